Background: an optimization exercise with open tools, aiming at small area and a short achievable clock period. Do not read the settings as production practice.
At most, simulation tests tie the RTL to the original design; equivalence was not proved.
Runs are listed by start time; runs that overlapped did not see each other's results, and the first one shown may already differ from the original design.
The series may have gaps, and a smaller design here may also do less where the tests do not look.
Function not checked in runs 2 to 4 and 7 to 11: the RTL went through the layout flow alone.
Power and IR drop assume default switching activity.

==> design.v <==
`timescale 1ns / 1ps
module line_buffer1
#(parameter  h_fpga = 150, w_fpga = 450,
msb_x = 8, msb_y = 7, msb_address_camera = 16,  
msb_gradien = 9, msb_phi = 6, msb_cordic_phi = 15,
thresh_gradien_add = 10,
thresh_gradien_sqrt = 16,  
dx_min = 5, dx_max = 50,
msb_rho = 8,                     
phi_min = 5, phi_max = 75, phi_min_ram = 0, phi_max_ram = phi_max,
rho_min = 12, rho_max = 60, rho_min_ram = 0, rho_max_ram = rho_max,
msb_number_vote = 8,
msb_address_bkram = ((msb_rho-3+1) + (msb_phi+1) - 1),
msb_depth_ram = 8192,  
msb_sin = 9, msb_cos = 9,
DEPTH = 16, W = 450,
T = 2.2
)
(clk, new_pixel, gray3x3_out);
input[7:0] new_pixel;
input clk;
output[71:0] gray3x3_out;
integer i;
reg[7:0] fifo_0[0:W-1], fifo_1[0:W-1];
reg[7:0] g1, g2, g3;
wire[7:0] g4, g5, g6, g7, g8, g9;
always @(posedge clk) begin
    fifo_0[0] <= new_pixel;
    fifo_1[0] <= fifo_0[W-1];
    for(i = 1; i < W; i = i +1) begin
        fifo_0[i] <= fifo_0[i-1];
        fifo_1[i] <= fifo_1[i-1];
    end      
end
always @(posedge clk) begin    
    g3 <= fifo_1[W-1];
    g2 <= g3;
    g1 <= g2;
end
assign g9 = fifo_0[0], g8 = fifo_0[1], g7 = fifo_0[2];
assign g6 = fifo_1[0], g5 = fifo_1[1], g4 = fifo_1[2];
assign gray3x3_out= {g1,g2,g3,g4,g5,g6,g7,g8,g9};
endmodule  
`timescale 1ns / 1ps
module gaussian(clk, gray3x3_in, gray_after_filter);
input clk;
input[71:0] gray3x3_in;
output[7:0] gray_after_filter;
wire[7:0] g1,g2,g3,g4,g5,g6,g7,g8,g9;
reg[7:0] pl_a5, pl_a6, pl_g5;
assign {g1,g2,g3,g4,g5,g6,g7,g8,g9} = gray3x3_in;
assign gray_after_filter = pl_a5 + pl_g5 + pl_a6;
always @(posedge clk) begin
    pl_a5 <= ((g1>>4) + (g3>>4)) + ((g7>>4) + (g9>>4));
    pl_a6 <= ((g2>>3) + (g4>>3)) + ((g6>>3) + (g8>>3));
    pl_g5 <= (g5>>2);
end
endmodule  
`timescale 1ns / 1ps
module line_buffer2
#(parameter  h_fpga = 150, w_fpga = 450,
msb_x = 8, msb_y = 7, msb_address_camera = 16,  
msb_gradien = 9, msb_phi = 6, msb_cordic_phi = 15,
thresh_gradien_add = 10,
thresh_gradien_sqrt = 16,  
dx_min = 5, dx_max = 50,
msb_rho = 8,                     
phi_min = 5, phi_max = 75, phi_min_ram = 0, phi_max_ram = phi_max,
rho_min = 12, rho_max = 60, rho_min_ram = 0, rho_max_ram = rho_max,
msb_number_vote = 8,
msb_address_bkram = ((msb_rho-3+1) + (msb_phi+1) - 1),
msb_depth_ram = 8192,  
msb_sin = 9, msb_cos = 9,
DEPTH = 16, W = 450,
T = 2.2
)
(clk, gray_after_filter, gray3x3_out);
input[7:0] gray_after_filter;
input clk;
output[71:0] gray3x3_out;
integer i;
reg[7:0] fifo_0[0:W-1], fifo_1[0:W-1];
reg[7:0] g1, g2, g3;
wire[7:0] g4, g5, g6, g7, g8, g9;
always @(posedge clk) begin
    fifo_0[0] <= gray_after_filter;
    fifo_1[0] <= fifo_0[W-1];
    for(i = 1; i < W; i = i +1) begin
        fifo_0[i] <= fifo_0[i-1];
        fifo_1[i] <= fifo_1[i-1];
    end      
end
always @(posedge clk) begin    
    g3 <= fifo_1[W-1];
    g2 <= g3;
    g1 <= g2;
end
assign g9 = fifo_0[0], g8 = fifo_0[1], g7 = fifo_0[2];
assign g6 = fifo_1[0], g5 = fifo_1[1], g4 = fifo_1[2];
assign gray3x3_out= {g1,g2,g3,g4,g5,g6,g7,g8,g9};
endmodule  
`timescale 1ns / 1ps
module lifo_xyphi
#(parameter  h_fpga = 150, w_fpga = 450,
msb_x = 8, msb_y = 7, msb_address_camera = 16,  
msb_gradien = 9, msb_phi = 6, msb_cordic_phi = 15,
thresh_gradien_add = 10,
thresh_gradien_sqrt = 16,  
dx_min = 5, dx_max = 50,
msb_rho = 8,                     
phi_min = 5, phi_max = 75, phi_min_ram = 0, phi_max_ram = phi_max,
rho_min = 12, rho_max = 60, rho_min_ram = 0, rho_max_ram = rho_max,
msb_number_vote = 8,
msb_address_bkram = ((msb_rho-3+1) + (msb_phi+1) - 1),
msb_depth_ram = 8192,  
msb_sin = 9, msb_cos = 9,
DEPTH = 16, W = 450,
T = 2.2
)
(clk, reset, x_in, phi_in, y_in, we, re, empty, full, x_out, phi_out, y_out);
input clk, we, re, reset;
input[msb_x:0] x_in;
input[msb_phi:0] phi_in;
input[msb_y:0] y_in;
output empty, full;
output[msb_x:0] x_out;
output[msb_phi:0] phi_out;
output[msb_y:0] y_out;
reg[msb_x:0] fifo_x[0:DEPTH-1];
reg[msb_phi:0] fifo_phi[0:DEPTH-1];
reg[msb_y:0] fifo_y[0:DEPTH-1];
reg[4:0] cnt;
reg empty, full;
wire we_real;
wire re_real;
wire re_and_we_same_time;
wire empty_interal, full_interal;
assign we_real = we & ~re & ~full_interal;
assign re_real = ~we & re & ~empty_interal;
assign re_and_we_same_time = we & re;
always @(posedge clk) begin
    if(reset) cnt <= 0;
    else begin
        if(we_real) cnt <= cnt + 1;
        else if(re_real) cnt <= cnt - 1;
        else cnt <= cnt;
    end
end
always @(posedge clk) begin
    if(we_real) begin
        fifo_x[cnt[3:0]] <= x_in;
        fifo_phi[cnt[3:0]] <= phi_in;
        fifo_y[cnt[3:0]] <= y_in;
    end
end
always @(posedge clk) begin
    empty <= empty_interal;
    full <= full_interal;
end
assign full_interal = (cnt == DEPTH);
assign empty_interal = (cnt == 0);
reg[msb_x:0] x_out;
reg[msb_phi:0] phi_out;
reg[msb_y:0] y_out;
wire[3:0] cnt_m1 = cnt[3:0] - 4'd1;  
always @(posedge clk) begin
    x_out <= (re_and_we_same_time) ? x_in : fifo_x[cnt_m1];
    y_out <= (re_and_we_same_time) ? y_in : fifo_y[cnt_m1];
    phi_out <= (re_and_we_same_time) ? phi_in : fifo_phi[cnt_m1];
end
endmodule 
`timescale 1ns / 1ps
module ht_rho_phi_vote
#(parameter  h_fpga = 150, w_fpga = 450,
msb_x = 8, msb_y = 7, msb_address_camera = 16,  
msb_gradien = 9, msb_phi = 6, msb_cordic_phi = 15,
thresh_gradien_add = 10,
thresh_gradien_sqrt = 16,  
dx_min = 5, dx_max = 50,
msb_rho = 8,                     
phi_min = 5, phi_max = 75, phi_min_ram = 0, phi_max_ram = phi_max,
rho_min = 12, rho_max = 60, rho_min_ram = 0, rho_max_ram = rho_max,
msb_number_vote = 8,
msb_address_bkram = ((msb_rho-3+1) + (msb_phi+1) - 1),
msb_depth_ram = 8192,  
msb_sin = 9, msb_cos = 9,
DEPTH = 16, W = 450,
T = 2.2
)
(clk, reset, x_in, y_in, phi_in, lifo_empty, load_new_point, ht_rho_vote, ht_phi_vote, ht_valid_rho_phi_vote);
input clk, reset;
input[msb_x:0] x_in;
input[msb_y:0] y_in;
input[msb_phi:0] phi_in;
input lifo_empty;
output load_new_point;
output[msb_rho-3:0] ht_rho_vote;
output[msb_phi:0] ht_phi_vote;
output ht_valid_rho_phi_vote;
reg[2:0] ht_denta_x;  
reg[3:0] ht_denta_phi;  
reg ht_free;
wire reset_denta_x, reset_denta_phi;
wire done_loop_xphi, phi_eq_10;
wire set_ht_free, rst_ht_free;
wire load_new_point;
assign phi_eq_10 = (ht_denta_phi == 10);
assign done_loop_xphi = (ht_denta_x == 4) & phi_eq_10;
assign load_new_point = (ht_free | done_loop_xphi) & (~lifo_empty);
assign reset_denta_x = load_new_point;
assign reset_denta_phi = load_new_point | phi_eq_10;
assign set_ht_free = (done_loop_xphi & lifo_empty) | reset;
assign rst_ht_free = load_new_point;
always @(posedge clk) begin
    if(set_ht_free) begin
        ht_free <= 1;
    end else begin
        if(rst_ht_free) ht_free <= 0;
    end
end
always @(posedge clk) begin
    if(load_new_point | reset) ht_denta_x <= 0;
    else ht_denta_x <= ht_denta_x + phi_eq_10;
end
always @(posedge clk) begin
    if(load_new_point | phi_eq_10 | reset) ht_denta_phi <= 0;
    else ht_denta_phi <= ht_denta_phi + 1;
end
reg[msb_x:0] ht_x_tmp;
reg[msb_phi:0] ht_phi_tmp;
reg[msb_y:0] ht_y1, ht_y2, ht_y3;
always @(posedge clk) begin
    if(load_new_point) begin
        ht_x_tmp <= x_in - 2;
        ht_phi_tmp <= phi_in - 5;
        ht_y1 <= y_in;
    end
end
wire[msb_sin:0] ht_sin_fxp;
wire[msb_cos:0] ht_cos_fxp;
reg[msb_phi:0] ht_phi_loop;
reg[msb_x:0] ht_x_loop, ht_x_loop_1;
reg[msb_x:0] ht_m1_x;
reg[msb_phi:0] ht_phi1, ht_phi2, ht_phi3, ht_phi4;
reg[msb_y:0] ht_m2_y;
reg[msb_sin:0] ht_m2_sin;
reg[msb_cos:0] ht_m1_cos;
always @(posedge clk) begin
    ht_phi_loop <= ht_phi_tmp + ht_denta_phi;
end
lut_sin md_lut_sin(.clk(clk), .phi_in(ht_phi_loop), .sin(ht_sin_fxp));
lut_cos md_lut_cos(.clk(clk), .phi_in(ht_phi_loop), .cos(ht_cos_fxp));
always @(posedge clk) begin
    ht_x_loop <= ht_x_tmp + ht_denta_x;
    ht_x_loop_1 <= ht_x_loop;
    ht_y2 <= ht_y1;
    ht_y3 <= ht_y2;
end
always @(posedge clk) begin
    ht_m1_x <= ht_x_loop_1;
    ht_m2_y <= ht_y3;
    ht_m1_cos <= ht_cos_fxp;
    ht_m2_sin <= ht_sin_fxp;
end
reg[(msb_rho*2+1):0] ht_m1, ht_m2;
reg[msb_rho-3:0] ht_rho;
always @(posedge clk) begin
    ht_m1 <= ht_m1_cos * {1'b0, ht_m1_x};
    ht_m2 <= ht_m2_sin * {2'b0, ht_m2_y};
    ht_rho <= ((ht_m1[(msb_rho*2+1):10] + ht_m2[(msb_rho*2+1):10]) >> 3);
end
always @(posedge clk) begin
    ht_phi1 <= ht_phi_loop;
    ht_phi2 <= ht_phi1;
    ht_phi3 <= ht_phi2;
    ht_phi4 <= ht_phi3;
end
reg ht_valid_gen_xyphi1, ht_valid_gen_xyphi2, ht_valid_gen_xyphi3, ht_valid_gen_xyphi4, ht_valid_gen_xyphi5;
always @(posedge clk) begin
    ht_valid_gen_xyphi1 <= ~ht_free;
    ht_valid_gen_xyphi2 <= ht_valid_gen_xyphi1;
    ht_valid_gen_xyphi3 <= ht_valid_gen_xyphi2;
    ht_valid_gen_xyphi4 <= ht_valid_gen_xyphi3;
    ht_valid_gen_xyphi5 <= ht_valid_gen_xyphi4;
end
assign ht_rho_vote = ht_rho;
assign ht_phi_vote = ht_phi4;
assign ht_valid_rho_phi_vote = ht_valid_gen_xyphi5;  
endmodule  
`timescale 1ns / 1ps
module lut_sin
#(parameter  h_fpga = 150, w_fpga = 450,
msb_x = 8, msb_y = 7, msb_address_camera = 16,  
msb_gradien = 9, msb_phi = 6, msb_cordic_phi = 15,
thresh_gradien_add = 10,
thresh_gradien_sqrt = 16,  
dx_min = 5, dx_max = 50,
msb_rho = 8,                     
phi_min = 5, phi_max = 75, phi_min_ram = 0, phi_max_ram = phi_max,
rho_min = 12, rho_max = 60, rho_min_ram = 0, rho_max_ram = rho_max,
msb_number_vote = 8,
msb_address_bkram = ((msb_rho-3+1) + (msb_phi+1) - 1),
msb_depth_ram = 8192,  
msb_sin = 9, msb_cos = 9,
DEPTH = 16, W = 450,
T = 2.2
)
(clk, phi_in, sin);
input clk;
input[msb_phi:0] phi_in;
output[msb_sin:0] sin;
reg[msb_sin:0] sin_q;
always @(posedge clk) begin
    case (phi_in)
    7'd0: sin_q <= 10'b0000000000;  
    7'd1: sin_q <= 10'b0000010001;  
    7'd2: sin_q <= 10'b0000100011;  
    7'd3: sin_q <= 10'b0000110101;  
    7'd4: sin_q <= 10'b0001000111;  
    7'd5: sin_q <= 10'b0001011001;  
    7'd6: sin_q <= 10'b0001101011;  
    7'd7: sin_q <= 10'b0001111100;  
    7'd8: sin_q <= 10'b0010001110;  
    7'd9: sin_q <= 10'b0010100000;  
    7'd10: sin_q <= 10'b0010110001;  
    7'd11: sin_q <= 10'b0011000011;  
    7'd12: sin_q <= 10'b0011010100;  
    7'd13: sin_q <= 10'b0011100110;  
    7'd14: sin_q <= 10'b0011110111;  
    7'd15: sin_q <= 10'b0100001001;  
    7'd16: sin_q <= 10'b0100011010;  
    7'd17: sin_q <= 10'b0100101011;  
    7'd18: sin_q <= 10'b0100111100;  
    7'd19: sin_q <= 10'b0101001101;  
    7'd20: sin_q <= 10'b0101011110;  
    7'd21: sin_q <= 10'b0101101110;  
    7'd22: sin_q <= 10'b0101111111;  
    7'd23: sin_q <= 10'b0110010000;  
    7'd24: sin_q <= 10'b0110100000;  
    7'd25: sin_q <= 10'b0110110000;  
    7'd26: sin_q <= 10'b0111000000;  
    7'd27: sin_q <= 10'b0111010000;  
    7'd28: sin_q <= 10'b0111100000;  
    7'd29: sin_q <= 10'b0111110000;  
    7'd30: sin_q <= 10'b0111111111;  
    7'd31: sin_q <= 10'b1000001111;  
    7'd32: sin_q <= 10'b1000011110;  
    7'd33: sin_q <= 10'b1000101101;  
    7'd34: sin_q <= 10'b1000111100;  
    7'd35: sin_q <= 10'b1001001011;  
    7'd36: sin_q <= 10'b1001011001;  
    7'd37: sin_q <= 10'b1001101000;  
    7'd38: sin_q <= 10'b1001110110;  
    7'd39: sin_q <= 10'b1010000100;  
    7'd40: sin_q <= 10'b1010010010;  
    7'd41: sin_q <= 10'b1010011111;  
    7'd42: sin_q <= 10'b1010101101;  
    7'd43: sin_q <= 10'b1010111010;  
    7'd44: sin_q <= 10'b1011000111;  
    7'd45: sin_q <= 10'b1011010100;  
    7'd46: sin_q <= 10'b1011100000;  
    7'd47: sin_q <= 10'b1011101100;  
    7'd48: sin_q <= 10'b1011111000;  
    7'd49: sin_q <= 10'b1100000100;  
    7'd50: sin_q <= 10'b1100010000;  
    7'd51: sin_q <= 10'b1100011011;  
    7'd52: sin_q <= 10'b1100100110;  
    7'd53: sin_q <= 10'b1100110001;  
    7'd54: sin_q <= 10'b1100111100;  
    7'd55: sin_q <= 10'b1101000110;  
    7'd56: sin_q <= 10'b1101010000;  
    7'd57: sin_q <= 10'b1101011010;  
    7'd58: sin_q <= 10'b1101100100;  
    7'd59: sin_q <= 10'b1101101101;  
    7'd60: sin_q <= 10'b1101110110;  
    7'd61: sin_q <= 10'b1101111111;  
    7'd62: sin_q <= 10'b1110001000;  
    7'd63: sin_q <= 10'b1110010000;  
    7'd64: sin_q <= 10'b1110011000;  
    7'd65: sin_q <= 10'b1110100000;  
    7'd66: sin_q <= 10'b1110100111;  
    7'd67: sin_q <= 10'b1110101110;  
    7'd68: sin_q <= 10'b1110110101;  
    7'd69: sin_q <= 10'b1110111011;  
    7'd70: sin_q <= 10'b1111000010;  
    7'd71: sin_q <= 10'b1111001000;  
    7'd72: sin_q <= 10'b1111001101;  
    7'd73: sin_q <= 10'b1111010011;  
    7'd74: sin_q <= 10'b1111011000;  
    7'd75: sin_q <= 10'b1111011101;  
    default: sin_q <= 10'b0000000000;
    endcase
end
assign sin = sin_q;
endmodule  
`timescale 1ns / 1ps
module lut_cos
#(parameter  h_fpga = 150, w_fpga = 450,
msb_x = 8, msb_y = 7, msb_address_camera = 16,  
msb_gradien = 9, msb_phi = 6, msb_cordic_phi = 15,
thresh_gradien_add = 10,
thresh_gradien_sqrt = 16,  
dx_min = 5, dx_max = 50,
msb_rho = 8,                     
phi_min = 5, phi_max = 75, phi_min_ram = 0, phi_max_ram = phi_max,
rho_min = 12, rho_max = 60, rho_min_ram = 0, rho_max_ram = rho_max,
msb_number_vote = 8,
msb_address_bkram = ((msb_rho-3+1) + (msb_phi+1) - 1),
msb_depth_ram = 8192,  
msb_sin = 9, msb_cos = 9,
DEPTH = 16, W = 450,
T = 2.2
)
(clk, phi_in, cos);
input clk;
input[msb_phi:0] phi_in;
output[msb_cos:0] cos;
reg[msb_cos:0] cos_q;
always @(posedge clk) begin
    case (phi_in)
    7'd0: cos_q <= 10'b1111111111;  
    7'd1: cos_q <= 10'b1111111111;  
    7'd2: cos_q <= 10'b1111111111;  
    7'd3: cos_q <= 10'b1111111110;  
    7'd4: cos_q <= 10'b1111111101;  
    7'd5: cos_q <= 10'b1111111100;  
    7'd6: cos_q <= 10'b1111111010;  
    7'd7: cos_q <= 10'b1111111000;  
    7'd8: cos_q <= 10'b1111110110;  
    7'd9: cos_q <= 10'b1111110011;  
    7'd10: cos_q <= 10'b1111110000;  
    7'd11: cos_q <= 10'b1111101101;  
    7'd12: cos_q <= 10'b1111101001;  
    7'd13: cos_q <= 10'b1111100101;  
    7'd14: cos_q <= 10'b1111100001;  
    7'd15: cos_q <= 10'b1111011101;  
    7'd16: cos_q <= 10'b1111011000;  
    7'd17: cos_q <= 10'b1111010011;  
    7'd18: cos_q <= 10'b1111001101;  
    7'd19: cos_q <= 10'b1111001000;  
    7'd20: cos_q <= 10'b1111000010;  
    7'd21: cos_q <= 10'b1110111011;  
    7'd22: cos_q <= 10'b1110110101;  
    7'd23: cos_q <= 10'b1110101110;  
    7'd24: cos_q <= 10'b1110100111;  
    7'd25: cos_q <= 10'b1110100000;  
    7'd26: cos_q <= 10'b1110011000;  
    7'd27: cos_q <= 10'b1110010000;  
    7'd28: cos_q <= 10'b1110001000;  
    7'd29: cos_q <= 10'b1101111111;  
    7'd30: cos_q <= 10'b1101110110;  
    7'd31: cos_q <= 10'b1101101101;  
    7'd32: cos_q <= 10'b1101100100;  
    7'd33: cos_q <= 10'b1101011010;  
    7'd34: cos_q <= 10'b1101010000;  
    7'd35: cos_q <= 10'b1101000110;  
    7'd36: cos_q <= 10'b1100111100;  
    7'd37: cos_q <= 10'b1100110001;  
    7'd38: cos_q <= 10'b1100100110;  
    7'd39: cos_q <= 10'b1100011011;  
    7'd40: cos_q <= 10'b1100010000;  
    7'd41: cos_q <= 10'b1100000100;  
    7'd42: cos_q <= 10'b1011111000;  
    7'd43: cos_q <= 10'b1011101100;  
    7'd44: cos_q <= 10'b1011100000;  
    7'd45: cos_q <= 10'b1011010100;  
    7'd46: cos_q <= 10'b1011000111;  
    7'd47: cos_q <= 10'b1010111010;  
    7'd48: cos_q <= 10'b1010101101;  
    7'd49: cos_q <= 10'b1010011111;  
    7'd50: cos_q <= 10'b1010010010;  
    7'd51: cos_q <= 10'b1010000100;  
    7'd52: cos_q <= 10'b1001110110;  
    7'd53: cos_q <= 10'b1001101000;  
    7'd54: cos_q <= 10'b1001011001;  
    7'd55: cos_q <= 10'b1001001011;  
    7'd56: cos_q <= 10'b1000111100;  
    7'd57: cos_q <= 10'b1000101101;  
    7'd58: cos_q <= 10'b1000011110;  
    7'd59: cos_q <= 10'b1000001111;  
    7'd60: cos_q <= 10'b1000000000;  
    7'd61: cos_q <= 10'b0111110000;  
    7'd62: cos_q <= 10'b0111100000;  
    7'd63: cos_q <= 10'b0111010000;  
    7'd64: cos_q <= 10'b0111000000;  
    7'd65: cos_q <= 10'b0110110000;  
    7'd66: cos_q <= 10'b0110100000;  
    7'd67: cos_q <= 10'b0110010000;  
    7'd68: cos_q <= 10'b0101111111;  
    7'd69: cos_q <= 10'b0101101110;  
    7'd70: cos_q <= 10'b0101011110;  
    7'd71: cos_q <= 10'b0101001101;  
    7'd72: cos_q <= 10'b0100111100;  
    7'd73: cos_q <= 10'b0100101011;  
    7'd74: cos_q <= 10'b0100011010;  
    7'd75: cos_q <= 10'b0100001001;  
    default: cos_q <= 10'b0000000000;
    endcase
end
assign cos = cos_q;
endmodule  
`timescale 1ns / 1ps
module lane_hough
#(parameter  h_fpga = 150, w_fpga = 64,  
msb_x = 8, msb_y = 7, msb_address_camera = 16,  
msb_gradien = 9, msb_phi = 6, msb_cordic_phi = 15,
thresh_gradien_add = 10,
thresh_gradien_sqrt = 16,  
dx_min = 5, dx_max = 50,
msb_rho = 8,                     
phi_min = 5, phi_max = 75, phi_min_ram = 0, phi_max_ram = phi_max,
rho_min = 12, rho_max = 60, rho_min_ram = 0, rho_max_ram = rho_max,
msb_number_vote = 8,
msb_address_bkram = ((msb_rho-3+1) + (msb_phi+1) - 1),
msb_depth_ram = 8192,  
msb_sin = 9, msb_cos = 9,
DEPTH = 16, W = 450,
T = 2.2
)
(clk, reset, in_xy_valid, in_new_pixel, in_x_nms, in_y_nms, in_end_one_row, out_rho_vote, out_phi_vote, out_vote_valid);
input clk, reset;
input[7:0] in_new_pixel;
input[msb_x:0] in_x_nms;
input[msb_y:0] in_y_nms;
input in_xy_valid;
input in_end_one_row;
output[(msb_rho-3):0] out_rho_vote;
output[msb_phi:0] out_phi_vote;
output out_vote_valid;
reg[7:0] new_pixel;
reg end_one_row;
reg[msb_x:0] x_nms1, x_nms2, x_nms3, x_nms4, x_nms5, x_nms6, x_nms7, x_nms8, x_nms9, x_nms10, x_nms11;
reg[msb_y:0] y_nms1, y_nms2, y_nms3, y_nms4, y_nms5, y_nms6, y_nms7, y_nms8, y_nms9, y_nms10, y_nms11, y_nms12, y_nms13;
reg end_one_row1, end_one_row2, end_one_row3, end_one_row4, end_one_row5, end_one_row6, end_one_row7, end_one_row8, end_one_row9, end_one_row10, end_one_row11; 
reg xy_valid1, xy_valid2, xy_valid3, xy_valid4, xy_valid5, xy_valid6, xy_valid7, xy_valid8, xy_valid9, xy_valid10, xy_valid11, xy_valid12;
wire[8*9-1:0] w3x3_first, w3x3_second;
wire[7:0] gray_after_filter;
reg[7:0] g1,g2,g3,g4,g5,g6,g7,g8,g9;
reg[msb_gradien:0] sbx_a1, sbx_a2, sbx_a3, sbx_a4, sbx_a5, sbx_a6;
reg sbx_sign_gx;
reg[msb_gradien:0] sbx_mux1;
reg[msb_gradien:0] sby_a1, sby_a2, sby_a3, sby_a4, sby_a5, sby_a6;
reg sby_sign_gy;
reg[msb_gradien:0] sby_mux1;
reg[msb_gradien:0] cd_y1, cd_y2, cd_y3, cd_y4, cd_y5, cd_y6;
reg[msb_gradien:0] cd_x1, cd_x2, cd_x3, cd_x4, cd_x5, cd_x6, cd_x7;
reg[msb_cordic_phi:0] cd_phi2, cd_phi3, cd_phi4, cd_phi5, cd_phi6;
reg[msb_phi:0] cd_phi7, cd_phi8;
reg cd_signy1, cd_signy2, cd_signy3, cd_signy4, cd_signy5, cd_signy6;
wire flag_left; 
reg ck_angle_left;
reg ck_angle_right;
reg ck_angle_in_roi_1;
reg ck_angle_in_roi_2;
reg ck_angle_in_roi_3;
reg ck_angle_in_roi_4;
reg ck_angle_in_roi_5;
reg ck_angle_in_roi_6;
reg ck_angle_in_roi_7;
reg ck_gadd_1;
reg ck_gadd_2;
reg ck_gadd_3;
reg ck_gadd_4;
reg ck_gadd_5;
reg ck_gadd_6;
reg ck_g_phi;
reg nms_ckgphi_g4;
reg nms_ckgphi_g5;
reg nms_ckgphi_g456;
reg[msb_gradien:0] nms_gadd_g4;
reg nms_gadd_sign_g54;
reg nms_gadd_g456_1;
reg nms_gadd_g456_2;
reg nms_gadd_g456_3;
reg nms_gadd_g456_4;
reg nms_gadd_g456_5;
reg nms_gadd_g456_6;
reg[msb_gradien:0] nms_gadd_g5_sub_g4;
reg nms_all;
reg[msb_phi:0] phiavg_1, phiavg_2, phiavg_3;
reg[7:0] rf_g4_sub_g5;
reg[7:0] rf_g5_sub_g6;
reg rf_g45_eq0, rf_g45_sign;
reg rf_g56_eq0, rf_g56_sign;
reg rf_flag_rise_1, rf_flag_rise_2, rf_flag_rise_3, rf_flag_rise_4, rf_flag_rise_5, rf_flag_rise_6, rf_flag_rise_7, rf_flag_rise_8, rf_flag_rise_9;  
reg rf_flag_fall_1, rf_flag_fall_2, rf_flag_fall_3, rf_flag_fall_4, rf_flag_fall_5, rf_flag_fall_6, rf_flag_fall_7, rf_flag_fall_8, rf_flag_fall_9;
reg rf_flag_rise_all;
reg rf_flag_fall_all;
reg lp_edge_rise, lp_edge_fall, lp_flag_rised, lp_valid1, lp_valid2;
reg[msb_x:0] lp_x, lp_x_mid, lp_denta_x;
reg[msb_phi:0] lp_phi, lp_phi_mid;
reg lp_check_width;
wire lifo_read, lifo_empty, lifo_full;
wire[msb_x:0] lifo_x;
wire[msb_phi:0] lifo_phi;
wire[msb_y:0] lifo_y;
wire[msb_rho-3:0] ht_rho_vote;
wire[msb_phi:0] ht_phi_vote;
wire ht_valid_rho_phi_vote;
always @(posedge clk) begin
    new_pixel <= in_new_pixel;
end
always @(posedge clk) begin
    x_nms1 <= in_x_nms;
    x_nms2 <= x_nms1;
    x_nms3 <= x_nms2;
    x_nms4 <= x_nms3;
    x_nms5 <= x_nms4;
    x_nms6 <= x_nms5;
    x_nms7 <= x_nms6;
    x_nms8 <= x_nms7;
    x_nms9 <= x_nms8;
    x_nms10 <= x_nms9;
    x_nms11 <= x_nms10;
end
always @(posedge clk) begin
    y_nms1 <= in_y_nms;
    y_nms2 <= y_nms1;
    y_nms3 <= y_nms2;
    y_nms4 <= y_nms3;
    y_nms5 <= y_nms4;
    y_nms6 <= y_nms5;
    y_nms7 <= y_nms6;
    y_nms8 <= y_nms7;
    y_nms9 <= y_nms8;
    y_nms10 <= y_nms9;
    y_nms11 <= y_nms10;
    y_nms12 <= y_nms11;
    y_nms13 <= y_nms12;
end
always @(posedge clk) begin
    xy_valid1 <= in_xy_valid;
    xy_valid2 <= xy_valid1;
    xy_valid3 <= xy_valid2;
    xy_valid4 <= xy_valid3;
    xy_valid5 <= xy_valid4;
    xy_valid6 <= xy_valid5;
    xy_valid7 <= xy_valid6;
    xy_valid8 <= xy_valid7;
    xy_valid9 <= xy_valid8;
    xy_valid10 <= xy_valid9;
    xy_valid11 <= xy_valid10;
    xy_valid12 <= xy_valid11;
end
always @(posedge clk) begin
    end_one_row1 <= in_end_one_row;
    end_one_row2 <= end_one_row1;
    end_one_row3 <= end_one_row2;
    end_one_row4 <= end_one_row3;
    end_one_row5 <= end_one_row4;
    end_one_row6 <= end_one_row5;
    end_one_row7 <= end_one_row6;
    end_one_row8 <= end_one_row7;
    end_one_row9 <= end_one_row8;
    end_one_row10 <= end_one_row9;
    end_one_row11 <= end_one_row10;
end
line_buffer1 #(.W(w_fpga)) line_buffer1_md(.clk(clk), .new_pixel(new_pixel), .gray3x3_out(w3x3_first));
gaussian gaussian_md(.clk(clk), .gray3x3_in(w3x3_first), .gray_after_filter(gray_after_filter));
line_buffer2 #(.W(w_fpga)) line_buffer2_md(.clk(clk), .gray_after_filter(gray_after_filter), .gray3x3_out(w3x3_second));
always @(posedge clk) begin
    {g1, g2, g3, g4, g5, g6, g7, g8, g9} <= w3x3_second;
end
always @(posedge clk) begin
    sbx_a2 <= g3 + g9 + (g6 << 1);
    sbx_a4 <= g1 + g7 + (g4 << 1);
end
always @(*) begin
    sbx_a5 <= sbx_a2 - sbx_a4;
    sbx_a6 <= sbx_a4 - sbx_a2;
    sbx_sign_gx <= sbx_a5[msb_gradien];
    sbx_mux1 <= (sbx_sign_gx) ? sbx_a6 : sbx_a5;
end
always @(posedge clk) begin
    sby_a2 <= g7 + g9 + (g8 << 1);
    sby_a4 <= g1 + g3 + (g2 << 1);
end
always @(*) begin
    sby_a5 <= sby_a2 - sby_a4;
    sby_a6 <= sby_a4 - sby_a2;
    sby_sign_gy <= sby_a5[msb_gradien];
    sby_mux1 <= (sby_sign_gy) ? sby_a6 : sby_a5;
end
always @(*) begin
    cd_signy1 <= cd_y1[msb_gradien];
    cd_signy2 <= cd_y2[msb_gradien];
    cd_signy3 <= cd_y3[msb_gradien];
    cd_signy4 <= cd_y4[msb_gradien];
    cd_signy5 <= cd_y5[msb_gradien];
    cd_signy6 <= cd_y6[msb_gradien];
end
wire[msb_cordic_phi:0] cd_romphi[0:6];  
assign cd_romphi[0] = 16'b0101101000000000;  
assign cd_romphi[1] = 16'b0011010100100001;  
assign cd_romphi[2] = 16'b0001110000010010;  
assign cd_romphi[3] = 16'b0000111001000000;  
assign cd_romphi[4] = 16'b0000011100100111;  
assign cd_romphi[5] = 16'b0000001110010100;  
assign cd_romphi[6] = 16'b0000000111001010;  
always @(posedge clk) begin
    cd_y1 <= sby_mux1 - sbx_mux1;
    cd_x1 <= sbx_mux1 + sby_mux1;
    cd_y2 <= (cd_signy1) ? cd_y1 + (cd_x1 >> 1) : cd_y1 - (cd_x1 >> 1);
    cd_x2 <= (cd_signy1) ? cd_x1 - (cd_y1 >> 1) : cd_x1 + (cd_y1 >> 1);
    cd_phi2 <= (cd_signy1) ? cd_romphi[0] + cd_romphi[1] : cd_romphi[0] - cd_romphi[1];
    cd_y3 <= (cd_signy2) ? cd_y2 + (cd_x2 >> 2) : cd_y2 - (cd_x2 >> 2);
    cd_x3 <= (cd_signy2) ? cd_x2 - (cd_y2 >> 2) : cd_x2 + (cd_y2 >> 2);
    cd_phi3 <= (cd_signy2) ? cd_phi2 + cd_romphi[2] : cd_phi2 - cd_romphi[2];
    cd_y4 <= (cd_signy3) ? cd_y3 + (cd_x3 >> 3) : cd_y3 - (cd_x3 >> 3);
    cd_x4 <= (cd_signy3) ? cd_x3 - (cd_y3 >> 3) : cd_x3 + (cd_y3 >> 3);
    cd_phi4 <= (cd_signy3) ? cd_phi3 + cd_romphi[3] : cd_phi3 - cd_romphi[3];
    cd_y5 <= (cd_signy4) ? cd_y4 + (cd_x4 >> 4) : cd_y4 - (cd_x4 >> 4);
    cd_x5 <= (cd_signy4) ? cd_x4 - (cd_y4 >> 4) : cd_x4 + (cd_y4 >> 4);
    cd_phi5 <= (cd_signy4) ? cd_phi4 + cd_romphi[4] : cd_phi4 - cd_romphi[4];
    cd_y6 <= (cd_signy5) ? cd_y5 + (cd_x5 >> 5) : cd_y5 - (cd_x5 >> 5);
    cd_x6 <= (cd_signy5) ? cd_x5 - (cd_y5 >> 5) : cd_x5 + (cd_y5 >> 5);
    cd_phi6 <= (cd_signy5) ? cd_phi5 + cd_romphi[5] : cd_phi5 - cd_romphi[5];
    cd_x7 <= (cd_signy6) ? (cd_x6 - (cd_y6 >> 6)) : (cd_x6 + (cd_y6 >> 6));
    cd_phi7 <= (cd_signy6) ? (cd_phi6[15:9] + cd_romphi[6][15:9]) : (cd_phi6[15:9] - cd_romphi[6][15:9]);
end
always @(*) begin
    cd_phi8 <= 90 - cd_phi7;
end
assign flag_left = 1'b1;
always @(*) begin
    ck_angle_left = ~(sbx_sign_gx ^ sby_sign_gy);
    ck_angle_right = ~ck_angle_left;
end
always @(posedge clk) begin
    ck_angle_in_roi_1 <= (flag_left) ? ck_angle_left : ck_angle_right;
    ck_angle_in_roi_2 <= ck_angle_in_roi_1;
    ck_angle_in_roi_3 <= ck_angle_in_roi_2;
    ck_angle_in_roi_4 <= ck_angle_in_roi_3;
    ck_angle_in_roi_5 <= ck_angle_in_roi_4;
    ck_angle_in_roi_6 <= ck_angle_in_roi_5;
    ck_angle_in_roi_7 <= ck_angle_in_roi_6;
end
always @(posedge clk) begin
    ck_gadd_1 <= (cd_x1 > thresh_gradien_add);
    ck_gadd_2 <= ck_gadd_1;
    ck_gadd_3 <= ck_gadd_2;
    ck_gadd_4 <= ck_gadd_3;
    ck_gadd_5 <= ck_gadd_4;
    ck_gadd_6 <= ck_gadd_5;
end
always @(*) begin
    ck_g_phi <= ck_angle_in_roi_7 & ck_gadd_6 & (cd_phi8 > phi_min) & (cd_phi8 < phi_max);
    nms_ckgphi_g456 <= ck_g_phi & nms_ckgphi_g5 & nms_ckgphi_g4;
end
always @(posedge clk) begin
    nms_ckgphi_g5 <= ck_g_phi;
    nms_ckgphi_g4 <= nms_ckgphi_g5;
end
always @(*) begin
    nms_gadd_g5_sub_g4 <= cd_x1 - nms_gadd_g4;
end
always @(posedge clk) begin
    nms_gadd_g4 <= cd_x1; 
    nms_gadd_sign_g54 <= (nms_gadd_g5_sub_g4 == 0) | nms_gadd_g5_sub_g4[msb_gradien];
    nms_gadd_g456_1 <= nms_gadd_g5_sub_g4[msb_gradien] & (~nms_gadd_sign_g54);
    nms_gadd_g456_2 <= nms_gadd_g456_1;
    nms_gadd_g456_3 <= nms_gadd_g456_2;
    nms_gadd_g456_4 <= nms_gadd_g456_3;
    nms_gadd_g456_5 <= nms_gadd_g456_4;
    nms_gadd_g456_6 <= nms_gadd_g456_5;
end
always @(*) begin
    nms_all <= nms_gadd_g456_6 & nms_ckgphi_g456;
end
always @(*) begin
    phiavg_3 <= (cd_phi8 >> 2) + (phiavg_1 >> 1) + (phiavg_2 >> 2);
end
always @(posedge clk) begin
    phiavg_1 <= cd_phi8;
    phiavg_2 <= phiavg_1;
end
always @(*) begin
    rf_g4_sub_g5 <= g4 - g5;
    rf_g5_sub_g6 <= g5 - g6;
end
always @(posedge clk) begin
    rf_g45_eq0 <= (rf_g4_sub_g5 == 0);
    rf_g45_sign <= rf_g4_sub_g5[7];
    rf_g56_eq0 <= (rf_g5_sub_g6 == 0);
    rf_g56_sign <= rf_g5_sub_g6[7];
end
always @(posedge clk) begin
    rf_flag_rise_1 <= (rf_g45_eq0 | rf_g45_sign) & (rf_g56_eq0 | rf_g56_sign);
    rf_flag_rise_2 <= rf_flag_rise_1;
    rf_flag_rise_3 <= rf_flag_rise_2;
    rf_flag_rise_4 <= rf_flag_rise_3;
    rf_flag_rise_5 <= rf_flag_rise_4;
    rf_flag_rise_6 <= rf_flag_rise_5;
    rf_flag_rise_7 <= rf_flag_rise_6;
    rf_flag_rise_8 <= rf_flag_rise_7;
    rf_flag_rise_9 <= rf_flag_rise_8;
end
always @(posedge clk) begin
    rf_flag_fall_1 <= ~(rf_g45_sign | rf_g56_sign);
    rf_flag_fall_2 <= rf_flag_fall_1;
    rf_flag_fall_3 <= rf_flag_fall_2;
    rf_flag_fall_4 <= rf_flag_fall_3;
    rf_flag_fall_5 <= rf_flag_fall_4;
    rf_flag_fall_6 <= rf_flag_fall_5;
    rf_flag_fall_7 <= rf_flag_fall_6;
    rf_flag_fall_8 <= rf_flag_fall_7;
    rf_flag_fall_9 <= rf_flag_fall_8;
end
always @(*) begin
    rf_flag_rise_all <= rf_flag_rise_7 & rf_flag_rise_8 & rf_flag_rise_9;
    rf_flag_fall_all <= rf_flag_fall_7 & rf_flag_fall_8 & rf_flag_fall_9;
end
always @(*) begin
    lp_edge_rise <= nms_all & rf_flag_rise_all;
    lp_edge_fall <= nms_all & rf_flag_fall_all;
    lp_valid1 <= lp_flag_rised & lp_edge_fall;
    lp_denta_x <= x_nms11 - lp_x;
    lp_check_width <= (lp_denta_x > dx_min) & (lp_denta_x < dx_max);
end
always @(posedge clk) begin
    if(lp_edge_rise) begin
        lp_x <= x_nms11;
        lp_phi <= phiavg_3;
    end 
    lp_flag_rised <= (lp_edge_rise) ? 1'b1 : (lp_edge_fall | end_one_row11) ? 1'b0 : lp_flag_rised;
end
always @(posedge clk) begin
    lp_valid2 <= lp_valid1 & xy_valid12 & lp_check_width;  
    lp_x_mid <= (lp_x >> 1) + (x_nms11 >> 1);
    lp_phi_mid <= (lp_phi >> 1) + (phiavg_3 >> 1);
end
lifo_xyphi md_lifo_xyphi(.clk(clk), .reset(reset), .x_in(lp_x_mid), .phi_in(lp_phi_mid), 
.y_in(y_nms13), .we(lp_valid2), .re(lifo_read), .empty(lifo_empty), 
.full(lifo_full), .x_out(lifo_x), .phi_out(lifo_phi), .y_out(lifo_y));
ht_rho_phi_vote md_ht_rho_phi_vote(.clk(clk), .reset(reset), .x_in(lifo_x), 
.y_in(lifo_y), .phi_in(lifo_phi), .lifo_empty(lifo_empty), .load_new_point(lifo_read), 
.ht_rho_vote(ht_rho_vote), .ht_phi_vote(ht_phi_vote), .ht_valid_rho_phi_vote(ht_valid_rho_phi_vote));
assign out_rho_vote = ht_rho_vote;
assign out_phi_vote = ht_phi_vote;
assign out_vote_valid = ht_valid_rho_phi_vote;
endmodule  
==> run.sh <==
#!/bin/bash
# synth_recipe.tcl (not shown) runs the flow's synth.tcl, then flattens the netlist and writes it again
# the make line also repeats each setting of config.mk as NAME=value (left out here)
make -C /OpenROAD-flow-scripts/flow DESIGN_CONFIG=/design/flow/config.mk WORK_HOME=/design/flow/orfs CLKGATE_MAP_FILE= SYNTH_SCRIPT=/design/flow/synth_recipe.tcl finish
==> config.mk <==
export PLATFORM = sky130hd
export DESIGN_NAME = lane_hough
export DESIGN_NICKNAME = lane_hough
export VERILOG_FILES = /design/flow/design.v
export SDC_FILE = /design/flow/constraint.sdc
export NUM_CORES = 4
export LEC_CHECK = 0
export CAP_MARGIN = 20
export CORE_MARGIN = 2
export CORE_UTILIZATION = 40
export SLEW_MARGIN = 20
==> constraint.sdc <==
create_clock -name core_clock -period 7.0 [get_ports {clk}]
set_input_delay 1.4000 -clock core_clock [delete_from_list [all_inputs] [get_ports {clk}]]
set_output_delay 1.4000 -clock core_clock [all_outputs]
set_load 0.01 [all_outputs]
==> results of run 1 <==
[cell usage in the layout, fill, tap and decap left out, drive strengths merged, types with 44 or more instances in the layout]
cell type,instances
a21o,63
a21oi,238
and2,112
clkbuf,416
clkinv,56
dfxtp,2471
edfxtp,423
fa,183
ha,399
inv,443
mux2i,44
mux4,99
nand2,194
nor2,220
nor3,54
o21ai,135
o21bai,58
xnor2,192
xor2,85
[cell families (layout without fill, tap and decap cells)]
logic type | count (synthesis) | after routing
other | 1 | 2
AO/OA/AOI/OAI | 671 | 671
multiplexers | 173 | 173
XOR/XNOR | 277 | 277
flip-flops | 2894 | 2894
AND/OR/NAND/NOR | 727 | 727
buffers and inverters | 529 | 1006
adder cells (fa/ha/maj) | 582 | 582
[routing by layer]
metal,global-route usage,vias to the layer above,share of wire
li1,-,20090,-
met1,0.1658,19480,0.47
met2,0.1965,721,0.45
met3,0.02534,309,0.044
met4,0.04614,0,0.029
met5,0,-,0
[worst paths after layout]
kind,start,slack (ns),endpoint,cells after the start
worst max-delay path,md_ht_rho_phi_vote.ht_m2_y[7],2.03,md_ht_rho_phi_vote.ht_m2[17],17
worst min-delay path,line_buffer2_md.fifo_0[39][4],0.27,line_buffer2_md.fifo_0[40][4],0
worst min register to register,line_buffer2_md.fifo_0[39][4],0.27,line_buffer2_md.fifo_0[40][4],0
worst max register to register,md_ht_rho_phi_vote.ht_m2_y[7],2.03,md_ht_rho_phi_vote.ht_m2[17],17
[where the power goes]
part           internal [µW]  switching, µW  total [µW]  leakage (µW)
clock network           9120           5990       15100       0.00471
logic                   4610           5260        9860        0.0122
registers              19000            995       20000        0.0242
[worst max-delay path, stage by stage (launching register included)]
cell and delay, ns:
dfxtp_1 0.50, nand2_1 0.14, fa_1 0.54, fa_1 0.55, inv_1 0.05, fa_1 0.53
inv_1 0.05, fa_1 0.52, inv_1 0.04, ha_1 0.30, a211o_1 0.25, a21oi_1 0.19
o31ai_2 0.15, o221a_2 0.26, o31ai_1 0.33, a21boi_0 0.19, nor2_1 0.15, xnor2_1 0.13
[flip-flops by register name, summed over array words and instances (netlist names), 14 cells and up]
signal	flops
cd_phi3	15
cd_phi4	15
cd_phi5	14
line_buffer1_md.fifo_0	384
line_buffer1_md.fifo_1	322
line_buffer2_md.fifo_0	512
line_buffer2_md.fifo_1	512
md_lifo_xyphi.fifo_phi	112
md_lifo_xyphi.fifo_x	144
md_lifo_xyphi.fifo_y	128
[area by class of cell]
class                           instances  area share
Timing Repair Buffer                   69    0.007985
Multi-Input combinational cell       2431      0.2202
Tap cell                             2838     0.03563
Antenna cell                            1  0.00002511
Inverter                              434     0.01635
Sequential cell                      2894      0.6239
Clock inverter                         87    0.009216
Clock buffer                          416     0.08662
[metrics by stage]
stage | worst slack [ns] | cells | total power [µW] | hold slack, ns | util
global route | 1.618 | 9170 | 47790 | 0.2662 | 0.4652
global placement | 2.066 | 8657 | 30160 | 0.3095 | 0.4195
detailed placement | 1.978 | 8664 | 30280 | 0.3121 | 0.4204
finish | 2.035 | 9170 | 44950 | 0.2703 | 0.4652
floorplan | 2.483 | 5854 | 28020 | 0.3096 | -
CTS | 1.973 | 9167 | 45650 | 0.2602 | 0.4649
==> reports/metrics.cfg, run 1 <==
[timing]
min_period_ns=4.965
max_freq_mhz=201.4
fin_skew_ns=0.07004
tightestPinTransition_ns=1.134
fin_tns_setup_ns=0
slew_headroom=0.2422
timing.final.max_slew_violations=0
finalSetupViolCount=0
final_hold_viol_count=0
grt_setup_unrepaired=false
period_share=0.7093

[clock_tree]
root_buffer=clkbuf_16
cts.htree.levels=5
clk_path_buf_depth=4
post_cts_buffers=0
cts_sinks=2894
cts_tree=yes
clk_latency_ns=0.92
cts_resized=0
path_clk_slew_ns=0.07
cts_buffers=292
hold_buffers=0

[synthesis]
synth-edff-count=423
ys_seq_area_frac=0.7231
synth_flop_cell=dfxtp_1
netlist_area_um2=85980
synthTopCellsByCount=2471 x dfxtp_1, 433 x inv_1, 423 x edfxtp_1
synth.most_common_cell=dfxtp_1
synth_xor_area_frac=0.02822
avgSynthCellArea_um2=14.69
synth_largest_area_cell=dfxtp_1
yosysUniqueCellTypes=84
synthAdderAreaFrac=0.1007
ys.warnings.count=12
synth.top_cell.area_share=0.5753
async_flop_share=0
ys_ff_latch=2894
synth_compound_area_frac=0.04895
synth_top_family_by_area=adder cells
synthSimpleGateAreaFrac=0.04046
synth_nets=6465
synth_area_leaders=dfxtp_1 58%, edfxtp_1 15%, ha_1 5.8%
synthMuxAreaShare=0.03503
syn_inst=5854

[run]
drv_cap=0

[cells_and_area]
fin_area_um2=99650
regArea_um2=62180
multi_input_area_um2=21950
drive_above_1_share=0.1025
area_delta_synth_final_pct=15.90
nets=6733
fillCellCount=18420

[critical_path]
cp_max_fo=10
cp.arrival_ns=5.73
worst_ep_required_time_ns=7.76
endpoint_kind=flop
criticalPathCategory=reg -> reg
setup.worst_path.start_class=flop

[die]
die-area_um2=218700
ios=43
coreArea_um2=214200
start_util=0.4014
num_rows=170
fp.dieH_um=467.6
die_w_um=467.6

[placed_design]
gp_congestion=0.7796
hpwl_um=81410
dpl_cell_area_um2=90040
io_buffers=39

[power]
powerDensity_nw_per_um2=451.1
p_leak_uw=0.04107
max-vdd-ir-drop_v=0.0003559

[route]
drt-initial-drc-count=2166
wl_um=132900
dr_total_vias=40600
drc=0
routed_via_density=4.427
drtPass1Iterations=5
drt-wirelength-per-cell_um=14.49
drtAntennaViolNets=0

[outcome]
outcome=complete, no violations

[global_routing]
grt_use_total=0.1234
grt_pass1_vias=41800
grt_max_degree=72
gr-total-overflow=0
antenna_found_initial=4
grt_pass1_wl_um=218700

[worst_hold_path]
holdCritPathClass=reg -> reg

==> inputs of run 2 (changes only) <==
==> design.v (replaced) <==
`timescale 1ns / 1ps
module lane_hough(clk, reset, in_xy_valid, in_new_pixel, in_x_nms, in_y_nms, in_end_one_row,
                  out_rho_vote, out_phi_vote, out_vote_valid);
input clk, reset;
input [7:0] in_new_pixel;
input [8:0] in_x_nms;
input [7:0] in_y_nms;
input in_xy_valid;
input in_end_one_row;
output [5:0] out_rho_vote;
output [6:0] out_phi_vote;
output out_vote_valid;
integer i;
reg [8:0] xd [1:11];
reg [7:0] yd [1:13];
reg [12:1] vd;
reg [11:1] ed;
always @(posedge clk) begin
    xd[1] <= in_x_nms;
    for (i = 2; i <= 11; i = i + 1) xd[i] <= xd[i-1];
    yd[1] <= in_y_nms;
    for (i = 2; i <= 13; i = i + 1) yd[i] <= yd[i-1];
    vd <= {vd[11:1], in_xy_valid};
    ed <= {ed[10:1], in_end_one_row};
end
reg [7:0] c1 [0:131];
always @(posedge clk) begin
    c1[0] <= in_new_pixel;
    for (i = 1; i <= 131; i = i + 1) c1[i] <= c1[i-1];
end
reg [7:0] pl_a5, pl_a6, pl_g5;
always @(posedge clk) begin
    pl_a5 <= ((c1[131] >> 4) + (c1[129] >> 4)) + ((c1[3] >> 4) + (c1[1] >> 4));
    pl_a6 <= ((c1[130] >> 3) + (c1[67] >> 3)) + ((c1[65] >> 3) + (c1[2] >> 3));
    pl_g5 <= (c1[66] >> 2);
end
wire [7:0] gf = pl_a5 + pl_g5 + pl_a6;
reg [7:0] c2 [1:132];
always @(posedge clk) begin
    c2[1] <= gf;
    for (i = 2; i <= 132; i = i + 1) c2[i] <= c2[i-1];
end
wire [7:0] g1 = c2[132], g2 = c2[131], g3 = c2[130];
wire [7:0] g4 = c2[68],  g5 = c2[67],  g6 = c2[66];
wire [7:0] g7 = c2[4],   g8 = c2[3],   g9 = c2[2];
wire [9:0] gxp = {2'b0, g3} + {2'b0, g9} + {1'b0, g6, 1'b0};
wire [9:0] gxn = {2'b0, g1} + {2'b0, g7} + {1'b0, g4, 1'b0};
wire [9:0] gyp = {2'b0, g7} + {2'b0, g9} + {1'b0, g8, 1'b0};
wire [9:0] gyn = {2'b0, g1} + {2'b0, g3} + {1'b0, g2, 1'b0};
reg [9:0] gx, gy;
always @(posedge clk) begin
    gx <= gxp - gxn;
    gy <= gyp - gyn;
end
wire sx = gx[9], sy = gy[9];
wire [7:0] d56 = g5 - g6;
reg [11:1] le_d, ge_d;
always @(posedge clk) begin
    le_d <= {le_d[10:1], (d56 == 8'd0) | d56[7]};
    ge_d <= {ge_d[10:1], ~d56[7]};
end
wire rf_flag_rise_all = le_d[8] & le_d[9] & le_d[10] & le_d[11];
wire rf_flag_fall_all = ge_d[8] & ge_d[9] & ge_d[10] & ge_d[11];
reg [9:0] cd_y1, cd_x1, cd_y2, cd_x2, cd_y3, cd_x3, cd_y4, cd_x4;
reg roi_1;
always @(posedge clk) begin
    cd_x1 <= (gx ^ {10{sx}}) + (gy ^ {10{sy}}) + {9'd0, sx} + {9'd0, sy};
    cd_y1 <= (gy ^ {10{sy}}) + (gx ^ {10{~sx}}) + {9'd0, sy} + {9'd0, ~sx};
    roi_1 <= ~(sx ^ sy);
    cd_y2 <= cd_y1[9] ? cd_y1 + (cd_x1 >> 1) : cd_y1 - (cd_x1 >> 1);
    cd_x2 <= cd_y1[9] ? cd_x1 - (cd_y1 >> 1) : cd_x1 + (cd_y1 >> 1);
    cd_y3 <= cd_y2[9] ? cd_y2 + (cd_x2 >> 2) : cd_y2 - (cd_x2 >> 2);
    cd_x3 <= cd_y2[9] ? cd_x2 - (cd_y2 >> 2) : cd_x2 + (cd_y2 >> 2);
    cd_y4 <= cd_y3[9] ? cd_y3 + (cd_x3 >> 3) : cd_y3 - (cd_x3 >> 3);
    cd_x4 <= cd_y3[9] ? cd_x3 - (cd_y3 >> 3) : cd_x3 + (cd_y3 >> 3);
end
wire [9:0] cd_y5_nx = cd_y4[9] ? cd_y4 + (cd_x4 >> 4) : cd_y4 - (cd_x4 >> 4);
reg cd_sign5;
always @(posedge clk) cd_sign5 <= cd_y5_nx[9];
reg [4:0] s1d; reg [3:0] s2d; reg [2:0] s3d; reg [1:0] s4d; reg s5d;
always @(posedge clk) begin
    s1d <= {s1d[3:0], cd_y1[9]};
    s2d <= {s2d[2:0], cd_y2[9]};
    s3d <= {s3d[1:0], cd_y3[9]};
    s4d <= {s4d[0], cd_y4[9]};
    s5d <= cd_sign5;
end
wire [4:0] sgn7 = {s5d, s4d[1], s3d[2], s2d[3], s1d[4]};
reg [6:0] phi8_nx; reg rng_nx;
always @(*) begin
    case (sgn7)
    5'd0: begin phi8_nx = 7'd99; rng_nx = 1'b0; end
    5'd1: begin phi8_nx = 7'd45; rng_nx = 1'b1; end
    5'd2: begin phi8_nx = 7'd71; rng_nx = 1'b1; end
    5'd3: begin phi8_nx = 7'd17; rng_nx = 1'b1; end
    5'd4: begin phi8_nx = 7'd84; rng_nx = 1'b0; end
    5'd5: begin phi8_nx = 7'd31; rng_nx = 1'b1; end
    5'd6: begin phi8_nx = 7'd56; rng_nx = 1'b1; end
    5'd7: begin phi8_nx = 7'd3; rng_nx = 1'b0; end
    5'd8: begin phi8_nx = 7'd91; rng_nx = 1'b0; end
    5'd9: begin phi8_nx = 7'd38; rng_nx = 1'b1; end
    5'd10: begin phi8_nx = 7'd63; rng_nx = 1'b1; end
    5'd11: begin phi8_nx = 7'd10; rng_nx = 1'b1; end
    5'd12: begin phi8_nx = 7'd77; rng_nx = 1'b0; end
    5'd13: begin phi8_nx = 7'd24; rng_nx = 1'b1; end
    5'd14: begin phi8_nx = 7'd49; rng_nx = 1'b1; end
    5'd15: begin phi8_nx = 7'd124; rng_nx = 1'b0; end
    5'd16: begin phi8_nx = 7'd95; rng_nx = 1'b0; end
    5'd17: begin phi8_nx = 7'd42; rng_nx = 1'b1; end
    5'd18: begin phi8_nx = 7'd67; rng_nx = 1'b1; end
    5'd19: begin phi8_nx = 7'd14; rng_nx = 1'b1; end
    5'd20: begin phi8_nx = 7'd81; rng_nx = 1'b0; end
    5'd21: begin phi8_nx = 7'd28; rng_nx = 1'b1; end
    5'd22: begin phi8_nx = 7'd53; rng_nx = 1'b1; end
    5'd23: begin phi8_nx = 7'd0; rng_nx = 1'b0; end
    5'd24: begin phi8_nx = 7'd88; rng_nx = 1'b0; end
    5'd25: begin phi8_nx = 7'd35; rng_nx = 1'b1; end
    5'd26: begin phi8_nx = 7'd60; rng_nx = 1'b1; end
    5'd27: begin phi8_nx = 7'd7; rng_nx = 1'b1; end
    5'd28: begin phi8_nx = 7'd74; rng_nx = 1'b1; end
    5'd29: begin phi8_nx = 7'd20; rng_nx = 1'b1; end
    5'd30: begin phi8_nx = 7'd46; rng_nx = 1'b1; end
    5'd31: begin phi8_nx = 7'd120; rng_nx = 1'b0; end
    endcase
end
reg [6:0] cd_phi8;    
reg phi_rng;          
always @(posedge clk) begin
    cd_phi8 <= phi8_nx;
    phi_rng <= rng_nx;
end
reg [5:0] rg_d;       
always @(posedge clk) begin
    rg_d <= {rg_d[4:0], roi_1 & (cd_x1 > 10'd10)};
end
wire ck_g_phi = rg_d[5] & phi_rng;
reg nms_ckgphi_g5, nms_ckgphi_g4;
always @(posedge clk) begin
    nms_ckgphi_g5 <= ck_g_phi;
    nms_ckgphi_g4 <= nms_ckgphi_g5;
end
wire nms_ckgphi_g456 = ck_g_phi & nms_ckgphi_g5 & nms_ckgphi_g4;
reg [9:0] nms_gadd_g4;
reg nms_gadd_sign_g54;
reg [6:1] g456;
wire [9:0] g5_sub_g4 = cd_x1 - nms_gadd_g4;
always @(posedge clk) begin
    nms_gadd_g4 <= cd_x1;
    nms_gadd_sign_g54 <= (g5_sub_g4 == 10'd0) | g5_sub_g4[9];
    g456 <= {g456[5:1], g5_sub_g4[9] & ~nms_gadd_sign_g54};
end
wire nms_all = g456[6] & nms_ckgphi_g456;
reg [6:0] phiavg_1, phiavg_2;
always @(posedge clk) begin
    phiavg_1 <= cd_phi8;
    phiavg_2 <= phiavg_1;
end
wire [6:0] phiavg_3 = (cd_phi8 >> 2) + (phiavg_1 >> 1) + (phiavg_2 >> 2);
wire [8:0] x_nms11 = xd[11];
wire lp_edge_rise = nms_all & rf_flag_rise_all;
wire lp_edge_fall = nms_all & rf_flag_fall_all;
reg lp_flag_rised, lp_valid2;
reg [8:0] lp_x, lp_x_mid;
reg [6:0] lp_phi, lp_phi_mid;
wire lp_valid1 = lp_flag_rised & lp_edge_fall;
wire [8:0] lp_denta_x = x_nms11 - lp_x;
wire lp_check_width = (lp_denta_x > 9'd5) & (lp_denta_x < 9'd50);
always @(posedge clk) begin
    if (lp_edge_rise) begin
        lp_x <= x_nms11;
        lp_phi <= phiavg_3;
    end
    lp_flag_rised <= lp_edge_rise ? 1'b1 : (lp_edge_fall | ed[11]) ? 1'b0 : lp_flag_rised;
    lp_valid2 <= lp_valid1 & vd[12] & lp_check_width;
    lp_x_mid <= (lp_x >> 1) + (x_nms11 >> 1);
    lp_phi_mid <= (lp_phi >> 1) + (phiavg_3 >> 1);
end
reg [8:0] fifo_x [0:15];
reg [6:0] fifo_phi [0:15];
reg [7:0] fifo_y [0:15];
reg [4:0] cnt;
reg lifo_empty;
reg [8:0] lifo_x;
reg [6:0] lifo_phi;
reg [7:0] lifo_y;
wire lifo_re;
wire lifo_we = lp_valid2;
wire full_int = (cnt == 5'd16);
wire empty_int = (cnt == 5'd0);
wire we_real = lifo_we & ~lifo_re & ~full_int;
wire re_real = ~lifo_we & lifo_re & ~empty_int;
wire rw_same = lifo_we & lifo_re;
wire [3:0] cnt_m1 = cnt[3:0] - 4'd1;
always @(posedge clk) begin
    if (reset) cnt <= 5'd0;
    else if (we_real) cnt <= cnt + 5'd1;
    else if (re_real) cnt <= cnt - 5'd1;
end
always @(posedge clk) begin
    if (we_real) begin
        fifo_x[cnt[3:0]] <= lp_x_mid;
        fifo_phi[cnt[3:0]] <= lp_phi_mid;
        fifo_y[cnt[3:0]] <= yd[13];
    end
end
always @(posedge clk) begin
    lifo_empty <= empty_int;
    lifo_x <= rw_same ? lp_x_mid : fifo_x[cnt_m1];
    lifo_y <= rw_same ? yd[13] : fifo_y[cnt_m1];
    lifo_phi <= rw_same ? lp_phi_mid : fifo_phi[cnt_m1];
end
reg [2:0] ht_denta_x;
reg [3:0] ht_denta_phi;
reg ht_free;
wire phi_eq_10 = (ht_denta_phi == 4'd10);
wire done_loop_xphi = (ht_denta_x == 3'd4) & phi_eq_10;
wire load_new_point = (ht_free | done_loop_xphi) & ~lifo_empty;
assign lifo_re = load_new_point;
always @(posedge clk) begin
    if ((done_loop_xphi & lifo_empty) | reset) ht_free <= 1'b1;
    else if (load_new_point) ht_free <= 1'b0;
    if (load_new_point | reset) ht_denta_x <= 3'd0;
    else ht_denta_x <= ht_denta_x + {2'b0, phi_eq_10};
    if (load_new_point | phi_eq_10 | reset) ht_denta_phi <= 4'd0;
    else ht_denta_phi <= ht_denta_phi + 4'd1;
end
reg [8:0] ht_x_tmp;
reg [6:0] ht_phi_tmp;
reg [7:0] ht_y1, ht_y2, ht_y3;
always @(posedge clk) begin
    if (load_new_point) begin
        ht_x_tmp <= lifo_x - 9'd2;
        ht_phi_tmp <= lifo_phi - 7'd5;
        ht_y1 <= lifo_y;
    end
end
reg [6:0] ht_phi_loop, ht_phi1, ht_phi2, ht_phi3, ht_phi4;
reg [8:0] ht_x_loop, ht_x_loop_1;
always @(posedge clk) begin
    ht_phi_loop <= ht_phi_tmp + {3'b0, ht_denta_phi};
    ht_x_loop <= ht_x_tmp + {6'b0, ht_denta_x};
    ht_y2 <= ht_y1;
    ht_x_loop_1 <= ht_x_loop;
    ht_y3 <= ht_y2;
    ht_phi1 <= ht_phi_loop;
    ht_phi2 <= ht_phi1;
    ht_phi3 <= ht_phi2;
    ht_phi4 <= ht_phi3;
end
reg [9:0] sin_nx, cos_nx;
always @(*) begin
    case (ht_phi_loop)
    7'd0: sin_nx = 10'd0;
    7'd1: sin_nx = 10'd17;
    7'd2: sin_nx = 10'd35;
    7'd3: sin_nx = 10'd53;
    7'd4: sin_nx = 10'd71;
    7'd5: sin_nx = 10'd89;
    7'd6: sin_nx = 10'd107;
    7'd7: sin_nx = 10'd124;
    7'd8: sin_nx = 10'd142;
    7'd9: sin_nx = 10'd160;
    7'd10: sin_nx = 10'd177;
    7'd11: sin_nx = 10'd195;
    7'd12: sin_nx = 10'd212;
    7'd13: sin_nx = 10'd230;
    7'd14: sin_nx = 10'd247;
    7'd15: sin_nx = 10'd265;
    7'd16: sin_nx = 10'd282;
    7'd17: sin_nx = 10'd299;
    7'd18: sin_nx = 10'd316;
    7'd19: sin_nx = 10'd333;
    7'd20: sin_nx = 10'd350;
    7'd21: sin_nx = 10'd366;
    7'd22: sin_nx = 10'd383;
    7'd23: sin_nx = 10'd400;
    7'd24: sin_nx = 10'd416;
    7'd25: sin_nx = 10'd432;
    7'd26: sin_nx = 10'd448;
    7'd27: sin_nx = 10'd464;
    7'd28: sin_nx = 10'd480;
    7'd29: sin_nx = 10'd496;
    7'd30: sin_nx = 10'd511;
    7'd31: sin_nx = 10'd527;
    7'd32: sin_nx = 10'd542;
    7'd33: sin_nx = 10'd557;
    7'd34: sin_nx = 10'd572;
    7'd35: sin_nx = 10'd587;
    7'd36: sin_nx = 10'd601;
    7'd37: sin_nx = 10'd616;
    7'd38: sin_nx = 10'd630;
    7'd39: sin_nx = 10'd644;
    7'd40: sin_nx = 10'd658;
    7'd41: sin_nx = 10'd671;
    7'd42: sin_nx = 10'd685;
    7'd43: sin_nx = 10'd698;
    7'd44: sin_nx = 10'd711;
    7'd45: sin_nx = 10'd724;
    7'd46: sin_nx = 10'd736;
    7'd47: sin_nx = 10'd748;
    7'd48: sin_nx = 10'd760;
    7'd49: sin_nx = 10'd772;
    7'd50: sin_nx = 10'd784;
    7'd51: sin_nx = 10'd795;
    7'd52: sin_nx = 10'd806;
    7'd53: sin_nx = 10'd817;
    7'd54: sin_nx = 10'd828;
    7'd55: sin_nx = 10'd838;
    7'd56: sin_nx = 10'd848;
    7'd57: sin_nx = 10'd858;
    7'd58: sin_nx = 10'd868;
    7'd59: sin_nx = 10'd877;
    7'd60: sin_nx = 10'd886;
    7'd61: sin_nx = 10'd895;
    7'd62: sin_nx = 10'd904;
    7'd63: sin_nx = 10'd912;
    7'd64: sin_nx = 10'd920;
    7'd65: sin_nx = 10'd928;
    7'd66: sin_nx = 10'd935;
    7'd67: sin_nx = 10'd942;
    7'd68: sin_nx = 10'd949;
    7'd69: sin_nx = 10'd955;
    7'd70: sin_nx = 10'd962;
    7'd71: sin_nx = 10'd968;
    7'd72: sin_nx = 10'd973;
    7'd73: sin_nx = 10'd979;
    7'd74: sin_nx = 10'd984;
    7'd75: sin_nx = 10'd989;
    default: sin_nx = 10'd0;
    endcase
end
always @(*) begin
    case (ht_phi_loop)
    7'd0: cos_nx = 10'd1023;
    7'd1: cos_nx = 10'd1023;
    7'd2: cos_nx = 10'd1023;
    7'd3: cos_nx = 10'd1022;
    7'd4: cos_nx = 10'd1021;
    7'd5: cos_nx = 10'd1020;
    7'd6: cos_nx = 10'd1018;
    7'd7: cos_nx = 10'd1016;
    7'd8: cos_nx = 10'd1014;
    7'd9: cos_nx = 10'd1011;
    7'd10: cos_nx = 10'd1008;
    7'd11: cos_nx = 10'd1005;
    7'd12: cos_nx = 10'd1001;
    7'd13: cos_nx = 10'd997;
    7'd14: cos_nx = 10'd993;
    7'd15: cos_nx = 10'd989;
    7'd16: cos_nx = 10'd984;
    7'd17: cos_nx = 10'd979;
    7'd18: cos_nx = 10'd973;
    7'd19: cos_nx = 10'd968;
    7'd20: cos_nx = 10'd962;
    7'd21: cos_nx = 10'd955;
    7'd22: cos_nx = 10'd949;
    7'd23: cos_nx = 10'd942;
    7'd24: cos_nx = 10'd935;
    7'd25: cos_nx = 10'd928;
    7'd26: cos_nx = 10'd920;
    7'd27: cos_nx = 10'd912;
    7'd28: cos_nx = 10'd904;
    7'd29: cos_nx = 10'd895;
    7'd30: cos_nx = 10'd886;
    7'd31: cos_nx = 10'd877;
    7'd32: cos_nx = 10'd868;
    7'd33: cos_nx = 10'd858;
    7'd34: cos_nx = 10'd848;
    7'd35: cos_nx = 10'd838;
    7'd36: cos_nx = 10'd828;
    7'd37: cos_nx = 10'd817;
    7'd38: cos_nx = 10'd806;
    7'd39: cos_nx = 10'd795;
    7'd40: cos_nx = 10'd784;
    7'd41: cos_nx = 10'd772;
    7'd42: cos_nx = 10'd760;
    7'd43: cos_nx = 10'd748;
    7'd44: cos_nx = 10'd736;
    7'd45: cos_nx = 10'd724;
    7'd46: cos_nx = 10'd711;
    7'd47: cos_nx = 10'd698;
    7'd48: cos_nx = 10'd685;
    7'd49: cos_nx = 10'd671;
    7'd50: cos_nx = 10'd658;
    7'd51: cos_nx = 10'd644;
    7'd52: cos_nx = 10'd630;
    7'd53: cos_nx = 10'd616;
    7'd54: cos_nx = 10'd601;
    7'd55: cos_nx = 10'd587;
    7'd56: cos_nx = 10'd572;
    7'd57: cos_nx = 10'd557;
    7'd58: cos_nx = 10'd542;
    7'd59: cos_nx = 10'd527;
    7'd60: cos_nx = 10'd512;
    7'd61: cos_nx = 10'd496;
    7'd62: cos_nx = 10'd480;
    7'd63: cos_nx = 10'd464;
    7'd64: cos_nx = 10'd448;
    7'd65: cos_nx = 10'd432;
    7'd66: cos_nx = 10'd416;
    7'd67: cos_nx = 10'd400;
    7'd68: cos_nx = 10'd383;
    7'd69: cos_nx = 10'd366;
    7'd70: cos_nx = 10'd350;
    7'd71: cos_nx = 10'd333;
    7'd72: cos_nx = 10'd316;
    7'd73: cos_nx = 10'd299;
    7'd74: cos_nx = 10'd282;
    7'd75: cos_nx = 10'd265;
    default: cos_nx = 10'd0;
    endcase
end
reg [9:0] ht_sin, ht_cos;
always @(posedge clk) begin
    ht_sin <= sin_nx;
    ht_cos <= cos_nx;
end
reg [9:0] m1_lo, m2_lo;
reg [13:0] m1_hi, m2_hi;
reg [7:0] m1_h, m2_h;
reg [5:0] ht_rho;
wire [14:0] m1_lo_full = ht_cos * ht_x_loop_1[4:0];
wire [13:0] m2_lo_full = ht_sin * ht_y3[3:0];
wire [13:0] m1_sum = {4'd0, m1_lo} + m1_hi;
wire [13:0] m2_sum = {4'd0, m2_lo} + m2_hi;
wire [7:0] rho_sum = m1_h + m2_h;
always @(posedge clk) begin
    m1_lo <= m1_lo_full[14:5];
    m1_hi <= ht_cos * ht_x_loop_1[8:5];
    m2_lo <= m2_lo_full[13:4];
    m2_hi <= ht_sin * ht_y3[7:4];
    m1_h <= m1_sum[12:5];
    m2_h <= m2_sum[13:6];
    ht_rho <= {1'b0, rho_sum[7:3]};
end
reg [5:1] ht_valid;
always @(posedge clk) ht_valid <= {ht_valid[4:1], ~ht_free};
assign out_rho_vote = ht_rho;
assign out_phi_vote = ht_phi4;
assign out_vote_valid = ht_valid[5];
endmodule
--- a/config.mk
+++ b/config.mk
@@ -6,6 +6,8 @@
 export NUM_CORES = 4
 export LEC_CHECK = 0
+export ABC_CLOCK_PERIOD_IN_PS = 2700
 export CAP_MARGIN = 20
 export CORE_MARGIN = 2
 export CORE_UTILIZATION = 40
+export SETUP_SLACK_MARGIN = 4.3
 export SLEW_MARGIN = 20
==> reports/metrics.cfg, run 2 <==
[placed_design]
dpl_cell_area_um2=86560
io_buffers=39
gp_congestion=0.7867
dp_slack_ns=3.028
hpwl_um=74150

[clock_tree]
clk_path_buf_depth=4
hold_buffers=0
cts_buffers=291
cts.htree.levels=5
clk_latency_ns=0.92
cts_sinks=2841
root_buffer=clkbuf_16
cts_tree=yes
path_clk_slew_ns=0.06

[power]
max-vdd-ir-drop_v=0.0003945
powerDensity_nw_per_um2=447.0
p_leak_uw=0.03986

[run]
drv_cap=0

[outcome]
outcome=complete, no violations

[global_routing]
gr-total-overflow=0
grt_pass1_vias=40100
grt_max_degree=91
grt_use_total=0.1250
antenna_found_initial=2
grt_pass1_wl_um=212400

[critical_path]
slowest_delay_ns=0.55
endpoint_kind=flop
cp_max_fo=3
setup.worst_path.start_class=flop
path_cells=fa_1, inv_2, fa_1, inv_2, fa_1, inv_2, fa_2, inv_2, a21oi_2, o21bai_1, a21o_1, a21oi_2, o21ai_2, xnor2_1
cp_num_buf_inv=4
criticalPathCategory=reg -> reg
crit_top_cell=inv_2
path_delay_family=adder cells
cp.arrival_ns=4.19
critPathSlowestCell=fa_1
worst_ep_required_time_ns=7.77

[timing]
finalSetupViolCount=0
slew_headroom=0.5431
hold_slack_ns=0.2595
timing.final.max_slew_violations=0
fin_skew_ns=0.08595
worst_slack_ns=3.587
max_freq_mhz=293.0
final_hold_viol_count=0
min_period_ns=3.413
grt_setup_unrepaired=true
period_share=0.4876
fin_tns_setup_ns=0
tightestPinTransition_ns=0.6845

[die]
die_w_um=458.3
ios=43
coreArea_um2=205000
num_rows=166
die-area_um2=210100
start_util=0.4028
fp.dieH_um=458.3

[synthesis]
synth.top_cell.area_share=0.5863
synth_xor_area_frac=0.02737
yosysUniqueCellTypes=75
syn_inst=5502
ys_ff_latch=2841
synth_compound_area_frac=0.04001
synth.most_common_cell=dfxtp_1
avgSynthCellArea_um2=15.01
synthTopCellsByCount=2418 x dfxtp_1, 423 x edfxtp_1, 371 x inv_1
synth_top_family_by_area=adder cells
synthMuxAreaShare=0.03504
ys.warnings.count=5
synthAdderAreaFrac=0.09386
synthSimpleGateAreaFrac=0.04161
synth_nets=6043
synth-edff-count=423
netlist_area_um2=82570
synth_largest_area_cell=dfxtp_1
ys_seq_area_frac=0.7401
synth_flop_cell=dfxtp_1
synth_area_leaders=dfxtp_1 59%, edfxtp_1 15%, ha_1 5.0%
async_flop_share=0

[cells_and_area]
drive_above_1_share=0.1716
final_common_cell=dfxtp_1
area_delta_synth_final_pct=19.15
nets=6454
largest-register=c2
layout_common_cells=2353 x dfxtp_1, 423 x edfxtp_1, 340 x inv_1, 302 x ha_1, 302 x clkbuf_16
fin_area_um2=98380
fillCellCount=17370
largest_reg_flops=1056

[route]
drtAntennaViolNets=0
drtPass1Iterations=5
drc=0
drt-initial-drc-count=2185
wl_um=131100
dr_total_vias=39090
drt-wirelength-per-cell_um=14.90
routed_via_density=4.441

[worst_hold_path]
holdCritPathClass=reg -> reg

-- run 2: changes by cell type after synthesis, sizes merged, moves of 12 or more --
cell	before	now
ha	399	333
inv	434	371
dfxtp	2471	2418
a21oi	238	197
o21bai	58	22
xnor2	192	163
a21o	63	38
o21a	25	13
o21ai	135	123
-- run 2: metrics by stage --
step / cells / power (µW) / util
floorplan: 5502 / 26010 / -
global placement: 8148 / 27820 / 0.4222
detailed placement: 8148 / 27930 / 0.4222
CTS: 8755 / 43650 / 0.4753
global route: 8801 / 46620 / 0.4799
finish: 8801 / 43980 / 0.4799
-- run 2: kinds of logic after synthesis --
| kind of cell | after synthesis |
|---|---|
| muxes | 163 |
| buffers and inverters | 471 |
| and+or+nand+nor | 721 |
| AOI/OAI and AO/OA | 535 |
| DFF | 2841 |
| xor gates and xnor gates | 258 |
| adders and majority gates | 512 |
| other | 1 |
-- run 2: power breakdown --
| part | switching, µW | leakage [µW] | internal [µW] |
|---|---|---|---|
| logic | 4800 | 0.0115 | 4990 |
| registers | 917 | 0.0237 | 18500 |
| clock network | 5830 | 0.00458 | 8950 |
-- run 2: per-layer routing --
layer / vias to the layer above / GRT usage / part of all wire
met1: 18900 / 0.1683 / 0.47
met3: 301 / 0.02811 / 0.051
met5: - / 0 / 0
li1: 19200 / - / -
met2: 688 / 0.1969 / 0.45
met4: 0 / 0.04737 / 0.031
-- run 2: path summary, 6_finish.rpt --
kind / start / slack [ns] / endpoint / depth (start not counted)
worst min-delay path: c1[5][6] / 0.26 / c1[6][6] / 0
worst min register to register: c1[5][6] / 0.26 / c1[6][6] / 0
worst max register to register: c2[130][2] / 3.59 / gx[9] / 14
worst max-delay path: c2[130][2] / 3.59 / gx[9] / 14
-- run 2: final cells by class --
cell class              count  area, µm²  share of cell area
diodes                      1      2.502          0.00002544
clock buffers             418       8521             0.08661
clock inverters            74      822.0            0.008356
inverters                 372       1411             0.01435
multi-input cells        2202      21000              0.2135
flip-flops and latches   2841      61280              0.6229
well taps                2688       3363             0.03419
repair buffers            204       1973             0.02006
repair inverters            1      7.507          0.00007631
-- run 2: worst register-to-register path, stage by stage (launching register included) --
cell and delay, ns:
dfxtp_4 0.36, fa_1 0.55, inv_2 0.04, fa_1 0.54, inv_2 0.04, fa_1 0.54
inv_2 0.05, fa_2 0.36, inv_2 0.07, a21oi_2 0.04, o21bai_1 0.19, a21o_1 0.18
a21oi_2 0.08, o21ai_2 0.12, xnor2_1 0.12
-- run 2: what timing repair did --
item,CTS,global route
buffers inserted,106,40
cloned,9,5
gates resized for setup,224,130
pin swaps,97,84
setup endpoints to repair,476,299
==> inputs of run 3 (changes only) <==
--- a/config.mk
+++ b/config.mk
@@ -6,8 +6,6 @@
 export NUM_CORES = 4
 export LEC_CHECK = 0
-export ABC_CLOCK_PERIOD_IN_PS = 2700
 export CAP_MARGIN = 20
 export CORE_MARGIN = 2
 export CORE_UTILIZATION = 40
-export SETUP_SLACK_MARGIN = 4.3
 export SLEW_MARGIN = 20
==> reports/metrics.cfg, run 3 <==
[outcome]
outcome=complete, no violations

[synthesis]
ys_seq_area_frac=0.7401
synth.top_cell.area_share=0.5863
netlist_area_um2=82570
ys.warnings.count=5
avgSynthCellArea_um2=15.01
yosysUniqueCellTypes=75
synth_largest_area_cell=dfxtp_1
synth-edff-count=423
async_flop_share=0
synth_area_leaders=dfxtp_1 59%, edfxtp_1 15%, ha_1 5.0%
syn_inst=5502
synth_nets=6043
ys_ff_latch=2841
synthTopCellsByCount=2418 x dfxtp_1, 423 x edfxtp_1, 371 x inv_1
synth.most_common_cell=dfxtp_1
synth_flop_cell=dfxtp_1

[critical_path]
worst_ep_required_time_ns=7.71
cp_max_fo=10
criticalPathCategory=reg -> reg
cp.arrival_ns=4.93
critPathSlowestCell=fa_1
crit_top_cell=fa_1
slowest_delay_ns=0.57
path_cells=nand2_1, fa_1, fa_1, fa_1, inv_1, ha_1, nand4_1, o21ai_0, a21oi_1, nor3_1, nor3_1, o21ba_2, xnor2_1
endpoint_kind=flop
setup.worst_path.start_class=flop

[cells_and_area]
area_delta_synth_final_pct=15.76
largest-register=c2
largest_reg_flops=1056
final_common_cell=dfxtp_1
fillCellCount=17690
layout_common_cells=2416 x dfxtp_1, 423 x edfxtp_1, 371 x inv_1, 332 x ha_1, 294 x clkbuf_16
final_util=0.4662
nets=6297
drive_above_1_share=0.1041

[placed_design]
gp_congestion=0.8034
hpwl_um=73940
dp_slack_ns=2.784
io_buffers=39

[route]
dr_total_vias=38260
drtAntennaViolNets=0
routed_via_density=4.425
drc=0
wl_um=125400
drtPass1Iterations=5
drt-wirelength-per-cell_um=14.51
drt-initial-drc-count=1994

[timing]
fin_skew_ns=0.06752
fin_tns_setup_ns=0
grt_setup_unrepaired=false
max_freq_mhz=237.4
slew_headroom=0.2792
tightestPinTransition_ns=1.079
hold_slack_ns=0.2751
period_share=0.6018
finalSetupViolCount=0
timing.final.max_slew_violations=0
worst_slack_ns=2.788
min_period_ns=4.212
final_hold_viol_count=0

[global_routing]
grt_max_degree=91
grt_use_total=0.1216
grt_pass1_wl_um=207600
antenna_found_initial=2
grt_pass1_vias=39630
gr-total-overflow=0

[clock_tree]
post_cts_buffers=0
cts_resized=0
path_clk_slew_ns=0.06
cts_sinks=2841
cts.htree.levels=5
cts_buffers=289
cts_tree=yes
hold_buffers=0
clk_path_buf_depth=4
root_buffer=clkbuf_16
clk_latency_ns=0.91

[power]
p_leak_uw=0.03883
max-vdd-ir-drop_v=0.0002897
powerDensity_nw_per_um2=439.8
power.total_uw=42040

[die]
fp.dieH_um=458.3
coreArea_um2=205000
num_rows=166
die_w_um=458.3
start_util=0.4028
ios=43
die-area_um2=210100

[run]
drv_cap=0

[worst_hold_path]
holdCritPathClass=reg -> reg

-- run 3: cell counts after synthesis --
No cell type changed its count.
-- run 3: kinds of logic after synthesis --
family,after synthesis,synth area share
AOI/OAI and AO/OA,535,0.04001
xor gates and xnor gates,258,0.02737
adders and majority gates,512,0.09386
buffers and inverters,471,0.02194
DFF,2841,0.7401
muxes,163,0.03504
other,1,0.00004542
and+or+nand+nor,721,0.04161
-- run 3: critical path: cells and delay by family (launching register included) --
kind	cells	cell delay (ns)
flops	1	0.50
fa+ha+maj	4	1.89
buf+inv	1	0.05
xor+xnor	1	0.11
simple gates	4	0.64
compound gates	3	0.88
-- run 3: area by class of cell --
| class | instances | area, µm² | share of cell area |
|---|---|---|---|
| clock inverter | 82 | 942.2 | 0.009857 |
| inverter | 372 | 1396 | 0.01461 |
| timing repair buffer | 62 | 663.1 | 0.006938 |
| clock buffer | 408 | 8318 | 0.08703 |
| antenna | 3 | 7.507 | 0.00007854 |
| sequential | 2841 | 61110 | 0.6394 |
| tap | 2688 | 3363 | 0.03519 |
| multi-input combinational | 2190 | 19780 | 0.2069 |
-- run 3: final timing paths --
check / startpoint / endpoint / slack (ns) / depth (start not counted)
max: ht_x_loop_1[4] / m1_lo[9] / 2.79 / 13
min: c2[127][0] / c2[128][0] / 0.28 / 0
max reg2reg: ht_x_loop_1[4] / m1_lo[9] / 2.79 / 13
min reg2reg: c2[127][0] / c2[128][0] / 0.28 / 0
-- run 3: through the flow --
step / instances / cell area (µm²)
floorplan: 5502 / 82570
global placement: 8148 / 86180
detailed placement: 8148 / 86180
CTS: 8638 / 95440
global route: 8645 / 95580
finish: 8646 / 95580
-- run 3: power breakdown --
part | total [µW] | switching (µW) | internal [µW]
Sequential | 19400 | 951 | 18500
Clock | 14700 | 5850 | 8890
Combinational | 7890 | 4160 | 3730
-- run 3: routing by layer --
metal | track usage | up-vias | wire, µm
li1 | - | 18890 | -
met4 | 0.04788 | 2 | 3794
met3 | 0.02604 | 308 | 5108
met5 | 0 | - | 13
met1 | 0.1609 | 18500 | 59080
met2 | 0.1948 | 570 | 57420
==> inputs of run 4 (changes only) <==
--- a/design.v
+++ b/design.v
@@ -36,20 +36,22 @@
 end
 wire [7:0] gf = pl_a5 + pl_g5 + pl_a6;
-reg [7:0] c2 [1:132];
+reg [7:0] c2 [1:131];
 always @(posedge clk) begin
     c2[1] <= gf;
-    for (i = 2; i <= 132; i = i + 1) c2[i] <= c2[i-1];
+    for (i = 2; i <= 131; i = i + 1) c2[i] <= c2[i-1];
+end
+wire [7:0] g5 = c2[67], g6 = c2[66];
+reg [9:0] vr0, vr1, vr2, sbot, stop;
+always @(posedge clk) begin
+    vr0 <= {2'b0, c2[129]} + {2'b0, c2[1]} + {1'b0, c2[65], 1'b0};
+    vr1 <= vr0;
+    vr2 <= vr1;
+    sbot <= {2'b0, c2[3]} + {2'b0, c2[1]} + {1'b0, c2[2], 1'b0};
+    stop <= {2'b0, c2[131]} + {2'b0, c2[129]} + {1'b0, c2[130], 1'b0};
 end
-wire [7:0] g1 = c2[132], g2 = c2[131], g3 = c2[130];
-wire [7:0] g4 = c2[68],  g5 = c2[67],  g6 = c2[66];
-wire [7:0] g7 = c2[4],   g8 = c2[3],   g9 = c2[2];
-wire [9:0] gxp = {2'b0, g3} + {2'b0, g9} + {1'b0, g6, 1'b0};
-wire [9:0] gxn = {2'b0, g1} + {2'b0, g7} + {1'b0, g4, 1'b0};
-wire [9:0] gyp = {2'b0, g7} + {2'b0, g9} + {1'b0, g8, 1'b0};
-wire [9:0] gyn = {2'b0, g1} + {2'b0, g3} + {1'b0, g2, 1'b0};
 reg [9:0] gx, gy;
 always @(posedge clk) begin
-    gx <= gxp - gxn;
-    gy <= gyp - gyn;
+    gx <= vr0 - vr2;
+    gy <= sbot - stop;
 end
 wire sx = gx[9], sy = gy[9];
@@ -151,10 +153,10 @@
 end
 wire nms_all = g456[6] & nms_ckgphi_g456;
-reg [6:0] phiavg_1, phiavg_2;
+reg [6:0] phiavg_1, phiavg_q;
 always @(posedge clk) begin
     phiavg_1 <= cd_phi8;
-    phiavg_2 <= phiavg_1;
+    phiavg_q <= (cd_phi8 >> 1) + (phiavg_1 >> 2);
 end
-wire [6:0] phiavg_3 = (cd_phi8 >> 2) + (phiavg_1 >> 1) + (phiavg_2 >> 2);
+wire [6:0] phiavg_3 = (cd_phi8 >> 2) + phiavg_q;
 wire [8:0] x_nms11 = xd[11];
 wire lp_edge_rise = nms_all & rf_flag_rise_all;
@@ -213,15 +215,18 @@
 reg [3:0] ht_denta_phi;
 reg ht_free;
-wire phi_eq_10 = (ht_denta_phi == 4'd10);
-wire done_loop_xphi = (ht_denta_x == 3'd4) & phi_eq_10;
+reg phi_eq_10;         
+reg done_loop_xphi;    
 wire load_new_point = (ht_free | done_loop_xphi) & ~lifo_empty;
+wire ht_clr = load_new_point | reset;
 assign lifo_re = load_new_point;
 always @(posedge clk) begin
     if ((done_loop_xphi & lifo_empty) | reset) ht_free <= 1'b1;
     else if (load_new_point) ht_free <= 1'b0;
-    if (load_new_point | reset) ht_denta_x <= 3'd0;
+    if (ht_clr) ht_denta_x <= 3'd0;
     else ht_denta_x <= ht_denta_x + {2'b0, phi_eq_10};
-    if (load_new_point | phi_eq_10 | reset) ht_denta_phi <= 4'd0;
+    if (ht_clr | phi_eq_10) ht_denta_phi <= 4'd0;
     else ht_denta_phi <= ht_denta_phi + 4'd1;
+    phi_eq_10 <= ~ht_clr & (ht_denta_phi == 4'd9);
+    done_loop_xphi <= ~ht_clr & (ht_denta_phi == 4'd9) & (ht_denta_x == 3'd4);
 end
 reg [8:0] ht_x_tmp;
@@ -416,20 +421,23 @@
     ht_cos <= cos_nx;
 end
+wire [12:0] m1_a = ht_cos * ht_x_loop_1[2:0];
+wire [12:0] m2_a = ht_sin * ht_y3[2:0];
 reg [9:0] m1_lo, m2_lo;
-reg [13:0] m1_hi, m2_hi;
+reg [12:0] m1_md, m1_hi, m2_md;
+reg [11:0] m2_hi;
 reg [7:0] m1_h, m2_h;
 reg [5:0] ht_rho;
-wire [14:0] m1_lo_full = ht_cos * ht_x_loop_1[4:0];
-wire [13:0] m2_lo_full = ht_sin * ht_y3[3:0];
-wire [13:0] m1_sum = {4'd0, m1_lo} + m1_hi;
-wire [13:0] m2_sum = {4'd0, m2_lo} + m2_hi;
+wire [16:0] m1_sum = {7'd0, m1_lo} + {4'd0, m1_md} + {1'b0, m1_hi, 3'd0};
+wire [15:0] m2_sum = {6'd0, m2_lo} + {3'd0, m2_md} + {1'b0, m2_hi, 3'd0};
 wire [7:0] rho_sum = m1_h + m2_h;
 always @(posedge clk) begin
-    m1_lo <= m1_lo_full[14:5];
-    m1_hi <= ht_cos * ht_x_loop_1[8:5];
-    m2_lo <= m2_lo_full[13:4];
-    m2_hi <= ht_sin * ht_y3[7:4];
-    m1_h <= m1_sum[12:5];
-    m2_h <= m2_sum[13:6];
+    m1_lo <= m1_a[12:3];
+    m1_md <= ht_cos * ht_x_loop_1[5:3];
+    m1_hi <= ht_cos * ht_x_loop_1[8:6];
+    m2_lo <= m2_a[12:3];
+    m2_md <= ht_sin * ht_y3[5:3];
+    m2_hi <= ht_sin * ht_y3[7:6];
+    m1_h <= m1_sum[14:7];
+    m2_h <= m2_sum[14:7];
     ht_rho <= {1'b0, rho_sum[7:3]};
 end
--- a/config.mk
+++ b/config.mk
@@ -9,3 +9,4 @@
 export CORE_MARGIN = 2
 export CORE_UTILIZATION = 40
+export SETUP_SLACK_MARGIN = 4.3
 export SLEW_MARGIN = 20
==> reports/metrics.cfg, run 4 <==
[clock_tree]
cts_tree=yes
clk_latency_ns=0.90
path_clk_slew_ns=0.06
cts_buffers=293
cts.htree.levels=5
cts_sinks=2909
clk_path_buf_depth=4
root_buffer=clkbuf_16

[timing]
period_share=0.3888
max_freq_mhz=367.5
final_hold_viol_count=0
hold_slack_ns=0.2726
worst_slack_ns=4.279
slew_headroom=0.2502
min_period_ns=2.721
tightestPinTransition_ns=1.122
finalSetupViolCount=0
grt_setup_unrepaired=true
fin_skew_ns=0.08361
timing.final.max_slew_violations=0
fin_tns_setup_ns=0

[critical_path]
cp_num_buf_inv=8
crit_top_cell=buf_6
critPathSlowestCell=fa_1
reg2reg_from=ht_cos[2]
r2r-end=m1_md[6]
cp.arrival_ns=3.44
endpoint_kind=flop
path_delay_family=adder cells
reg2reg_depth=15
worst_ep_required_time_ns=7.72
cp_max_fo=6
regToRegSetupSlack_ns=4.28
slowest_delay_ns=0.45
criticalPathCategory=reg -> reg
path_cells=buf_6, buf_4, nand2_1, fa_1, buf_4, fa_2, nor2b_2, o21ai_2, a21boi_2, buf_4, buf_6, buf_6, buf_6, buf_6, nor2_2
setup.worst_path.start_class=flop

[power]
comb_power_share=0.185
p_int_uw=31850
p_sw_uw=11080
seqPwrFrac=0.462
max-vdd-ir-drop_v=0.0003709
p_sw_frac=0.2582
p_leak_uw=0.04020
powerDensity_nw_per_um2=434.0
p_clk_frac=0.353

[placed_design]
io_buffers=39
hpwl_um=74800
gp_congestion=0.7647
dp_cells=8448
dp_slack_ns=3.466

[die]
ios=43
fp.dieH_um=463.5
die_w_um=463.5
start_util=0.4026
coreArea_um2=209800
num_rows=168
die-area_um2=214900

[synthesis]
yosysUniqueCellTypes=76
syn_inst=5703
avgSynthCellArea_um2=14.81
ys.warnings.count=5
synthMuxAreaShare=0.03607
synth_largest_area_cell=dfxtp_1
ys_ff_latch=2909
synth.most_common_cell=dfxtp_1
synth_area_leaders=dfxtp_1 59%, edfxtp_1 15%, ha_1 5.5%
netlist_area_um2=84460
synthAdderAreaFrac=0.08533
ys_seq_area_frac=0.7396
synth-edff-count=423
synthTopCellsByCount=2486 x dfxtp_1, 423 x edfxtp_1, 368 x ha_1
synth_nets=6230
synthSimpleGateAreaFrac=0.04564
synth_top_family_by_area=adder cells
async_flop_share=0
synth_compound_area_frac=0.04357
synth_xor_area_frac=0.03007
synth.top_cell.area_share=0.5892
synth_flop_cell=dfxtp_1

[route]
drc=0
drt-wirelength-per-cell_um=14.41
wl_um=130200
dr_total_vias=40110
routed_via_density=4.438
drtPass1Iterations=7
drtAntennaViolNets=0
drt-initial-drc-count=1979

[cells_and_area]
drive_above_1_share=0.1407
layout_common_cells=2430 x dfxtp_1, 423 x edfxtp_1, 363 x ha_1, 296 x inv_1, 296 x clkbuf_16
largest-register=c2
fillCellCount=18250
final_common_cell=dfxtp_1
area_delta_synth_final_pct=17.10
fin_cells=9037
nets=6551
largest_reg_flops=1048

[worst_hold_path]
hp-start=c2[108][0]
hold_end=c2[109][0]
holdCritPathClass=reg -> reg
whs_path_depth=0

[global_routing]
grt_pass1_wl_um=211800
grt_max_degree=77
grt_use_total=0.1203
grt_pass1_vias=40490
antenna_found_initial=3
gr-total-overflow=0

[outcome]
outcome=complete, no violations

[run]
drv_cap=0

-- run 4: cell types whose count changed after synthesis, moves of 14 or more --
cell | previous run | this run
a21o_1 | 38 | 56
and2_1 | 103 | 58
buf_2 | 20 | 34
dfxtp_1 | 2418 | 2486
fa_1 | 179 | 130
ha_1 | 333 | 368
inv_1 | 371 | 299
nand2_1 | 198 | 272
nor2_1 | 210 | 227
nor2b_1 | 35 | 57
nor3_1 | 58 | 86
o21ai_1 | 0 | 26
xnor2_1 | 163 | 185
-- run 4: power by group through the flow --
stage	Clock (µW)	Combinational [µW]	Sequential, µW
finish	15100	7940	19900
CTS	15600	7740	19900
global placement	0	7480	20200
global route	16300	9100	20100
floorplan	0	6230	19800
detailed placement	0	7600	20200
-- run 4: kinds of logic after synthesis --
| logic type | count (synthesis) |
|---|---|
| AO/OA/AOI/OAI | 591 |
| other | 1 |
| multiplexers | 172 |
| buffers and inverters | 413 |
| flip-flops | 2909 |
| adder cells (fa/ha/maj) | 498 |
| AND/OR/NAND/NOR | 829 |
| XOR/XNOR | 290 |
-- run 4: repair_timing --
action                                  in CTS  in global routing
pin swaps                                   11                 50
endpoints found under the setup margin     305                336
setup buffers                               15                 66
hold buffers                                 0                  0
cloned                                       0                  3
gates resized for setup                    156                122
hold endpoints to repair                     0                  0
-- run 4: worst max-delay path by stage --
stage	end	cells past startpoint	slack, ns	from
detailed placement	lifo_x[7]	6	3.47	cnt[0]
CTS	fifo_x[1][2]	7	3.97	cnt[1]
floorplan	fifo_phi[1][0]	10	4.30	cnt[0]
global placement	lifo_x[7]	6	3.49	cnt[0]
finish	m1_md[6]	15	4.28	ht_cos[2]
global route	m1_md[6]	15	4.16	ht_cos[2]
-- run 4: per-layer routing --
| layer | vias to the layer above | track usage | part of all wire |
|---|---|---|---|
| met3 | 319 | 0.02643 | 0.045 |
| met1 | 19240 | 0.1646 | 0.48 |
| li1 | 19860 | - | - |
| met5 | - | 0 | 0 |
| met4 | 0 | 0.04664 | 0.030 |
| met2 | 689 | 0.1861 | 0.45 |
-- run 4: final cells by class --
cell class,instances,area [µm²],area share
Inverter,300,1136,0.01149
Multi-Input combinational cell,2384,20850,0.2108
Antenna cell,1,2.502,0.00002530
Timing Repair Buffer,136,1306,0.01321
Tap cell,2805,3510,0.03548
Clock buffer,397,8258,0.08349
Sequential cell,2909,62620,0.6331
Clock inverter,105,1231,0.01245
-- run 4: worst register-to-register path, delay by kind of cell, from the launching register on --
kind	cells	cell delay (ns)
adders and majority gates	2	0.85
buffers and inverters	8	0.85
DFF	1	0.40
AOI/OAI and AO/OA	2	0.28
and+or+nand+nor	3	0.21
-- run 4: metrics by stage --
| step | util | total power, µW | area [µm²] |
|---|---|---|---|
| 2_1_floorplan | - | 26010 | 84500 |
| 3_3_place_gp | 0.4197 | 27670 | 88050 |
| 3_5_place_dp | 0.4197 | 27810 | 88050 |
| 4_1_cts | 0.4665 | 43240 | 97860 |
| 5_1_grt | 0.4715 | 45420 | 98910 |
| 6_report | 0.4715 | 42930 | 98910 |
==> inputs of run 5 (changes only) <==
--- a/design.v
+++ b/design.v
@@ -183,7 +183,5 @@
 reg [4:0] cnt;
 reg lifo_empty;
-reg [8:0] lifo_x;
-reg [6:0] lifo_phi;
-reg [7:0] lifo_y;
+reg [3:0] lifo_rp;     
 wire lifo_re;
 wire lifo_we = lp_valid2;
@@ -192,6 +190,4 @@
 wire we_real = lifo_we & ~lifo_re & ~full_int;
 wire re_real = ~lifo_we & lifo_re & ~empty_int;
-wire rw_same = lifo_we & lifo_re;
-wire [3:0] cnt_m1 = cnt[3:0] - 4'd1;
 always @(posedge clk) begin
     if (reset) cnt <= 5'd0;
@@ -208,8 +204,9 @@
 always @(posedge clk) begin
     lifo_empty <= empty_int;
-    lifo_x <= rw_same ? lp_x_mid : fifo_x[cnt_m1];
-    lifo_y <= rw_same ? yd[13] : fifo_y[cnt_m1];
-    lifo_phi <= rw_same ? lp_phi_mid : fifo_phi[cnt_m1];
+    lifo_rp <= cnt[3:0] - 4'd1;
 end
+wire [8:0] lifo_x = fifo_x[lifo_rp];
+wire [6:0] lifo_phi = fifo_phi[lifo_rp];
+wire [7:0] lifo_y = fifo_y[lifo_rp];
 reg [2:0] ht_denta_x;
 reg [3:0] ht_denta_phi;
==> reports/metrics.cfg, run 5 <==
[run]
drv_cap=0

[synthesis]
synth_largest_area_cell=dfxtp_1
ys_seq_area_frac=0.7439
synth.top_cell.area_share=0.5917
synth.most_common_cell=dfxtp_1
synthTopCellsByCount=2466 x dfxtp_1, 423 x edfxtp_1, 368 x ha_1
yosysUniqueCellTypes=72
async_flop_share=0
synth_flop_cell=dfxtp_1
ys_ff_latch=2889
avgSynthCellArea_um2=15.08
synth-edff-count=423
ys.warnings.count=5
netlist_area_um2=83430
synth_nets=6060
syn_inst=5533
synth_area_leaders=dfxtp_1 59%, edfxtp_1 15%, ha_1 5.5%

[global_routing]
gr-total-overflow=0
grt_use_total=0.1196
antenna_found_initial=3
grt_pass1_vias=39320
grt_pass1_wl_um=205700
grt_max_degree=81

[clock_tree]
hold_buffers=0
clk_latency_ns=0.90
clk_path_buf_depth=4
root_buffer=clkbuf_16
cts_sinks=2889
cts_tree=yes
cts.htree.levels=5
cts_buffers=292
path_clk_slew_ns=0.06

[power]
p_leak_uw=0.04030
max-vdd-ir-drop_v=0.0003328
powerDensity_nw_per_um2=431.2

[die]
ios=43
die-area_um2=212200
fp.dieH_um=460.7
coreArea_um2=207300
num_rows=167
die_w_um=460.7
start_util=0.4025

[critical_path]
worst_ep_required_time_ns=5.60
cp_num_buf_inv=1
setup.worst_path.start_class=flop
endpoint_kind=output pin
path_delay_family=flip-flops
criticalPathCategory=reg -> out
cp.arrival_ns=1.33
critPathSlowestCell=dfxtp_2
cp_max_fo=1
path_cells=buf_6
slowest_delay_ns=0.31

[route]
wl_um=125400
drtPass1Iterations=8
routed_via_density=4.377
dr_total_vias=38890
drc=0
drtAntennaViolNets=0
drt-wirelength-per-cell_um=14.12
drt-initial-drc-count=2118

[cells_and_area]
area_delta_synth_final_pct=17.86
layout_common_cells=2407 x dfxtp_1, 423 x edfxtp_1, 359 x ha_1, 318 x inv_1, 300 x clkbuf_16
final_common_cell=dfxtp_1
largest-register=c2
final_util=0.4744
drive_above_1_share=0.1496
nets=6413
largest_reg_flops=1048

[placed_design]
gp_congestion=0.7886
hpwl_um=71960
io_buffers=39

[timing]
timing.final.max_slew_violations=0
period_share=0.3899
tightestPinTransition_ns=1.088
min_period_ns=2.730
slew_headroom=0.2731
finalSetupViolCount=0
max_freq_mhz=366.4
final_hold_viol_count=0
grt_setup_unrepaired=true
fin_skew_ns=0.06751
fin_tns_setup_ns=0

[worst_hold_path]
holdCritPathClass=reg -> reg

[outcome]
outcome=complete, no violations

==> run 5: final cells by class <==
class	count	area, µm²
antenna	1	2.502
clock buffer	400	8353
clock inverter	104	1096
fill	17800	108900
inverter	328	1242
multi-input combinational	2215	20430
sequential	2889	62230
tap	2788	3488
timing repair buffer	159	1483
timing repair inverter	1	5.005
==> run 5: cell families after synthesis <==
family	Yosys count	synth area share
DFF	2889	0.7439
and+or+nand+nor	714	0.04085
adders and majority gates	498	0.08638
other	1	0.00004495
muxes	146	0.03697
xor gates and xnor gates	275	0.02887
buffers and inverters	429	0.01996
AOI/OAI and AO/OA	581	0.04298
==> run 5: per-layer routing <==
layer | up-vias | global-route usage | share of wire
met5 | - | 0 | 0.00010
met2 | 683 | 0.1881 | 0.45
met1 | 18520 | 0.1613 | 0.47
met4 | 2 | 0.04358 | 0.027
li1 | 19400 | - | -
met3 | 279 | 0.02761 | 0.049
==> run 5: final timing paths <==
path / slack (ns) / start / end / depth (start not counted)
setup / recovery: 4.27 / ht_valid[5] / out_vote_valid / 1
hold / removal: 0.28 / yd[9][4] / yd[10][4] / 0
setup reg to reg: 4.29 / lifo_rp[0] / ht_x_tmp[7] / 10
hold reg to reg: 0.28 / yd[9][4] / yd[10][4] / 0
==> run 5: through the flow <==
step	power [µW]	hold WS (ns)	cell area [µm²]	cells	setup WS, ns
floorplan	25590	0.3096	83530	5533	4.022
global placement	27230	0.3098	87210	8280	3.061
detailed placement	27370	0.3121	87210	8280	3.066
CTS	42740	0.2677	97450	8829	4.156
global route	44920	0.2732	98330	8885	4.160
finish	42400	0.2756	98330	8885	4.270
==> run 5: timing repair <==
item,in CTS,in global routing
cloned,3,2
gates resized for setup,200,142
pin swaps,21,65
setup buffers,42,53
setup endpoints to repair,273,84
==> run 5: power breakdown <==
part	leakage, µW	internal, µW	switching [µW]
clock network	0.00465	9020	5990
registers	0.0241	18800	953
logic	0.0115	3660	4010
total	0.0403	31400	11000
==> inputs of run 6 (changes only) <==
--- a/config.mk
+++ b/config.mk
@@ -8,5 +8,8 @@
 export CAP_MARGIN = 20
 export CORE_MARGIN = 2
-export CORE_UTILIZATION = 40
-export SETUP_SLACK_MARGIN = 4.3
+export CORE_UTILIZATION = 65
+export CTS_CLUSTER_DIAMETER = 80
+export CTS_CLUSTER_SIZE = 30
+export PLACE_DENSITY = 0.75
+export SETUP_SLACK_MARGIN = 4.4
 export SLEW_MARGIN = 20
==> reports/metrics.cfg, run 6 <==
[outcome]
outcome=complete, no violations

[synthesis]
synth.top_cell.area_share=0.5917
synth.most_common_cell=dfxtp_1
synth_nets=6060
ys_seq_area_frac=0.7439
ys.warnings.count=5
ys_ff_latch=2889
avgSynthCellArea_um2=15.08
synth_flop_cell=dfxtp_1
synth_area_leaders=dfxtp_1 59%, edfxtp_1 15%, ha_1 5.5%
synth-edff-count=423
synth_largest_area_cell=dfxtp_1
yosysUniqueCellTypes=72
synthTopCellsByCount=2466 x dfxtp_1, 423 x edfxtp_1, 368 x ha_1
syn_inst=5533
netlist_area_um2=83430
async_flop_share=0

[cells_and_area]
antenna_cells=0
fin_area_um2=91810
drive_above_1_share=0.1314
layout_common_cells=2390 x dfxtp_1, 423 x edfxtp_1, 348 x ha_1, 308 x inv_1, 222 x nand2_1
largest-register=c2
area_delta_synth_final_pct=10.04
final_common_cell=dfxtp_1
nets=6283
largest_reg_flops=1048

[worst_hold_path]
holdCritPathClass=reg -> reg
hp-start=c2[98][0]

[timing]
final_hold_viol_count=0
period_share=0.3926
timing.final.max_slew_violations=0
max_freq_mhz=363.9
finalSetupViolCount=0
grt_setup_unrepaired=true
min_period_ns=2.748
fin_tns_setup_ns=0
slew_headroom=0.2385
tightestPinTransition_ns=1.140
fin_skew_ns=0.08222

[clock_tree]
clk_path_buf_depth=3
cts_tree=yes
cts.htree.levels=3
cts_buffers=113
clk_latency_ns=0.79
cts_sinks=2889
root_buffer=clkbuf_16
path_clk_slew_ns=0.10

[power]
p_leak_uw=0.03759
max-vdd-ir-drop_v=0.0003051
powerDensity_nw_per_um2=391.2

[global_routing]
grt_use_total=0.2033
gr-total-overflow=0
grt_pass1_vias=39440
grt_max_degree=81
antenna_found_initial=9
grt_pass1_wl_um=210500

[placed_design]
hpwl_um=77500
io_buffers=39
gp_congestion=0.8100
dpl_cell_area_um2=85880

[route]
drtAntennaViolNets=0
drt-wirelength-per-cell_um=17.83
wl_um=133100
drc=0
drt-initial-drc-count=2512
dr_total_vias=38730
routed_via_density=5.189
drtPass1Iterations=5

[die]
num_rows=131
fp.dieH_um=362.3
die_w_um=362.3
start_util=0.6543
coreArea_um2=127500
ios=43
die-area_um2=131200

[critical_path]
endpoint_kind=flop
reg2reg_from=ht_cos[2]
criticalPathCategory=reg -> reg
cp_max_fo=5
cp.arrival_ns=3.36
setup.worst_path.start_class=flop
worst_ep_required_time_ns=7.62
cp-startpoint=ht_cos[2]

[run]
drv_cap=0

[run 6: worst paths after layout]
path                to  slack [ns]  depth (start not counted)
max reg2reg   m1_lo[7]        4.25                         12
min reg2reg  c2[99][0]        0.30                          0
max           m1_lo[7]        4.25                         12
min          c2[99][0]        0.30                          0
[run 6: layout make-up]
cell class	instances	area, µm²
clock buffers	130	2892
clock inverters	30	549.3
fillers	7862	35710
inverters	328	1255
multi-input cells	2215	20880
flip-flops and latches	2889	62270
well taps	1662	2079
repair buffers	207	1877
repair inverters	2	12.51
[run 6: critical path, stage by stage (launching register included)]
cell and delay (ns):
dfxtp_4 0.39, buf_4 0.13, nand2_4 0.04, fa_1 0.45, or3_4 0.35, fa_2 0.39, nor2b_4 0.15, o21ai_2 0.08
a21boi_2 0.18, o21ai_1 0.08, nand2b_1 0.16, a31oi_4 0.12, xnor2_1 0.13
[run 6: metal layers]
metal | up-vias | track usage | share of wire
li1 | 18940 | - | -
met4 | 4 | 0.05524 | 0.022
met1 | 18850 | 0.2855 | 0.46
met5 | - | 0 | 0.00020
met2 | 748 | 0.3350 | 0.48
met3 | 192 | 0.02889 | 0.045
[run 6: kinds of logic after synthesis]
kind of cell | share of synthesized area
AO/OA/AOI/OAI | 0.04298
flip-flops | 0.7439
other | 0.00004495
XOR/XNOR | 0.02887
AND/OR/NAND/NOR | 0.04085
multiplexers | 0.03697
adder cells (fa/ha/maj) | 0.08638
buffers and inverters | 0.01996
[run 6: what timing repair did]
| item | CTS | global route |
|---|---|---|
| pin swaps | 55 | 112 |
| resized for setup | 257 | 216 |
| endpoints found under the setup margin | 317 | 217 |
| buffers inserted | 78 | 59 |
| cloned | 1 | 4 |
| hold buffers | 0 | 0 |
[run 6: stage by stage]
stage	hold WS, ns	total power, µW	setup slack, ns	util	cells
2_1_floorplan	0.3096	25610	4.022	-	5533
3_3_place_gp	0.3095	27150	3.537	0.6735	7160
3_5_place_dp	0.3121	27430	3.490	0.6735	7160
4_1_cts	0.2975	35690	4.257	0.7091	7399
5_1_grt	0.3004	37960	4.146	0.7200	7463
6_report	0.2996	35910	4.252	0.7200	7463
[run 6: where the power goes]
part	total [µW]	internal [µW]	leakage, µW	switching, µW
logic	8180	3870	0.0118	4310
registers	19700	18700	0.0241	964
clock network	8030	3190	0.00166	4840
total	35900	25800	0.0376	10100
==> inputs of run 7 (changes only) <==
--- a/design.v
+++ b/design.v
@@ -163,6 +163,8 @@
 wire lp_edge_fall = nms_all & rf_flag_fall_all;
 reg lp_flag_rised, lp_valid2;
-reg [8:0] lp_x, lp_x_mid;
-reg [6:0] lp_phi, lp_phi_mid;
+reg [8:0] lp_x;
+reg [6:0] lp_phi_h;       
+reg [8:0] lp_x_mid_m2;    
+reg [6:0] lp_phi_mid_m5;  
 wire lp_valid1 = lp_flag_rised & lp_edge_fall;
 wire [8:0] lp_denta_x = x_nms11 - lp_x;
@@ -171,10 +173,10 @@
     if (lp_edge_rise) begin
         lp_x <= x_nms11;
-        lp_phi <= phiavg_3;
+        lp_phi_h <= (phiavg_3 >> 1) - 7'd5;
     end
     lp_flag_rised <= lp_edge_rise ? 1'b1 : (lp_edge_fall | ed[11]) ? 1'b0 : lp_flag_rised;
     lp_valid2 <= lp_valid1 & vd[12] & lp_check_width;
-    lp_x_mid <= (lp_x >> 1) + (x_nms11 >> 1);
-    lp_phi_mid <= (lp_phi >> 1) + (phiavg_3 >> 1);
+    lp_x_mid_m2 <= (lp_x >> 1) + (x_nms11 >> 1) - 9'd2;
+    lp_phi_mid_m5 <= lp_phi_h + (phiavg_3 >> 1);
 end
 reg [8:0] fifo_x [0:15];
@@ -189,4 +191,5 @@
 wire empty_int = (cnt == 5'd0);
 wire we_real = lifo_we & ~lifo_re & ~full_int;
+wire we_mem = lifo_we & ~full_int;
 wire re_real = ~lifo_we & lifo_re & ~empty_int;
 always @(posedge clk) begin
@@ -196,7 +199,7 @@
 end
 always @(posedge clk) begin
-    if (we_real) begin
-        fifo_x[cnt[3:0]] <= lp_x_mid;
-        fifo_phi[cnt[3:0]] <= lp_phi_mid;
+    if (we_mem) begin
+        fifo_x[cnt[3:0]] <= lp_x_mid_m2;
+        fifo_phi[cnt[3:0]] <= lp_phi_mid_m5;
         fifo_y[cnt[3:0]] <= yd[13];
     end
@@ -232,6 +235,6 @@
 always @(posedge clk) begin
     if (load_new_point) begin
-        ht_x_tmp <= lifo_x - 9'd2;
-        ht_phi_tmp <= lifo_phi - 7'd5;
+        ht_x_tmp <= lifo_x;
+        ht_phi_tmp <= lifo_phi;
         ht_y1 <= lifo_y;
     end
@@ -418,23 +421,54 @@
     ht_cos <= cos_nx;
 end
-wire [12:0] m1_a = ht_cos * ht_x_loop_1[2:0];
-wire [12:0] m2_a = ht_sin * ht_y3[2:0];
-reg [9:0] m1_lo, m2_lo;
-reg [12:0] m1_md, m1_hi, m2_md;
-reg [11:0] m2_hi;
+reg [10:0] ht_x3;
+reg [9:0] ht_y3x;
+always @(posedge clk) begin
+    ht_x3 <= {2'b0, ht_x_loop} + {1'b0, ht_x_loop, 1'b0};
+    ht_y3x <= {2'b0, ht_y2} + {1'b0, ht_y2, 1'b0};
+end
+function [10:0] sel_x;
+    input [1:0] d; input [8:0] v; input [10:0] v3;
+    case (d)
+    2'd0: sel_x = 11'd0;
+    2'd1: sel_x = {2'b0, v};
+    2'd2: sel_x = {1'b0, v, 1'b0};
+    default: sel_x = v3;
+    endcase
+endfunction
+function [9:0] sel_y;
+    input [1:0] d; input [7:0] v; input [9:0] v3;
+    case (d)
+    2'd0: sel_y = 10'd0;
+    2'd1: sel_y = {2'b0, v};
+    2'd2: sel_y = {1'b0, v, 1'b0};
+    default: sel_y = v3;
+    endcase
+endfunction
+wire [12:0] m1_a = {2'b0, sel_x(ht_cos[1:0], ht_x_loop_1, ht_x3)} + {sel_x(ht_cos[3:2], ht_x_loop_1, ht_x3), 2'b0};
+wire [12:0] m1_b = {2'b0, sel_x(ht_cos[5:4], ht_x_loop_1, ht_x3)} + {sel_x(ht_cos[7:6], ht_x_loop_1, ht_x3), 2'b0};
+wire [10:0] m1_c = sel_x(ht_cos[9:8], ht_x_loop_1, ht_x3);
+wire [11:0] m2_a = {2'b0, sel_y(ht_sin[1:0], ht_y3, ht_y3x)} + {sel_y(ht_sin[3:2], ht_y3, ht_y3x), 2'b0};
+wire [11:0] m2_b = {2'b0, sel_y(ht_sin[5:4], ht_y3, ht_y3x)} + {sel_y(ht_sin[7:6], ht_y3, ht_y3x), 2'b0};
+wire [9:0] m2_c = sel_y(ht_sin[9:8], ht_y3, ht_y3x);
+reg [8:0] m1_lo;
+reg [12:0] m1_md;
+reg [10:0] m1_hi;
+reg [7:0] m2_lo;
+reg [11:0] m2_md;
+reg [9:0] m2_hi;
 reg [7:0] m1_h, m2_h;
 reg [5:0] ht_rho;
-wire [16:0] m1_sum = {7'd0, m1_lo} + {4'd0, m1_md} + {1'b0, m1_hi, 3'd0};
-wire [15:0] m2_sum = {6'd0, m2_lo} + {3'd0, m2_md} + {1'b0, m2_hi, 3'd0};
+wire [14:0] m1_sum = {6'd0, m1_lo} + {2'd0, m1_md} + {m1_hi, 4'd0};
+wire [13:0] m2_sum = {6'd0, m2_lo} + {2'd0, m2_md} + {m2_hi, 4'd0};
 wire [7:0] rho_sum = m1_h + m2_h;
 always @(posedge clk) begin
-    m1_lo <= m1_a[12:3];
-    m1_md <= ht_cos * ht_x_loop_1[5:3];
-    m1_hi <= ht_cos * ht_x_loop_1[8:6];
-    m2_lo <= m2_a[12:3];
-    m2_md <= ht_sin * ht_y3[5:3];
-    m2_hi <= ht_sin * ht_y3[7:6];
-    m1_h <= m1_sum[14:7];
-    m2_h <= m2_sum[14:7];
+    m1_lo <= m1_a[12:4];
+    m1_md <= m1_b;
+    m1_hi <= m1_c;
+    m2_lo <= m2_a[11:4];
+    m2_md <= m2_b;
+    m2_hi <= m2_c;
+    m1_h <= m1_sum[13:6];
+    m2_h <= m2_sum[13:6];
     ht_rho <= {1'b0, rho_sum[7:3]};
 end
==> reports/metrics.cfg, run 7 <==
[route]
drt-initial-drc-count=2705
drt-wirelength-per-cell_um=18.44
wl_um=133800
dr_total_vias=37930
drtAntennaViolNets=0
drtPass1Iterations=5
routed_via_density=5.227
drc=0

[power]
seqPwrFrac=0.551
p_leak_uw=0.03646
comb_power_share=0.227
p_sw_uw=10140
max-vdd-ir-drop_v=0.0003098
powerDensity_nw_per_um2=399.4
p_int_uw=25910
p_sw_frac=0.2813
p_clk_frac=0.222

[synthesis]
synth_largest_area_cell=dfxtp_1
synth-edff-count=424
synth.top_cell.area_share=0.5963
ys.warnings.count=5
synth_flop_cell=dfxtp_1
synth_area_leaders=dfxtp_1 60%, edfxtp_1 15%, ha_1 5.4%
yosysUniqueCellTypes=77
ys_ff_latch=2901
synthTopCellsByCount=2477 x dfxtp_1, 424 x edfxtp_1, 361 x ha_1
synth_nets=5894
avgSynthCellArea_um2=15.34
async_flop_share=0
ys_seq_area_frac=0.7494
synth.most_common_cell=dfxtp_1
netlist_area_um2=83150
syn_inst=5421

[cells_and_area]
nets=6020
area_delta_synth_final_pct=8.541
fin_cells=7256
largest_reg_flops=1048
layout_common_cells=2410 x dfxtp_1, 424 x edfxtp_1, 346 x ha_1, 251 x inv_1, 154 x a21oi_1
final_common_cell=dfxtp_1
largest-register=c2
drive_above_1_share=0.1214

[die]
num_rows=131
fp.dieH_um=361.7
start_util=0.6538
die-area_um2=130800
die_w_um=361.7
coreArea_um2=127200
ios=43

[timing]
fin_tns_setup_ns=0
tightestPinTransition_ns=1.206
final_hold_viol_count=0
fin_skew_ns=0.04392
timing.final.max_slew_violations=0
period_share=0.3737
finalSetupViolCount=0
grt_setup_unrepaired=true
slew_headroom=0.1941
max_freq_mhz=382.3
min_period_ns=2.616

[outcome]
outcome=complete, no violations

[placed_design]
io_buffers=39
gp_congestion=0.8429
hpwl_um=76190
dp_cells=7013

[clock_tree]
cts_buffers=113
cts_tree=yes
clk_path_buf_depth=3
hold_buffers=0
clk_latency_ns=0.76
path_clk_slew_ns=0.11
cts.htree.levels=3
cts_sinks=2901
root_buffer=clkbuf_16

[critical_path]
endpoint_kind=flop
cp_max_fo=4
worst_ep_required_time_ns=7.65
setup.worst_path.start_class=flop
criticalPathCategory=reg -> reg
cp.arrival_ns=3.27

[run]
drv_cap=0

[global_routing]
grt_max_degree=78
antenna_found_initial=7
grt_pass1_wl_um=210400
gr-total-overflow=0
grt_use_total=0.2047
grt_pass1_vias=38620

[worst_hold_path]
holdCritPathClass=reg -> reg

-- run 7: cell count changes after synthesis, moves of 17 or more --
cell      change
inv_1        -72
nand2_1     -121
mux2_2       +72
o21ai_0      -21
fa_1         -47
and2_1       -38
a22o_1       +70
clkbuf_1     +17
-- run 7: cell type report --
class | count | area, µm²
Multi-Input combinational cell | 2142 | 20190
Timing Repair inverter | 1 | 5.005
Inverter | 257 | 984.7
Fill cell | 7917 | 36940
Clock inverter | 27 | 436.7
Timing Repair Buffer | 131 | 1141
Tap cell | 1662 | 2079
Antenna cell | 2 | 5.005
Sequential cell | 2901 | 62460
Clock buffer | 133 | 2955
-- run 7: cells by family (layout without fill, tap and decap cells) --
group,after synthesis,after routing,synth area share
xor gates and xnor gates,267,267,0.02812
other,1,3,0.00004510
muxes,220,220,0.04645
DFF,2901,2901,0.7494
and+or+nand+nor,557,557,0.03265
adders and majority gates,444,444,0.07430
AOI/OAI and AO/OA,653,653,0.05154
buffers and inverters,378,549,0.01745
-- run 7: power groups by stage --
stage / Combinational [µW] / Clock, µW / Sequential (µW)
floorplan: 5980 / 0 / 19700
global placement: 7140 / 0 / 20100
detailed placement: 7290 / 0 / 20200
CTS: 7730 / 8220 / 19900
global route: 9290 / 8770 / 20000
finish: 8180 / 8010 / 19900
-- run 7: routing by layer --
layer  global-route usage  routed length [µm]  vias up
met5                    0                  20        -
met4              0.04886                2402        2
met3              0.02340                5587      160
met2               0.3532               66320      675
met1               0.2797               59490    18410
li1                     -                   -    18670
-- run 7: worst paths after layout --
| kind | from | to | slack (ns) | depth (start not counted) |
|---|---|---|---|---|
| min | c2[18][2] | c2[19][2] | 0.32 | 0 |
| max | m1_lo[5] | m1_h[6] | 4.38 | 9 |
| max reg2reg | m1_lo[5] | m1_h[6] | 4.38 | 9 |
| min reg2reg | c2[18][2] | c2[19][2] | 0.32 | 0 |
-- run 7: timing repair --
item | in CTS | in global routing
pin swaps | 29 | 63
endpoints found under the setup margin | 105 | 99
gates cloned | 1 | 1
setup buffers | 27 | 50
resized for setup | 190 | 133
-- run 7: critical path, stage by stage (launching register included) --
cell and delay, ns:
dfxtp_2 0.34, fa_1 0.47, ha_1 0.32, o21a_1 0.19, o21a_1 0.17, o21ai_2 0.14
a21oi_2 0.08, o31a_1 0.31, or4_4 0.43, o311ai_2 0.09
-- run 7: through the flow --
step / total power (µW) / instance area, µm² / setup slack, ns / hold slack (ns) / utilization
floorplan: 25720 / 83210 / 4.387 / 0.3096 / -
detailed placement: 27470 / 85370 / 3.746 / 0.3121 / 0.6712
finish: 36050 / 90260 / 4.384 / 0.3153 / 0.7096
global placement: 27250 / 85370 / 3.685 / 0.3096 / 0.6712
global route: 38100 / 90250 / 4.275 / 0.3249 / 0.7096
CTS: 35830 / 89330 / 4.276 / 0.3164 / 0.7023
==> inputs of run 8 (changes only) <==
--- a/config.mk
+++ b/config.mk
@@ -9,7 +9,7 @@
 export CORE_MARGIN = 2
 export CORE_UTILIZATION = 65
-export CTS_CLUSTER_DIAMETER = 80
-export CTS_CLUSTER_SIZE = 30
+export CTS_CLUSTER_DIAMETER = 60
+export CTS_CLUSTER_SIZE = 36
 export PLACE_DENSITY = 0.75
-export SETUP_SLACK_MARGIN = 4.4
+export SETUP_SLACK_MARGIN = 4.45
 export SLEW_MARGIN = 20
==> reports/metrics.cfg, run 8 <==
[placed_design]
gp_congestion=0.8201
hpwl_um=75090
dp_cells=7013
dpl_cell_area_um2=85390
io_buffers=39

[cells_and_area]
regArea_um2=62460
drive_above_1_share=0.1454
area_delta_synth_final_pct=10.78
final_common_cell=dfxtp_1
fillCellCount=7785
nets=6081
fin_cells=7365
largest_reg_flops=1048
largest-register=c2
layout_common_cells=2418 x dfxtp_1, 424 x edfxtp_1, 343 x ha_1, 245 x inv_1, 150 x xnor2_1
antenna_cells=0
multi_input_area_um2=20400
fin_area_um2=92120

[clock_tree]
clk_path_buf_depth=3
cts.htree.levels=4
cts_tree=yes
clk_latency_ns=0.81
cts_sinks=2901
root_buffer=clkbuf_16
path_clk_slew_ns=0.11
cts_buffers=138
hold_buffers=0

[critical_path]
critPathSlowestCell=or4_4
reg2reg_from=ht_sin[0]
cp_max_fo=5
path_cells=mux2_4, a22o_1, ha_1, nand3_2, or4_4, a21boi_4, a311o_2, o31ai_4, o211ai_1, a21boi_1
cp_num_buf_inv=0
criticalPathCategory=reg -> reg
worst_ep_required_time_ns=7.62
endpoint_kind=flop
r2r-end=m2_lo[7]
regToRegSetupSlack_ns=4.24
path_delay_family=compound AO/OA/AOI/OAI gates
reg2reg_depth=10
slowest_delay_ns=0.52
setup.worst_path.start_class=flop
cp.arrival_ns=3.38

[timing]
period_share=0.3942
timing.final.max_slew_violations=0
final_hold_viol_count=0
max_freq_mhz=362.4
fin_skew_ns=0.05054
finalSetupViolCount=0
tightestPinTransition_ns=1.097
fin_tns_setup_ns=0
grt_setup_unrepaired=true
min_period_ns=2.759
slew_headroom=0.2673

[synthesis]
synth.most_common_cell=dfxtp_1
syn_inst=5421
synth_flop_cell=dfxtp_1
synth_largest_area_cell=dfxtp_1
ys.warnings.count=5
synth_area_leaders=dfxtp_1 60%, edfxtp_1 15%, ha_1 5.4%
avgSynthCellArea_um2=15.34
synth-edff-count=424
synth.top_cell.area_share=0.5963
ys_ff_latch=2901
synthTopCellsByCount=2477 x dfxtp_1, 424 x edfxtp_1, 361 x ha_1
ys_seq_area_frac=0.7494
yosysUniqueCellTypes=77
netlist_area_um2=83150
synth_nets=5894
async_flop_share=0

[route]
drt-wirelength-per-cell_um=17.59
dr_total_vias=38180
drc=0
wl_um=129500
drtPass1Iterations=5
drtAntennaViolNets=0
routed_via_density=5.184
drt-initial-drc-count=2667

[worst_hold_path]
holdCritPathClass=reg -> reg
hold_end=c2[126][2]
hp-start=c2[125][2]
whs_path_depth=0

[die]
die-area_um2=130800
fp.dieH_um=361.7
die_w_um=361.7
coreArea_um2=127200
ios=43
start_util=0.6538
num_rows=131

[run]
drv_cap=0

[power]
p_leak_uw=0.03737
max-vdd-ir-drop_v=0.0003289
powerDensity_nw_per_um2=413.1

[global_routing]
antenna_found_initial=3
grt_max_degree=78
grt_pass1_wl_um=205600
grt_pass1_vias=38480
gr-total-overflow=0
grt_use_total=0.1982

[outcome]
outcome=complete, no violations

-- run 8: changes by cell type in the layout (fill, tap and decap cells not counted), sizes merged --
cell and delta:
diode -2, clkbuf +21, clkinv +12, inv +40, clkinvlp +1, buf +36
bufinv +1
-- run 8: area by class of cell --
cell class                 count  area share
clock buffer                 154     0.03959
clock inverter                81     0.01228
inverter                     257     0.01064
multi-input combinational   2142      0.2215
sequential                  2901      0.6780
tap                         1662     0.02257
timing repair buffer         167     0.01528
timing repair inverter         1  0.00008150
-- run 8: cells by family after synthesis --
| kind of cell | count (synthesis) | share of synthesized area |
|---|---|---|
| muxes | 220 | 0.04645 |
| and+or+nand+nor | 557 | 0.03265 |
| AOI/OAI and AO/OA | 653 | 0.05154 |
| adders and majority gates | 444 | 0.07430 |
| DFF | 2901 | 0.7494 |
| buffers and inverters | 378 | 0.01745 |
| other | 1 | 0.00004510 |
| xor gates and xnor gates | 267 | 0.02812 |
-- run 8: report_power, final --
group          leakage [µW]  internal (µW)  switching [µW]
logic                0.0108           4190            4410
clock network       0.00232           4160            5470
registers            0.0242          18800             995
total                0.0374          27200           10900
-- run 8: routing by layer --
layer	GRT usage	part of all wire
met5	0	0
met4	0.05204	0.020
met3	0.02937	0.040
met2	0.3311	0.48
met1	0.2742	0.46
-- run 8: worst max-delay path by stage --
stage	endpoint	start	depth (start not counted)	slack, ns
2_1_floorplan	m2_lo[7]	ht_sin[2]	11	4.39
3_3_place_gp	ht_sin[4]	ht_phi_loop[0]	8	3.51
3_5_place_dp	ht_sin[4]	ht_phi_loop[0]	8	3.49
4_1_cts	m2_lo[7]	ht_sin[0]	10	4.26
5_1_grt	m2_lo[7]	ht_sin[0]	10	4.15
6_report	m2_lo[7]	ht_sin[0]	10	4.24
-- run 8: stage by stage --
stage | utilization | hold slack [ns] | worst slack, ns | total power, µW
4_1_cts | 0.7160 | 0.2923 | 4.262 | 37680
3_3_place_gp | 0.6714 | 0.3095 | 3.511 | 27230
3_5_place_dp | 0.6714 | 0.3121 | 3.485 | 27470
6_report | 0.7242 | 0.2967 | 4.241 | 38060
2_1_floorplan | - | 0.3096 | 4.387 | 25730
5_1_grt | 0.7242 | 0.2924 | 4.154 | 40120
-- run 8: what timing repair did --
item	CTS	global route
hold endpoints to repair	0	0
setup buffers	56	58
setup endpoints to repair	119	79
gates resized for setup	225	137
pin swaps	50	97
cloned	1	0
==> inputs of run 9 (changes only) <==
--- a/design.v
+++ b/design.v
@@ -70,12 +70,12 @@
     cd_y1 <= (gy ^ {10{sy}}) + (gx ^ {10{~sx}}) + {9'd0, sy} + {9'd0, ~sx};
     roi_1 <= ~(sx ^ sy);
-    cd_y2 <= cd_y1[9] ? cd_y1 + (cd_x1 >> 1) : cd_y1 - (cd_x1 >> 1);
-    cd_x2 <= cd_y1[9] ? cd_x1 - (cd_y1 >> 1) : cd_x1 + (cd_y1 >> 1);
-    cd_y3 <= cd_y2[9] ? cd_y2 + (cd_x2 >> 2) : cd_y2 - (cd_x2 >> 2);
-    cd_x3 <= cd_y2[9] ? cd_x2 - (cd_y2 >> 2) : cd_x2 + (cd_y2 >> 2);
-    cd_y4 <= cd_y3[9] ? cd_y3 + (cd_x3 >> 3) : cd_y3 - (cd_x3 >> 3);
-    cd_x4 <= cd_y3[9] ? cd_x3 - (cd_y3 >> 3) : cd_x3 + (cd_y3 >> 3);
+    cd_y2 <= cd_y1 + ((cd_x1 >> 1) ^ {10{~cd_y1[9]}}) + {9'd0, ~cd_y1[9]};
+    cd_x2 <= cd_x1 + ((cd_y1 >> 1) ^ {10{cd_y1[9]}}) + {9'd0, cd_y1[9]};
+    cd_y3 <= cd_y2 + ((cd_x2 >> 2) ^ {10{~cd_y2[9]}}) + {9'd0, ~cd_y2[9]};
+    cd_x3 <= cd_x2 + ((cd_y2 >> 2) ^ {10{cd_y2[9]}}) + {9'd0, cd_y2[9]};
+    cd_y4 <= cd_y3 + ((cd_x3 >> 3) ^ {10{~cd_y3[9]}}) + {9'd0, ~cd_y3[9]};
+    cd_x4 <= cd_x3 + ((cd_y3 >> 3) ^ {10{cd_y3[9]}}) + {9'd0, cd_y3[9]};
 end
-wire [9:0] cd_y5_nx = cd_y4[9] ? cd_y4 + (cd_x4 >> 4) : cd_y4 - (cd_x4 >> 4);
+wire [9:0] cd_y5_nx = cd_y4 + ((cd_x4 >> 4) ^ {10{~cd_y4[9]}}) + {9'd0, ~cd_y4[9]};
 reg cd_sign5;
 always @(posedge clk) cd_sign5 <= cd_y5_nx[9];
@@ -185,5 +185,4 @@
 reg [4:0] cnt;
 reg lifo_empty;
-reg [3:0] lifo_rp;     
 wire lifo_re;
 wire lifo_we = lp_valid2;
@@ -205,11 +204,20 @@
     end
 end
+reg [15:0] lifo_rp_oh;
 always @(posedge clk) begin
     lifo_empty <= empty_int;
-    lifo_rp <= cnt[3:0] - 4'd1;
+    for (i = 0; i < 16; i = i + 1) lifo_rp_oh[i] <= (cnt[3:0] == ((i + 1) & 15));
+end
+reg [8:0] lifo_x;
+reg [6:0] lifo_phi;
+reg [7:0] lifo_y;
+always @(*) begin
+    lifo_x = 9'd0; lifo_phi = 7'd0; lifo_y = 8'd0;
+    for (i = 0; i < 16; i = i + 1) begin
+        lifo_x = lifo_x | (fifo_x[i] & {9{lifo_rp_oh[i]}});
+        lifo_phi = lifo_phi | (fifo_phi[i] & {7{lifo_rp_oh[i]}});
+        lifo_y = lifo_y | (fifo_y[i] & {8{lifo_rp_oh[i]}});
+    end
 end
-wire [8:0] lifo_x = fifo_x[lifo_rp];
-wire [6:0] lifo_phi = fifo_phi[lifo_rp];
-wire [7:0] lifo_y = fifo_y[lifo_rp];
 reg [2:0] ht_denta_x;
 reg [3:0] ht_denta_phi;
@@ -253,171 +261,171 @@
     ht_phi4 <= ht_phi3;
 end
-reg [9:0] sin_nx, cos_nx;
+reg [14:0] sin_oh, cos_oh;
 always @(*) begin
     case (ht_phi_loop)
-    7'd0: sin_nx = 10'd0;
-    7'd1: sin_nx = 10'd17;
-    7'd2: sin_nx = 10'd35;
-    7'd3: sin_nx = 10'd53;
-    7'd4: sin_nx = 10'd71;
-    7'd5: sin_nx = 10'd89;
-    7'd6: sin_nx = 10'd107;
-    7'd7: sin_nx = 10'd124;
-    7'd8: sin_nx = 10'd142;
-    7'd9: sin_nx = 10'd160;
-    7'd10: sin_nx = 10'd177;
-    7'd11: sin_nx = 10'd195;
-    7'd12: sin_nx = 10'd212;
-    7'd13: sin_nx = 10'd230;
-    7'd14: sin_nx = 10'd247;
-    7'd15: sin_nx = 10'd265;
-    7'd16: sin_nx = 10'd282;
-    7'd17: sin_nx = 10'd299;
-    7'd18: sin_nx = 10'd316;
-    7'd19: sin_nx = 10'd333;
-    7'd20: sin_nx = 10'd350;
-    7'd21: sin_nx = 10'd366;
-    7'd22: sin_nx = 10'd383;
-    7'd23: sin_nx = 10'd400;
-    7'd24: sin_nx = 10'd416;
-    7'd25: sin_nx = 10'd432;
-    7'd26: sin_nx = 10'd448;
-    7'd27: sin_nx = 10'd464;
-    7'd28: sin_nx = 10'd480;
-    7'd29: sin_nx = 10'd496;
-    7'd30: sin_nx = 10'd511;
-    7'd31: sin_nx = 10'd527;
-    7'd32: sin_nx = 10'd542;
-    7'd33: sin_nx = 10'd557;
-    7'd34: sin_nx = 10'd572;
-    7'd35: sin_nx = 10'd587;
-    7'd36: sin_nx = 10'd601;
-    7'd37: sin_nx = 10'd616;
-    7'd38: sin_nx = 10'd630;
-    7'd39: sin_nx = 10'd644;
-    7'd40: sin_nx = 10'd658;
-    7'd41: sin_nx = 10'd671;
-    7'd42: sin_nx = 10'd685;
-    7'd43: sin_nx = 10'd698;
-    7'd44: sin_nx = 10'd711;
-    7'd45: sin_nx = 10'd724;
-    7'd46: sin_nx = 10'd736;
-    7'd47: sin_nx = 10'd748;
-    7'd48: sin_nx = 10'd760;
-    7'd49: sin_nx = 10'd772;
-    7'd50: sin_nx = 10'd784;
-    7'd51: sin_nx = 10'd795;
-    7'd52: sin_nx = 10'd806;
-    7'd53: sin_nx = 10'd817;
-    7'd54: sin_nx = 10'd828;
-    7'd55: sin_nx = 10'd838;
-    7'd56: sin_nx = 10'd848;
-    7'd57: sin_nx = 10'd858;
-    7'd58: sin_nx = 10'd868;
-    7'd59: sin_nx = 10'd877;
-    7'd60: sin_nx = 10'd886;
-    7'd61: sin_nx = 10'd895;
-    7'd62: sin_nx = 10'd904;
-    7'd63: sin_nx = 10'd912;
-    7'd64: sin_nx = 10'd920;
-    7'd65: sin_nx = 10'd928;
-    7'd66: sin_nx = 10'd935;
-    7'd67: sin_nx = 10'd942;
-    7'd68: sin_nx = 10'd949;
-    7'd69: sin_nx = 10'd955;
-    7'd70: sin_nx = 10'd962;
-    7'd71: sin_nx = 10'd968;
-    7'd72: sin_nx = 10'd973;
-    7'd73: sin_nx = 10'd979;
-    7'd74: sin_nx = 10'd984;
-    7'd75: sin_nx = 10'd989;
-    default: sin_nx = 10'd0;
+    7'd0: sin_oh = 15'b000000000000000;
+    7'd1: sin_oh = 15'b000000000000101;
+    7'd2: sin_oh = 15'b000010010000000;
+    7'd3: sin_oh = 15'b001000000000011;
+    7'd4: sin_oh = 15'b000010000001010;
+    7'd5: sin_oh = 15'b000000001001101;
+    7'd6: sin_oh = 15'b000010011001000;
+    7'd7: sin_oh = 15'b001100000001000;
+    7'd8: sin_oh = 15'b000100100100000;
+    7'd9: sin_oh = 15'b000000110000000;
+    7'd10: sin_oh = 15'b001000100000001;
+    7'd11: sin_oh = 15'b010010000000000;
+    7'd12: sin_oh = 15'b010000000000110;
+    7'd13: sin_oh = 15'b010000010100010;
+    7'd14: sin_oh = 15'b011010000000010;
+    7'd15: sin_oh = 15'b000000001010001;
+    7'd16: sin_oh = 15'b000000001110100;
+    7'd17: sin_oh = 15'b000010011010000;
+    7'd18: sin_oh = 15'b001100000010000;
+    7'd19: sin_oh = 15'b000100000011001;
+    7'd20: sin_oh = 15'b000100000111100;
+    7'd21: sin_oh = 15'b000100010111000;
+    7'd22: sin_oh = 15'b001110000011000;
+    7'd23: sin_oh = 15'b000000100010100;
+    7'd24: sin_oh = 15'b000000110010000;
+    7'd25: sin_oh = 15'b001000100010000;
+    7'd26: sin_oh = 15'b010000000010000;
+    7'd27: sin_oh = 15'b010000000010100;
+    7'd28: sin_oh = 15'b010000010010000;
+    7'd29: sin_oh = 15'b011000000010000;
+    7'd30: sin_oh = 15'b011110000010000;
+    7'd31: sin_oh = 15'b000111000000000;
+    7'd32: sin_oh = 15'b000101000100100;
+    7'd33: sin_oh = 15'b000101010000001;
+    7'd34: sin_oh = 15'b001101000000000;
+    7'd35: sin_oh = 15'b000011001001000;
+    7'd36: sin_oh = 15'b000001001001101;
+    7'd37: sin_oh = 15'b000001011001000;
+    7'd38: sin_oh = 15'b001001000101010;
+    7'd39: sin_oh = 15'b000001100000010;
+    7'd40: sin_oh = 15'b000001100100100;
+    7'd41: sin_oh = 15'b000111100000100;
+    7'd42: sin_oh = 15'b000101110000001;
+    7'd43: sin_oh = 15'b001001101100000;
+    7'd44: sin_oh = 15'b010011000000010;
+    7'd45: sin_oh = 15'b010001000000110;
+    7'd46: sin_oh = 15'b010001010000000;
+    7'd47: sin_oh = 15'b010101010000000;
+    7'd48: sin_oh = 15'b011001001000000;
+    7'd49: sin_oh = 15'b100000000000010;
+    7'd50: sin_oh = 15'b100000000000100;
+    7'd51: sin_oh = 15'b100010001000100;
+    7'd52: sin_oh = 15'b100000010100010;
+    7'd53: sin_oh = 15'b101000000000001;
+    7'd54: sin_oh = 15'b101100000000000;
+    7'd55: sin_oh = 15'b100000000101010;
+    7'd56: sin_oh = 15'b100000000001100;
+    7'd57: sin_oh = 15'b100000001101100;
+    7'd58: sin_oh = 15'b100000010001010;
+    7'd59: sin_oh = 15'b100100010001001;
+    7'd60: sin_oh = 15'b101000000101010;
+    7'd61: sin_oh = 15'b101110000001000;
+    7'd62: sin_oh = 15'b100000101000000;
+    7'd63: sin_oh = 15'b100000100000100;
+    7'd64: sin_oh = 15'b100000101000100;
+    7'd65: sin_oh = 15'b100000110000000;
+    7'd66: sin_oh = 15'b100010110000010;
+    7'd67: sin_oh = 15'b100100110100000;
+    7'd68: sin_oh = 15'b101000100000011;
+    7'd69: sin_oh = 15'b101010101000000;
+    7'd70: sin_oh = 15'b110000000100000;
+    7'd71: sin_oh = 15'b110000001000000;
+    7'd72: sin_oh = 15'b110100000000001;
+    7'd73: sin_oh = 15'b110010000000100;
+    7'd74: sin_oh = 15'b110000001000100;
+    7'd75: sin_oh = 15'b110100000000101;
+    default: sin_oh = 15'd0;
     endcase
 end
 always @(*) begin
     case (ht_phi_loop)
-    7'd0: cos_nx = 10'd1023;
-    7'd1: cos_nx = 10'd1023;
-    7'd2: cos_nx = 10'd1023;
-    7'd3: cos_nx = 10'd1022;
-    7'd4: cos_nx = 10'd1021;
-    7'd5: cos_nx = 10'd1020;
-    7'd6: cos_nx = 10'd1018;
-    7'd7: cos_nx = 10'd1016;
-    7'd8: cos_nx = 10'd1014;
-    7'd9: cos_nx = 10'd1011;
-    7'd10: cos_nx = 10'd1008;
-    7'd11: cos_nx = 10'd1005;
-    7'd12: cos_nx = 10'd1001;
-    7'd13: cos_nx = 10'd997;
-    7'd14: cos_nx = 10'd993;
-    7'd15: cos_nx = 10'd989;
-    7'd16: cos_nx = 10'd984;
-    7'd17: cos_nx = 10'd979;
-    7'd18: cos_nx = 10'd973;
-    7'd19: cos_nx = 10'd968;
-    7'd20: cos_nx = 10'd962;
-    7'd21: cos_nx = 10'd955;
-    7'd22: cos_nx = 10'd949;
-    7'd23: cos_nx = 10'd942;
-    7'd24: cos_nx = 10'd935;
-    7'd25: cos_nx = 10'd928;
-    7'd26: cos_nx = 10'd920;
-    7'd27: cos_nx = 10'd912;
-    7'd28: cos_nx = 10'd904;
-    7'd29: cos_nx = 10'd895;
-    7'd30: cos_nx = 10'd886;
-    7'd31: cos_nx = 10'd877;
-    7'd32: cos_nx = 10'd868;
-    7'd33: cos_nx = 10'd858;
-    7'd34: cos_nx = 10'd848;
-    7'd35: cos_nx = 10'd838;
-    7'd36: cos_nx = 10'd828;
-    7'd37: cos_nx = 10'd817;
-    7'd38: cos_nx = 10'd806;
-    7'd39: cos_nx = 10'd795;
-    7'd40: cos_nx = 10'd784;
-    7'd41: cos_nx = 10'd772;
-    7'd42: cos_nx = 10'd760;
-    7'd43: cos_nx = 10'd748;
-    7'd44: cos_nx = 10'd736;
-    7'd45: cos_nx = 10'd724;
-    7'd46: cos_nx = 10'd711;
-    7'd47: cos_nx = 10'd698;
-    7'd48: cos_nx = 10'd685;
-    7'd49: cos_nx = 10'd671;
-    7'd50: cos_nx = 10'd658;
-    7'd51: cos_nx = 10'd644;
-    7'd52: cos_nx = 10'd630;
-    7'd53: cos_nx = 10'd616;
-    7'd54: cos_nx = 10'd601;
-    7'd55: cos_nx = 10'd587;
-    7'd56: cos_nx = 10'd572;
-    7'd57: cos_nx = 10'd557;
-    7'd58: cos_nx = 10'd542;
-    7'd59: cos_nx = 10'd527;
-    7'd60: cos_nx = 10'd512;
-    7'd61: cos_nx = 10'd496;
-    7'd62: cos_nx = 10'd480;
-    7'd63: cos_nx = 10'd464;
-    7'd64: cos_nx = 10'd448;
-    7'd65: cos_nx = 10'd432;
-    7'd66: cos_nx = 10'd416;
-    7'd67: cos_nx = 10'd400;
-    7'd68: cos_nx = 10'd383;
-    7'd69: cos_nx = 10'd366;
-    7'd70: cos_nx = 10'd350;
-    7'd71: cos_nx = 10'd333;
-    7'd72: cos_nx = 10'd316;
-    7'd73: cos_nx = 10'd299;
-    7'd74: cos_nx = 10'd282;
-    7'd75: cos_nx = 10'd265;
-    default: cos_nx = 10'd0;
+    7'd0: cos_oh = 15'b111110000000000;
+    7'd1: cos_oh = 15'b111110000000000;
+    7'd2: cos_oh = 15'b111110000000000;
+    7'd3: cos_oh = 15'b111100000100000;
+    7'd4: cos_oh = 15'b111100000000001;
+    7'd5: cos_oh = 15'b111100000000000;
+    7'd6: cos_oh = 15'b111000001100000;
+    7'd7: cos_oh = 15'b111000001000000;
+    7'd8: cos_oh = 15'b111000000100010;
+    7'd9: cos_oh = 15'b111010000000000;
+    7'd10: cos_oh = 15'b111000000000000;
+    7'd11: cos_oh = 15'b110100010000001;
+    7'd12: cos_oh = 15'b110000011000001;
+    7'd13: cos_oh = 15'b110000010000011;
+    7'd14: cos_oh = 15'b110000010000001;
+    7'd15: cos_oh = 15'b110100000000101;
+    7'd16: cos_oh = 15'b110000001000100;
+    7'd17: cos_oh = 15'b110010000000100;
+    7'd18: cos_oh = 15'b110100000000001;
+    7'd19: cos_oh = 15'b110000001000000;
+    7'd20: cos_oh = 15'b110000000100000;
+    7'd21: cos_oh = 15'b101010101000000;
+    7'd22: cos_oh = 15'b101000100000011;
+    7'd23: cos_oh = 15'b100100110100000;
+    7'd24: cos_oh = 15'b100010110000010;
+    7'd25: cos_oh = 15'b100000110000000;
+    7'd26: cos_oh = 15'b100000101000100;
+    7'd27: cos_oh = 15'b100000100000100;
+    7'd28: cos_oh = 15'b100000101000000;
+    7'd29: cos_oh = 15'b101110000001000;
+    7'd30: cos_oh = 15'b101000000101010;
+    7'd31: cos_oh = 15'b100100010001001;
+    7'd32: cos_oh = 15'b100000010001010;
+    7'd33: cos_oh = 15'b100000001101100;
+    7'd34: cos_oh = 15'b100000000001100;
+    7'd35: cos_oh = 15'b100000000101010;
+    7'd36: cos_oh = 15'b101100000000000;
+    7'd37: cos_oh = 15'b101000000000001;
+    7'd38: cos_oh = 15'b100000010100010;
+    7'd39: cos_oh = 15'b100010001000100;
+    7'd40: cos_oh = 15'b100000000000100;
+    7'd41: cos_oh = 15'b100000000000010;
+    7'd42: cos_oh = 15'b011001001000000;
+    7'd43: cos_oh = 15'b010101010000000;
+    7'd44: cos_oh = 15'b010001010000000;
+    7'd45: cos_oh = 15'b010001000000110;
+    7'd46: cos_oh = 15'b010011000000010;
+    7'd47: cos_oh = 15'b001001101100000;
+    7'd48: cos_oh = 15'b000101110000001;
+    7'd49: cos_oh = 15'b000111100000100;
+    7'd50: cos_oh = 15'b000001100100100;
+    7'd51: cos_oh = 15'b000001100000010;
+    7'd52: cos_oh = 15'b001001000101010;
+    7'd53: cos_oh = 15'b000001011001000;
+    7'd54: cos_oh = 15'b000001001001101;
+    7'd55: cos_oh = 15'b000011001001000;
+    7'd56: cos_oh = 15'b001101000000000;
+    7'd57: cos_oh = 15'b000101010000001;
+    7'd58: cos_oh = 15'b000101000100100;
+    7'd59: cos_oh = 15'b000111000000000;
+    7'd60: cos_oh = 15'b000001000000000;
+    7'd61: cos_oh = 15'b011000000010000;
+    7'd62: cos_oh = 15'b010000010010000;
+    7'd63: cos_oh = 15'b010000000010100;
+    7'd64: cos_oh = 15'b010000000010000;
+    7'd65: cos_oh = 15'b001000100010000;
+    7'd66: cos_oh = 15'b000000110010000;
+    7'd67: cos_oh = 15'b000000100010100;
+    7'd68: cos_oh = 15'b001110000011000;
+    7'd69: cos_oh = 15'b000100010111000;
+    7'd70: cos_oh = 15'b000100000111100;
+    7'd71: cos_oh = 15'b000100000011001;
+    7'd72: cos_oh = 15'b001100000010000;
+    7'd73: cos_oh = 15'b000010011010000;
+    7'd74: cos_oh = 15'b000000001110100;
+    7'd75: cos_oh = 15'b000000001010001;
+    default: cos_oh = 15'd0;
     endcase
 end
-reg [9:0] ht_sin, ht_cos;
+reg [4:0] cos_d1, cos_d2, cos_d3, sin_d1, sin_d2, sin_d3;
 always @(posedge clk) begin
-    ht_sin <= sin_nx;
-    ht_cos <= cos_nx;
+    {cos_d3, cos_d2, cos_d1} <= cos_oh;
+    {sin_d3, sin_d2, sin_d1} <= sin_oh;
 end
 reg [10:0] ht_x3;
@@ -428,47 +436,31 @@
 end
 function [10:0] sel_x;
-    input [1:0] d; input [8:0] v; input [10:0] v3;
-    case (d)
-    2'd0: sel_x = 11'd0;
-    2'd1: sel_x = {2'b0, v};
-    2'd2: sel_x = {1'b0, v, 1'b0};
-    default: sel_x = v3;
-    endcase
+    input d1, d2, d3; input [8:0] v; input [10:0] v3;
+    sel_x = ({11{d1}} & {2'b0, v}) | ({11{d2}} & {1'b0, v, 1'b0}) | ({11{d3}} & v3);
 endfunction
 function [9:0] sel_y;
-    input [1:0] d; input [7:0] v; input [9:0] v3;
-    case (d)
-    2'd0: sel_y = 10'd0;
-    2'd1: sel_y = {2'b0, v};
-    2'd2: sel_y = {1'b0, v, 1'b0};
-    default: sel_y = v3;
-    endcase
+    input d1, d2, d3; input [7:0] v; input [9:0] v3;
+    sel_y = ({10{d1}} & {2'b0, v}) | ({10{d2}} & {1'b0, v, 1'b0}) | ({10{d3}} & v3);
 endfunction
-wire [12:0] m1_a = {2'b0, sel_x(ht_cos[1:0], ht_x_loop_1, ht_x3)} + {sel_x(ht_cos[3:2], ht_x_loop_1, ht_x3), 2'b0};
-wire [12:0] m1_b = {2'b0, sel_x(ht_cos[5:4], ht_x_loop_1, ht_x3)} + {sel_x(ht_cos[7:6], ht_x_loop_1, ht_x3), 2'b0};
-wire [10:0] m1_c = sel_x(ht_cos[9:8], ht_x_loop_1, ht_x3);
-wire [11:0] m2_a = {2'b0, sel_y(ht_sin[1:0], ht_y3, ht_y3x)} + {sel_y(ht_sin[3:2], ht_y3, ht_y3x), 2'b0};
-wire [11:0] m2_b = {2'b0, sel_y(ht_sin[5:4], ht_y3, ht_y3x)} + {sel_y(ht_sin[7:6], ht_y3, ht_y3x), 2'b0};
-wire [9:0] m2_c = sel_y(ht_sin[9:8], ht_y3, ht_y3x);
+wire [14:0] m1_a = {4'b0, sel_x(cos_d1[0], cos_d2[0], cos_d3[0], ht_x_loop_1, ht_x3)} + {2'b0, sel_x(cos_d1[1], cos_d2[1], cos_d3[1], ht_x_loop_1, ht_x3), 2'b0} + {sel_x(cos_d1[2], cos_d2[2], cos_d3[2], ht_x_loop_1, ht_x3), 4'b0};
+wire [12:0] m1_b = {2'b0, sel_x(cos_d1[3], cos_d2[3], cos_d3[3], ht_x_loop_1, ht_x3)} + {sel_x(cos_d1[4], cos_d2[4], cos_d3[4], ht_x_loop_1, ht_x3), 2'b0};
+wire [13:0] m2_a = {4'b0, sel_y(sin_d1[0], sin_d2[0], sin_d3[0], ht_y3, ht_y3x)} + {2'b0, sel_y(sin_d1[1], sin_d2[1], sin_d3[1], ht_y3, ht_y3x), 2'b0} + {sel_y(sin_d1[2], sin_d2[2], sin_d3[2], ht_y3, ht_y3x), 4'b0};
+wire [11:0] m2_b = {2'b0, sel_y(sin_d1[3], sin_d2[3], sin_d3[3], ht_y3, ht_y3x)} + {sel_y(sin_d1[4], sin_d2[4], sin_d3[4], ht_y3, ht_y3x), 2'b0};
 reg [8:0] m1_lo;
-reg [12:0] m1_md;
-reg [10:0] m1_hi;
+reg [12:0] m1_hi;
 reg [7:0] m2_lo;
-reg [11:0] m2_md;
-reg [9:0] m2_hi;
+reg [11:0] m2_hi;
 reg [7:0] m1_h, m2_h;
 reg [5:0] ht_rho;
-wire [14:0] m1_sum = {6'd0, m1_lo} + {2'd0, m1_md} + {m1_hi, 4'd0};
-wire [13:0] m2_sum = {6'd0, m2_lo} + {2'd0, m2_md} + {m2_hi, 4'd0};
+wire [12:0] m1_sum = {4'd0, m1_lo} + m1_hi;
+wire [11:0] m2_sum = {4'd0, m2_lo} + m2_hi;
 wire [7:0] rho_sum = m1_h + m2_h;
 always @(posedge clk) begin
-    m1_lo <= m1_a[12:4];
-    m1_md <= m1_b;
-    m1_hi <= m1_c;
-    m2_lo <= m2_a[11:4];
-    m2_md <= m2_b;
-    m2_hi <= m2_c;
-    m1_h <= m1_sum[13:6];
-    m2_h <= m2_sum[13:6];
+    m1_lo <= m1_a[14:6];
+    m1_hi <= m1_b;
+    m2_lo <= m2_a[13:6];
+    m2_hi <= m2_b;
+    m1_h <= m1_sum[11:4];
+    m2_h <= m2_sum[11:4];
     ht_rho <= {1'b0, rho_sum[7:3]};
 end
--- a/config.mk
+++ b/config.mk
@@ -8,8 +8,8 @@
 export CAP_MARGIN = 20
 export CORE_MARGIN = 2
-export CORE_UTILIZATION = 65
-export CTS_CLUSTER_DIAMETER = 60
-export CTS_CLUSTER_SIZE = 36
-export PLACE_DENSITY = 0.75
-export SETUP_SLACK_MARGIN = 4.45
+export CORE_UTILIZATION = 60
+export CTS_CLUSTER_DIAMETER = 80
+export CTS_CLUSTER_SIZE = 26
+export PLACE_DENSITY = 0.7
+export SETUP_SLACK_MARGIN = 4.4
 export SLEW_MARGIN = 20
==> reports/metrics.cfg, run 9 <==
[route]
routed_via_density=5.205
drtAntennaViolNets=0
dr_total_vias=38170
drc=0
wl_um=129100
drtPass1Iterations=7
drt-initial-drc-count=3151
drt-wirelength-per-cell_um=17.61

[synthesis]
synth_largest_area_cell=dfxtp_1
ys_ff_latch=2902
netlist_area_um2=80750
synth_area_leaders=dfxtp_1 61%, edfxtp_1 16%, ha_1 4.9%
yosysUniqueCellTypes=77
syn_inst=5381
synth_flop_cell=dfxtp_1
ys_seq_area_frac=0.7720
synth-edff-count=424
ys.warnings.count=5
synthTopCellsByCount=2478 x dfxtp_1, 424 x edfxtp_1, 317 x ha_1
synth.top_cell.area_share=0.6143
avgSynthCellArea_um2=15.01
async_flop_share=0
synth_nets=5812
synth.most_common_cell=dfxtp_1

[timing]
period_share=0.4394
hold_slack_ns=0.3151
finalSetupViolCount=0
timing.final.max_slew_violations=0
final_hold_viol_count=0
worst_slack_ns=3.924
tightestPinTransition_ns=1.174
fin_tns_setup_ns=0
slew_headroom=0.2152
fin_skew_ns=0.03659
max_freq_mhz=325.1
min_period_ns=3.076
grt_setup_unrepaired=true

[clock_tree]
hold_buffers=0
cts_buffers=132
cts.htree.levels=4
root_buffer=clkbuf_16
cts_sinks=2902
clk_path_buf_depth=3
clk_latency_ns=0.81
path_clk_slew_ns=0.09
cts_tree=yes

[critical_path]
setup.worst_path.start_class=flop
worst_ep_required_time_ns=7.70
criticalPathCategory=reg -> reg
endpoint_kind=flop
cp.arrival_ns=3.78
path_cells=a222oi_1, fa_1, inv_2, ha_4, a21oi_4, and2b_1, o31ai_4, a21oi_2, or3_1, a31oi_1, xor2_1
reg2reg_from=cos_d1[1]
slowest_delay_ns=0.49
critPathSlowestCell=fa_1
cp_max_fo=9
cp-startpoint=cos_d1[1]

[placed_design]
io_buffers=39
dp_slack_ns=3.689
gp_congestion=0.8434
hpwl_um=76230

[global_routing]
grt_use_total=0.1897
grt_pass1_vias=37620
antenna_found_initial=1
grt_pass1_wl_um=204900
gr-total-overflow=0
grt_max_degree=80

[worst_hold_path]
hp-start=c2[57][0]
holdCritPathClass=reg -> reg

[power]
p_leak_uw=0.03576
max-vdd-ir-drop_v=0.0003034
power.total_uw=36620
powerDensity_nw_per_um2=413.4

[cells_and_area]
fillCellCount=9287
largest-register=c2
final_util=0.6638
area_delta_synth_final_pct=9.705
layout_common_cells=2406 x dfxtp_1, 424 x edfxtp_1, 294 x inv_1, 292 x ha_1, 164 x xnor2_1
largest_reg_flops=1048
drive_above_1_share=0.08913
nets=5950
final_common_cell=dfxtp_1

[die]
die-area_um2=137500
ios=43
coreArea_um2=133500
num_rows=134
fp.dieH_um=370.9
die_w_um=370.9
start_util=0.6051

[run]
drv_cap=0

[outcome]
outcome=complete, no violations

## run 9: per-layer routing
metal,vias to the layer above,share of wire,global-route usage
met5,-,0,0
met4,0,0.022,0.05162
met3,205,0.057,0.03302
met2,943,0.46,0.2979
met1,18390,0.47,0.2739
li1,18640,-,-
## run 9: cells by family after synthesis
group,after synthesis,share of synthesized area
XOR/XNOR,278,0.03015
flip-flops,2902,0.7720
AO/OA/AOI/OAI,824,0.07374
AND/OR/NAND/NOR,518,0.03049
buffers and inverters,439,0.02067
multiplexers,17,0.002758
other,1,0.00004644
adder cells (fa/ha/maj),402,0.07019
## run 9: worst paths after layout
kind         cells after the start  slack (ns)         to
max                             11        3.92   m1_lo[8]
min                              0        0.32  c2[58][0]
max reg2reg                     11        3.92   m1_lo[8]
min reg2reg                      0        0.32  c2[58][0]
## run 9: power by group
group	internal (µW)	switching [µW]	total, µW
clock network	3620	4880	8510
registers	18900	943	19800
logic	4070	4250	8320
total	26500	10100	36600
## run 9: stage by stage
step	area (µm²)	std cells
detailed placement	83140	7070
global route	88590	7333
global placement	83140	7070
floorplan	80870	5381
CTS	87560	7288
finish	88590	7334
## run 9: area by class of cell
cell class	count	area, µm²	share of cell area
sequential	2902	62490	0.7054
timing repair buffer	136	1190	0.01343
clock inverter	25	445.4	0.005028
inverter	306	1155	0.01304
antenna	1	2.502	0.00002825
multi-input combinational	2040	17680	0.1995
tap	1768	2212	0.02497
timing repair inverter	1	5.005	0.00005649
clock buffer	155	3411	0.03850
## run 9: repair_timing
item                       CTS  global route
setup endpoints to repair   88           101
pin swaps                   54            83
gates resized for setup    162           143
cloned                       1             0
setup buffers               37            43
## run 9: worst max-delay path, delay by kind of cell (launching register included)
family                   cells  cell delay [ns]
AND/OR/NAND/NOR              2             0.54
buffers and inverters        1             0.08
XOR/XNOR                     1             0.19
flip-flops                   1             0.39
adder cells (fa/ha/maj)      2             0.69
AO/OA/AOI/OAI                5             1.10
==> inputs of run 10 (changes only) <==
--- a/design.v
+++ b/design.v
@@ -443,24 +443,30 @@
     sel_y = ({10{d1}} & {2'b0, v}) | ({10{d2}} & {1'b0, v, 1'b0}) | ({10{d3}} & v3);
 endfunction
-wire [14:0] m1_a = {4'b0, sel_x(cos_d1[0], cos_d2[0], cos_d3[0], ht_x_loop_1, ht_x3)} + {2'b0, sel_x(cos_d1[1], cos_d2[1], cos_d3[1], ht_x_loop_1, ht_x3), 2'b0} + {sel_x(cos_d1[2], cos_d2[2], cos_d3[2], ht_x_loop_1, ht_x3), 4'b0};
-wire [12:0] m1_b = {2'b0, sel_x(cos_d1[3], cos_d2[3], cos_d3[3], ht_x_loop_1, ht_x3)} + {sel_x(cos_d1[4], cos_d2[4], cos_d3[4], ht_x_loop_1, ht_x3), 2'b0};
-wire [13:0] m2_a = {4'b0, sel_y(sin_d1[0], sin_d2[0], sin_d3[0], ht_y3, ht_y3x)} + {2'b0, sel_y(sin_d1[1], sin_d2[1], sin_d3[1], ht_y3, ht_y3x), 2'b0} + {sel_y(sin_d1[2], sin_d2[2], sin_d3[2], ht_y3, ht_y3x), 4'b0};
-wire [11:0] m2_b = {2'b0, sel_y(sin_d1[3], sin_d2[3], sin_d3[3], ht_y3, ht_y3x)} + {sel_y(sin_d1[4], sin_d2[4], sin_d3[4], ht_y3, ht_y3x), 2'b0};
+wire [12:0] m1_a = {2'b0, sel_x(cos_d1[0], cos_d2[0], cos_d3[0], ht_x_loop_1, ht_x3)} + {sel_x(cos_d1[1], cos_d2[1], cos_d3[1], ht_x_loop_1, ht_x3), 2'b0};
+wire [12:0] m1_b = {2'b0, sel_x(cos_d1[2], cos_d2[2], cos_d3[2], ht_x_loop_1, ht_x3)} + {sel_x(cos_d1[3], cos_d2[3], cos_d3[3], ht_x_loop_1, ht_x3), 2'b0};
+wire [10:0] m1_c = sel_x(cos_d1[4], cos_d2[4], cos_d3[4], ht_x_loop_1, ht_x3);
+wire [11:0] m2_a = {2'b0, sel_y(sin_d1[0], sin_d2[0], sin_d3[0], ht_y3, ht_y3x)} + {sel_y(sin_d1[1], sin_d2[1], sin_d3[1], ht_y3, ht_y3x), 2'b0};
+wire [11:0] m2_b = {2'b0, sel_y(sin_d1[2], sin_d2[2], sin_d3[2], ht_y3, ht_y3x)} + {sel_y(sin_d1[3], sin_d2[3], sin_d3[3], ht_y3, ht_y3x), 2'b0};
+wire [9:0] m2_c = sel_y(sin_d1[4], sin_d2[4], sin_d3[4], ht_y3, ht_y3x);
 reg [8:0] m1_lo;
-reg [12:0] m1_hi;
+reg [12:0] m1_md;
+reg [10:0] m1_hi;
 reg [7:0] m2_lo;
-reg [11:0] m2_hi;
+reg [11:0] m2_md;
+reg [9:0] m2_hi;
 reg [7:0] m1_h, m2_h;
 reg [5:0] ht_rho;
-wire [12:0] m1_sum = {4'd0, m1_lo} + m1_hi;
-wire [11:0] m2_sum = {4'd0, m2_lo} + m2_hi;
+wire [14:0] m1_sum = {6'd0, m1_lo} + {2'd0, m1_md} + {m1_hi, 4'd0};
+wire [13:0] m2_sum = {6'd0, m2_lo} + {2'd0, m2_md} + {m2_hi, 4'd0};
 wire [7:0] rho_sum = m1_h + m2_h;
 always @(posedge clk) begin
-    m1_lo <= m1_a[14:6];
-    m1_hi <= m1_b;
-    m2_lo <= m2_a[13:6];
-    m2_hi <= m2_b;
-    m1_h <= m1_sum[11:4];
-    m2_h <= m2_sum[11:4];
+    m1_lo <= m1_a[12:4];
+    m1_md <= m1_b;
+    m1_hi <= m1_c;
+    m2_lo <= m2_a[11:4];
+    m2_md <= m2_b;
+    m2_hi <= m2_c;
+    m1_h <= m1_sum[13:6];
+    m2_h <= m2_sum[13:6];
     ht_rho <= {1'b0, rho_sum[7:3]};
 end
--- a/config.mk
+++ b/config.mk
@@ -10,5 +10,5 @@
 export CORE_UTILIZATION = 60
 export CTS_CLUSTER_DIAMETER = 80
-export CTS_CLUSTER_SIZE = 26
+export CTS_CLUSTER_SIZE = 28
 export PLACE_DENSITY = 0.7
 export SETUP_SLACK_MARGIN = 4.4
==> reports/metrics.cfg, run 10 <==
[synthesis]
ys_seq_area_frac=0.7696
yosysUniqueCellTypes=81
ys_ff_latch=2923
synth.most_common_cell=dfxtp_1
synth_nets=5879
synth.top_cell.area_share=0.6135
netlist_area_um2=81550
ys.warnings.count=5
avgSynthCellArea_um2=14.98
synthTopCellsByCount=2499 x dfxtp_1, 424 x edfxtp_1, 328 x ha_1
synth_area_leaders=dfxtp_1 61%, edfxtp_1 16%, ha_1 5.0%
syn_inst=5442
synth-edff-count=424
synth_largest_area_cell=dfxtp_1
synth_flop_cell=dfxtp_1
async_flop_share=0

[die]
num_rows=135
start_util=0.6035
fp.dieH_um=372.7
die_w_um=372.7
coreArea_um2=135100
ios=43
die-area_um2=138900

[timing]
timing.final.max_slew_violations=0
tightestPinTransition_ns=1.121
min_period_ns=2.625
fin_skew_ns=0.03968
finalSetupViolCount=0
final_hold_viol_count=0
fin_tns_setup_ns=0
slew_headroom=0.2510
max_freq_mhz=381.0
grt_setup_unrepaired=true
period_share=0.3749

[clock_tree]
hold_buffers=0
clk_latency_ns=0.78
cts_buffers=121
clk_path_buf_depth=3
root_buffer=clkbuf_16
cts_tree=yes
cts_sinks=2923
cts.htree.levels=3
path_clk_slew_ns=0.10

[outcome]
outcome=complete, no violations

[critical_path]
criticalPathCategory=reg -> reg
reg2reg_depth=11
reg2reg_from=gy[9]
cp.arrival_ns=3.31
cp_max_fo=4
endpoint_kind=flop
setup.worst_path.start_class=flop
worst_ep_required_time_ns=7.69
r2r-end=cd_x1[9]
regToRegSetupSlack_ns=4.38
cp-startpoint=gy[9]

[power]
comb_power_share=0.216
p_sw_frac=0.2714
p_clk_frac=0.229
power.total_uw=35890
p_int_uw=26150
max-vdd-ir-drop_v=0.0003377
p_sw_uw=9739
powerDensity_nw_per_um2=405.2
p_leak_uw=0.03595
seqPwrFrac=0.555

[run]
drv_cap=0

[cells_and_area]
fin_cells=7381
regArea_um2=62910
largest-register=c2
nets=5983
fillCellCount=9551
drive_above_1_share=0.07787
largest_reg_flops=1048
final_common_cell=dfxtp_1
area_delta_synth_final_pct=8.608
final_util=0.6554
layout_common_cells=2422 x dfxtp_1, 424 x edfxtp_1, 315 x ha_1, 312 x inv_1, 166 x xnor2_1
multi_input_area_um2=17630

[global_routing]
grt_max_degree=80
antenna_found_initial=5
grt_use_total=0.1834
gr-total-overflow=0
grt_pass1_wl_um=203300
grt_pass1_vias=37900

[worst_hold_path]
whs_path_depth=0
holdCritPathClass=reg -> reg
hp-start=c2[105][0]
hold_end=c2[106][0]

[placed_design]
gp_congestion=0.8674
hpwl_um=75330
io_buffers=39
dp_cells=7143

[route]
wl_um=128200
routed_via_density=5.184
drtAntennaViolNets=0
drt-initial-drc-count=2870
drt-wirelength-per-cell_um=17.37
drtPass1Iterations=13
dr_total_vias=38260
drc=0

run 10: changes by cell type after synthesis, moves of 5 or more:
cell / change
a211oi_1: +8
a21o_1: +8
a21oi_1: -6
dfxtp_1: +21
fa_1: -5
ha_1: +11
inv_1: +12
nand2_1: +17
nand3_1: +5
nor2_1: -17
o311ai_0: +5
o31ai_1: -5
run 10: cell families after synthesis:
kind of cell / Yosys count / share of synthesized area
adders and majority gates: 408 / 0.06997
and+or+nand+nor: 532 / 0.03115
muxes: 19 / 0.003130
DFF: 2923 / 0.7696
buffers and inverters: 450 / 0.02163
xor gates and xnor gates: 278 / 0.02986
AOI/OAI and AO/OA: 831 / 0.07460
other: 1 / 0.00004599
run 10: power groups by stage:
| stage | clock network (µW) | registers [µW] | logic (µW) |
|---|---|---|---|
| 2_1_floorplan | 0 | 19900 | 5890 |
| 3_3_place_gp | 0 | 20300 | 6950 |
| 3_5_place_dp | 0 | 20300 | 7100 |
| 4_1_cts | 8440 | 20000 | 7430 |
| 5_1_grt | 9010 | 20100 | 8850 |
| 6_report | 8200 | 19900 | 7760 |
run 10: worst max path at each step:
stage,cells after the start,slack [ns],end
after CTS,10,4.12,cd_y1[9]
after global routing,11,4.28,cd_x1[9]
final,11,4.38,cd_x1[9]
after detailed placement,10,3.78,cd_y1[9]
after global placement,10,3.81,cd_y1[9]
after floorplan,12,4.26,cd_x1[9]
run 10: final cells by class:
class                      count  share of cell area
antenna                        1          0.00002825
clock buffer                 147             0.03576
clock inverter                29            0.004704
inverter                     315             0.01344
multi-input combinational   2069              0.1990
sequential                  2923              0.7103
tap                         1781             0.02516
timing repair buffer         115             0.01156
timing repair inverter         1          0.00005651
run 10: critical path, stage by stage (launching register included):
cell and delay (ns):
dfxtp_4 0.39, xor2_4 0.16, buf_4 0.15, ha_4 0.27
ha_4 0.19, a21o_1 0.19, a21oi_2 0.14, nor2b_1 0.06
o21a_1 0.21, o41ai_4 0.23, or4b_1 0.47, o211ai_1 0.10
run 10: layer usage:
metal  wire, µm  track usage
met5         13            0
met4       2627      0.05139
met3       8514      0.02982
met2      58140       0.2919
met1      58930       0.2620
run 10: per-stage QoR:
step | worst slack, ns | instance area, µm² | hold slack, ns
2_1_floorplan | 4.263 | 81590 | 0.3096
5_1_grt | 4.283 | 88560 | 0.3262
3_3_place_gp | 3.807 | 83860 | 0.3097
6_report | 4.375 | 88570 | 0.3098
3_5_place_dp | 3.782 | 83890 | 0.3121
4_1_cts | 4.120 | 87820 | 0.3152
run 10: repair_timing:
action,in CTS,in global routing
pin swaps,18,40
setup buffers,15,43
endpoints found under the setup margin,68,72
cloned,0,1
resized for setup,123,119
==> inputs of run 11 (changes only) <==
--- a/config.mk
+++ b/config.mk
@@ -9,6 +9,6 @@
 export CORE_MARGIN = 2
 export CORE_UTILIZATION = 60
-export CTS_CLUSTER_DIAMETER = 80
-export CTS_CLUSTER_SIZE = 28
+export CTS_CLUSTER_DIAMETER = 70
+export CTS_CLUSTER_SIZE = 30
 export PLACE_DENSITY = 0.7
 export SETUP_SLACK_MARGIN = 4.4
==> reports/metrics.cfg, run 11 <==
[synthesis]
async_flop_share=0
ys_ff_latch=2923
avgSynthCellArea_um2=14.98
netlist_area_um2=81550
ys.warnings.count=5
synth_largest_area_cell=dfxtp_1
ys_seq_area_frac=0.7696
synth_flop_cell=dfxtp_1
yosysUniqueCellTypes=81
synth.most_common_cell=dfxtp_1
synth-edff-count=424
synth_nets=5879
syn_inst=5442
synth_area_leaders=dfxtp_1 61%, edfxtp_1 16%, ha_1 5.0%
synth.top_cell.area_share=0.6135
synthTopCellsByCount=2499 x dfxtp_1, 424 x edfxtp_1, 328 x ha_1

[outcome]
outcome=complete, no violations

[cells_and_area]
final_common_cell=dfxtp_1
nets=5999
largest_reg_flops=1048
layout_common_cells=2424 x dfxtp_1, 424 x edfxtp_1, 312 x inv_1, 312 x ha_1, 165 x xnor2_1
fillCellCount=9385
area_delta_synth_final_pct=9.522
largest-register=c2
final_util=0.6609
fin_cells=7412
drive_above_1_share=0.08493

[critical_path]
worst_ep_required_time_ns=5.60
endpoint_kind=output pin
cp.arrival_ns=1.24
cp_max_fo=1
cp_num_buf_inv=1
criticalPathCategory=reg -> out
path_cells=buf_6
slowest_delay_ns=0.33
reg2reg_depth=11
regToRegSetupSlack_ns=4.36
critPathSlowestCell=dfxtp_2
path_delay_family=flip-flops
r2r-end=cd_x1[9]
reg2reg_from=gx[9]
setup.worst_path.start_class=flop

[die]
coreArea_um2=135100
ios=43
die-area_um2=138900
num_rows=135
fp.dieH_um=372.7
die_w_um=372.7
start_util=0.6035

[timing]
slew_headroom=0.2418
min_period_ns=2.643
max_freq_mhz=378.3
final_hold_viol_count=0
period_share=0.3776
tightestPinTransition_ns=1.135
finalSetupViolCount=0
grt_setup_unrepaired=true
fin_tns_setup_ns=0
timing.final.max_slew_violations=0
fin_skew_ns=0.04310

[global_routing]
grt_pass1_vias=38040
antenna_found_initial=5
gr-total-overflow=0
grt_use_total=0.1846
grt_max_degree=80
grt_pass1_wl_um=204000

[clock_tree]
cts_buffers=132
cts_tree=yes
path_clk_slew_ns=0.10
cts_sinks=2923
clk_latency_ns=0.81
root_buffer=clkbuf_16
cts.htree.levels=4
clk_path_buf_depth=3

[route]
drtAntennaViolNets=0
wl_um=128100
dr_total_vias=38360
drt-initial-drc-count=2997
drc=0
drtPass1Iterations=8
routed_via_density=5.175
drt-wirelength-per-cell_um=17.28

[placed_design]
hpwl_um=75330
dp_cells=7143
gp_congestion=0.8674
io_buffers=39

[worst_hold_path]
hp-start=c2[92][0]
whs_path_depth=0
holdCritPathClass=reg -> reg
hold_end=c2[93][0]

[power]
p_leak_uw=0.03629
max-vdd-ir-drop_v=0.0003477
powerDensity_nw_per_um2=412.2

[run]
drv_cap=0

## run 11: cell counts after synthesis
Identical to the previous run, type by type.
## run 11: cells by family (layout without fill, tap and decap cells)
logic type	Yosys count	in the layout	share of synthesized area
compound gates	831	831	0.07460
xor+xnor	278	278	0.02986
fa+ha+maj	408	408	0.06997
buf+inv	450	636	0.02163
flops	2923	2923	0.7696
mux	19	19	0.003130
other cells	1	4	0.00004599
simple gates	532	532	0.03115
## run 11: cell type report
| type | count | area, µm² | area share |
|---|---|---|---|
| diodes | 3 | 7.507 | 0.00008406 |
| clock buffers | 149 | 3440 | 0.03851 |
| clock inverters | 51 | 790.8 | 0.008854 |
| inverters | 315 | 1190 | 0.01332 |
| multi-input cells | 2069 | 17690 | 0.1980 |
| flip-flops and latches | 2923 | 62900 | 0.7043 |
| well taps | 1781 | 2228 | 0.02495 |
| repair buffers | 120 | 1061 | 0.01188 |
| repair inverters | 1 | 5.005 | 0.00005604 |
## run 11: per-layer routing
layer / global-route usage / routed length [µm]
met4: 0.04893 / 2478
met1: 0.2639 / 59520
met5: 0 / 0
met2: 0.2921 / 57870
met3: 0.03364 / 8193
## run 11: power by group
group / leakage, µW / total [µW] / switching [µW] / internal [µW]
sequential: 0.0244 / 19900 / 947 / 19000
clock: 0.00205 / 8970 / 5120 / 3850
combinational: 0.00982 / 7920 / 3990 / 3920
## run 11: worst max-delay path by stage
| stage | slack [ns] | from | to | cells past startpoint |
|---|---|---|---|---|
| 6_report | 4.36 | ht_valid[5] | out_vote_valid | 1 |
| 5_1_grt | 4.25 | gy[9] | cd_y1[9] | 10 |
| 4_1_cts | 4.11 | gy[9] | cd_y1[9] | 10 |
| 3_5_place_dp | 3.78 | gy[9] | cd_y1[9] | 10 |
| 3_3_place_gp | 3.81 | gy[9] | cd_y1[9] | 10 |
| 2_1_floorplan | 4.26 | gx[9] | cd_x1[9] | 12 |
## run 11: per-stage QoR
stage | area (µm²) | worst slack, ns | hold slack (ns) | power (µW)
floorplan | 81590 | 4.263 | 0.3096 | 25740
global placement | 83860 | 3.807 | 0.3097 | 27210
detailed placement | 83890 | 3.782 | 0.3121 | 27400
CTS | 88480 | 4.107 | 0.3103 | 36640
global route | 89300 | 4.254 | 0.3146 | 38950
finish | 89310 | 4.357 | 0.3195 | 36810
## run 11: what timing repair did
item	in CTS	in global routing
gates cloned	0	1
setup buffers	15	48
resized for setup	127	118
pin swaps	18	46
hold buffers	0	0
endpoints found under the setup margin	71	79
==> inputs of run 12 (changes only) <==
--- a/design.v
+++ b/design.v
@@ -190,5 +190,4 @@
 wire empty_int = (cnt == 5'd0);
 wire we_real = lifo_we & ~lifo_re & ~full_int;
-wire we_mem = lifo_we & ~full_int;
 wire re_real = ~lifo_we & lifo_re & ~empty_int;
 always @(posedge clk) begin
@@ -197,9 +196,12 @@
     else if (re_real) cnt <= cnt - 5'd1;
 end
+wire rw_rst = lifo_we & lifo_re & reset;
+wire we_mem = lifo_we & (~full_int | (lifo_re & reset));
+wire [3:0] wa = rw_rst ? cnt[3:0] - 4'd1 : cnt[3:0];
 always @(posedge clk) begin
     if (we_mem) begin
-        fifo_x[cnt[3:0]] <= lp_x_mid_m2;
-        fifo_phi[cnt[3:0]] <= lp_phi_mid_m5;
-        fifo_y[cnt[3:0]] <= yd[13];
+        fifo_x[wa] <= lp_x_mid_m2;
+        fifo_phi[wa] <= lp_phi_mid_m5;
+        fifo_y[wa] <= yd[13];
     end
 end
--- a/config.mk
+++ b/config.mk
@@ -9,6 +9,6 @@
 export CORE_MARGIN = 2
 export CORE_UTILIZATION = 60
-export CTS_CLUSTER_DIAMETER = 70
-export CTS_CLUSTER_SIZE = 30
+export CTS_CLUSTER_DIAMETER = 80
+export CTS_CLUSTER_SIZE = 28
 export PLACE_DENSITY = 0.7
 export SETUP_SLACK_MARGIN = 4.4
==> reports/metrics.cfg, run 12 <==
[outcome]
outcome=complete, no violations

[synthesis]
netlist_area_um2=81530
avgSynthCellArea_um2=14.99
ys.warnings.count=5
synthTopCellsByCount=2499 x dfxtp_1, 424 x edfxtp_1, 332 x ha_1
synth-edff-count=424
synth_nets=5881
async_flop_share=0
synth.top_cell.area_share=0.6136
synth_flop_cell=dfxtp_1
syn_inst=5440
synth_largest_area_cell=dfxtp_1
synth_area_leaders=dfxtp_1 61%, edfxtp_1 16%, ha_1 5.1%
synth.most_common_cell=dfxtp_1
ys_seq_area_frac=0.7698
yosysUniqueCellTypes=78
ys_ff_latch=2923

[cells_and_area]
largest_reg_flops=1048
final_util=0.6644
area_delta_synth_final_pct=10.12
largest-register=c2
antenna_cells=0
drive_above_1_share=0.08972
nets=6058
layout_common_cells=2444 x dfxtp_1, 424 x edfxtp_1, 319 x ha_1, 311 x inv_1, 167 x xnor2_1
final_common_cell=dfxtp_1

[die]
start_util=0.6034
ios=43
num_rows=135
coreArea_um2=135100
fp.dieH_um=372.6
die_w_um=372.6
die-area_um2=138800

[placed_design]
hpwl_um=76370
gp_congestion=0.8488
io_buffers=39
dp_slack_ns=2.783

[timing]
timing.final.max_slew_violations=0
tightestPinTransition_ns=0.9126
min_period_ns=2.741
grt_setup_unrepaired=true
hold_slack_ns=0.3183
slew_headroom=0.3910
fin_skew_ns=0.02868
period_share=0.3915
worst_slack_ns=4.259
finalSetupViolCount=0
fin_tns_setup_ns=0
max_freq_mhz=364.9
final_hold_viol_count=0

[global_routing]
grt_max_degree=88
grt_use_total=0.1924
gr-total-overflow=0
antenna_found_initial=5
grt_pass1_vias=38460
grt_pass1_wl_um=210000

[critical_path]
setup.worst_path.start_class=primary input
path_depth=8
reg2reg_from=cnt[1]
path_cells=clkdlybuf4s15_2, and3_4, buf_4, nor4_1, a31oi_4, buf_12, nor2_4, buf_12
critPathSlowestCell=nor4_1
regToRegSetupSlack_ns=4.36
cp_num_buf_inv=4
cp-startpoint=reset
endpoint_kind=flop
cp.arrival_ns=3.21
path_delay_family=simple AND/OR/NAND/NOR gates
cp_max_fo=12
slowest_delay_ns=0.45
crit_top_cell=buf_12
r2r-end=fifo_phi[4][1]
crit_end=fifo_phi[4][1]
criticalPathCategory=in -> reg
worst_ep_required_time_ns=7.47
reg2reg_depth=9

[route]
routed_via_density=5.199
drtAntennaViolNets=0
dr_total_vias=38760
drt-initial-drc-count=3123
drtPass1Iterations=11
wl_um=134000
drc=0
drt-wirelength-per-cell_um=17.98

[clock_tree]
hold_buffers=0
path_clk_slew_ns=0.10
cts_tree=yes
clk_path_buf_depth=3
cts_buffers=130
cts.htree.levels=4
cts_sinks=2923
clk_latency_ns=0.79
root_buffer=clkbuf_16

[power]
max-vdd-ir-drop_v=0.0003394
p_leak_uw=0.03654
powerDensity_nw_per_um2=400.2
power.total_uw=35930

[worst_hold_path]
hp-start=c1[89][5]
holdCritPathClass=reg -> reg

[run]
drv_cap=0

run 12: changes by cell type in the layout (fill, tap and decap cells not counted), sizes merged, moves of 7 or more:
cell	before	now
nor4	8	15
buf	94	134
o21bai	24	34
and2	15	24
and3	9	18
a21oi	165	179
nand2	135	113
nor3	48	28
nor2	154	161
inv	345	328
run 12: area by class of cell:
| class | instances | area, µm² |
|---|---|---|
| clock buffers | 152 | 3410 |
| clock inverters | 36 | 521.8 |
| fillers | 9303 | 45350 |
| inverters | 315 | 1194 |
| multi-input cells | 2087 | 17930 |
| flip-flops and latches | 2923 | 62860 |
| well taps | 1781 | 2228 |
| repair buffers | 160 | 1642 |
run 12: cell families after synthesis:
logic type	count (synthesis)	share of synthesized area
flops	2923	0.7698
compound gates	862	0.07650
mux	11	0.001842
buf+inv	446	0.02083
fa+ha+maj	412	0.07059
simple gates	503	0.03012
other cells	1	0.00004599
xor+xnor	282	0.03029
run 12: report_power, final:
part | total, µW | switching [µW] | leakage, µW | internal [µW]
clock | 8700 | 4950 | 0.00191 | 3750
combinational | 7310 | 3800 | 0.0102 | 3520
sequential | 19900 | 955 | 0.0244 | 19000
run 12: metrics by stage:
| stage | cells | area [µm²] |
|---|---|---|
| floorplan | 5440 | 81810 |
| global placement | 7146 | 84020 |
| detailed placement | 7146 | 84020 |
| CTS | 7422 | 89150 |
| global route | 7454 | 89780 |
| finish | 7454 | 89780 |
run 12: routing by layer:
layer,track usage,vias to the layer above,share of wire
met5,0,-,0
met4,0.06466,0,0.030
met3,0.03553,252,0.062
met2,0.3078,1082,0.46
met1,0.2664,18460,0.45
li1,-,18970,-
run 12: timing repair:
action | 4_1_cts | 5_1_grt
resized for setup | 127 | 112
gates cloned | 16 | 0
pin swaps | 45 | 43
endpoints found under the setup margin | 455 | 377
buffers inserted | 72 | 32
run 12: how the worst min path moves through the flow:
stage	end	slack, ns	cells past startpoint
after floorplan	c1[100][3]	0.31	0
after CTS	yd[6][6]	0.31	0
after global routing	yd[6][6]	0.32	0
final	c1[90][5]	0.32	0
after global placement	yd[4][2]	0.31	0
after detailed placement	c1[52][4]	0.31	0
==> inputs of run 13 (changes only) <==
--- a/config.mk
+++ b/config.mk
@@ -12,4 +12,4 @@
 export CTS_CLUSTER_SIZE = 28
 export PLACE_DENSITY = 0.7
-export SETUP_SLACK_MARGIN = 4.4
+export SETUP_SLACK_MARGIN = 4.3
 export SLEW_MARGIN = 20
==> reports/metrics.cfg, run 13 <==
[timing]
period_share=0.3753
fin_tns_setup_ns=0
tightestPinTransition_ns=0.9712
max_freq_mhz=380.6
final_hold_viol_count=0
min_period_ns=2.627
grt_setup_unrepaired=true
finalSetupViolCount=0
timing.final.max_slew_violations=0
worst_slack_ns=4.373
slew_headroom=0.3519
fin_skew_ns=0.03139

[synthesis]
synth_area_leaders=dfxtp_1 61%, edfxtp_1 16%, ha_1 5.1%
synth_largest_area_cell=dfxtp_1
synth.top_cell.area_share=0.6136
yosysUniqueCellTypes=78
synth_nets=5881
ys.warnings.count=5
synth_flop_cell=dfxtp_1
async_flop_share=0
synth-edff-count=424
ys_ff_latch=2923
synth.most_common_cell=dfxtp_1
avgSynthCellArea_um2=14.99
ys_seq_area_frac=0.7698
synthTopCellsByCount=2499 x dfxtp_1, 424 x edfxtp_1, 332 x ha_1
netlist_area_um2=81530
syn_inst=5440

[placed_design]
io_buffers=39
gp_congestion=0.8438
dp_slack_ns=2.775
hpwl_um=76380

[global_routing]
grt_pass1_vias=38250
grt_pass1_wl_um=208800
gr-total-overflow=0
antenna_found_initial=7
grt_max_degree=88
grt_use_total=0.1908

[cells_and_area]
final_util=0.6622
drive_above_1_share=0.07699
layout_common_cells=2460 x dfxtp_1, 424 x edfxtp_1, 326 x ha_1, 313 x inv_1, 171 x xnor2_1
area_delta_synth_final_pct=9.753
largest-register=c2
largest_reg_flops=1048
nets=6035
final_common_cell=dfxtp_1

[route]
drt-initial-drc-count=3094
dr.max_layer_used=met4
wl_met3_um=8451
wl_met1_um=59940
routed_via_density=5.233
drc=0
drtPass1Iterations=11
dr_total_vias=38900
wl_met2_um=60400
wl_um=132300
drtAntennaViolNets=0
drt-wirelength-per-cell_um=17.80

[run]
drv_cap=0

[critical_path]
path_cells=nor2_1, or2_2, inv_1, and3_4, nor4_2, a31oi_4, nor2_4
criticalPathCategory=reg -> reg
critPathSlowestCell=a31oi_4
slowest_delay_ns=0.62
cp.arrival_ns=3.09
endpoint_kind=flop
worst_ep_required_time_ns=7.47
setup.worst_path.start_class=flop
cp_max_fo=12

[clock_tree]
clk_latency_ns=0.79
cts_sinks=2923
clk_path_buf_depth=3
path_clk_slew_ns=0.10
root_buffer=clkbuf_16
cts_tree=yes
cts_buffers=131
cts.htree.levels=4

[power]
power.total_uw=35770
max-vdd-ir-drop_v=0.0003011
powerDensity_nw_per_um2=399.8
p_leak_uw=0.03646

[die]
fp.dieH_um=372.6
die_w_um=372.6
start_util=0.6034
ios=43
num_rows=135
coreArea_um2=135100
die-area_um2=138800

[worst_hold_path]
holdCritPathClass=reg -> reg

[outcome]
outcome=complete, no violations

[run 13: cell counts after synthesis]
No cell type changed its count.
[run 13: routing by layer]
metal / vias to the layer above / GRT usage
met5: - / 0
met4: 0 / 0.06236
met3: 247 / 0.02645
met2: 1102 / 0.3065
met1: 18640 / 0.2696
li1: 18910 / -
[run 13: repair_timing]
| action | CTS | global route |
|---|---|---|
| buffers inserted | 60 | 20 |
| resized for setup | 103 | 68 |
| hold buffers | 0 | 0 |
| endpoints found under the setup margin | 435 | 383 |
| gates cloned | 16 | 0 |
| pin swaps | 38 | 13 |
[run 13: area by class of cell]
| class | instances | area, µm² |
|---|---|---|
| clock buffer | 155 | 3536 |
| antenna | 2 | 5.005 |
| multi-input combinational | 2087 | 17740 |
| tap | 1781 | 2228 |
| clock inverter | 34 | 509.2 |
| sequential | 2923 | 62830 |
| inverter | 315 | 1190 |
| timing repair buffer | 136 | 1446 |
| fill | 9410 | 45650 |
[run 13: cells by family (layout without fill, tap and decap cells)]
logic type | after synthesis | count (layout) | share of synthesized area
buf+inv | 446 | 640 | 0.02083
fa+ha+maj | 412 | 412 | 0.07059
compound gates | 862 | 862 | 0.07650
xor+xnor | 282 | 282 | 0.03029
other cells | 1 | 3 | 0.00004599
mux | 11 | 11 | 0.001842
simple gates | 503 | 519 | 0.03012
flops | 2923 | 2923 | 0.7698
[run 13: critical path, delay by kind of cell (launching register included)]
kind | cells | cell delay (ns)
AO/OA/AOI/OAI | 1 | 0.62
flip-flops | 1 | 0.38
buffers and inverters | 1 | 0.20
AND/OR/NAND/NOR | 5 | 1.09
[run 13: where the power goes]
group / switching [µW] / leakage, µW / internal, µW
combinational: 3710 / 0.0101 / 3390
sequential: 947 / 0.0244 / 19000
clock: 4950 / 0.00197 / 3820
total: 9600 / 0.0365 / 26200
[run 13: metrics by stage]
step	cell area [µm²]	std cells	hold WS [ns]
6_report	89480	7433	0.3019
5_1_grt	89480	7431	0.3028
4_1_cts	89090	7410	0.2968
3_5_place_dp	83990	7145	0.3121
3_3_place_gp	83990	7145	0.3095
2_1_floorplan	81790	5440	0.3096
[run 13: worst paths after layout]
path / startpoint / to / slack (ns) / cells after the start
min: c2[109][5] / c2[110][5] / 0.30 / 0
min reg2reg: c2[109][5] / c2[110][5] / 0.30 / 0
max: done_loop_xphi / fifo_x[9][3] / 4.37 / 7
max reg2reg: done_loop_xphi / fifo_x[9][3] / 4.37 / 7
==> inputs of run 14 (changes only) <==
--- a/design.v
+++ b/design.v
@@ -197,11 +197,10 @@
 end
 wire rw_rst = lifo_we & lifo_re & reset;
-wire we_mem = lifo_we & (~full_int | (lifo_re & reset));
-wire [3:0] wa = rw_rst ? cnt[3:0] - 4'd1 : cnt[3:0];
+wire we_mem = lifo_we & (~full_int | rw_rst);
 always @(posedge clk) begin
     if (we_mem) begin
-        fifo_x[wa] <= lp_x_mid_m2;
-        fifo_phi[wa] <= lp_phi_mid_m5;
-        fifo_y[wa] <= yd[13];
+        fifo_x[cnt[3:0]] <= lp_x_mid_m2;
+        fifo_phi[cnt[3:0]] <= lp_phi_mid_m5;
+        fifo_y[cnt[3:0]] <= yd[13];
     end
 end
@@ -209,5 +208,6 @@
 always @(posedge clk) begin
     lifo_empty <= empty_int;
-    for (i = 0; i < 16; i = i + 1) lifo_rp_oh[i] <= (cnt[3:0] == ((i + 1) & 15));
+    for (i = 0; i < 16; i = i + 1)
+        lifo_rp_oh[i] <= rw_rst ? (cnt[3:0] == i) : (cnt[3:0] == ((i + 1) & 15));
 end
 reg [8:0] lifo_x;
--- a/config.mk
+++ b/config.mk
@@ -12,4 +12,4 @@
 export CTS_CLUSTER_SIZE = 28
 export PLACE_DENSITY = 0.7
-export SETUP_SLACK_MARGIN = 4.3
+export SETUP_SLACK_MARGIN = 4.4
 export SLEW_MARGIN = 20
==> reports/metrics.cfg, run 14 <==
[outcome]
outcome=complete, no violations

[clock_tree]
clk_path_buf_depth=3
cts.htree.levels=3
cts_sinks=2923
cts_buffers=120
hold_buffers=0
root_buffer=clkbuf_16
cts_tree=yes
path_clk_slew_ns=0.10
clk_latency_ns=0.77

[cells_and_area]
drive_above_1_share=0.07201
fillCellCount=9458
layout_common_cells=2436 x dfxtp_1, 424 x edfxtp_1, 318 x ha_1, 312 x inv_1, 165 x xnor2_1
largest-register=c2
antenna_cells=0
largest_reg_flops=1048
nets=6012
final_common_cell=dfxtp_1
area_delta_synth_final_pct=8.284
fin_cells=7405

[die]
start_util=0.6037
fp.dieH_um=373.0
num_rows=135
coreArea_um2=135300
die_w_um=373.0
ios=43
die-area_um2=139100

[synthesis]
synth_nets=5922
synth_largest_area_cell=dfxtp_1
ys.warnings.count=5
synth_area_leaders=dfxtp_1 61%, edfxtp_1 16%, ha_1 5.0%
async_flop_share=0
synth.top_cell.area_share=0.6125
synth.most_common_cell=dfxtp_1
synth_xor_area_frac=0.02970
synthSimpleGateAreaFrac=0.03159
ys_seq_area_frac=0.7683
synthMuxAreaShare=0.002589
synth_flop_cell=dfxtp_1
synth_compound_area_frac=0.07628
synth-edff-count=424
synth_top_family_by_area=compound AO/OA/AOI/OAI gates
netlist_area_um2=81680
synthAdderAreaFrac=0.06985
yosysUniqueCellTypes=83
avgSynthCellArea_um2=14.89
ys_ff_latch=2923
synthTopCellsByCount=2499 x dfxtp_1, 424 x edfxtp_1, 328 x ha_1
syn_inst=5485

[route]
wl_um=131200
drt-wirelength-per-cell_um=17.72
drtPass1Iterations=11
drc=0
drtAntennaViolNets=0
dr_total_vias=38510
routed_via_density=5.201
drt-initial-drc-count=3013

[timing]
finalSetupViolCount=0
tightestPinTransition_ns=1.164
min_period_ns=2.674
slew_headroom=0.2224
grt_setup_unrepaired=true
hold_slack_ns=0.3039
period_share=0.3819
final_hold_viol_count=0
max_freq_mhz=374.0
timing.final.max_slew_violations=0
worst_slack_ns=4.326
fin_tns_setup_ns=0
fin_skew_ns=0.04243

[placed_design]
gp_congestion=0.8898
dp_cells=7188
dp_slack_ns=3.287
io_buffers=39
hpwl_um=78050

[power]
powerDensity_nw_per_um2=405.2
p_sw_frac=0.2726
max-vdd-ir-drop_v=0.0003071
seqPwrFrac=0.557
p_sw_uw=9771
p_clk_frac=0.225
comb_power_share=0.219
p_leak_uw=0.03595
p_int_uw=26070
power.total_uw=35840

[global_routing]
grt_use_met1=0.2670
grt_use_total=0.1886
grt_pass1_wl_um=209100
grt_pass1_vias=38050
grtUsageMet3=0.02415
busiest_layer=met2
use_met2=0.3101
gr-total-overflow=0
antenna_found_initial=2
grt_max_degree=78

[run]
drv_cap=0

[critical_path]
cp.arrival_ns=3.35
path_cells=xnor2_2, inv_1, ha_4, ha_1, a21o_1, a21oi_2, nor2b_1, o21a_1, o41ai_4, or4b_1, o211ai_1
worst_ep_required_time_ns=7.68
setup.worst_path.start_class=flop
criticalPathCategory=reg -> reg
slowest_delay_ns=0.47
cp_num_buf_inv=1
critPathSlowestCell=or4b_1
endpoint_kind=flop
cp_max_fo=7
path_delay_family=compound AO/OA/AOI/OAI gates

[worst_hold_path]
holdCritPathClass=reg -> reg

run 14: cell types whose count changed in the layout (fill, tap and decap cells not counted), moves of 17 or more:
cell and delta:
nor2_1 +37, nor2_4 -18, buf_12 -27, dfxtp_1 -24
clkbuf_16 -17
run 14: logic make-up (layout without fill, tap and decap cells):
group / Yosys count / count (layout)
buffers and inverters: 451 / 589
and+or+nand+nor: 541 / 541
AOI/OAI and AO/OA: 867 / 868
DFF: 2923 / 2923
other: 1 / 1
muxes: 17 / 17
adders and majority gates: 408 / 408
xor gates and xnor gates: 277 / 277
run 14: cell type report:
class / instances / area (µm²) / share of cell area
flip-flops and latches: 2923 / 62890 / 0.7110
inverters: 316 / 1186 / 0.01341
multi-input cells: 2112 / 17760 / 0.2008
repair buffers: 102 / 907.1 / 0.01026
clock inverters: 32 / 404.1 / 0.004569
clock buffers: 139 / 3074 / 0.03476
well taps: 1781 / 2228 / 0.02519
run 14: worst paths after layout:
check                               start   endpoint  slack (ns)  cells past startpoint
worst max-delay path                gx[9]   cd_x1[9]        4.33                     11
worst min-delay path            yd[12][1]  yd[13][1]        0.30                      0
worst max register to register      gx[9]   cd_x1[9]        4.33                     11
worst min register to register  yd[12][1]  yd[13][1]        0.30                      0
run 14: per-stage QoR:
stage / util / area, µm²
after CTS: 0.6488 / 87790
final: 0.6537 / 88450
after global placement: 0.6210 / 84020
after floorplan: - / 81750
after detailed placement: 0.6212 / 84040
after global routing: 0.6537 / 88450
run 14: what timing repair did:
item / in CTS / in global routing
setup buffers: 18 / 25
gates resized for setup: 112 / 118
gates cloned: 1 / 0
setup endpoints to repair: 87 / 102
pin swaps: 18 / 50
run 14: per-layer routing:
layer	vias up	routed length, µm
li1	18890	-
met1	18530	60180
met2	923	61010
met3	164	7455
met4	0	2544
met5	-	0
run 14: worst register-to-register path, delay by kind of cell, from the launching register on:
family          cells  cell delay, ns
flops               1            0.46
fa+ha+maj           2            0.49
xor+xnor            1            0.15
simple gates        2            0.53
compound gates      5            0.88
buf+inv             1            0.10
run 14: power by group through the flow:
stage / clock (µW) / combinational [µW] / sequential, µW
detailed placement: 0 / 7230 / 20300
finish: 8050 / 7830 / 20000
global placement: 0 / 7090 / 20300
global route: 8880 / 8920 / 20200
floorplan: 0 / 5930 / 19900
CTS: 8310 / 7480 / 20000
==> inputs of run 15 (changes only) <==
--- a/config.mk
+++ b/config.mk
@@ -8,8 +8,8 @@
 export CAP_MARGIN = 20
 export CORE_MARGIN = 2
-export CORE_UTILIZATION = 60
+export CORE_UTILIZATION = 58
 export CTS_CLUSTER_DIAMETER = 80
-export CTS_CLUSTER_SIZE = 28
-export PLACE_DENSITY = 0.7
-export SETUP_SLACK_MARGIN = 4.4
+export CTS_CLUSTER_SIZE = 30
+export PLACE_DENSITY = 0.68
+export SETUP_SLACK_MARGIN = 4.45
 export SLEW_MARGIN = 20
==> reports/metrics.cfg, run 15 <==
[outcome]
outcome=complete, no violations

[power]
p_int_uw=26070
max-vdd-ir-drop_v=0.0003064
p_leak_uw=0.03600
power.total_uw=35910
p_sw_frac=0.2739
comb_power_share=0.223
seqPwrFrac=0.554
powerDensity_nw_per_um2=404.3
p_clk_frac=0.223
p_sw_uw=9835

[synthesis]
synthTopCellsByCount=2499 x dfxtp_1, 424 x edfxtp_1, 328 x ha_1
synth_largest_area_cell=dfxtp_1
ys.warnings.count=5
yosysUniqueCellTypes=83
avgSynthCellArea_um2=14.89
synth.most_common_cell=dfxtp_1
synth-edff-count=424
synth.top_cell.area_share=0.6125
synth_flop_cell=dfxtp_1
synth_area_leaders=dfxtp_1 61%, edfxtp_1 16%, ha_1 5.0%
syn_inst=5485
netlist_area_um2=81680
async_flop_share=0
ys_seq_area_frac=0.7683
ys_ff_latch=2923
synth_nets=5922

[cells_and_area]
nets=6026
largest-register=c2
regArea_um2=62910
layout_common_cells=2427 x dfxtp_1, 424 x edfxtp_1, 309 x inv_1, 305 x ha_1, 167 x xnor2_1
drive_above_1_share=0.08143
fin_area_um2=88820
multi_input_area_um2=17920
final_common_cell=dfxtp_1
area_delta_synth_final_pct=8.733
fillCellCount=10070
largest_reg_flops=1048

[clock_tree]
cts_buffers=116
cts.htree.levels=3
clk_path_buf_depth=3
hold_buffers=0
clk_latency_ns=0.75
cts_sinks=2923
path_clk_slew_ns=0.10
cts_tree=yes
root_buffer=clkbuf_16

[route]
drc=0
drtPass1Iterations=12
drt-initial-drc-count=2694
dr_total_vias=38310
wl_um=127600
drtAntennaViolNets=0
routed_via_density=5.098
drt-wirelength-per-cell_um=16.98

[run]
drv_cap=0

[critical_path]
setup.worst_path.start_class=flop
path_cells=xnor2_4, inv_2, ha_4, ha_4, a21o_1, a21oi_2, nor2b_1, o21a_1, o41ai_4, or4b_1, o211ai_1
criticalPathCategory=reg -> reg
crit_top_cell=ha_4
endpoint_kind=flop
slowest_delay_ns=0.48
cp.arrival_ns=3.36
cp_max_fo=6
critPathSlowestCell=or4b_1
cp_num_buf_inv=1
worst_ep_required_time_ns=7.67
path_delay_family=compound AO/OA/AOI/OAI gates

[timing]
finalSetupViolCount=0
fin_tns_setup_ns=0
timing.final.max_slew_violations=0
fin_skew_ns=0.04035
tightestPinTransition_ns=1.148
max_freq_mhz=371.0
grt_setup_unrepaired=true
slew_headroom=0.2330
final_hold_viol_count=0
period_share=0.3851
hold_slack_ns=0.3172
min_period_ns=2.696

[die]
die-area_um2=143900
start_util=0.5847
fp.dieH_um=379.3
die_w_um=379.3
num_rows=137
coreArea_um2=139700
ios=43

[global_routing]
gr-total-overflow=0
grt_pass1_vias=37400
grt_pass1_wl_um=200300
grt_use_total=0.1773
grt_max_degree=78
antenna_found_initial=4

[worst_hold_path]
holdCritPathClass=reg -> reg

[placed_design]
io_buffers=39
hpwl_um=75930
gp_congestion=0.8672
dpl_cell_area_um2=84140

[run 15: cell counts after synthesis]
Identical to the previous run, type by type.
[run 15: cells by family (layout without fill, tap and decap cells)]
family | Yosys count | after routing | share of synthesized area
xor gates and xnor gates | 277 | 277 | 0.02970
adders and majority gates | 408 | 408 | 0.06985
DFF | 2923 | 2923 | 0.7683
muxes | 17 | 17 | 0.002589
other | 1 | 3 | 0.00004591
buffers and inverters | 451 | 603 | 0.02160
and+or+nand+nor | 541 | 541 | 0.03159
AOI/OAI and AO/OA | 867 | 867 | 0.07628
[run 15: final timing paths]
check,slack [ns],cells past startpoint,endpoint,start
setup reg to reg,4.30,11,cd_x1[9],gx[9]
hold / removal,0.32,0,c2[118][2],c2[117][2]
setup / recovery,4.30,11,cd_x1[9],gx[9]
hold reg to reg,0.32,0,c2[118][2],c2[117][2]
[run 15: layout make-up]
| cell class | instances | area share |
|---|---|---|
| repair buffers | 120 | 0.01150 |
| diodes | 2 | 0.00005635 |
| multi-input cells | 2111 | 0.2017 |
| clock inverters | 31 | 0.004494 |
| repair inverters | 1 | 0.00005635 |
| inverters | 316 | 0.01340 |
| flip-flops and latches | 2923 | 0.7083 |
| clock buffers | 135 | 0.03408 |
| well taps | 1876 | 0.02643 |
[run 15: worst register-to-register path, stage by stage, from the launching register on]
cell	delay [ns]
dfxtp_4	0.46
xnor2_4	0.15
inv_2	0.06
ha_4	0.28
ha_4	0.19
a21o_1	0.17
a21oi_2	0.16
nor2b_1	0.06
o21a_1	0.20
o41ai_4	0.32
or4b_1	0.48
o211ai_1	0.11
[run 15: routing by layer]
layer | GRT usage | vias to the layer above | routed length, µm
met4 | 0.05151 | 0 | 2816
met2 | 0.2838 | 929 | 57730
met3 | 0.03092 | 187 | 7664
met5 | 0 | - | 0
li1 | - | 18930 | -
met1 | 0.2492 | 18270 | 59410
[run 15: power groups by stage]
stage	logic (µW)	registers (µW)	clock network (µW)
after floorplan	5930	19900	0
after CTS	7550	19900	8260
after global routing	9040	20100	8820
after global placement	7130	20200	0
after detailed placement	7240	20300	0
final	7990	19900	8010
[run 15: repair_timing]
item | in CTS | in global routing
cloned | 1 | 0
resized for setup | 136 | 140
pin swaps | 23 | 63
setup buffers | 22 | 41
endpoints found under the setup margin | 94 | 149
hold endpoints to repair | 0 | 0
[run 15: metrics by stage]
step / cells / util / setup slack (ns)
2_1_floorplan: 5485 / - / 4.264
3_3_place_gp: 7281 / 0.6023 / 3.647
3_5_place_dp: 7281 / 0.6023 / 3.644
4_1_cts: 7470 / 0.6295 / 4.315
5_1_grt: 7513 / 0.6357 / 4.195
6_report: 7515 / 0.6357 / 4.304

[static timing again, ports no longer ideal]
No port has a modelled driver above. Below, the same layouts with a new extraction and two added sets of constraints.
Step 1, drivers: a clkbuf_16 drives clk and a buf_2 each remaining input, both assumed.
Step 2 times the ports against the registers' clock, not the clock port: input delays grow and output delays shrink by t, the midpoint of the rising clock arrivals with the driver on.
Slacks: no drivers / after step 1 / after step 2; pairs: no drivers / after step 1.
| run | t (ns) | slack for setup (ns) | hold slack, ns | worst setup path at the end | cell pins on the clock port's net |
|---|---|---|---|---|---|
| run 1 | 0.954 | 2.035 / 2.035 / 2.035 | 0.270 / 0.270 / 0.270 | register to register | 1 |
| run 2 | 0.953 | 3.587 / 3.587 / 3.587 | 0.259 / 0.259 / 0.259 | register to register | 1 |
| run 3 | 0.954 | 2.788 / 2.788 / 2.788 | 0.275 / 0.275 / 0.275 | register to register | 1 |
| run 4 | 0.946 | 4.279 / 4.242 / 4.031 | 0.273 / 0.273 / 0.273 | input to register | 1 |
| run 5 | 0.955 | 4.270 / 4.189 / 4.150 | 0.276 / 0.276 / 0.276 | input to register | 1 |
| run 6 | 0.823 | 4.252 / 4.252 / 4.075 | 0.300 / 0.300 / 0.300 | input to register | 1 |
| run 7 | 0.808 | 4.384 / 4.345 / 4.136 | 0.315 / 0.315 / 0.315 | input to register | 1 |
| run 8 | 0.853 | 4.241 / 4.241 / 4.078 | 0.297 / 0.297 / 0.297 | input to register | 1 |
| run 9 | 0.863 | 3.924 / 3.924 / 3.924 | 0.315 / 0.315 / 0.315 | register to register | 1 |
| run 10 | 0.833 | 4.375 / 4.305 / 3.892 | 0.310 / 0.310 / 0.310 | input to register | 1 |
| run 11 | 0.857 | 4.357 / 4.284 / 3.785 | 0.320 / 0.320 / 0.320 | input to register | 1 |
| run 12 | 0.843 | 4.259 / 4.262 / 3.419 | 0.318 / 0.318 / 0.318 | input to register | 1 |
| run 13 | 0.849 | 4.373 / 4.296 / 3.614 | 0.302 / 0.302 / 0.302 | input to register | 1 |
| run 14 | 0.828 | 4.326 / 4.325 / 3.705 | 0.304 / 0.304 / 0.304 | input to register | 1 |
| run 15 | 0.800 | 4.304 / 4.304 / 3.635 | 0.317 / 0.317 / 0.317 | input to register | 1 |
After both steps every run listed still meets setup and hold. The setup slack of run 12, which loses most, moves by +0.003 ns with the drivers and by -0.840 ns with both steps.
